From an optimization exercise on the open Yosys and OpenROAD flow, aimed at small area, a short achievable clock period and few clock cycles per item; shortcuts taken in it are not production practice.
Where RTL was checked, it was by simulation tests only, not by an equivalence proof against the original.
The runs stand in the order in which they began. Some may have run side by side, so a run need not build on the results above it, and the first need not be the original design.
Not every run is shown, and edits may drop behaviour that the tests do not exercise.
For runs 2 to 6, 9, 10, 17, 19, 22, 28 and 29, only the layout was checked, not whether the RTL still works.
No activity file was given, so power comes from the tool's default toggle rates.

==> design/flow/run.sh <==
#!/bin/bash
# synth_recipe.tcl (not shown) runs the flow's synth.tcl, then flattens the netlist and writes it again
# the make line also repeats each setting of config.mk as NAME=value (left out here)
make -C /OpenROAD-flow-scripts/flow DESIGN_CONFIG=/design/flow/config.mk WORK_HOME=/design/flow/orfs CLKGATE_MAP_FILE= SYNTH_SCRIPT=/design/flow/synth_recipe.tcl finish
==> design/flow/config.mk <==
export PLATFORM = sky130hd
export DESIGN_NAME = restoringDividerFinal
export DESIGN_NICKNAME = restoringDividerFinal
export VERILOG_FILES = /design/flow/design.v
export SDC_FILE = /design/flow/constraint.sdc
export NUM_CORES = 4
export LEC_CHECK = 0
export CAP_MARGIN = 20
export CORE_MARGIN = 2
export CORE_UTILIZATION = 40
export SLEW_MARGIN = 20
==> design/flow/constraint.sdc <==
create_clock -name core_clock -period 4.0 [get_ports {clk}]
set_input_delay 0.8000 -clock core_clock [delete_from_list [all_inputs] [get_ports {clk}]]
set_output_delay 0.8000 -clock core_clock [all_outputs]
set_load 0.01 [all_outputs]
==> design/flow/design.v <==
`timescale 1ns / 1ps
module restoringDividerFinal (
    input  logic        clk,          
    input  logic        rst,          
    input  logic        start,        
    input  logic        toggle,       
    input  logic        push,         
    input  logic [15:0] user_input,   
    output logic        valid,        
    output logic [6:0]  seg,          
    output logic [7:0]  an,           
    output logic [15:0] quotient,     
    output logic [15:0] remainder     
);
    typedef enum logic {
        IDLE,          
        DIVIDE         
    } state_t;
    state_t current_state, next_state;
    logic [31:0] combined_reg, next_combined_reg;
    logic [31:0] shifted_reg;
    logic [16:0] temp_diff;           
    logic [4:0] iteration_count, next_iteration_count;
    logic next_valid;
    assign remainder = combined_reg[31:16];
    assign quotient  = combined_reg[15:0];
    logic [15:0] divisor; 
    logic [15:0] dividend;
    always_ff@(posedge clk or posedge rst) begin
        if (rst) begin                           
            divisor <= 16'd0;
            dividend <= 16'd0;
        end else if (push) begin                
            if (toggle) begin                   
                divisor <= user_input;
            end else begin
                dividend <= user_input;
            end        
        end
    end
    always_ff @(posedge clk or posedge rst) begin
        if (rst) begin                                   
            combined_reg     <= 32'd0;
            current_state    <= IDLE;
            iteration_count  <= 5'd0;
            valid            <= 1'b0;
        end else begin                                   
            combined_reg     <= next_combined_reg;       
            current_state    <= next_state;              
            iteration_count  <= next_iteration_count;    
            valid            <= next_valid;              
        end
    end
    always_comb begin
        next_state           = current_state;
        next_combined_reg    = combined_reg;  
        next_iteration_count = iteration_count;
        next_valid           = 1'b0;
        shifted_reg          = combined_reg << 1;
        temp_diff            = {combined_reg[31], shifted_reg[31:16]} - {1'b0, divisor};
        case (current_state)
            IDLE: begin
                next_iteration_count = 5'd0;
                if (start) begin
                    if (divisor == 16'd0) begin                  
                        next_state        = IDLE;
                        next_combined_reg = {dividend, 16'd0};   
                        next_valid        = 1'b1;                
                    end else begin
                        next_state        = DIVIDE;              
                        next_combined_reg = {16'd0, dividend};   
                    end
                end else begin
                    next_state        = IDLE;                    
                    next_combined_reg = 32'd0;                   
                end
            end
            DIVIDE: begin                                       
                if (temp_diff[16]) begin
                    next_combined_reg = {shifted_reg[31:16], shifted_reg[15:1], 1'b0};
                end else begin
                    next_combined_reg = {temp_diff[15:0], shifted_reg[15:1], 1'b1};
                end
                next_iteration_count = iteration_count + 1;
                if (iteration_count == 5'd15) begin   
                    next_state = IDLE;
                    next_valid = 1'b1;
                end else begin
                    next_state = DIVIDE;
                    next_valid = 1'b0;
                end
            end
        endcase
    end
    sevenSegController disp (
        .clk(clk),
        .rst(rst),
        .remainder(remainder),
        .quotient(quotient),
        .seg(seg),
        .an(an),
        .valid(valid)
    );
endmodule
module sevenSegController (
    input  logic clk,
    input  logic rst,
    input  logic valid,
    input  logic [15:0] remainder,
    input  logic [15:0] quotient,
    output logic [6:0] seg,
    output logic [7:0] an
);
    logic clk_100Hz;
    logic scan_tick;    
    logic [3:0] digit;
    logic [2:0] active_sel;
    logic [16:0] clk_div_count;
    logic [3:0] r_digit0,r_digit1,r_digit2,r_digit3;  
    logic [3:0] q_digit0,q_digit1,q_digit2,q_digit3;  
        always_ff@(posedge clk or posedge rst) begin
                if(rst) begin   
                        r_digit0 <= 4'h0;  
                        r_digit1 <= 4'h0;
                        r_digit2 <= 4'h0;
                        r_digit3 <= 4'h0;  
                        q_digit0 <= 4'h0;  
                        q_digit1 <= 4'h0;
                        q_digit2 <= 4'h0;
                        q_digit3 <= 4'h0;
                end else if (valid) begin   
                        r_digit3 <= remainder[15:12];   
                        r_digit2 <= remainder[11:8];
                        r_digit1 <= remainder[7:4];
                        r_digit0 <= remainder[3:0];     
                        q_digit3 <= quotient[15:12];    
                        q_digit2 <= quotient[11:8];
                        q_digit1 <= quotient[7:4];
                        q_digit0 <= quotient[3:0];      
                end
        end
        always_ff @(posedge clk or posedge rst) begin 
            if (rst) begin
                clk_div_count <= 0;
                clk_100Hz <= 0;
            end else if (clk_div_count == 10) begin
                clk_div_count <= 0;
                clk_100Hz <= ~clk_100Hz;
            end else begin
                clk_div_count <= clk_div_count + 1;
            end
        end
        assign scan_tick = (clk_div_count == 10) && !clk_100Hz;
        always_ff @(posedge clk or posedge rst) begin
            if (rst) begin
                active_sel <= 0;
            end else if (scan_tick) begin
                active_sel <= active_sel + 1;
            end
        end
    always_comb begin
        case (active_sel)
            3'd0: begin an = 8'b11111110; digit = r_digit0; end
            3'd1: begin an = 8'b11111101; digit = r_digit1; end
            3'd2: begin an = 8'b11111011; digit = r_digit2; end
            3'd3: begin an = 8'b11110111; digit = r_digit3; end
            3'd4: begin an = 8'b11101111; digit = q_digit0; end
            3'd5: begin an = 8'b11011111; digit = q_digit1; end
            3'd6: begin an = 8'b10111111; digit = q_digit2; end
            3'd7: begin an = 8'b01111111; digit = q_digit3; end
        endcase
        case (digit)
            4'h0: seg = 7'b1000000;
            4'h1: seg = 7'b1111001;
            4'h2: seg = 7'b0100100;
            4'h3: seg = 7'b0110000;
            4'h4: seg = 7'b0011001;
            4'h5: seg = 7'b0010010;
            4'h6: seg = 7'b0000010;
            4'h7: seg = 7'b1111000;
            4'h8: seg = 7'b0000000;
            4'h9: seg = 7'b0011000;
            4'hA: seg = 7'b0001000;   
            4'hB: seg = 7'b0000011;   
            4'hC: seg = 7'b1000110;   
            4'hD: seg = 7'b0100001;   
            4'hE: seg = 7'b0000110;   
            4'hF: seg = 7'b0001110;   
            default: seg = 7'b0111111;  
        endcase
    end
endmodule
==> reports/results.ini, run 1 <==
[cts]
cts.clk_slew.worst_paths_ns=0.06
clockRootBuffer=clkbuf_16
clock_sinks=124
cts_max_level=4
cts_made_buffers=17
clk_path_buf_depth=2
clock_latency_ns=0.41
cts_tree=yes

[timing]
slew_headroom=0.454
final_max_slew_viol_count=0
tns_ns=0
hold_viol=0
finClkSkew_ns=0.0127
period_share=0.970
clock.fmax_mhz=258
period_needed_ns=3.88
tightest_slew_ns=0.818
setup_violations=0
setup_ws_ns=0.119

[finish]
drive_above_1_share=0.196
final_util=0.510
area_delta_synth_final_pct=25.5
fin_cells=896
fin_area_mm2=0.00804
largest_reg_flops=32
nets=720
diodes=0

[worst_setup_path]
path_max_fanout=8
crit_start=disp.active_sel[1]
critical_path_arrival_ns=3.08
crit_type=reg -> out
worstPathRequired_ns=3.20
r2r_start=combined_reg[15]
end_kind=output port
start_kind=flop

[die]
coreArea_mm2=0.0158
num_io_pins=69
initial_core_util=0.406
die_h_um=131
die_w_um=131
rows=46
die_area_mm2=0.0170

[power]
leakagePower_nw=3.63
power_density_mw_per_mm2=756
ir_drop_uv=403

[drt]
antenna_left=0
route.detailed.drc=0
vias_per_cell=5.45
wl_per_cell_um=17.5
route.vias.total=4883
drtIter0Drc=266
wl_um=15600
drt_first_pass_iters=5

[worst_hold_path]
hp-start=disp.clk_100Hz
hold_path.class=reg -> reg

[logic_synthesis]
yosysWarnings=2
yosysMostFrequentCell=dfrtp_1
synth_ff_type=dfrtp_1
ys_top_cells_by_count=dfrtp_1 (124), mux2_2 (65), nand2_1 (61), ha_1 (31), inv_1 (30)
ys_async_sr_fraction=1.00
synth.top_cell.area_share=0.485
synth_cell_types=55
synth-edff-count=0
ys_seq_area_frac=0.485
synthCells=591
synthesis.area_mm2=0.00640
synth_area_leader_cell=dfrtp_1
synth_area_leaders=dfrtp_1 (48%), mux2_2 (11%), ha_1 (6.1%)
ys_ff_latch=124
avgSynthCellArea_um2=10.8

[placement]
gp_congestion=0.895
dp_hpwl_um=11500
post_dp_cell_area_mm2=0.00735
place_ws_ns=0.0554
io_buffers=68
dp.cells=858

[flow_run]
drv_cap=0

[status]
status=timing/DRC/antenna clean

[global_route]
antenna_found_initial=0
grt_overflow=0
grt_pass1_vias=4855
grt_pass1_wl_um=25000
grtUsageTotal=0.191
grt_max_degree=89

final timing paths:
check                                   endpoint  slack, ns  cells after the start
worst max-delay path                      seg[1]       0.12                     12
worst min-delay path              disp.clk_100Hz       0.47                      1
worst max register to register  combined_reg[16]       1.15                     10
worst min register to register    disp.clk_100Hz       0.47                      1
max in group asynchronous       combined_reg[29]       2.23                      3
min in group asynchronous            dividend[5]       0.88                      2
through the flow:
step	power [mW]	hold slack, ns
finish	6.08	0.471
global route	6.46	0.496
CTS	6.06	0.473
detailed placement	4.54	0.459
global placement	4.45	0.445
floorplan	3.57	0.432
what timing repair did:
item	CTS	global route
endpoints found under the setup margin	7	7
buffers inserted	2	3
pin swaps	2	2
hold buffers	0	0
gates resized for setup	10	18
worst max-delay path: stages (launching register included):
cell and delay [ns]:
dfrtp_1 0.38, inv_1 0.09, ha_1 0.24, buf_4 0.18, a22oi_1 0.19, nor2_1 0.08, a31oi_2 0.22, a31oi_4 0.13
buf_4 0.17, ha_1 0.35, mux2_2 0.28, o32ai_1 0.15, buf_2 0.20
final cells by class:
class | instances | area, µm²
Fill cell | 1426 | 7730
Multi-Input combinational cell | 410 | 3150
Sequential cell | 124 | 3100
Timing Repair Buffer | 84 | 816
Clock buffer | 22 | 464
Tap cell | 216 | 270
Inverter | 30 | 116
Clock inverter | 10 | 115
report_power, final:
group / total, mW / internal (mW) / switching (mW)
registers: 2.02 / 1.63 / 0.393
logic: 2.55 / 1.29 / 1.26
clock network: 1.50 / 0.948 / 0.552
total: 6.08 / 3.87 / 2.21
logic make-up (layout without fill, tap and decap cells):
group / count (synthesis) / in the layout / synth area share
fa+ha+maj: 32 / 32 / 0.0637
compound gates: 118 / 118 / 0.129
flops: 124 / 124 / 0.485
buf+inv: 57 / 146 / 0.0354
simple gates: 161 / 161 / 0.125
mux: 70 / 70 / 0.122
xor+xnor: 29 / 29 / 0.0397
placed cells by master, fill, tap and decap left out, types with 4 or more instances in the layout:
cell type        instances
dfrtp_1                124
mux2_2                  65
nand2_1                 61
clkdlybuf4s50_1         61
ha_1                    29
inv_1                   28
a21oi_1                 21
nor2_1                  20
o21ai_0                 19
a22o_1                  18
clkbuf_16               17
nand3_1                 16
xor2_1                  15
xnor2_1                 14
buf_4                   14
o211ai_1                12
nor2b_1                  9
nor4_1                   8
nand2b_1                 8
and3_1                   7
a211oi_1                 6
nand4_1                  6
and2_1                   5
mux2i_1                  5
nor3_1                   4
a21o_1                   4
o21ai_1                  4
o22ai_1                  4
a31o_2                   4
clkinvlp_4               4
dlymetal6s2s_1           4
layer usage:
metal / track usage / wire length (µm) / up-vias
li1: - / - / 2294
met1: 0.254 / 7180 / 2422
met2: 0.311 / 7500 / 147
met3: 0.0460 / 716 / 20
met4: 0.0594 / 248 / 0
met5: 0 / 0 / -
Testbench counts, summed over its fixed seeds: cycles 45,600, items 2,400.
==> run 2, diff against run 1 <==
==> design/flow/design.v (replaced) <==
`timescale 1ns / 1ps
module restoringDividerFinal (
    input  logic        clk,
    input  logic        rst,
    input  logic        start,
    input  logic        toggle,
    input  logic        push,
    input  logic [15:0] user_input,
    output logic        valid,
    output logic [6:0]  seg,
    output logic [7:0]  an,
    output logic [15:0] quotient,
    output logic [15:0] remainder
);
    function automatic logic [3:0] msb_pos(input logic [15:0] v);
        logic [7:0] v8;
        logic [3:0] v4;
        logic [1:0] v2;
        msb_pos[3] = |v[15:8];
        v8 = msb_pos[3] ? v[15:8] : v[7:0];
        msb_pos[2] = |v8[7:4];
        v4 = msb_pos[2] ? v8[7:4] : v8[3:0];
        msb_pos[1] = |v4[3:2];
        v2 = msb_pos[1] ? v4[3:2] : v4[1:0];
        msb_pos[0] = v2[1];
    endfunction
    logic [15:0] divisor, dividend;
    logic [3:0]  pb, pa;            
    always_ff @(posedge clk or posedge rst) begin
        if (rst) begin
            divisor  <= 16'd0;
            dividend <= 16'd0;
            pb       <= 4'd0;
            pa       <= 4'd0;
        end else if (push) begin
            if (toggle) begin
                divisor <= user_input;
                pb      <= msb_pos(user_input);
            end else begin
                dividend <= user_input;
                pa       <= msb_pos(user_input);
            end
        end
    end
    logic [15:0] rem_reg;           
    logic [15:0] quo_reg;           
    logic        abit;              
    logic [3:0]  count;             
    logic        busy;
    logic [4:0]  m_diff;            
    logic [3:0]  m;                 
    logic        zero_q;            
    logic [15:0] init_rem;
    always_comb begin
        m_diff   = {1'b0, pa} - {1'b0, pb};
        m        = m_diff[3:0];
        zero_q   = m_diff[4] || (divisor == 16'd0);
        init_rem = zero_q ? dividend : ((dividend >> 1) >> m);
    end
    logic [16:0] shifted;
    logic [16:0] diff;
    logic        qbit;
    logic [3:0]  next_index;
    always_comb begin
        shifted    = {rem_reg, abit};
        diff       = shifted - {1'b0, divisor};
        qbit       = ~diff[16];
        next_index = busy ? count - 4'd1 : m;
    end
    always_ff @(posedge clk) begin
        if (busy) begin
            rem_reg <= qbit ? diff[15:0] : shifted[15:0];
            quo_reg <= {quo_reg[14:0], qbit};
            count   <= count - 4'd1;
        end else begin
            rem_reg <= init_rem;
            quo_reg <= 16'd0;
            count   <= m;
        end
        abit <= dividend[next_index];
    end
    always_ff @(posedge clk or posedge rst) begin
        if (rst) begin
            busy  <= 1'b0;
            valid <= 1'b0;
        end else if (busy) begin
            busy  <= (count != 4'd0);
            valid <= (count == 4'd0);
        end else begin
            busy  <= start && !zero_q;
            valid <= start && zero_q;
        end
    end
    assign remainder = rem_reg;
    assign quotient  = quo_reg;
    logic [31:0] shown, shown_next;     
    logic [3:0]  div_count;             
    logic        phase;
    logic        scan_tick;
    logic [7:0]  an_next;
    logic [3:0]  digit_next;
    logic [6:0]  seg_next;
    always_comb begin
        shown_next = valid ? {quotient, remainder} : shown;
        scan_tick  = (div_count == 4'd10) && !phase;
        an_next    = scan_tick ? {an[6:0], an[7]} : an;
        digit_next = 4'd0;
        for (int i = 0; i < 8; i++)
            digit_next = digit_next | (shown_next[i*4 +: 4] & {4{~an_next[i]}});
        case (digit_next)
            4'h0: seg_next = 7'b1000000;
            4'h1: seg_next = 7'b1111001;
            4'h2: seg_next = 7'b0100100;
            4'h3: seg_next = 7'b0110000;
            4'h4: seg_next = 7'b0011001;
            4'h5: seg_next = 7'b0010010;
            4'h6: seg_next = 7'b0000010;
            4'h7: seg_next = 7'b1111000;
            4'h8: seg_next = 7'b0000000;
            4'h9: seg_next = 7'b0011000;
            4'hA: seg_next = 7'b0001000;
            4'hB: seg_next = 7'b0000011;
            4'hC: seg_next = 7'b1000110;
            4'hD: seg_next = 7'b0100001;
            4'hE: seg_next = 7'b0000110;
            default: seg_next = 7'b0001110;
        endcase
    end
    always_ff @(posedge clk or posedge rst) begin
        if (rst) begin
            shown     <= 32'd0;
            div_count <= 4'd0;
            phase     <= 1'b0;
            an        <= 8'b11111110;
            seg       <= 7'b1000000;
        end else begin
            shown <= shown_next;
            if (div_count == 4'd10) begin
                div_count <= 4'd0;
                phase     <= ~phase;
            end else begin
                div_count <= div_count + 4'd1;
            end
            an  <= an_next;
            seg <= seg_next;
        end
    end
endmodule
==> run 2 against run 1 <==
Net effect:
- design area rose by 7.9%
- clock skew fell by 0.0058 ns
- still clean
- critical path depth fell by 2
==> reports/results.ini, run 2 <==
[timing]
tns_ns=0  ; unchanged
period_share=0.829  ; -0.141
period_needed_ns=3.32  ; -0.563 ns
tightest_slew_ns=1.04  ; +0.226 ns
setup_violations=0  ; unchanged
hold_viol=0  ; unchanged
final_max_slew_viol_count=0  ; unchanged
slew_headroom=0.303  ; -0.152
rsz0062_at_grt=false
finClkSkew_ns=0.00689  ; -0.00577 ns
clock.fmax_mhz=301  ; +17%

[logic_synthesis]
ys_seq_area_frac=0.437  ; -0.0480
ys_ff_latch=131  ; +5.6%
avgSynthCellArea_um2=10.8  ; -0.62%
ys_top_cells_by_count=dfrtp_1 (86), mux2i_1 (74), inv_1 (66), mux2_2 (42), dfxtp_1 (37)
synth-edff-count=0  ; unchanged
synthesis.area_mm2=0.00711  ; +11%
synth_area_leader_cell=dfrtp_1
synth_ff_type=dfrtp_1
synth_area_leaders=dfrtp_1 (30%), dfxtp_1 (10%), mux2i_1 (10%)
yosysWarnings=1  ; -1
ys_async_sr_fraction=0.718  ; -0.282
synthCells=660  ; +12%
yosysMostFrequentCell=dfrtp_1
synth.top_cell.area_share=0.303  ; -0.182
synth_cell_types=59  ; +7.3%

[worst_setup_path]
critPathTopFamily=simple AND/OR/NAND/NOR gates
cp.buffers_inverters=1  ; -3
cpPeakStageDelay_ns=0.71  ; +0.33 ns
start_kind=flop
ff2ff_setup_slack_ns=0.68  ; -0.47 ns
worstPathRequired_ns=4.33  ; +1.13 ns
r2r_start=abit
cp_slowest_cell=or3_1
path_max_fanout=18  ; +10
end_kind=flop
r2r-end=rem_reg[14]
critical_path_arrival_ns=3.65  ; +0.57 ns
path_cells=inv_1 -> ha_1 -> fa_1 -> nor2b_1 -> o31a_1 -> o21ai_1 -> and3b_1 -> or3_1 -> and2_1 -> a211oi_1
cp.depth=10  ; -2
ff2ff_path_depth=10  ; unchanged
crit_type=reg -> reg

[worst_hold_path]
hp-start=pb[2]
hold_path_depth=2  ; +1
min_to=pb[2]
hold_path.class=reg -> reg

[finish]
largest_reg_flops=32  ; unchanged
diodes=0  ; unchanged
layout_commonest_cell=dfrtp_1
drive_above_1_share=0.154  ; -0.0412
final_cell_mix=dfrtp_1 (85), mux2i_1 (74), clkdlybuf4s50_1 (68), inv_1 (65), mux2_2 (42)
fillers=1570  ; +10%
final_util=0.500  ; -0.00982
nets=781  ; +8.5%
area_delta_synth_final_pct=22.1

[placement]
dp_hpwl_um=13800  ; +20%
io_buffers=68  ; unchanged
gp_congestion=0.845  ; -5.6%

[power]
ir_drop_uv=417  ; +3.7%
leakagePower_nw=3.84  ; +5.8%
finalPower_mw=6.94  ; +14%
power_density_mw_per_mm2=800  ; +5.8%

[drt]
route.detailed.drc=0  ; unchanged
wl_per_cell_um=18.8  ; +7.4%
antenna_left=0  ; unchanged
drt_first_pass_iters=5  ; unchanged
route.vias.total=5337  ; +9.3%
wl_um=18200  ; +16%
vias_per_cell=5.50  ; +0.96%
drtIter0Drc=336  ; +26%

[global_route]
grtUsageTotal=0.203  ; +0.0117
grt_pass1_wl_um=28600  ; +14%
grt_overflow=0  ; unchanged
antenna_found_initial=0  ; unchanged
grt_max_degree=47  ; -47%
grt_pass1_vias=5330  ; +9.8%

[die]
num_io_pins=69  ; unchanged
rows=48  ; +4.3%
coreArea_mm2=0.0174  ; +10%
die_w_um=137  ; +5.2%
die_area_mm2=0.0188  ; +11%
initial_core_util=0.409  ; +0.00340
die_h_um=137  ; +5.2%

[cts]
clockRootBuffer=clkbuf_16
cts_tree=yes
cts_max_level=4  ; unchanged
postCtsSetupBuffers=0  ; -2
clock_sinks=131  ; +5.6%
cts_resized=0  ; -10
hold_buffers=0  ; unchanged
clock_latency_ns=0.43  ; +0.02 ns
cts.clk_slew.worst_paths_ns=0.06  ; about the same
clk_path_buf_depth=2  ; unchanged
cts_made_buffers=17  ; unchanged

[status]
status=timing/DRC/antenna clean

[flow_run]
drv_cap=0  ; unchanged

[run 2: cell count changes after synthesis, moves of 15 or more]
cell	previous run	this run
mux2i_1	5	74
inv_1	30	66
a22o_1	18	1
o22ai_1	4	19
mux4_2	0	15
mux2_2	65	42
dfrtp_1	124	86
dfxtp_1	0	37
nand2_1	61	32
[run 2: worst min-delay path, stage by stage (launching register included)]
cell     delay [ns]
dfrtp_1        0.34
nand2_1        0.05
o21ai_0        0.06
[run 2: through the flow]
stage / cells / setup slack (ns) / instance area [µm²] / hold slack, ns
4_1_cts: 970 / 0.691 / 8680 / 0.484
6_report: 970 / 0.682 / 8680 / 0.477
3_3_place_gp: 938 / 0.836 / 8060 / 0.463
5_1_grt: 970 / 0.470 / 8680 / 0.496
2_1_floorplan: 660 / 0.765 / 7110 / 0.446
3_5_place_dp: 938 / 0.728 / 8060 / 0.471
[run 2: final cells by class]
| class | count | area, µm² | share of cell area |
|---|---|---|---|
| clock buffers | 20 | 457 | 0.0526 |
| clock inverters | 12 | 156 | 0.0180 |
| inverters | 67 | 253 | 0.0291 |
| multi-input cells | 437 | 3660 | 0.421 |
| flip-flops and latches | 131 | 3100 | 0.358 |
| well taps | 225 | 282 | 0.0324 |
| repair buffers | 78 | 768 | 0.0885 |
[run 2: worst max-delay path by stage]
| stage | startpoint | end |
|---|---|---|
| floorplan | rst | an[0] |
| global placement | abit | rem_reg[14] |
| detailed placement | abit | rem_reg[14] |
| CTS | abit | rem_reg[14] |
| global route | abit | rem_reg[14] |
| finish | abit | rem_reg[14] |
[run 2: kinds of logic (layout without fill, tap and decap cells)]
logic type | after synthesis | count (layout) | share of synthesized area
AOI/OAI and AO/OA | 131 | 131 | 0.121
xor gates and xnor gates | 17 | 17 | 0.0210
adders and majority gates | 28 | 28 | 0.0514
buffers and inverters | 92 | 177 | 0.0493
DFF | 131 | 131 | 0.437
muxes | 132 | 132 | 0.220
and+or+nand+nor | 129 | 129 | 0.101
[run 2: layer usage]
| layer | wire (µm) | GRT usage | up-vias | share of wire |
|---|---|---|---|---|
| met3 | 763 | 0.0423 | 37 | 0.042 |
| met5 | 0 | 0 | - | 0 |
| met4 | 514 | 0.0951 | 0 | 0.028 |
| met2 | 8910 | 0.343 | 153 | 0.49 |
| li1 | - | - | 2526 | - |
| met1 | 8010 | 0.247 | 2621 | 0.44 |
[run 2: where the power goes]
group	switching [mW]	internal [mW]
clock	0.599	1.01
sequential	0.346	1.68
combinational	1.75	1.56
==> run 3, diff against run 2 <==
--- a/design/flow/config.mk
+++ b/design/flow/config.mk
@@ -7,5 +7,7 @@
 export LEC_CHECK = 0
+export ABC_CLOCK_PERIOD_IN_PS = 2000
 export CAP_MARGIN = 20
 export CORE_MARGIN = 2
-export CORE_UTILIZATION = 40
+export CORE_UTILIZATION = 60
+export SETUP_SLACK_MARGIN = 2.0
 export SLEW_MARGIN = 20
==> run 3 against run 2 <==
Net effect:
- critical endpoint is now seg[4]
- design area up 14%
- setup slack better by 0.58 ns
- global-route usage up 13 points
- still clean on timing, DRC and antenna
- synthesized cell count did not move
- sequential cell count stayed put
- largest cell class unchanged
- count of clock-buffer cells in the layout stayed put
==> reports/results.ini, run 3 <==
[logic_synthesis]
synth_xor_area_frac=0.0210  ; unchanged
synth_ff_type=dfrtp_1
synthSimpleGateAreaFrac=0.101  ; unchanged
synth-edff-count=0  ; unchanged
synth_cell_types=59  ; unchanged
avgSynthCellArea_um2=10.8  ; unchanged
ys_seq_area_frac=0.437  ; unchanged
synthCells=660  ; unchanged
ys_top_cells_by_count=dfrtp_1 (86), mux2i_1 (74), inv_1 (66), mux2_2 (42), dfxtp_1 (37)
synth.top_cell.area_share=0.303  ; unchanged
synth_area_leaders=dfrtp_1 (30%), dfxtp_1 (10%), mux2i_1 (10%)
synth_area_leader_cell=dfrtp_1
muxShareOfSynthArea=0.220  ; unchanged
synthesis.area_mm2=0.00711  ; unchanged
synth_top_family_by_area=multiplexers
synth_compound_area_frac=0.121  ; unchanged
ys_ff_latch=131  ; unchanged
ys_async_sr_fraction=0.718  ; unchanged
yosysMostFrequentCell=dfrtp_1
synth_fa_ha_area_frac=0.0514  ; unchanged
yosysWarnings=1  ; unchanged

[die]
die_w_um=113  ; -18%
rows=39  ; -19%
coreArea_mm2=0.0115  ; -34%
die_area_mm2=0.0127  ; -32%
die_h_um=113  ; -18%
num_io_pins=69  ; unchanged
initial_core_util=0.620  ; +0.210

[timing]
finClkSkew_ns=0.00843  ; +0.00154 ns
final_max_slew_viol_count=0  ; unchanged
period_share=0.684  ; -0.146
tns_ns=0  ; unchanged
setup_violations=0  ; unchanged
hold_viol=0  ; unchanged
clock.fmax_mhz=366  ; +21%
slew_headroom=0.558  ; +0.255
tightest_slew_ns=0.664  ; -0.381 ns
period_needed_ns=2.73  ; -0.583 ns
rsz0062_at_grt=true

[drt]
drtIter0Drc=405  ; +21%
route.detailed.drc=0  ; unchanged
wl_um=21900  ; +20%
route.vias.total=6002  ; +12%
drt_first_pass_iters=6  ; +1
antenna_left=0  ; unchanged
vias_per_cell=6.30  ; +15%
wl_per_cell_um=23.0  ; +23%

[global_route]
grt_overflow=0  ; unchanged
grt_util_met1=0.392  ; +0.145
grt_max_degree=53  ; +13%
met2_usage=0.613  ; +0.269
grtUsageTotal=0.337  ; +0.135
grt_util_met3=0.0525  ; +0.0102
grt_pass1_vias=6056  ; +14%
top_usage_layer=met2
antenna_found_initial=0  ; unchanged
grt_pass1_wl_um=32800  ; +15%

[cts]
cts.clk_slew.worst_paths_ns=0.06  ; about the same
clockRootBuffer=clkbuf_16
clock_sinks=131  ; unchanged
clk_path_buf_depth=2  ; unchanged
cts_max_level=4  ; unchanged
hold_buffers=0  ; unchanged
clock_latency_ns=0.43  ; about the same
cts_made_buffers=17  ; unchanged
cts_tree=yes

[power]
power_density_mw_per_mm2=845  ; +5.7%
ir_drop_uv=623  ; +49%
leakagePower_nw=4.46  ; +16%

[finish]
largest_reg_flops=32  ; unchanged
diodes=0  ; unchanged
area_delta_synth_final_pct=39.1
fin_cells=952  ; -1.9%
final_util=0.862  ; +0.362
final_cell_mix=dfrtp_1 (84), mux2i_1 (63), inv_1 (59), buf_4 (47), dlygate4sd2_1 (43)
layout_commonest_cell=dfrtp_1
drive_above_1_share=0.392  ; +0.237
nets=845  ; +8.2%

[worst_setup_path]
ff2ff_setup_slack_ns=1.27  ; +0.58 ns
start_kind=flop
r2r-end=seg[4]
end_kind=flop
critical_path_arrival_ns=3.08  ; -0.57 ns
path_max_fanout=5  ; -13
endpoint=seg[4]
worstPathRequired_ns=4.34  ; about the same
r2r_start=div_count[2]
crit_type=reg -> reg
ff2ff_path_depth=12  ; +2
crit_start=div_count[2]

[worst_hold_path]
hold_path.class=reg -> reg
hp-start=pa[3]

[placement]
dp_hpwl_um=12700  ; -8.0%
gp_congestion=0.934  ; +11%
dp.cells=855  ; -8.8%
io_buffers=68  ; unchanged

[status]
status=timing/DRC/antenna clean

[flow_run]
drv_cap=0  ; unchanged

==> run 3: cell counts after synthesis <==
No cell type changed its count.
==> run 3: power breakdown <==
group          leakage, nW  switching [mW]  internal (mW)
Sequential            1.44           0.381           1.70
Clock                0.303           0.593           1.08
Combinational         2.72            2.36           2.25
==> run 3: worst min-delay path by stage <==
stage | end | slack, ns | cells past startpoint
CTS | shown[27] | 0.48 | 2
global route | shown[26] | 0.51 | 2
floorplan | shown[10] | 0.45 | 2
global placement | pa[0] | 0.47 | 2
detailed placement | shown[27] | 0.47 | 2
finish | pa[3] | 0.48 | 2
==> run 3: logic make-up after synthesis <==
logic type / Yosys count
simple gates: 129
xor+xnor: 17
mux: 132
compound gates: 131
buf+inv: 92
flops: 131
fa+ha+maj: 28
==> run 3: repair_timing <==
action,CTS,global route
buffers inserted,42,19
gates resized for setup,166,86
pin swaps,28,43
endpoints found under the setup margin,114,38
endpoints found under the hold margin,0,0
gates cloned,3,1
==> run 3: area by class of cell <==
type,count,area (µm²)
clock buffers,20,457
flip-flops and latches,131,3130
repair buffers,140,1280
inverters,67,263
multi-input cells,439,4400
clock inverters,12,179
fillers,586,1580
well taps,143,179
==> run 3: through the flow <==
step                      hold slack, ns  worst slack, ns  total power, mW  cell area, µm²
after floorplan                    0.446             1.43             4.62            7380
after global placement             0.465            0.996             5.40            8160
after detailed placement           0.467            0.916             5.50            8160
after CTS                          0.481             1.38             7.73            9510
after global routing               0.508             1.17             8.73            9890
final                              0.477             1.27             8.36            9890
==> run 3: routing by layer <==
metal	wire (µm)	vias to the layer above
met5	0	-
met4	928	0
met3	1360	71
met2	11700	288
met1	7940	2981
li1	-	2662
==> run 3: critical path: stages (launching register included) <==
cell and delay (ns):
dfrtp_1 0.39, nand2b_4 0.16, nor3_4 0.26, buf_6 0.15, buf_16 0.11, mux2_4 0.22
o22ai_4 0.09, nor4_4 0.38, buf_4 0.20, ha_4 0.16, inv_1 0.08, mux2_4 0.30
o22ai_2 0.15
==> run 4, diff against run 3 <==
--- a/design/flow/config.mk
+++ b/design/flow/config.mk
@@ -7,3 +7,3 @@
 export LEC_CHECK = 0
-export ABC_CLOCK_PERIOD_IN_PS = 2000
+export ABC_CLOCK_PERIOD_IN_PS = 2500
 export CAP_MARGIN = 20
@@ -11,3 +11,3 @@
 export CORE_UTILIZATION = 60
-export SETUP_SLACK_MARGIN = 2.0
+export SETUP_SLACK_MARGIN = 1.5
 export SLEW_MARGIN = 20
==> run 4 against run 3 <==
Net effect:
- still clean
- routed wire length down 11%
- fmax about the same
- worst hold slack better by 0.0044 ns
- via count down 4.0%
- design area down 5.6%
- total power down 8.4%
- critical endpoint unchanged
- largest cell class unchanged
- largest power group unchanged
==> reports/results.ini, run 4 <==
[power]
switching_power_mw=3.03  ; -9.2%
p_comb_frac=0.541  ; -0.010
clkPwrFrac=0.194  ; -0.006
seqPwrFrac=0.264  ; +0.015
switching_share=0.395  ; -0.00363
leakagePower_nw=4.07  ; -8.6%
ir_drop_uv=499  ; -20%
internal_power_mw=4.63  ; -7.8%
power_density_mw_per_mm2=820  ; -2.9%

[finish]
layout_commonest_cell=dfrtp_1
fillers=686  ; +17%
area_delta_synth_final_pct=31.3
largest_reg_flops=32  ; unchanged
diodes=0  ; unchanged
fin_area_mm2=0.00933  ; -5.6%
final_cell_mix=dfrtp_1 (84), mux2i_1 (69), clkdlybuf4s50_1 (68), inv_1 (60), dfxtp_1 (36)
nets=816  ; -3.4%
drive_above_1_share=0.279  ; -0.112

[timing]
slew_headroom=0.339  ; -0.218
period_share=0.683  ; about the same
rsz0062_at_grt=true
hold_viol=0  ; unchanged
finClkSkew_ns=0.00574  ; -0.00269 ns
tightest_slew_ns=0.988  ; +0.325 ns
setup_violations=0  ; unchanged
clock.fmax_mhz=366  ; about the same
tns_ns=0  ; unchanged
period_needed_ns=2.73  ; -0.00172 ns
final_max_slew_viol_count=0  ; unchanged

[cts]
clock_sinks=131  ; unchanged
cts.clk_slew.worst_paths_ns=0.06  ; about the same
cts_tree=yes
clk_path_buf_depth=2  ; unchanged
clock_latency_ns=0.42  ; about the same
clockRootBuffer=clkbuf_16
cts_made_buffers=17  ; unchanged
cts_max_level=4  ; unchanged

[global_route]
antenna_found_initial=0  ; unchanged
grt_max_degree=52  ; -1.9%
grt_util_met3=0.0493  ; -0.00321
top_usage_layer=met2
met2_usage=0.505  ; -0.107
grt_pass1_wl_um=29100  ; -11%
grt_overflow=0  ; unchanged
grtUsageTotal=0.293  ; -0.0441
grt_pass1_vias=5686  ; -6.1%
grt_util_met1=0.353  ; -0.0388

[placement]
dp_hpwl_um=12300  ; -2.8%
io_buffers=68  ; unchanged
post_dp_cell_area_mm2=0.00803  ; -1.6%
gp_congestion=0.961  ; +2.9%

[die]
die_area_mm2=0.0127  ; unchanged
die_w_um=113  ; unchanged
coreArea_mm2=0.0115  ; unchanged
rows=39  ; unchanged
die_h_um=113  ; unchanged
num_io_pins=69  ; unchanged
initial_core_util=0.620  ; unchanged

[logic_synthesis]
synth-edff-count=0  ; unchanged
synthCells=660  ; unchanged
synth_cell_types=59  ; unchanged
synth_ff_type=dfrtp_1
ys_ff_latch=131  ; unchanged
ys_seq_area_frac=0.437  ; unchanged
ys_top_cells_by_count=dfrtp_1 (86), mux2i_1 (74), inv_1 (66), mux2_2 (42), dfxtp_1 (37)
synthesis.area_mm2=0.00711  ; unchanged
synth_area_leader_cell=dfrtp_1
ys_async_sr_fraction=0.718  ; unchanged
synth_area_leaders=dfrtp_1 (30%), dfxtp_1 (10%), mux2i_1 (10%)
yosysWarnings=1  ; unchanged
avgSynthCellArea_um2=10.8  ; unchanged
synth.top_cell.area_share=0.303  ; unchanged
yosysMostFrequentCell=dfrtp_1

[worst_setup_path]
worstPathRequired_ns=4.34  ; about the same
path_common_cell=mux2_4
cp_slowest_cell=nor4_4
path_cells=nand2b_4 -> nor3_4 -> clkbuf_16 -> mux2_4 -> o22ai_4 -> nor4_4 -> buf_4 -> ha_4 -> inv_2 -> mux2_4 -> o22ai_2
critical_path_arrival_ns=3.07  ; about the same
cpPeakStageDelay_ns=0.41  ; +0.02 ns
end_kind=flop
crit_type=reg -> reg
path_max_fanout=5  ; unchanged
start_kind=flop

[drt]
wl_per_cell_um=21.1  ; -8.3%
route.detailed.drc=0  ; unchanged
vias_per_cell=6.24  ; -0.95%
drt_first_pass_iters=5  ; -1
wl_um=19500  ; -11%
route.vias.total=5764  ; -4.0%
drtIter0Drc=370  ; -8.6%
antenna_left=0  ; unchanged

[flow_run]
drv_cap=0  ; unchanged

[worst_hold_path]
hold_path.class=reg -> reg

[status]
status=timing/DRC/antenna clean

## run 4: cell count changes in the layout (fill, tap and decap cells not counted), moves of 11 or more
cell / change
buf_4: -15
buf_6: -11
clkdlybuf4s50_1: +62
dfxtp_1: +16
dfxtp_2: -16
dlygate4sd2_1: -43
## run 4: cell families (layout without fill, tap and decap cells)
| kind of cell | count (synthesis) | after routing | share of synthesized area |
|---|---|---|---|
| multiplexers | 132 | 132 | 0.220 |
| AO/OA/AOI/OAI | 131 | 131 | 0.121 |
| flip-flops | 131 | 131 | 0.437 |
| AND/OR/NAND/NOR | 129 | 130 | 0.101 |
| buffers and inverters | 92 | 211 | 0.0493 |
| adder cells (fa/ha/maj) | 28 | 28 | 0.0514 |
| XOR/XNOR | 17 | 17 | 0.0210 |
## run 4: routing by layer
metal	vias to the layer above	routed length (µm)
met2	239	9970
met5	-	0
met4	0	847
li1	2604	-
met1	2859	7600
met3	62	1040
## run 4: power by group through the flow
stage | Sequential (mW) | Combinational (mW) | Clock [mW]
final | 2.02 | 4.15 | 1.49
after global routing | 2.05 | 4.45 | 1.56
after CTS | 2.00 | 3.74 | 1.50
after detailed placement | 2.03 | 3.30 | 0
after global placement | 2.01 | 3.20 | 0
after floorplan | 1.93 | 2.52 | 0
## run 4: timing repair
item / CTS / global route
endpoints found under the setup margin: 27 / 26
resized for setup: 41 / 43
pin swaps: 18 / 17
hold endpoints to repair: 0 / 0
hold buffers: 0 / 0
gates cloned: 1 / 1
setup buffers: 22 / 13
## run 4: final timing paths
path / from / endpoint / slack (ns) / cells after the start
max: div_count[2] / seg[4] / 1.27 / 11
min: pb[1] / pb[1] / 0.48 / 2
min reg2reg: pb[1] / pb[1] / 0.48 / 2
max reg2reg: div_count[2] / seg[4] / 1.27 / 11
max in group asynchronous: rst / seg[6] / 2.28 / 3
min in group asynchronous: rst / valid / 0.93 / 2
## run 4: metrics by stage
step                      hold slack (ns)  utilization  cells  total power [mW]  setup slack [ns]
after floorplan                     0.446            -    660              4.45              1.48
after global placement              0.460        0.700    854              5.22             0.995
after detailed placement            0.465        0.700    854              5.33             0.929
after CTS                           0.480        0.784    909              7.24              1.43
after global routing                0.518        0.814    923              8.07              1.23
final                               0.481        0.814    923              7.66              1.27
## run 4: critical path, delay by kind of cell, from the launching register on
family / cells / cell delay [ns]
AND/OR/NAND/NOR: 3 / 0.88
multiplexers: 2 / 0.49
buffers and inverters: 3 / 0.46
flip-flops: 1 / 0.38
AO/OA/AOI/OAI: 2 / 0.27
adder cells (fa/ha/maj): 1 / 0.16
## run 4: layout make-up
type | instances | area (µm²) | share of cell area
Clock inverter | 12 | 105 | 0.0113
Timing Repair Buffer | 112 | 1100 | 0.118
Multi-Input combinational cell | 438 | 4110 | 0.440
Inverter | 67 | 258 | 0.0276
Sequential cell | 131 | 3110 | 0.333
Clock buffer | 20 | 467 | 0.0500
Tap cell | 143 | 179 | 0.0192
==> run 5, diff against run 4 <==
--- a/design/flow/design.v
+++ b/design/flow/design.v
@@ -60,3 +60,5 @@
     logic [16:0] shifted;
-    logic [16:0] diff;
+    logic [16:0] bg, bp;            
+    logic [16:0] borrow;            
+    logic [15:0] diff;
     logic        qbit;
@@ -64,5 +66,17 @@
     always_comb begin
-        shifted    = {rem_reg, abit};
-        diff       = shifted - {1'b0, divisor};
-        qbit       = ~diff[16];
+        logic [16:0] g, p;
+        shifted = {rem_reg, abit};
+        bg = ~shifted & {1'b0, divisor};
+        bp = ~(shifted ^ {1'b0, divisor});
+        g = bg;
+        p = bp;
+        for (int d = 1; d < 17; d = d * 2) begin
+            for (int i = 16; i >= d; i--) begin
+                g[i] = g[i] | (p[i] & g[i-d]);
+                p[i] = p[i] & p[i-d];
+            end
+        end
+        borrow     = {g[15:0], 1'b0};
+        diff       = shifted[15:0] ^ divisor ^ borrow[15:0];
+        qbit       = ~g[16];
         next_index = busy ? count - 4'd1 : m;
@@ -71,3 +85,3 @@
         if (busy) begin
-            rem_reg <= qbit ? diff[15:0] : shifted[15:0];
+            rem_reg <= qbit ? diff : shifted[15:0];
             quo_reg <= {quo_reg[14:0], qbit};
@@ -98,3 +112,3 @@
     logic        phase;
-    logic        scan_tick;
+    logic        scan_tick;             
     logic [7:0]  an_next;
@@ -104,3 +118,2 @@
         shown_next = valid ? {quotient, remainder} : shown;
-        scan_tick  = (div_count == 4'd10) && !phase;
         an_next    = scan_tick ? {an[6:0], an[7]} : an;
@@ -133,2 +146,3 @@
             phase     <= 1'b0;
+            scan_tick <= 1'b0;
             an        <= 8'b11111110;
@@ -143,2 +157,3 @@
             end
+            scan_tick <= (div_count == 4'd9) && !phase;
             an  <= an_next;
--- a/design/flow/config.mk
+++ b/design/flow/config.mk
@@ -7,3 +7,2 @@
 export LEC_CHECK = 0
-export ABC_CLOCK_PERIOD_IN_PS = 2500
 export CAP_MARGIN = 20
@@ -11,3 +10,3 @@
 export CORE_UTILIZATION = 60
-export SETUP_SLACK_MARGIN = 1.5
+export SETUP_SLACK_MARGIN = 2.2
 export SLEW_MARGIN = 20
==> run 5 against run 4 <==
Net effect:
- still clean
- clock skew grew 0.0012 ns
- total power grew 13%
- setup slack gained 0.0032 ns
- largest cell class unchanged
==> reports/results.ini, run 5 <==
[logic_synthesis]
synth_fa_ha_area_frac=0.0510  ; -0.000377
synth_area_leaders=dfrtp_1 (30%), dfxtp_1 (10%), mux2_2 (10%)
ys_seq_area_frac=0.437  ; about the same
synth_area_leader_cell=dfrtp_1
avgSynthCellArea_um2=10.4  ; -3.1%
yosysMostFrequentCell=dfrtp_1
synth_compound_area_frac=0.134  ; +0.0133
ys_async_sr_fraction=0.720  ; +0.00214
synth-edff-count=0  ; unchanged
synth_top_family_by_area=multiplexers
synth_ff_type=dfrtp_1
yosysWarnings=1  ; unchanged
synthSimpleGateAreaFrac=0.114  ; +0.0136
synthCells=686  ; +3.9%
synthesis.area_mm2=0.00716  ; +0.74%
ys_ff_latch=132  ; +0.76%
synth_cell_types=65  ; +10%
ys_top_cells_by_count=dfrtp_1 (87), mux2_2 (65), mux2i_1 (53), inv_1 (45), nand2_1 (44)
synth_xor_area_frac=0.0208  ; -0.000154
muxShareOfSynthArea=0.196  ; -0.0236
synth.top_cell.area_share=0.304  ; +0.00127

[finish]
diodes=0  ; unchanged
final_util=0.870  ; +0.0558
layout_commonest_cell=dfrtp_1
drive_above_1_share=0.465  ; +0.186
largest_reg_flops=32  ; unchanged
nets=887  ; +8.7%
area_delta_synth_final_pct=39.9
final_cell_mix=dfrtp_1 (82), buf_6 (57), mux2_2 (56), buf_4 (53)

[global_route]
antenna_found_initial=0  ; unchanged
grt_pass1_vias=6304  ; +11%
grt_overflow=0  ; unchanged
grt_max_degree=52  ; unchanged
grt_pass1_wl_um=34700  ; +19%
grtUsageTotal=0.353  ; +0.0600

[die]
initial_core_util=0.622  ; +0.00194
num_io_pins=69  ; unchanged
coreArea_mm2=0.0115  ; +0.43%
die_area_mm2=0.0128  ; +0.71%
rows=39  ; unchanged
die_h_um=113  ; +0.35%
die_w_um=113  ; +0.35%

[cts]
hold_buffers=0  ; unchanged
cts.clk_slew.worst_paths_ns=0.06  ; about the same
cts_max_level=4  ; unchanged
clock_sinks=132  ; +0.76%
cts_tree=yes
clk_path_buf_depth=2  ; unchanged
cts_made_buffers=17  ; unchanged
clock_latency_ns=0.43  ; about the same
clockRootBuffer=clkbuf_16

[placement]
io_buffers=68  ; unchanged
place_ws_ns=1.01  ; +0.0763 ns
gp_congestion=0.958  ; -0.28%
dp_hpwl_um=13700  ; +11%

[power]
switching_power_mw=3.52  ; +16%
p_comb_frac=0.568  ; +0.027
switching_share=0.406  ; +0.0109
power_density_mw_per_mm2=865  ; +5.4%
leakagePower_nw=4.52  ; +11%
seqPwrFrac=0.242  ; -0.022
clkPwrFrac=0.190  ; -0.004
ir_drop_uv=551  ; +10%
finalPower_mw=8.66  ; +13%
internal_power_mw=5.14  ; +11%

[drt]
wl_per_cell_um=24.5  ; +16%
route.vias.total=6511  ; +13%
drtIter0Drc=795  ; +110%
route.detailed.drc=0  ; unchanged
wl_um=24300  ; +25%
drt_first_pass_iters=16  ; +11
vias_per_cell=6.55  ; +4.9%
antenna_left=0  ; unchanged

[timing]
tightest_slew_ns=0.655  ; -0.334 ns
rsz0062_at_grt=true
setup_violations=0  ; unchanged
final_max_slew_viol_count=0  ; unchanged
slew_headroom=0.564  ; +0.224
setup_ws_ns=1.27  ; +0.00324 ns
whs_ns=0.476  ; -0.00579 ns
period_needed_ns=2.73  ; -0.00324 ns
period_share=0.682  ; -0.000810
finClkSkew_ns=0.00697  ; +0.00122 ns
hold_viol=0  ; unchanged
clock.fmax_mhz=366  ; +0.12%
tns_ns=0  ; unchanged

[worst_setup_path]
crit_type=reg -> reg
critical_path_arrival_ns=3.04  ; -0.03 ns
r2r_start=valid
ff2ff_path_depth=8  ; -3
crit_start=valid
start_kind=flop
end_kind=flop
r2r-end=seg[3]
worstPathRequired_ns=4.31  ; -0.03 ns
ff2ff_setup_slack_ns=1.27  ; about the same
endpoint=seg[3]
path_max_fanout=6  ; +1

[flow_run]
drv_cap=0  ; unchanged

[worst_hold_path]
hold_path.class=reg -> reg

[status]
status=timing/DRC/antenna clean

-- run 5: cell count changes after synthesis, moves of 7 or more --
| cell | before | now |
|---|---|---|
| o21ai_0 | 28 | 38 |
| mux4_2 | 15 | 5 |
| mux2_2 | 42 | 65 |
| nor2_1 | 17 | 35 |
| mux2i_1 | 74 | 53 |
| nand2_1 | 32 | 44 |
| inv_1 | 66 | 45 |
| a22oi_1 | 0 | 9 |
| a22o_1 | 1 | 8 |
| a21oi_1 | 24 | 34 |
| o22ai_1 | 19 | 4 |
-- run 5: per-stage QoR --
step / cell area, µm² / instances
2_1_floorplan: 7400 / 686
5_1_grt: 10000 / 994
6_report: 10000 / 994
3_5_place_dp: 8110 / 873
4_1_cts: 9580 / 965
3_3_place_gp: 8110 / 873
-- run 5: kinds of logic (layout without fill, tap and decap cells) --
kind of cell / count (synthesis) / count (layout)
and+or+nand+nor: 160 / 161
muxes: 125 / 125
xor gates and xnor gates: 17 / 17
DFF: 132 / 132
adders and majority gates: 28 / 28
buffers and inverters: 77 / 240
AOI/OAI and AO/OA: 147 / 148
-- run 5: layout make-up --
class	instances	area, µm²
multi-input cells	479	4330
flip-flops and latches	132	3210
fillers	554	1500
repair buffers	163	1500
clock buffers	19	443
inverters	45	180
well taps	143	179
clock inverters	13	171
-- run 5: power groups by stage --
stage	Combinational [mW]	Sequential, mW	Clock [mW]
after floorplan	2.64	1.97	0
after global routing	5.20	2.12	1.70
after global placement	3.35	2.09	0
after detailed placement	3.43	2.11	0
after CTS	4.16	2.05	1.63
final	4.92	2.10	1.65
-- run 5: worst min path at each step --
stage / start / end / slack, ns / depth (start not counted)
3_5_place_dp: pb[2] / pb[2] / 0.47 / 2
2_1_floorplan: phase / scan_tick / 0.43 / 1
6_report: quo_reg[7] / quo_reg[8] / 0.48 / 1
3_3_place_gp: phase / scan_tick / 0.45 / 1
5_1_grt: quo_reg[14] / quo_reg[15] / 0.50 / 1
4_1_cts: quo_reg[4] / quo_reg[5] / 0.47 / 1
-- run 5: layer usage --
| layer | up-vias | GRT usage | share of wire |
|---|---|---|---|
| met5 | - | 0 | 0 |
| met4 | 0 | 0.107 | 0.033 |
| met3 | 95 | 0.0761 | 0.088 |
| met2 | 398 | 0.561 | 0.47 |
| met1 | 3217 | 0.491 | 0.41 |
| li1 | 2801 | - | - |
-- run 5: worst max-delay path, cell delays in order, from the launching register on --
cell and delay [ns]:
dfrtp_4 0.53, buf_8 0.16, mux2_4 0.33, a22oi_2 0.17
and3_4 0.20, nand4_1 0.21, ha_4 0.39, mux2_4 0.30
a221o_1 0.31
-- run 5: what timing repair did --
action | in CTS | in global routing
gates cloned | 3 | 2
endpoints found under the setup margin | 119 | 84
buffers inserted | 57 | 27
pin swaps | 28 | 39
hold endpoints to repair | 0 | 0
resized for setup | 361 | 92
==> run 6, diff against run 5 <==
--- a/design/flow/config.mk
+++ b/design/flow/config.mk
@@ -10,2 +10,3 @@
 export CORE_UTILIZATION = 60
+export CTS_BUF_LIST = sky130_fd_sc_hd__clkbuf_8
 export SETUP_SLACK_MARGIN = 2.2
==> run 6 against run 5 <==
Net effect:
- still clean on timing, DRC and antenna
- worst hold slack got worse by 0.0055 ns
- routed wire length down 0.94%
- register-to-register slack improved by 0.05 ns
- critical endpoint unchanged
- largest power group unchanged
- highest routed layer unchanged
==> reports/results.ini, run 6 <==
[placement]
dp_hpwl_um=13700  ; unchanged
post_dp_cell_area_mm2=0.00811  ; unchanged
io_buffers=68  ; unchanged
dp.cells=873  ; unchanged
place_ws_ns=1.01  ; unchanged
gp_congestion=0.958  ; unchanged

[logic_synthesis]
synth.top_cell.area_share=0.304  ; unchanged
yosysWarnings=1  ; unchanged
synth_area_leader_cell=dfrtp_1
ys_seq_area_frac=0.437  ; unchanged
synthCells=686  ; unchanged
synth_cell_types=65  ; unchanged
synthesis.area_mm2=0.00716  ; unchanged
avgSynthCellArea_um2=10.4  ; unchanged
synth_ff_type=dfrtp_1
synth_area_leaders=dfrtp_1 (30%), dfxtp_1 (10%), mux2_2 (10%)
synth-edff-count=0  ; unchanged
ys_top_cells_by_count=dfrtp_1 (87), mux2_2 (65), mux2i_1 (53), inv_1 (45), nand2_1 (44)
ys_async_sr_fraction=0.720  ; unchanged
ys_ff_latch=132  ; unchanged
yosysMostFrequentCell=dfrtp_1

[drt]
vias_per_cell=6.55  ; about the same
wl_um=24100  ; -0.94%
drt_first_pass_iters=17  ; +1
route.vias.total=6546  ; +0.54%
drtIter0Drc=562  ; -29%
wl_per_cell_um=24.1  ; -1.5%
antenna_left=0  ; unchanged
route.detailed.drc=0  ; unchanged

[die]
initial_core_util=0.622  ; unchanged
num_io_pins=69  ; unchanged
die_w_um=113  ; unchanged
die_h_um=113  ; unchanged
rows=39  ; unchanged
die_area_mm2=0.0128  ; unchanged
coreArea_mm2=0.0115  ; unchanged

[cts]
cts_tree=yes
cts_made_buffers=17  ; unchanged
cts.clk_slew.worst_paths_ns=0.09  ; +0.03 ns
clockRootBuffer=clkbuf_8
clock_sinks=132  ; unchanged
cts_max_level=4  ; unchanged
clk_path_buf_depth=2  ; unchanged
clock_latency_ns=0.47  ; +0.04 ns
hold_buffers=0  ; unchanged

[timing]
whs_ns=0.470  ; -0.00547 ns
setup_violations=0  ; unchanged
clock.fmax_mhz=374  ; +2.0%
rsz0062_at_grt=true
finClkSkew_ns=0.0145  ; +0.00755 ns
tns_ns=0  ; unchanged
period_needed_ns=2.68  ; -0.0526 ns
hold_viol=0  ; unchanged
slew_headroom=0.551  ; -0.0122
tightest_slew_ns=0.673  ; +0.0183 ns
final_max_slew_viol_count=0  ; unchanged
setup_ws_ns=1.32  ; +0.0526 ns
period_share=0.669  ; -0.0132

[global_route]
grt_max_degree=52  ; unchanged
grt_util_met3=0.0916  ; +0.0155
antenna_found_initial=1  ; +1
top_usage_layer=met2
grt_overflow=0  ; unchanged
grt_util_met1=0.482  ; -0.00882
met2_usage=0.572  ; +0.0104
grtUsageTotal=0.357  ; +0.00411
grt_pass1_vias=6117  ; -3.0%
grt_pass1_wl_um=34700  ; -0.10%

[status]
status=timing/DRC/antenna clean

[worst_setup_path]
end_kind=flop
critical_path_arrival_ns=3.04  ; about the same
start_kind=flop
cpPeakStageDelay_ns=0.53  ; about the same
crit_type=reg -> reg
path_cells=buf_12 -> mux2_4 -> a22oi_2 -> and3_4 -> nand4_1 -> ha_4 -> mux2_4 -> a221o_1
path_max_fanout=5  ; -1
cp_slowest_cell=dfrtp_4
worstPathRequired_ns=4.36  ; +0.05 ns
path_common_cell=mux2_4

[power]
finalPower_mw=8.18  ; -5.6%
ir_drop_uv=519  ; -5.7%
power_density_mw_per_mm2=820  ; -5.1%
leakagePower_nw=4.49  ; -0.72%

[finish]
regArea_mm2=0.00321  ; -0.19%
fin_cells=1000  ; +0.60%
nets=893  ; +0.68%
fillers=555  ; +0.18%
final_util=0.865  ; -0.00424
fin_area_mm2=0.00997  ; -0.49%
final_cell_mix=dfrtp_1 (82), buf_6 (67), mux2_2 (57), buf_4 (57), nand2_1 (41)
multi_input_area_mm2=0.00436  ; +0.64%
layout_commonest_cell=dfrtp_1
diodes=0  ; unchanged
area_delta_synth_final_pct=39.2
drive_above_1_share=0.474  ; +0.00841
largest_reg_flops=32  ; unchanged

[worst_hold_path]
hold_path.class=reg -> reg

[flow_run]
drv_cap=0  ; unchanged

-- run 6: cell counts after synthesis --
No cell type changed its count.
-- run 6: critical path, delay by kind of cell, from the launching register on --
kind            cells  cell delay (ns)
compound gates      2             0.48
fa+ha+maj           1             0.38
buf+inv             1             0.15
flops               1             0.53
mux                 2             0.62
simple gates        2             0.41
-- run 6: final cells by class --
type / count / share of cell area
Tap cell: 143 / 0.0180
Timing Repair Buffer: 169 / 0.163
Clock inverter: 14 / 0.0176
Multi-Input combinational cell: 479 / 0.437
Inverter: 45 / 0.0181
Clock buffer: 18 / 0.0249
Sequential cell: 132 / 0.322
-- run 6: path summary, 6_finish.rpt --
| kind | start | endpoint | slack (ns) | depth (start not counted) |
|---|---|---|---|---|
| min in group asynchronous | rst | valid | 0.56 | 2 |
| setup / recovery | valid | seg[3] | 1.32 | 8 |
| setup reg to reg | valid | seg[3] | 1.32 | 8 |
| hold / removal | quo_reg[4] | quo_reg[5] | 0.47 | 1 |
| max in group asynchronous | rst | divisor[12] | 2.54 | 3 |
| hold reg to reg | quo_reg[4] | quo_reg[5] | 0.47 | 1 |
-- run 6: cell families (layout without fill, tap and decap cells) --
group | after synthesis | in the layout | share of synthesized area
AND/OR/NAND/NOR | 160 | 161 | 0.114
XOR/XNOR | 17 | 17 | 0.0208
buffers and inverters | 77 | 246 | 0.0463
flip-flops | 132 | 132 | 0.437
AO/OA/AOI/OAI | 147 | 148 | 0.134
multiplexers | 125 | 125 | 0.196
adder cells (fa/ha/maj) | 28 | 28 | 0.0510
-- run 6: where the power goes --
part / internal [mW] / leakage [nW] / switching, mW / total (mW)
Combinational: 2.37 / 2.83 / 2.50 / 4.87
Sequential: 1.75 / 1.46 / 0.333 / 2.09
Clock: 0.640 / 0.206 / 0.582 / 1.22
-- run 6: repair_timing --
action	in CTS	in global routing
endpoints found under the setup margin	119	84
pin swaps	28	29
resized for setup	387	77
gates cloned	3	3
endpoints found under the hold margin	0	0
setup buffers	61	28
-- run 6: routing by layer --
metal / routed length (µm) / share of wire
met1: 9500 / 0.39
met2: 11600 / 0.48
met3: 2310 / 0.096
met4: 731 / 0.030
met5: 0 / 0
==> run 7, diff against run 6 <==
--- a/design/flow/design.v
+++ b/design/flow/design.v
@@ -49,3 +49,2 @@
     logic        busy;
-    logic [4:0]  m_diff;            
     logic [3:0]  m;                 
@@ -54,11 +53,20 @@
     always_comb begin
-        m_diff   = {1'b0, pa} - {1'b0, pb};
-        m        = m_diff[3:0];
-        zero_q   = m_diff[4] || (divisor == 16'd0);
-        init_rem = zero_q ? dividend : ((dividend >> 1) >> m);
+        logic [4:0]  bw;            
+        logic [15:0] sh;
+        bw[0] = 1'b0;
+        for (int i = 0; i < 4; i++) begin
+            m[i]    = pa[i] ^ pb[i] ^ bw[i];
+            bw[i+1] = (~pa[i] & pb[i]) | (~(pa[i] ^ pb[i]) & bw[i]);
+        end
+        zero_q = bw[4] || (divisor == 16'd0);
+        sh = {1'b0, dividend[15:1]};
+        if (m[0]) sh = {1'b0, sh[15:1]};
+        if (m[1]) sh = {2'b0, sh[15:2]};
+        if (m[2]) sh = {4'b0, sh[15:4]};
+        if (m[3]) sh = {8'b0, sh[15:8]};
+        init_rem = zero_q ? dividend : sh;
     end
     logic [16:0] shifted;
-    logic [16:0] bg, bp;            
     logic [16:0] borrow;            
-    logic [15:0] diff;
+    logic [15:0] rem_sub;           
     logic        qbit;
@@ -66,12 +74,10 @@
     always_comb begin
-        logic [16:0] g, p;
+        logic [16:0] g, t;
         shifted = {rem_reg, abit};
-        bg = ~shifted & {1'b0, divisor};
-        bp = ~(shifted ^ {1'b0, divisor});
-        g = bg;
-        p = bp;
+        g = ~shifted & {1'b0, divisor};       
+        t = ~shifted | {1'b0, divisor};       
         for (int d = 1; d < 17; d = d * 2) begin
             for (int i = 16; i >= d; i--) begin
-                g[i] = g[i] | (p[i] & g[i-d]);
-                p[i] = p[i] & p[i-d];
+                g[i] = g[i] | (t[i] & g[i-d]);
+                t[i] = t[i] & t[i-d];
             end
@@ -79,4 +85,4 @@
         borrow     = {g[15:0], 1'b0};
-        diff       = shifted[15:0] ^ divisor ^ borrow[15:0];
         qbit       = ~g[16];
+        rem_sub    = shifted[15:0] ^ ({16{qbit}} & (divisor ^ borrow[15:0]));
         next_index = busy ? count - 4'd1 : m;
@@ -85,3 +91,3 @@
         if (busy) begin
-            rem_reg <= qbit ? diff : shifted[15:0];
+            rem_reg <= rem_sub;
             quo_reg <= {quo_reg[14:0], qbit};
@@ -109,3 +115,3 @@
     assign quotient  = quo_reg;
-    logic [31:0] shown, shown_next;     
+    logic [31:0] shown;                 
     logic [3:0]  div_count;             
@@ -117,7 +123,13 @@
     always_comb begin
-        shown_next = valid ? {quotient, remainder} : shown;
-        an_next    = scan_tick ? {an[6:0], an[7]} : an;
-        digit_next = 4'd0;
-        for (int i = 0; i < 8; i++)
-            digit_next = digit_next | (shown_next[i*4 +: 4] & {4{~an_next[i]}});
+        logic [3:0] new_digit, old_digit;
+        an_next   = scan_tick ? {an[6:0], an[7]} : an;
+        new_digit = 4'd0;
+        old_digit = 4'd0;
+        for (int i = 0; i < 4; i++) begin
+            new_digit = new_digit | (remainder[i*4 +: 4] & {4{~an_next[i]}})
+                                  | (quotient[i*4 +: 4]  & {4{~an_next[i+4]}});
+            old_digit = old_digit | (shown[i*4 +: 4]      & {4{~an_next[i]}})
+                                  | (shown[i*4+16 +: 4]   & {4{~an_next[i+4]}});
+        end
+        digit_next = valid ? new_digit : old_digit;
         case (digit_next)
@@ -150,3 +162,3 @@
         end else begin
-            shown <= shown_next;
+            if (valid) shown <= {quotient, remainder};
             if (div_count == 4'd10) begin
==> design/flow/flow/run.sh (new file) <==
#!/bin/bash
# The standard ORFS flow (standard.sh) with two changes:
#  - synthesis does not extract full/half adder cells (ABC maps that logic)
#  - port buffers are buf_1 cells (the resizer upsizes those that timing needs)
# make's full output goes to flow.log; ORFS keeps each step's log under orfs/logs.
bash standard.sh ADDER_MAP_FILE= "BUFFER_PORTS_ARGS=-buffer_cell sky130_fd_sc_hd__buf_1" finish > flow.log 2>&1
==> design/flow/standard.sh (new file) <==
#!/bin/bash
# synth_recipe.tcl (not shown) runs the flow's synth.tcl, then flattens the netlist and writes it again
# the make line also repeats each setting of config.mk as NAME=value (left out here)
make -C /OpenROAD-flow-scripts/flow DESIGN_CONFIG=/design/flow/config.mk WORK_HOME=/design/flow/orfs CLKGATE_MAP_FILE= SYNTH_SCRIPT=/design/flow/synth_recipe.tcl "${@:-finish}"
--- a/design/flow/config.mk
+++ b/design/flow/config.mk
@@ -10,4 +10,3 @@
 export CORE_UTILIZATION = 60
-export CTS_BUF_LIST = sky130_fd_sc_hd__clkbuf_8
-export SETUP_SLACK_MARGIN = 2.2
+export SETUP_SLACK_MARGIN = 1.8
 export SLEW_MARGIN = 20
removed: design/flow/run.sh
==> run 7 against run 6 <==
Net effect:
- clock power is 34% higher
- critical path depth is 3 higher
- setup slack worse by 0.033 ns
- core utilization is 2.9 points lower
- count of clock-buffer cells in the layout is 3 higher
- non-clock buffer count is 21 lower
- design area is 3.8% lower
- sequential share of layout area is 0.72 points higher
- combinational power is 25% lower
- register-to-register slack worse by 0.03 ns
- clock skew is 0.0075 ns lower
- critical endpoint is now rem_reg[9]
==> reports/results.ini, run 7 <==
[timing]
period_share=0.677  ; +0.00815
final_max_slew_viol_count=0  ; unchanged
tightest_slew_ns=1.07  ; +0.402 ns
clock.fmax_mhz=369  ; -1.2%
slew_headroom=0.280  ; -0.271
tns_ns=0  ; unchanged
setup_ws_ns=1.29  ; -0.0326 ns
rsz0062_at_grt=true
whs_ns=0.462  ; -0.00813 ns
setup_violations=0  ; unchanged
finClkSkew_ns=0.00703  ; -0.00749 ns
period_needed_ns=2.71  ; +0.0326 ns
hold_viol=0  ; unchanged

[logic_synthesis]
avgSynthCellArea_um2=10.6  ; +1.6%
synth_area_leader_cell=dfrtp_1
synthCells=668  ; -2.6%
synth.top_cell.area_share=0.308  ; +0.00339
ys_seq_area_frac=0.442  ; +0.00487
ys_ff_latch=132  ; unchanged
synth-edff-count=0  ; unchanged
yosysMostFrequentCell=dfrtp_1
synth_ff_type=dfrtp_1
ys_top_cells_by_count=dfrtp_1 (87), mux2_2 (64), nand2_1 (42), dfxtp_1 (37), a21oi_1 (34)
yosysWarnings=1  ; unchanged
synth_cell_types=66  ; +1.5%
synthesis.area_mm2=0.00708  ; -1.1%
synth_area_leaders=dfrtp_1 (31%), dfxtp_1 (10%), mux2_2 (10%)
ys_async_sr_fraction=0.720  ; unchanged

[power]
switching_share=0.403  ; -0.0151
finalPower_mw=7.67  ; -6.1%
seqPwrFrac=0.311  ; +0.056
power_density_mw_per_mm2=800  ; -2.5%
leakagePower_nw=3.94  ; -12%
clkPwrFrac=0.213  ; +0.064
internal_power_mw=4.58  ; -3.7%
switching_power_mw=3.09  ; -9.5%
p_comb_frac=0.476  ; -0.119
ir_drop_uv=608  ; +17%

[drt]
antenna_left=0  ; unchanged
drt_first_pass_iters=8  ; -9
wl_um=22400  ; -7.2%
vias_per_cell=6.67  ; +1.8%
wl_per_cell_um=23.2  ; -3.8%
drtIter0Drc=933  ; +66%
route.detailed.drc=0  ; unchanged
route.vias.total=6432  ; -1.7%

[die]
die_h_um=113  ; -0.53%
rows=39  ; unchanged
die_area_mm2=0.0127  ; -1.1%
coreArea_mm2=0.0115  ; -0.42%
initial_core_util=0.617  ; -0.00423
num_io_pins=69  ; unchanged
die_w_um=113  ; -0.53%

[finish]
fillers=644  ; +16%
multi_input_area_mm2=0.00454  ; +4.3%
layout_commonest_cell=dfrtp_1
diodes=0  ; unchanged
drive_above_1_share=0.401  ; -0.0723
regArea_mm2=0.00315  ; -1.6%
area_delta_synth_final_pct=35.4
fin_cells=965  ; -3.5%
fin_area_mm2=0.00959  ; -3.8%
nets=830  ; -7.1%
final_util=0.836  ; -0.0293
largest_reg_flops=32  ; unchanged
final_cell_mix=dfrtp_1 (79), buf_1 (65), mux2_2 (64), buf_4 (59), nand2_1 (37)

[worst_setup_path]
cp_slowest_cell=dfxtp_2
critical_path_arrival_ns=2.99  ; -0.05 ns
start_kind=flop
path_max_fanout=6  ; +1
path_cells=nand2b_4 -> nand4_1 -> nand4_1 -> o211ai_2 -> nand3_2 -> a211oi_4 -> buf_6 -> o221a_4 -> o31ai_2 -> xnor2_1 -> a21oi_1
worstPathRequired_ns=4.28  ; -0.08 ns
path_common_cell=nand4_1
cpPeakStageDelay_ns=0.47  ; -0.06 ns
crit_type=reg -> reg
end_kind=flop

[global_route]
grt_pass1_wl_um=33800  ; -2.5%
grt_max_degree=64  ; +23%
antenna_found_initial=0  ; -1
grtUsageTotal=0.346  ; -0.0116
grt_overflow=0  ; unchanged
grt_pass1_vias=6300  ; +3.0%

[placement]
dp_hpwl_um=13500  ; -1.6%
io_buffers=68  ; unchanged
post_dp_cell_area_mm2=0.00763  ; -5.9%
dp.cells=854  ; -2.2%
place_ws_ns=1.02  ; +0.0119 ns
gp_congestion=0.980  ; +2.2%

[cts]
clk_path_buf_depth=2  ; unchanged
cts_made_buffers=17  ; unchanged
cts_tree=yes
cts.clk_slew.worst_paths_ns=0.06  ; -0.03 ns
clockRootBuffer=clkbuf_16
cts_max_level=4  ; unchanged
clock_latency_ns=0.43  ; -0.04 ns
clock_sinks=132  ; unchanged

[flow_run]
drv_cap=0  ; unchanged

[status]
status=timing/DRC/antenna clean

[worst_hold_path]
hold_path.class=reg -> reg

[run 7: metal layers]
| metal | global-route usage | vias to the layer above | share of wire |
|---|---|---|---|
| met3 | 0.0772 | 100 | 0.069 |
| met5 | 0 | - | 0 |
| met2 | 0.571 | 344 | 0.50 |
| met1 | 0.422 | 3215 | 0.38 |
| met4 | 0.190 | 0 | 0.051 |
| li1 | - | 2773 | - |
[run 7: layout make-up]
type	instances	area share
Clock buffer	21	0.0491
Clock inverter	11	0.0154
Inverter	26	0.0106
Multi-Input combinational cell	484	0.474
Sequential cell	132	0.329
Tap cell	143	0.0187
Timing Repair Buffer	148	0.103
[run 7: cells by family after synthesis]
family,count (synthesis),share of synthesized area
AOI/OAI and AO/OA,160,0.167
xor gates and xnor gates,36,0.0483
adders and majority gates,9,0.0131
DFF,132,0.442
buffers and inverters,57,0.0322
and+or+nand+nor,170,0.122
muxes,104,0.176
[run 7: worst paths after layout]
check | from | to | slack [ns] | depth (start not counted)
setup / recovery | rem_reg[4] | rem_reg[9] | 1.29 | 11
hold / removal | phase | scan_tick | 0.46 | 1
setup reg to reg | rem_reg[4] | rem_reg[9] | 1.29 | 11
hold reg to reg | phase | scan_tick | 0.46 | 1
max in group asynchronous | rst | pa[0] | 2.72 | 3
min in group asynchronous | rst | shown[20] | 0.49 | 2
[run 7: worst max-delay path, delay by kind of cell, from the launching register on]
family	cells	cell delay, ns
AO/OA/AOI/OAI	5	1.04
AND/OR/NAND/NOR	4	0.62
flip-flops	1	0.47
XOR/XNOR	1	0.27
buffers and inverters	1	0.15
[run 7: what timing repair did]
item | 4_1_cts | 5_1_grt
setup buffers | 58 | 16
gates cloned | 5 | 0
pin swaps | 67 | 48
gates resized for setup | 91 | 60
hold buffers | 0 | 0
endpoints found under the setup margin | 29 | 29
[run 7: power by group through the flow]
| stage | clock, mW | sequential (mW) | combinational (mW) |
|---|---|---|---|
| floorplan | 0 | 2.16 | 2.14 |
| global placement | 0 | 2.32 | 2.66 |
| detailed placement | 0 | 2.33 | 2.73 |
| CTS | 1.64 | 2.34 | 3.34 |
| global route | 1.69 | 2.42 | 3.88 |
| finish | 1.63 | 2.39 | 3.65 |
Testbench counts for the RTL of run 7, summed over its fixed seeds: cycles 12,627, items 2,400.
==> run 8, diff against run 7 <==
==> design/flow/run.sh (new file) <==
#!/bin/bash
# synth_recipe.tcl (not shown) runs the flow's synth.tcl, then flattens the netlist and writes it again
# the make line also repeats each setting of config.mk as NAME=value (left out here)
make -C /OpenROAD-flow-scripts/flow DESIGN_CONFIG=/design/flow/config.mk WORK_HOME=/design/flow/orfs CLKGATE_MAP_FILE= SYNTH_SCRIPT=/design/flow/synth_recipe.tcl finish
removed: design/flow/flow/run.sh
removed: design/flow/standard.sh
==> run 8 against run 7 <==
Net effect:
- routed wire length increased by 10%
- design area rose by 5.5%
- global-route usage rose by 2.0 points
- count of clock-buffer cells in the layout is the same
- critical endpoint is now rem_reg[1]
==> reports/results.ini, run 8 <==
[status]
status=timing/DRC/antenna clean

[power]
power_density_mw_per_mm2=788  ; -1.5%
leakagePower_nw=4.40  ; +12%
ir_drop_uv=572  ; -5.8%
finalPower_mw=7.97  ; +3.9%

[global_route]
antenna_found_initial=0  ; unchanged
grt_max_degree=54  ; -16%
grt_pass1_wl_um=35300  ; +4.3%
grt_pass1_vias=6525  ; +3.6%
grtUsageTotal=0.366  ; +0.0197
grt_overflow=0  ; unchanged

[cts]
hold_buffers=0  ; unchanged
clock_sinks=132  ; unchanged
clock_latency_ns=0.43  ; about the same
cts.clk_slew.worst_paths_ns=0.06  ; about the same
clk_path_buf_depth=2  ; unchanged
clockRootBuffer=clkbuf_16
cts_tree=yes
cts_made_buffers=17  ; unchanged
cts_max_level=4  ; unchanged

[placement]
dp.cells=876  ; +2.6%
gp_congestion=0.978  ; -0.23%
io_buffers=68  ; unchanged
post_dp_cell_area_mm2=0.00823  ; +7.8%
dp_hpwl_um=14300  ; +6.1%

[drt]
wl_per_cell_um=25.0  ; +7.8%
antenna_left=0  ; unchanged
drtIter0Drc=644  ; -31%
vias_per_cell=6.63  ; -0.60%
wl_um=24600  ; +10%
route.detailed.drc=0  ; unchanged
drt_first_pass_iters=6  ; -2
route.vias.total=6539  ; +1.7%

[logic_synthesis]
synth-edff-count=0  ; unchanged
ys_top_cells_by_count=dfrtp_1 (87), mux2_2 (71), a21oi_1 (53), nand2_1 (48), inv_1 (40)
yosysMostFrequentCell=dfrtp_1
synth_ff_type=dfrtp_1
synth_area_leader_cell=dfrtp_1
avgSynthCellArea_um2=10.4  ; -2.3%
ys_seq_area_frac=0.442  ; about the same
synth_cell_types=67  ; +1.5%
synth_area_leaders=dfrtp_1 (31%), mux2_2 (11%), dfxtp_1 (10%)
synth.top_cell.area_share=0.307  ; about the same
ys_ff_latch=132  ; unchanged
ys_async_sr_fraction=0.720  ; unchanged
yosysWarnings=1  ; unchanged
synthCells=684  ; +2.4%
synthesis.area_mm2=0.00708  ; about the same

[worst_setup_path]
path_max_fanout=6  ; unchanged
crit_type=reg -> reg
start_kind=flop
end_kind=flop
worstPathRequired_ns=4.30  ; +0.02 ns
critical_path_arrival_ns=3.14  ; +0.15 ns

[timing]
setup_violations=0  ; unchanged
period_needed_ns=2.84  ; +0.131 ns
final_max_slew_viol_count=0  ; unchanged
finClkSkew_ns=0.0105  ; +0.00347 ns
tightest_slew_ns=1.25  ; +0.171 ns
clock.fmax_mhz=352  ; -4.6%
hold_viol=0  ; unchanged
slew_headroom=0.170  ; -0.111
tns_ns=0  ; unchanged
period_share=0.710  ; +0.0328
rsz0062_at_grt=true

[finish]
area_delta_synth_final_pct=42.9
drive_above_1_share=0.440  ; +0.0381
fin_cells=987  ; +2.3%
final_util=0.882  ; +0.0462
final_cell_mix=dfrtp_1 (79), mux2_2 (68), buf_4 (54), a21oi_1 (44), nand2_1 (43)
largest_reg_flops=32  ; unchanged
layout_commonest_cell=dfrtp_1
fillers=518  ; -20%
diodes=0  ; unchanged
nets=863  ; +4.0%
fin_area_mm2=0.0101  ; +5.5%

[flow_run]
drv_cap=0  ; unchanged

[die]
die_w_um=113  ; about the same
initial_core_util=0.617  ; about the same
die_area_mm2=0.0127  ; about the same
coreArea_mm2=0.0115  ; unchanged
rows=39  ; unchanged
die_h_um=113  ; about the same
num_io_pins=69  ; unchanged

[worst_hold_path]
hold_path.class=reg -> reg

## run 8: where the power goes
group	internal, mW	switching [mW]
logic	2.09	2.07
registers	1.76	0.577
clock network	0.872	0.606
total	4.72	3.25
## run 8: area by class of cell
class	instances	area [µm²]	share of cell area
sequential	132	3190	0.315
clock buffer	21	450	0.0445
inverter	40	166	0.0164
multi-input combinational	484	4500	0.445
clock inverter	11	105	0.0104
tap	143	179	0.0177
timing repair buffer	156	1520	0.151
## run 8: through the flow
step | worst slack, ns | hold slack (ns)
global route | 1.02 | 0.522
global placement | 0.900 | 0.454
CTS | 1.21 | 0.469
detailed placement | 0.847 | 0.451
finish | 1.16 | 0.506
floorplan | 1.42 | 0.430
## run 8: worst max-delay path: stages (launching register included)
cell	delay [ns]
dfrtp_1	0.37
inv_1	0.06
ha_2	0.16
inv_2	0.04
fa_2	0.33
fa_2	0.35
inv_2	0.07
fa_2	0.48
buf_6	0.17
buf_4	0.14
a211oi_2	0.20
a211oi_2	0.05
a21oi_1	0.31
## run 8: layer usage
layer | up-vias | global-route usage | routed length [µm]
li1 | 2792 | - | -
met1 | 3190 | 0.412 | 8700
met2 | 422 | 0.620 | 12400
met3 | 135 | 0.0821 | 1730
met4 | 0 | 0.245 | 1830
met5 | - | 0 | 0
## run 8: final timing paths
kind / startpoint / endpoint / slack (ns) / cells past startpoint
max: pa[0] / rem_reg[1] / 1.16 / 12
min: phase / scan_tick / 0.51 / 1
max reg2reg: pa[0] / rem_reg[1] / 1.16 / 12
min reg2reg: phase / scan_tick / 0.51 / 1
max in group asynchronous: rst / an[4] / 2.29 / 3
min in group asynchronous: rst / div_count[0] / 0.92 / 2
## run 8: cells by family (layout without fill, tap and decap cells)
family	Yosys count	count (layout)	synth area share
simple gates	155	155	0.112
xor+xnor	31	31	0.0383
buf+inv	69	228	0.0369
flops	132	132	0.442
mux	110	111	0.175
compound gates	171	171	0.166
fa+ha+maj	16	16	0.0300
## run 8: timing repair
| item | CTS | global route |
|---|---|---|
| cloned | 2 | 1 |
| gates resized for setup | 113 | 109 |
| buffers inserted | 62 | 14 |
| endpoints found under the setup margin | 61 | 49 |
| pin swaps | 21 | 36 |
==> run 9, diff against run 8 <==
--- a/design/flow/design.v
+++ b/design/flow/design.v
@@ -27,3 +27,14 @@
     logic [15:0] divisor, dividend;
-    logic [3:0]  pb, pa;            
+    logic [3:0]  m;                 
+    logic        zero_q;            
+    logic [3:0]  in_pos, pa, pb;    
+    logic [4:0]  m_new_a;           
+    logic [4:0]  m_new_b;           
+    assign in_pos = msb_pos(user_input);
+    assign pa     = msb_pos(dividend);
+    assign pb     = msb_pos(divisor);
+    always_comb begin
+        m_new_a = {1'b0, in_pos} - {1'b0, pb};
+        m_new_b = {1'b0, pa} - {1'b0, in_pos};
+    end
     always_ff @(posedge clk or posedge rst) begin
@@ -32,4 +43,4 @@
             dividend <= 16'd0;
-            pb       <= 4'd0;
-            pa       <= 4'd0;
+            m        <= 4'd0;
+            zero_q   <= 1'b1;
         end else if (push) begin
@@ -37,6 +48,8 @@
                 divisor <= user_input;
-                pb      <= msb_pos(user_input);
+                m       <= m_new_b[3:0];
+                zero_q  <= m_new_b[4] || (user_input == 16'd0);
             end else begin
                 dividend <= user_input;
-                pa       <= msb_pos(user_input);
+                m        <= m_new_a[3:0];
+                zero_q   <= m_new_a[4] || (divisor == 16'd0);
             end
@@ -49,53 +62,23 @@
     logic        busy;
-    logic [3:0]  m;                 
-    logic        zero_q;            
-    logic [15:0] init_rem;
-    always_comb begin
-        logic [4:0]  bw;            
-        logic [15:0] sh;
-        bw[0] = 1'b0;
-        for (int i = 0; i < 4; i++) begin
-            m[i]    = pa[i] ^ pb[i] ^ bw[i];
-            bw[i+1] = (~pa[i] & pb[i]) | (~(pa[i] ^ pb[i]) & bw[i]);
-        end
-        zero_q = bw[4] || (divisor == 16'd0);
-        sh = {1'b0, dividend[15:1]};
-        if (m[0]) sh = {1'b0, sh[15:1]};
-        if (m[1]) sh = {2'b0, sh[15:2]};
-        if (m[2]) sh = {4'b0, sh[15:4]};
-        if (m[3]) sh = {8'b0, sh[15:8]};
-        init_rem = zero_q ? dividend : sh;
-    end
-    logic [16:0] shifted;
-    logic [16:0] borrow;            
-    logic [15:0] rem_sub;           
-    logic        qbit;
+    logic [15:0] shr;               
+    dv_shr u_shr (.a(dividend), .m(m), .y(shr));
+    logic [15:0] keep;              
+    logic        qsel;              
+    logic [15:0] rem_next;
     logic [3:0]  next_index;
     always_comb begin
-        logic [16:0] g, t;
-        shifted = {rem_reg, abit};
-        g = ~shifted & {1'b0, divisor};       
-        t = ~shifted | {1'b0, divisor};       
-        for (int d = 1; d < 17; d = d * 2) begin
-            for (int i = 16; i >= d; i--) begin
-                g[i] = g[i] | (t[i] & g[i-d]);
-                t[i] = t[i] & t[i-d];
-            end
-        end
-        borrow     = {g[15:0], 1'b0};
-        qbit       = ~g[16];
-        rem_sub    = shifted[15:0] ^ ({16{qbit}} & (divisor ^ borrow[15:0]));
+        for (int i = 0; i < 16; i++)
+            keep[i] = (busy || zero_q) ? (busy ? (i == 0 ? abit : rem_reg[i-1]) : dividend[i])
+                                       : shr[i];
         next_index = busy ? count - 4'd1 : m;
     end
+    dv_step u_step (
+        .r(rem_reg), .abit(abit), .b(divisor), .busy(busy), .keep(keep),
+        .qsel(qsel), .r_next(rem_next)
+    );
     always_ff @(posedge clk) begin
-        if (busy) begin
-            rem_reg <= rem_sub;
-            quo_reg <= {quo_reg[14:0], qbit};
-            count   <= count - 4'd1;
-        end else begin
-            rem_reg <= init_rem;
-            quo_reg <= 16'd0;
-            count   <= m;
-        end
-        abit <= dividend[next_index];
+        rem_reg <= rem_next;
+        quo_reg <= {quo_reg[14:0] & {15{busy}}, qsel};
+        count   <= busy ? count - 4'd1 : m;
+        abit    <= dividend[next_index];
     end
@@ -175 +158,109 @@
 endmodule
+module dv_shr (
+    input  logic [15:0] a,
+    input  logic [3:0]  m,
+    output logic [15:0] y
+);
+    logic [15:0] s1;
+    always_comb begin
+        case (m[1:0])
+            2'd0: s1 = {1'b0, a[15:1]};
+            2'd1: s1 = {2'b0, a[15:2]};
+            2'd2: s1 = {3'b0, a[15:3]};
+            default: s1 = {4'b0, a[15:4]};
+        endcase
+        case (m[3:2])
+            2'd0: y = s1;
+            2'd1: y = {4'b0, s1[15:4]};
+            2'd2: y = {8'b0, s1[15:8]};
+            default: y = {12'b0, s1[15:12]};
+        endcase
+    end
+endmodule
+module dv_step (
+    input  logic [15:0] r,
+    input  logic        abit,
+    input  logic [15:0] b,
+    input  logic        busy,
+    input  logic [15:0] keep,
+    output logic        qsel,
+    output logic [15:0] r_next
+);
+    logic [16:0] x, y;
+    assign x = {r, abit};
+    assign y = {1'b0, b};
+    logic [16:0] g0, t0;
+    logic [16:0] g1n, t1n;
+    logic [16:0] g2, t2;
+    logic [16:0] g3n, t3n;
+    logic [16:0] g4, t4;
+    genvar i;
+    generate
+        for (i = 0; i < 17; i++) begin : l0
+            dv_pg c (.x(x[i]), .y(y[i]), .g(g0[i]), .t(t0[i]));
+        end
+        for (i = 0; i < 17; i++) begin : l1
+            if (i < 1) begin : p
+                dv_inv c (.a(g0[i]), .y(g1n[i]));
+                assign t1n[i] = 1'b1;
+            end else begin : c
+                dv_pre_p c (.gh(g0[i]), .th(t0[i]), .gl(g0[i-1]), .tl(t0[i-1]), .gn(g1n[i]), .tn(t1n[i]));
+            end
+        end
+        for (i = 0; i < 17; i++) begin : l2
+            if (i < 2) begin : p
+                dv_inv c (.a(g1n[i]), .y(g2[i]));
+                assign t2[i] = 1'b0;
+            end else begin : c
+                dv_pre_n c (.gnh(g1n[i]), .tnh(t1n[i]), .gnl(g1n[i-2]), .tnl(t1n[i-2]), .g(g2[i]), .t(t2[i]));
+            end
+        end
+        for (i = 0; i < 17; i++) begin : l3
+            if (i < 4) begin : p
+                dv_inv c (.a(g2[i]), .y(g3n[i]));
+                assign t3n[i] = 1'b1;
+            end else begin : c
+                dv_pre_p c (.gh(g2[i]), .th(t2[i]), .gl(g2[i-4]), .tl(t2[i-4]), .gn(g3n[i]), .tn(t3n[i]));
+            end
+        end
+        for (i = 0; i < 17; i++) begin : l4
+            if (i < 8) begin : p
+                dv_inv c (.a(g3n[i]), .y(g4[i]));
+                assign t4[i] = 1'b0;
+            end else begin : c
+                dv_pre_n c (.gnh(g3n[i]), .tnh(t3n[i]), .gnl(g3n[i-8]), .tnl(t3n[i-8]), .g(g4[i]), .t(t4[i]));
+            end
+        end
+    endgenerate
+    dv_sel u_sel (.g16(g4[16]), .t16(t4[16]), .g0(g4[0]), .busy(busy), .qsel(qsel));
+    generate
+        for (i = 0; i < 16; i++) begin : rb
+            if (i == 0) begin : z
+                dv_rbit c (.t(t0[i]), .bin(1'b0), .sel(qsel), .keep(keep[i]), .o(r_next[i]));
+            end else begin : n
+                dv_rbit c (.t(t0[i]), .bin(g4[i-1]), .sel(qsel), .keep(keep[i]), .o(r_next[i]));
+            end
+        end
+    endgenerate
+endmodule
+module dv_pg (input logic x, y, output logic g, t);
+    assign g = ~x & y;
+    assign t = ~(x ^ y);
+endmodule
+module dv_inv (input logic a, output logic y);
+    assign y = ~a;
+endmodule
+module dv_pre_p (input logic gh, th, gl, tl, output logic gn, tn);
+    assign gn = ~(gh | (th & gl));
+    assign tn = ~(th & tl);
+endmodule
+module dv_pre_n (input logic gnh, tnh, gnl, tnl, output logic g, t);
+    assign g = ~(gnh & (tnh | gnl));
+    assign t = ~(tnh | tnl);
+endmodule
+module dv_sel (input logic g16, t16, g0, busy, output logic qsel);
+    assign qsel = busy & ~(g16 | (t16 & g0));
+endmodule
+module dv_rbit (input logic t, bin, sel, keep, output logic o);
+    assign o = sel ? ~(t ^ bin) : keep;
+endmodule
==> design/flow/flow/run.sh (new file) <==
#!/bin/bash
# The standard ORFS flow (standard.sh) with two changes:
#  - synthesis does not extract full/half adder cells (ABC maps that logic)
#  - port buffers are buf_1 cells (the resizer upsizes those that timing needs)
# make's full output goes to flow.log; ORFS keeps each step's log under orfs/logs.
bash standard.sh ADDER_MAP_FILE= "BUFFER_PORTS_ARGS=-buffer_cell sky130_fd_sc_hd__buf_1" finish > flow.log 2>&1
==> design/flow/standard.sh (new file) <==
#!/bin/bash
# synth_recipe.tcl (not shown) runs the flow's synth.tcl, then flattens the netlist and writes it again
# the make line also repeats each setting of config.mk as NAME=value (left out here)
make -C /OpenROAD-flow-scripts/flow DESIGN_CONFIG=/design/flow/config.mk WORK_HOME=/design/flow/orfs CLKGATE_MAP_FILE= SYNTH_SCRIPT=/design/flow/synth_recipe.tcl "${@:-finish}"
removed: design/flow/run.sh
==> run 9 against run 8 <==
Net effect:
- still clean
- core utilization down 9.1 points
- worst hold slack lost 0.027 ns
- synthesized area grew 6.7%
- design area down 4.8%
- sequential cell count shrank 3
- die area increased by 6.4%
- total power is 7.2% lower
- first-iteration DRC count up 40%
- global-route usage decreased by 1.1 points
- sequential share of layout area is 0.45 points higher
==> reports/results.ini, run 9 <==
[logic_synthesis]
synth_xor_area_frac=0.0510  ; +0.0127
muxShareOfSynthArea=0.161  ; -0.0144
synth_area_leader_cell=dfrtp_1
synth_compound_area_frac=0.181  ; +0.0150
yosysWarnings=2  ; +1
synthSimpleGateAreaFrac=0.135  ; +0.0230
synth.top_cell.area_share=0.275  ; -0.0325
avgSynthCellArea_um2=9.65  ; -6.8%
synth-edff-count=0  ; unchanged
ys_top_cells_by_count=dfrtp_1 (83), mux2_2 (76), nor2_1 (61), a21oi_1 (59), nand2_1 (49)
ys_ff_latch=129  ; -2.3%
synth_fa_ha_area_frac=0.0136  ; -0.0165
ys_seq_area_frac=0.404  ; -0.0374
synth_ff_type=dfrtp_1
synth_cell_types=77  ; +15%
synth_area_leaders=dfrtp_1 (27%), mux2_2 (11%), dfxtp_1 (9.8%)
synthesis.area_mm2=0.00755  ; +6.7%
ys_async_sr_fraction=0.713  ; -0.00652
yosysMostFrequentCell=dfrtp_1
synthCells=783  ; +14%
synth_top_family_by_area=compound AO/OA/AOI/OAI gates

[timing]
tns_ns=0  ; unchanged
finClkSkew_ns=0.0103  ; -0.000160 ns
clock.fmax_mhz=354  ; +0.63%
tightest_slew_ns=0.983  ; -0.262 ns
final_max_slew_viol_count=0  ; unchanged
setup_violations=0  ; unchanged
period_share=0.706  ; -0.00446
hold_viol=0  ; unchanged
slew_headroom=0.343  ; +0.173
period_needed_ns=2.82  ; -0.0178 ns
rsz0062_at_grt=true
whs_ns=0.479  ; -0.0271 ns

[worst_setup_path]
critPathTopFamily=compound AO/OA/AOI/OAI gates
r2r_start=divisor[0]
ff2ff_path_depth=11  ; -1
path_max_fanout=5  ; -1
cp.depth=11  ; -1
critical_path_arrival_ns=3.12  ; -0.02 ns
cp_slowest_cell=dfrtp_2
path_cells=nor2b_4 -> a211oi_4 -> buf_6 -> o31ai_4 -> a31oi_2 -> o21a_1 -> maj3_2 -> a221oi_2 -> nor4b_2 -> xnor2_1 -> mux2i_1
cp.buffers_inverters=1  ; -4
end_kind=flop
start_kind=flop
crit_start=divisor[0]
crit_type=reg -> reg
cpPeakStageDelay_ns=0.44  ; -0.04 ns
worstPathRequired_ns=4.30  ; about the same

[finish]
drive_above_1_share=0.350  ; -0.0895
largest_reg_flops=32  ; unchanged
fillers=771  ; +49%
diodes=0  ; unchanged
regArea_mm2=0.00308  ; -3.5%
layout_commonest_cell=mux2_2
area_delta_synth_final_pct=27.4
multi_input_area_mm2=0.00472  ; +4.7%
final_cell_mix=mux2_2 (76), dfrtp_1 (70), buf_1 (61), buf_4 (51), a21oi_1 (50)
nets=905  ; +4.9%

[global_route]
grt_pass1_wl_um=36000  ; +2.0%
grtUsageTotal=0.355  ; -0.0108
grt_max_degree=51  ; -5.6%
antenna_found_initial=0  ; unchanged
grt_overflow=0  ; unchanged
grt_pass1_vias=6660  ; +2.1%

[status]
status=timing/DRC/antenna clean

[cts]
cts_tree=yes
cts_max_level=4  ; unchanged
clk_path_buf_depth=2  ; unchanged
cts.clk_slew.worst_paths_ns=0.06  ; about the same
clock_sinks=129  ; -2.3%
cts_made_buffers=17  ; unchanged
clock_latency_ns=0.43  ; about the same
clockRootBuffer=clkbuf_16

[power]
switching_power_mw=3.15  ; -3.2%
switching_share=0.426  ; +0.0176
internal_power_mw=4.25  ; -10%
ir_drop_uv=483  ; -16%
leakagePower_nw=3.89  ; -12%
seqPwrFrac=0.321  ; +0.028
p_comb_frac=0.469  ; -0.053
power_density_mw_per_mm2=769  ; -2.5%
clkPwrFrac=0.211  ; +0.026

[die]
initial_core_util=0.621  ; +0.00363
die_w_um=116  ; +3.2%
rows=40  ; +2.6%
die_h_um=116  ; +3.2%
num_io_pins=69  ; unchanged
die_area_mm2=0.0135  ; +6.4%
coreArea_mm2=0.0122  ; +6.1%

[drt]
antenna_left=0  ; unchanged
wl_um=26100  ; +5.8%
drt_first_pass_iters=6  ; unchanged
route.detailed.drc=0  ; unchanged
wl_per_cell_um=24.5  ; -2.0%
route.vias.total=7142  ; +9.2%
vias_per_cell=6.71  ; +1.2%
drtIter0Drc=903  ; +40%

[worst_hold_path]
hold_path_depth=1  ; unchanged
hold_path.class=reg -> reg
hp-start=phase

[placement]
dp_hpwl_um=15400  ; +7.6%
io_buffers=68  ; unchanged
gp_congestion=0.886  ; -9.4%

[flow_run]
drv_cap=0  ; unchanged

run 9: changes by cell type in the layout (fill, tap and decap cells not counted), sizes merged, moves of 6 or more:
cell,delta
nor2,+29
buf,+44
a22oi,+9
ha,-8
clkdlybuf4s50,-34
a21oi,+6
a211oi,-6
and3,+10
dlygate4sd2,-19
xor2,+8
dlymetal6s2s,-12
run 9: what timing repair did:
action                     in CTS  in global routing
hold endpoints to repair        0                  0
pin swaps                      40                 39
hold buffers                    0                  0
buffers inserted               35                 27
resized for setup              61                 66
setup endpoints to repair      31                 31
cloned                          3                  0
run 9: layout make-up:
| class | count | area share |
|---|---|---|
| flip-flops and latches | 129 | 0.320 |
| inverters | 34 | 0.0139 |
| clock inverters | 12 | 0.0126 |
| clock buffers | 20 | 0.0486 |
| well taps | 168 | 0.0218 |
| repair buffers | 135 | 0.0936 |
| multi-input cells | 567 | 0.490 |
run 9: through the flow:
stage               cells  cell area, µm²  total power, mW  setup WS [ns]  utilization
floorplan             783            7750             4.34          0.858            -
global placement      968            7970             4.91          0.524        0.655
detailed placement    968            7970             5.00          0.473        0.655
CTS                  1038            9150             6.87           1.10        0.752
global route         1065            9630             7.72           1.09        0.792
finish               1065            9630             7.40           1.18        0.792
run 9: cell families after synthesis:
logic type	Yosys count
adder cells (fa/ha/maj)	10
buffers and inverters	90
XOR/XNOR	44
AND/OR/NAND/NOR	203
multiplexers	108
AO/OA/AOI/OAI	199
flip-flops	129
run 9: layer usage:
| layer | wire, µm | track usage | up-vias |
|---|---|---|---|
| met5 | 0 | 0 | - |
| met4 | 1660 | 0.194 | 0 |
| met3 | 2550 | 0.0815 | 141 |
| met2 | 12600 | 0.602 | 488 |
| met1 | 9260 | 0.418 | 3461 |
| li1 | - | - | 3052 |
run 9: worst paths after layout:
kind,end,slack (ns)
setup reg to reg,rem_reg[14],1.18
min in group asynchronous,shown[22],0.58
hold reg to reg,scan_tick,0.48
setup / recovery,rem_reg[14],1.18
hold / removal,scan_tick,0.48
max in group asynchronous,zero_q,2.61
run 9: power groups by stage:
stage | Clock [mW] | Sequential (mW) | Combinational [mW]
after floorplan | 0 | 2.01 | 2.34
after global placement | 0 | 2.30 | 2.61
after detailed placement | 0 | 2.32 | 2.67
after CTS | 1.54 | 2.31 | 3.02
after global routing | 1.63 | 2.40 | 3.69
final | 1.56 | 2.37 | 3.47
run 9: worst reg2reg max path: stages, from the launching register on:
cell      delay (ns)
dfrtp_2         0.44
nor2b_4         0.15
a211oi_4        0.32
buf_6           0.16
o31ai_4         0.06
a31oi_2         0.22
o21a_1          0.21
maj3_2          0.32
a221oi_2        0.11
nor4b_2         0.33
xnor2_1         0.24
mux2i_1         0.13
==> run 10, diff against run 9 <==
--- a/design/flow/config.mk
+++ b/design/flow/config.mk
@@ -12 +12,3 @@
 export SLEW_MARGIN = 20
+export SYNTH_HIERARCHICAL = 1
+export SYNTH_MINIMUM_KEEP_SIZE = 0
==> run 10 against run 9 <==
Net effect:
- still clean
- sequential share of layout area fell by 1.4 points
- design area rose by 5.1%
- global-route usage down 1.2 points
- synthesized cell count up 7.0%
- register-to-register slack improved by 0.10 ns
- non-clock buffer count fell by 11
- count of clock-buffer cells in the layout rose by 3
- sequential cell count unchanged
- setup slack lost 0.055 ns
- via count rose by 1.9%
- critical endpoint is now zero_q
- largest power group unchanged
==> reports/results.ini, run 10 <==
[logic_synthesis]
avgSynthCellArea_um2=9.53  ; -1.3%
yosysWarnings=8  ; +6
synthesis.area_mm2=0.00798  ; +5.7%
synthCells=838  ; +7.0%

[finish]
largest_reg_flops=32  ; unchanged
fin_cells=1146  ; +7.6%
fin_area_mm2=0.0101  ; +5.1%
multi_input_area_mm2=0.00523  ; +11%
final_cell_mix=nand2_1 (121), dfrtp_1 (70), buf_1 (65), mux2_2 (51), nor2_1 (44)
fillers=893  ; +16%
nets=978  ; +8.1%
regArea_mm2=0.00309  ; +0.53%
drive_above_1_share=0.355  ; +0.00458
layout_commonest_cell=nand2_1
area_delta_synth_final_pct=26.7
final_util=0.770  ; -0.0216
diodes=0  ; unchanged

[worst_setup_path]
end_kind=flop
start_kind=input pin
crit_type=in -> reg
path_max_fanout=3  ; -2
worstPathRequired_ns=4.35  ; +0.05 ns
cpPeakStageDelay_ns=0.53  ; +0.09 ns
critical_path_arrival_ns=3.23  ; +0.11 ns
path_cells=buf_8 -> or4_4 -> a311o_4 -> o211a_4 -> a211oi_2 -> o32ai_2 -> maj3_2 -> a211oi_2 -> or3_1 -> o211ai_2
cp_slowest_cell=or4_4
path_common_cell=a211oi_2

[die]
die_w_um=119  ; +2.7%
num_io_pins=69  ; unchanged
die_h_um=119  ; +2.7%
initial_core_util=0.608  ; -0.0135
rows=42  ; +5.0%
coreArea_mm2=0.0131  ; +8.0%
die_area_mm2=0.0142  ; +5.5%

[global_route]
grt_pass1_vias=7080  ; +6.3%
antenna_found_initial=0  ; unchanged
grt_max_degree=93  ; +82%
grt_pass1_wl_um=37700  ; +4.8%
grt_overflow=0  ; unchanged
grtUsageTotal=0.343  ; -0.0120

[power]
power_density_mw_per_mm2=778  ; +1.2%
finalPower_mw=7.87  ; +6.4%
ir_drop_uv=539  ; +11%
leakagePower_nw=4.21  ; +8.2%

[cts]
clock_latency_ns=0.43  ; about the same
cts.clk_slew.worst_paths_ns=0.06  ; about the same
clock_sinks=129  ; unchanged
hold_buffers=0  ; unchanged
cts_made_buffers=17  ; unchanged
clk_path_buf_depth=2  ; unchanged
cts_tree=yes
clockRootBuffer=clkbuf_16
cts_max_level=4  ; unchanged

[status]
status=timing/DRC/antenna clean

[timing]
rsz0062_at_grt=true
slew_headroom=0.429  ; +0.0864
final_max_slew_viol_count=0  ; unchanged
setup_ws_ns=1.12  ; -0.0554 ns
setup_violations=0  ; unchanged
clock.fmax_mhz=347  ; -1.9%
whs_ns=0.465  ; -0.0142 ns
tns_ns=0  ; unchanged
finClkSkew_ns=0.00707  ; -0.00327 ns
period_share=0.720  ; +0.0139
period_needed_ns=2.88  ; +0.0554 ns
hold_viol=0  ; unchanged
tightest_slew_ns=0.854  ; -0.130 ns

[placement]
io_buffers=68  ; unchanged
dp.cells=1064  ; +9.9%
dp_hpwl_um=15800  ; +2.6%
place_ws_ns=0.478  ; +0.00525 ns
post_dp_cell_area_mm2=0.00851  ; +6.8%
gp_congestion=0.946  ; +6.8%

[drt]
route.vias.total=7278  ; +1.9%
drt_first_pass_iters=7  ; +1
drtIter0Drc=661  ; -27%
antenna_left=0  ; unchanged
vias_per_cell=6.35  ; -5.3%
route.detailed.drc=0  ; unchanged
wl_per_cell_um=21.5  ; -12%
wl_um=24600  ; -5.5%

[worst_hold_path]
hold_path.class=reg -> reg

[flow_run]
drv_cap=0  ; unchanged

## run 10: timing repair
item | 4_1_cts | 5_1_grt
endpoints found under the setup margin | 29 | 29
pin swaps | 34 | 17
gates resized for setup | 101 | 39
gates cloned | 1 | 0
buffers inserted | 42 | 7
## run 10: worst paths after layout
check	startpoint	depth (start not counted)	slack (ns)	end
max	user_input[7]	10	1.12	zero_q
min reg2reg	phase	1	0.46	scan_tick
max reg2reg	dividend[8]	9	1.28	zero_q
min in group asynchronous	rst	3	0.50	shown[2]
min	phase	1	0.46	scan_tick
max in group asynchronous	rst	3	3.07	dividend[14]
## run 10: area by class of cell
type	instances	area share
Tap cell	176	0.0218
Clock inverter	9	0.00792
Sequential cell	129	0.306
Timing Repair Buffer	124	0.0797
Multi-Input combinational cell	647	0.517
Inverter	38	0.0147
Clock buffer	23	0.0537
## run 10: metal layers
metal | share of wire | global-route usage
met4 | 0.044 | 0.179
met2 | 0.51 | 0.594
met5 | 0 | 0
met1 | 0.37 | 0.406
met3 | 0.079 | 0.0623
## run 10: worst max-delay path: cells and delay by family
| kind | cells | cell delay [ns] |
|---|---|---|
| AOI/OAI and AO/OA | 6 | 1.29 |
| and+or+nand+nor | 2 | 0.67 |
| adders and majority gates | 1 | 0.37 |
| buffers and inverters | 1 | 0.10 |
## run 10: power breakdown
part,internal [mW],switching (mW)
combinational,1.91,2.05
sequential,1.69,0.598
clock,0.974,0.635
total,4.58,3.29
==> run 11, diff against run 10 <==
==> design/flow/design.v: back to that of run 7 <==
==> design/flow/run.sh (new file) <==
#!/bin/bash
# synth_recipe.tcl (not shown) runs the flow's synth.tcl, then flattens the netlist and writes it again
# the make line also repeats each setting of config.mk as NAME=value (left out here)
make -C /OpenROAD-flow-scripts/flow DESIGN_CONFIG=/design/flow/config.mk WORK_HOME=/design/flow/orfs CLKGATE_MAP_FILE= SYNTH_SCRIPT=/design/flow/synth_recipe.tcl finish
--- a/design/flow/config.mk
+++ b/design/flow/config.mk
@@ -7,2 +7,3 @@
 export LEC_CHECK = 0
+export ABC_AREA = 1
 export CAP_MARGIN = 20
@@ -10,5 +11,3 @@
 export CORE_UTILIZATION = 60
-export SETUP_SLACK_MARGIN = 1.8
+export SETUP_SLACK_MARGIN = 2.0
 export SLEW_MARGIN = 20
-export SYNTH_HIERARCHICAL = 1
-export SYNTH_MINIMUM_KEEP_SIZE = 0
removed: design/flow/flow/run.sh
removed: design/flow/standard.sh
==> run 11 against run 10 <==
Net effect:
- design area down 2.1%
- non-clock buffer count is 1 higher
- largest cell class unchanged
- sequential share of layout area up 1.3 points
- synthesized cell count rose by 31%
- first-iteration DRC count is 17% higher
- worst hold slack worse by 0.027 ns
- fmax increased by 10%
- critical path depth is 4 higher
- die area decreased by 4.4%
==> reports/results.ini, run 11 <==
[finish]
final_cell_mix=nand2_1 (312), inv_1 (128), o21ai_0 (112), dfrtp_1 (86), nand3_1 (51)
largest_reg_flops=32  ; unchanged
drive_above_1_share=0.223  ; -0.131
fin_area_mm2=0.00991  ; -2.1%
nets=1245  ; +27%
fin_cells=1398  ; +22%
diodes=0  ; unchanged
fillers=942  ; +5.5%
layout_commonest_cell=nand2_1
area_delta_synth_final_pct=30.0
final_util=0.791  ; +0.0214

[logic_synthesis]
ys_seq_area_frac=0.411
yosysMostFrequentCell=nand2_1
ys_top_cells_by_count=nand2_1 (348), inv_1 (149), o21ai_0 (130), dfrtp_1 (87), nor2_1 (56)
ys_ff_latch=132
synthesis.area_mm2=0.00762  ; -4.5%
synthCells=1101  ; +31%
synth-edff-count=0
avgSynthCellArea_um2=6.92  ; -27%
synth_top_family_by_area=simple AND/OR/NAND/NOR gates
synth_xor_area_frac=0.0115
muxShareOfSynthArea=0.00263
synth_area_leader_cell=dfrtp_1
synth.top_cell.area_share=0.286
synth_fa_ha_area_frac=0.0210
synthSimpleGateAreaFrac=0.297
ys_async_sr_fraction=0.720
synth_area_leaders=dfrtp_1 (29%), nand2_1 (17%), dfxtp_1 (9.7%)
synth_cell_types=44
synth_compound_area_frac=0.153
synth_ff_type=dfrtp_1
yosysWarnings=1  ; -7

[global_route]
grt_pass1_wl_um=35600  ; -5.5%
grt_pass1_vias=7063  ; -0.24%
grtUsageTotal=0.346  ; +0.00281
grt_overflow=0  ; unchanged
antenna_found_initial=0  ; unchanged
grt_max_degree=62  ; -33%

[power]
power_density_mw_per_mm2=752  ; -3.3%
finalPower_mw=7.45  ; -5.3%
ir_drop_uv=538  ; -0.17%
internal_power_mw=4.05  ; -12%
switching_power_mw=3.40  ; +3.5%
leakagePower_nw=5.02  ; +19%
clkPwrFrac=0.201  ; -0.003
p_comb_frac=0.506  ; +0.002
seqPwrFrac=0.293  ; +0.002
switching_share=0.457  ; +0.0387

[cts]
cts.clk_slew.worst_paths_ns=0.06  ; about the same
clk_path_buf_depth=2  ; unchanged
clock_sinks=132  ; +2.3%
clock_latency_ns=0.42  ; about the same
cts_tree=yes
clockRootBuffer=clkbuf_16
hold_buffers=0  ; unchanged
cts_made_buffers=17  ; unchanged
cts_max_level=4  ; unchanged

[die]
die_h_um=117  ; -2.2%
num_io_pins=69  ; unchanged
die_w_um=117  ; -2.2%
coreArea_mm2=0.0125  ; -4.7%
rows=41  ; -2.4%
initial_core_util=0.609  ; +0.00114
die_area_mm2=0.0136  ; -4.4%

[timing]
hold_viol=0  ; unchanged
tns_ns=0  ; unchanged
period_needed_ns=2.62  ; -0.261 ns
clock.fmax_mhz=382  ; +10%
slew_headroom=0.501  ; +0.0714
setup_violations=0  ; unchanged
whs_ns=0.438  ; -0.0266 ns
finClkSkew_ns=0.00973  ; +0.00265 ns
tightest_slew_ns=0.747  ; -0.107 ns
final_max_slew_viol_count=0  ; unchanged
setup_ws_ns=1.38  ; +0.261 ns
period_share=0.654  ; -0.0653
rsz0062_at_grt=true

[drt]
antenna_left=0  ; unchanged
drt_first_pass_iters=5  ; -2
drtIter0Drc=775  ; +17%
wl_per_cell_um=17.3  ; -19%
route.vias.total=7880  ; +8.3%
wl_um=24200  ; -1.7%
route.detailed.drc=0  ; unchanged
vias_per_cell=5.64  ; -11%

[worst_setup_path]
worstPathRequired_ns=4.36  ; about the same
end_kind=flop
ff2ff_path_depth=14  ; +5
critical_path_arrival_ns=2.98  ; -0.25 ns
start_kind=flop
crit_type=reg -> reg
path_max_fanout=5  ; +2

[worst_hold_path]
hold_path.class=reg -> reg
hold_path_depth=2  ; +1

[placement]
place_ws_ns=1.33  ; +0.848 ns
dp.cells=1313  ; +23%
io_buffers=68  ; unchanged
post_dp_cell_area_mm2=0.00843  ; -1.0%
dp_hpwl_um=16200  ; +2.6%
gp_congestion=0.960  ; +1.5%

[status]
status=timing/DRC/antenna clean

[flow_run]
drv_cap=0  ; unchanged

run 11: cell types whose count changed in the layout (fill, tap and decap cells not counted), moves of 46 or more:
cell	before	now
buf_1	65	0
mux2_2	51	0
o21ai_0	35	112
inv_1	35	128
nand3_1	5	51
nand2_1	121	312
run 11: power groups by stage:
stage	Sequential [mW]	Combinational, mW	Clock (mW)
2_1_floorplan	2.09	2.34	0
3_3_place_gp	2.15	3.30	0
3_5_place_dp	2.15	3.34	0
4_1_cts	2.16	3.43	1.50
5_1_grt	2.22	4.19	1.56
6_report	2.18	3.77	1.50
run 11: critical path, stage by stage, from the launching register on:
cell and delay [ns]:
dfrtp_1 0.38, inv_1 0.06, ha_2 0.16, inv_2 0.03
fa_2 0.34, fa_2 0.39, inv_2 0.06, fa_2 0.49
buf_4 0.18, buf_6 0.11, nor2_4 0.08, nor2_2 0.05
inv_1 0.06, nand3_1 0.08, nand2_2 0.09
run 11: worst paths after layout:
kind                            startpoint         end  slack [ns]
min in group asynchronous              rst   shown[15]        0.86
worst max register to register       pa[0]        abit        1.38
worst min-delay path            quo_reg[1]  quo_reg[2]        0.44
max in group asynchronous              rst       pa[2]        2.35
worst min register to register  quo_reg[1]  quo_reg[2]        0.44
worst max-delay path                 pa[0]        abit        1.38
run 11: logic make-up (layout without fill, tap and decap cells):
| group | after synthesis | in the layout |
|---|---|---|
| AND/OR/NAND/NOR | 527 | 527 |
| AO/OA/AOI/OAI | 216 | 216 |
| XOR/XNOR | 10 | 10 |
| buffers and inverters | 203 | 328 |
| adder cells (fa/ha/maj) | 11 | 11 |
| multiplexers | 2 | 2 |
| flip-flops | 132 | 132 |
run 11: layout make-up:
type	instances	area, µm²	area share
Timing Repair Buffer	125	1120	0.113
Tap cell	172	215	0.0217
Multi-Input combinational cell	766	4170	0.420
Timing Repair inverter	1	5.00	0.000505
Sequential cell	132	3160	0.319
Inverter	170	674	0.0681
Clock buffer	21	460	0.0465
Clock inverter	11	105	0.0106
run 11: metal layers:
metal	GRT usage	share of wire	vias up
met5	0	0	-
li1	-	-	3754
met3	0.0778	0.073	86
met1	0.412	0.38	3645
met4	0.152	0.041	0
met2	0.599	0.50	395
run 11: repair_timing:
item	in CTS	in global routing
cloned	1	0
buffers inserted	35	17
endpoints found under the setup margin	83	37
pin swaps	25	43
gates resized for setup	156	102
Testbench counts for the RTL of run 11, summed over its fixed seeds: cycles 12,627, items 2,400.
==> run 12, diff against run 11 <==
==> design/flow/flow/run.sh (new file) <==
#!/bin/bash
# The standard ORFS flow (standard.sh) with two changes:
#  - synthesis does not extract full/half adder cells (ABC maps that logic)
#  - port buffers are buf_1 cells (the resizer upsizes those that timing needs)
# make's full output goes to flow.log; ORFS keeps each step's log under orfs/logs.
bash standard.sh ADDER_MAP_FILE= "BUFFER_PORTS_ARGS=-buffer_cell sky130_fd_sc_hd__buf_1" finish > flow.log 2>&1
==> design/flow/standard.sh (new file) <==
#!/bin/bash
# synth_recipe.tcl (not shown) runs the flow's synth.tcl, then flattens the netlist and writes it again
# the make line also repeats each setting of config.mk as NAME=value (left out here)
make -C /OpenROAD-flow-scripts/flow DESIGN_CONFIG=/design/flow/config.mk WORK_HOME=/design/flow/orfs CLKGATE_MAP_FILE= SYNTH_SCRIPT=/design/flow/synth_recipe.tcl "${@:-finish}"
removed: design/flow/run.sh
==> run 12 against run 11 <==
Net effect:
- non-clock buffer count is 18 lower
- sequential cell count did not move
- design area fell by 5.8%
- total power is 3.3% lower
- via count fell by 0.76%
- core utilization fell by 5.2 points
- first-iteration DRC count is 20% lower
- die area rose by 2.0%
- routed wire length is 5.6% lower
- critical path type unchanged
- largest cell class unchanged
==> reports/results.ini, run 12 <==
[status]
status=timing/DRC/antenna clean

[die]
die_w_um=118  ; +1.0%
initial_core_util=0.617  ; +0.00784
die_area_mm2=0.0139  ; +2.0%
coreArea_mm2=0.0126  ; +0.82%
die_h_um=118  ; +1.0%
num_io_pins=69  ; unchanged
rows=41  ; unchanged

[cts]
cts_tree=yes
cts.clk_slew.worst_paths_ns=0.06  ; about the same
clock_sinks=132  ; unchanged
clock_latency_ns=0.43  ; about the same
cts_made_buffers=17  ; unchanged
cts_max_level=4  ; unchanged
clk_path_buf_depth=2  ; unchanged
clockRootBuffer=clkbuf_16
hold_buffers=0  ; unchanged

[timing]
finClkSkew_ns=0.00547  ; -0.00426 ns
rsz0062_at_grt=true
tightest_slew_ns=0.751  ; +0.00379 ns
hold_viol=0  ; unchanged
clock.fmax_mhz=506  ; +32%
setup_violations=0  ; unchanged
period_needed_ns=1.98  ; -0.640 ns
period_share=0.494  ; -0.160
final_max_slew_viol_count=0  ; unchanged
slew_headroom=0.498  ; -0.00269
tns_ns=0  ; unchanged

[logic_synthesis]
avgSynthCellArea_um2=6.70  ; -3.2%
synthSimpleGateAreaFrac=0.331  ; +0.0347
synth_xor_area_frac=0.0201  ; +0.00861
yosysWarnings=1  ; unchanged
ys_async_sr_fraction=0.720  ; unchanged
ys_top_cells_by_count=nand2_1 (439), inv_1 (147), o21ai_0 (123), dfrtp_1 (87), nor2_1 (63)
synth.top_cell.area_share=0.280  ; -0.00593
synth_ff_type=dfrtp_1
synth-edff-count=0  ; unchanged
synth_area_leader_cell=dfrtp_1
ys_seq_area_frac=0.402  ; -0.00852
synth_area_leaders=dfrtp_1 (28%), nand2_1 (21%), dfxtp_1 (9.5%)
synth_fa_ha_area_frac=0  ; -0.0210
synth_top_family_by_area=simple AND/OR/NAND/NOR gates
synthCells=1161  ; +5.4%
muxShareOfSynthArea=0  ; -0.00263
yosysMostFrequentCell=nand2_1
ys_ff_latch=132  ; unchanged
synth_cell_types=47  ; +6.8%
synth_compound_area_frac=0.140  ; -0.0131
synthesis.area_mm2=0.00778  ; +2.1%

[worst_setup_path]
path_common_cell=nand2_1
cp_slowest_cell=dfxtp_1
crit_type=reg -> reg
path_cells=inv_1 -> nand2_1 -> nand2_1 -> nand2_1 -> nand2_1 -> nand2_1 -> nand2_1 -> nand2_2 -> nand2_2 -> nor2_4 -> clkbuf_16 -> nand4_1 -> nand3_1 -> nand2_1
ff2ff_setup_slack_ns=2.02  ; +0.64 ns
path_max_fanout=6  ; +1
cpPeakStageDelay_ns=0.40  ; -0.09 ns
end_kind=flop
critical_path_arrival_ns=2.29  ; -0.69 ns
endpoint=rem_reg[13]
r2r-end=rem_reg[13]
ff2ff_path_depth=14  ; unchanged
worstPathRequired_ns=4.32  ; -0.04 ns
start_kind=flop
crit_start=rem_reg[2]
r2r_start=rem_reg[2]

[finish]
fillers=1065  ; +13%
final_cell_mix=nand2_1 (413), inv_1 (131), o21ai_0 (114), dfrtp_1 (81), buf_1 (68)
fin_area_mm2=0.00933  ; -5.8%
area_delta_synth_final_pct=19.9
diodes=0  ; unchanged
nets=1277  ; +2.6%
largest_reg_flops=32  ; unchanged
drive_above_1_share=0.161  ; -0.0627
fin_cells=1441  ; +3.1%
layout_commonest_cell=nand2_1

[placement]
post_dp_cell_area_mm2=0.00810  ; -3.9%
gp_congestion=0.926  ; -3.6%
io_buffers=68  ; unchanged
dp.cells=1371  ; +4.4%
dp_hpwl_um=16400  ; +1.0%

[global_route]
antenna_found_initial=0  ; unchanged
grt_pass1_wl_um=34900  ; -1.9%
grtUsageTotal=0.321  ; -0.0245
grt_max_degree=90  ; +45%
grt_overflow=0  ; unchanged
grt_pass1_vias=7022  ; -0.58%

[flow_run]
drv_cap=0  ; unchanged

[drt]
vias_per_cell=5.43  ; -3.7%
drtIter0Drc=621  ; -20%
route.vias.total=7820  ; -0.76%
drt_first_pass_iters=5  ; unchanged
wl_per_cell_um=15.9  ; -8.4%
antenna_left=0  ; unchanged
route.detailed.drc=0  ; unchanged
wl_um=22900  ; -5.6%

[worst_hold_path]
hold_path.class=in -> async

[power]
ir_drop_uv=550  ; +2.2%
power_density_mw_per_mm2=772  ; +2.6%
leakagePower_nw=4.68  ; -6.8%

-- run 12: cell types whose count changed in the layout (fill, tap and decap cells not counted), moves of 8 or more --
cell             previous run  this run
buf_1                       0        68
buf_4                      38        29
buf_6                      15         3
clkdlybuf4s50_1            13         0
dfxtp_1                    21        33
dfxtp_2                    12         4
dlygate4sd2_1              39         0
dlymetal6s2s_1              8         0
nand2_1                   312       413
nand2_4                    19         6
nand3_1                    51        59
nor2_1                     49        57
-- run 12: cell families (layout without fill, tap and decap cells) --
| family | Yosys count | in the layout |
|---|---|---|
| DFF | 132 | 132 |
| AOI/OAI and AO/OA | 199 | 200 |
| xor gates and xnor gates | 14 | 14 |
| and+or+nand+nor | 617 | 619 |
| buffers and inverters | 199 | 304 |
-- run 12: area by class of cell --
cell class	count	area, µm²	area share
sequential	132	3140	0.337
clock buffer	23	489	0.0524
clock inverter	9	92.6	0.00992
timing repair buffer	107	637	0.0682
tap	172	215	0.0231
multi-input combinational	833	4120	0.441
inverter	165	639	0.0685
-- run 12: repair_timing --
action,in CTS,in global routing
cloned,0,4
pin swaps,5,21
resized for setup,20,83
setup endpoints to repair,37,29
buffers inserted,10,24
-- run 12: power breakdown --
part	internal, mW	switching [mW]
registers	1.69	0.333
clock network	0.931	0.602
logic	1.26	2.39
total	3.88	3.32
-- run 12: metrics by stage --
step                 util  total power [mW]  hold WS (ns)  setup WS, ns
floorplan               -              4.30         0.429          2.03
detailed placement  0.642              5.05         0.444          1.51
CTS                 0.702              6.75         0.273          1.94
global route        0.739              7.70         0.285          1.93
global placement    0.642              5.02         0.436          1.52
finish              0.739              7.20         0.279          2.02
-- run 12: worst min path at each step --
stage                     depth (start not counted)       start           end
after floorplan                                   1       phase     scan_tick
after global placement                            2  quo_reg[9]   quo_reg[10]
after detailed placement                          1       phase     scan_tick
after CTS                                         2         rst         phase
after global routing                              2         rst  div_count[1]
final                                             2         rst  div_count[2]
-- run 12: worst max-delay path, delay by kind of cell, from the launching register on --
| kind | cells | cell delay [ns] |
|---|---|---|
| buffers and inverters | 2 | 0.33 |
| DFF | 1 | 0.40 |
| and+or+nand+nor | 12 | 1.16 |
-- run 12: metal layers --
layer  wire, µm  up-vias  GRT usage
met5          0        -          0
met4        715        0      0.120
met3       1830       61     0.0795
met2      11200      323      0.541
met1       9120     3569      0.399
li1           -     3867          -
==> run 13, diff against run 12 <==
--- a/design/flow/config.mk
+++ b/design/flow/config.mk
@@ -11,3 +11,3 @@
 export CORE_UTILIZATION = 60
-export SETUP_SLACK_MARGIN = 2.0
+export SETUP_SLACK_MARGIN = 2.2
 export SLEW_MARGIN = 20
==> run 13 against run 12 <==
Net effect:
- still clean on timing, DRC and antenna
- sequential cell count unchanged
- setup slack worse by 0.11 ns
- core utilization is 13 points higher
- synthesized cell count is the same
- fmax is 5.4% lower
- critical path depth decreased by 1
- non-clock buffer count increased by 73
- count of clock-buffer cells in the layout down 5
- clock power rose by 12%
==> reports/results.ini, run 13 <==
[cts]
cts.clk_slew.worst_paths_ns=0.06  ; about the same
cts_max_level=4  ; unchanged
clockRootBuffer=clkbuf_16
clock_sinks=132  ; unchanged
cts_tree=yes
clock_latency_ns=0.43  ; about the same
clk_path_buf_depth=2  ; unchanged
cts_made_buffers=17  ; unchanged

[placement]
io_buffers=68  ; unchanged
post_dp_cell_area_mm2=0.00812  ; +0.22%
dp.cells=1372  ; +0.073%
dp_hpwl_um=16500  ; +1.0%
place_ws_ns=1.58  ; +0.0678 ns
gp_congestion=0.945  ; +2.0%

[worst_setup_path]
ff2ff_setup_slack_ns=1.91  ; -0.11 ns
ff2ff_path_depth=13  ; -1
start_kind=flop
path_common_cell=nand2_1
path_max_fanout=5  ; -1
cpPeakStageDelay_ns=0.42  ; +0.02 ns
cp_slowest_cell=dfrtp_1
worstPathRequired_ns=4.37  ; +0.05 ns
critical_path_arrival_ns=2.46  ; +0.17 ns
r2r-end=rem_reg[2]
path_cells=inv_2 -> nand2_8 -> o21ai_4 -> buf_6 -> buf_8 -> buf_12 -> xor2_4 -> nand2_1 -> nand2_1 -> nand2_1 -> nand3_1 -> nand3_1 -> nand2_1
end_kind=flop
r2r_start=pa[0]
crit_start=pa[0]
crit_type=reg -> reg

[die]
die_w_um=118  ; unchanged
rows=41  ; unchanged
num_io_pins=69  ; unchanged
initial_core_util=0.617  ; unchanged
coreArea_mm2=0.0126  ; unchanged
die_area_mm2=0.0139  ; unchanged
die_h_um=118  ; unchanged

[drt]
drtIter0Drc=1143  ; +84%
wl_per_cell_um=20.2  ; +27%
wl_um=30600  ; +34%
vias_per_cell=6.03  ; +11%
route.vias.total=9156  ; +17%
route.detailed.drc=0  ; unchanged
antenna_left=0  ; unchanged
drt_first_pass_iters=6  ; +1

[finish]
nets=1355  ; +6.1%
drive_above_1_share=0.335  ; +0.174
regArea_mm2=0.00318  ; +1.0%
area_delta_synth_final_pct=40.6
largest_reg_flops=32  ; unchanged
fillers=697  ; -35%
layout_commonest_cell=nand2_1
diodes=0  ; unchanged
final_cell_mix=nand2_1 (358), inv_1 (114), o21ai_0 (95), dfrtp_1 (78), buf_4 (70)
multi_input_area_mm2=0.00480  ; +17%
fin_cells=1519  ; +5.4%
fin_area_mm2=0.0109  ; +17%

[global_route]
grt_max_degree=43  ; -52%
antenna_found_initial=0  ; unchanged
grtUsageTotal=0.377  ; +0.0563
grt_pass1_vias=7903  ; +13%
grt_pass1_wl_um=41000  ; +17%
grt_overflow=0  ; unchanged

[logic_synthesis]
ys_top_cells_by_count=nand2_1 (439), inv_1 (147), o21ai_0 (123), dfrtp_1 (87), nor2_1 (63)
synthCells=1161  ; unchanged
synth_ff_type=dfrtp_1
synth_area_leader_cell=dfrtp_1
synth.top_cell.area_share=0.280  ; unchanged
synth_area_leaders=dfrtp_1 (28%), nand2_1 (21%), dfxtp_1 (9.5%)
yosysMostFrequentCell=nand2_1
synth-edff-count=0  ; unchanged
ys_ff_latch=132  ; unchanged
avgSynthCellArea_um2=6.70  ; unchanged
ys_async_sr_fraction=0.720  ; unchanged
yosysWarnings=1  ; unchanged
synthesis.area_mm2=0.00778  ; unchanged
ys_seq_area_frac=0.402  ; unchanged
synth_cell_types=47  ; unchanged

[power]
finalPower_mw=8.57  ; +19%
power_density_mw_per_mm2=783  ; +1.4%
seqPwrFrac=0.240  ; -0.041
leakagePower_nw=5.44  ; +16%
switching_share=0.471  ; +0.00965
clkPwrFrac=0.199  ; -0.014
internal_power_mw=4.53  ; +17%
p_comb_frac=0.561  ; +0.055
switching_power_mw=4.03  ; +21%
ir_drop_uv=490  ; -11%

[worst_hold_path]
hold_path.class=reg -> reg
min_to=quo_reg[10]
hold_path_depth=2
hp-start=quo_reg[9]

[timing]
clock.fmax_mhz=478  ; -5.4%
period_needed_ns=2.09  ; +0.113 ns
slew_headroom=0.406  ; -0.0921
finClkSkew_ns=0.0111  ; +0.00559 ns
setup_violations=0  ; unchanged
hold_viol=0  ; unchanged
tightest_slew_ns=0.889  ; +0.138 ns
tns_ns=0  ; unchanged
period_share=0.523  ; +0.0282
rsz0062_at_grt=true
final_max_slew_viol_count=0  ; unchanged
setup_ws_ns=1.91  ; -0.113 ns

[flow_run]
drv_cap=0  ; unchanged

[status]
status=timing/DRC/antenna clean

run 13: worst max-delay path, delay by kind of cell, from the launching register on:
kind | cells | cell delay [ns]
buffers and inverters | 4 | 0.49
flip-flops | 1 | 0.42
AO/OA/AOI/OAI | 1 | 0.21
AND/OR/NAND/NOR | 7 | 0.66
XOR/XNOR | 1 | 0.23
run 13: how the worst max path moves through the flow:
stage	end	slack, ns	depth (start not counted)
3_3_place_gp	divisor[5]	1.51	5
6_report	rem_reg[2]	1.91	13
4_1_cts	valid	2.04	1
3_5_place_dp	divisor[5]	1.58	5
5_1_grt	seg[3]	1.83	14
2_1_floorplan	an[0]	2.09	1
run 13: cell type report:
type | count | area share
Clock buffer | 18 | 0.0392
Clock inverter | 14 | 0.0183
Inverter | 165 | 0.0635
Multi-Input combinational cell | 836 | 0.439
Sequential cell | 132 | 0.290
Tap cell | 172 | 0.0197
Timing Repair Buffer | 180 | 0.129
Timing Repair inverter | 2 | 0.00183
run 13: power by group through the flow:
stage,Sequential [mW],Clock (mW),Combinational (mW)
finish,2.06,1.71,4.81
global route,2.07,1.76,5.14
CTS,2.01,1.68,3.79
detailed placement,2.02,0,3.01
global placement,2.02,0,2.99
floorplan,1.97,0,2.33
run 13: cell families (layout without fill, tap and decap cells):
group / after synthesis / count (layout) / synth area share
AO/OA/AOI/OAI: 199 / 200 / 0.140
flip-flops: 132 / 132 / 0.402
buffers and inverters: 199 / 379 / 0.107
XOR/XNOR: 14 / 15 / 0.0201
AND/OR/NAND/NOR: 617 / 621 / 0.331
run 13: per-stage QoR:
| step | hold slack (ns) | utilization |
|---|---|---|
| 6_report | 0.439 | 0.867 |
| 5_1_grt | 0.470 | 0.867 |
| 2_1_floorplan | 0.429 | - |
| 4_1_cts | 0.444 | 0.790 |
| 3_3_place_gp | 0.434 | 0.643 |
| 3_5_place_dp | 0.434 | 0.643 |
run 13: what timing repair did:
action                                  CTS  global route
gates cloned                              7             2
pin swaps                                55            89
resized for setup                       188           201
hold buffers                              0             0
setup buffers                            62            44
endpoints found under the setup margin   76            67
run 13: routing by layer:
layer | global-route usage | share of wire | vias to the layer above
met5 | 0 | 0 | -
met4 | 0.202 | 0.074 | 0
met3 | 0.0756 | 0.098 | 222
met2 | 0.638 | 0.48 | 728
met1 | 0.454 | 0.35 | 4178
li1 | - | - | 4028
==> run 14, diff against run 13 <==
--- a/design/flow/config.mk
+++ b/design/flow/config.mk
@@ -11,3 +11,3 @@
 export CORE_UTILIZATION = 60
-export SETUP_SLACK_MARGIN = 2.2
+export SETUP_SLACK_MARGIN = 1.9
 export SLEW_MARGIN = 20
==> run 14 against run 13 <==
Net effect:
- final cell count decreased by 6.6%
- total power decreased by 20%
- clock skew decreased by 0.0058 ns
- critical path type unchanged
- synthesized area unchanged
- clock power decreased by 11%
- register-to-register slack improved by 0.10 ns
- worst hold slack got worse by 0.16 ns
- global-route usage decreased by 5.8 points
==> reports/results.ini, run 14 <==
[placement]
io_buffers=68  ; unchanged
gp_congestion=0.926  ; -2.0%
dp.cells=1371  ; -0.073%
place_ws_ns=1.51  ; -0.0678 ns
dp_hpwl_um=16400  ; -1.0%

[global_route]
grtUsageTotal=0.319  ; -0.0585
grt_overflow=0  ; unchanged
grt_max_degree=90  ; +110%
antenna_found_initial=0  ; unchanged
grt_pass1_vias=6963  ; -12%
grt_pass1_wl_um=34700  ; -15%

[finish]
largest_reg_flops=32  ; unchanged
fillers=1135  ; +63%
layout_commonest_cell=nand2_1
regArea_mm2=0.00314  ; -1.3%
drive_above_1_share=0.115  ; -0.219
final_cell_mix=nand2_1 (430), inv_1 (142), o21ai_0 (118), dfrtp_1 (83), buf_1 (68)
multi_input_area_mm2=0.00398  ; -17%
fin_cells=1419  ; -6.6%
nets=1255  ; -7.4%
area_delta_synth_final_pct=15.2
diodes=0  ; unchanged

[power]
ir_drop_uv=489  ; -0.23%
leakagePower_nw=4.53  ; -17%
power_density_mw_per_mm2=766  ; -2.2%

[drt]
wl_per_cell_um=15.4  ; -24%
wl_um=21900  ; -29%
antenna_left=0  ; unchanged
route.detailed.drc=0  ; unchanged
route.vias.total=7639  ; -17%
drtIter0Drc=612  ; -46%
drt_first_pass_iters=5  ; -1
vias_per_cell=5.38  ; -11%

[cts]
cts_made_buffers=17  ; unchanged
clk_path_buf_depth=2  ; unchanged
cts.clk_slew.worst_paths_ns=0.06  ; about the same
cts_max_level=4  ; unchanged
cts_tree=yes
clock_latency_ns=0.42  ; about the same
clock_sinks=132  ; unchanged
clockRootBuffer=clkbuf_16
hold_buffers=0  ; unchanged

[worst_setup_path]
worstPathRequired_ns=4.37  ; about the same
cpPeakStageDelay_ns=0.42  ; about the same
start_kind=flop
path_common_cell=nand2_1
end_kind=flop
path_cells=inv_2 -> nand2_4 -> nand2_4 -> o21ai_0 -> o21ai_0 -> nand2_1 -> nand2_1 -> nand3_1 -> o21ai_1 -> nand2_1 -> nand2_1
path_max_fanout=30  ; +25
cp.buffers_inverters=1  ; -3
cp_slowest_cell=dfrtp_1
critical_path_arrival_ns=2.36  ; -0.10 ns
crit_type=reg -> reg
critPathTopFamily=simple AND/OR/NAND/NOR gates

[logic_synthesis]
ys_ff_latch=132  ; unchanged
ys_top_cells_by_count=nand2_1 (439), inv_1 (147), o21ai_0 (123), dfrtp_1 (87), nor2_1 (63)
ys_seq_area_frac=0.402  ; unchanged
synth_cell_types=47  ; unchanged
synth_area_leader_cell=dfrtp_1
synth_area_leaders=dfrtp_1 (28%), nand2_1 (21%), dfxtp_1 (9.5%)
synth_ff_type=dfrtp_1
yosysMostFrequentCell=nand2_1
ys_async_sr_fraction=0.720  ; unchanged
synthCells=1161  ; unchanged
synth-edff-count=0  ; unchanged
yosysWarnings=1  ; unchanged
avgSynthCellArea_um2=6.70  ; unchanged
synth.top_cell.area_share=0.280  ; unchanged
synthesis.area_mm2=0.00778  ; unchanged

[timing]
finClkSkew_ns=0.00522  ; -0.00583 ns
tns_ns=0  ; unchanged
final_max_slew_viol_count=0  ; unchanged
hold_viol=0  ; unchanged
tightest_slew_ns=0.555  ; -0.334 ns
rsz0062_at_grt=true
clock.fmax_mhz=502  ; +5.0%
setup_violations=0  ; unchanged
slew_headroom=0.628  ; +0.222
period_needed_ns=1.99  ; -0.100 ns
period_share=0.498  ; -0.0250
setup_ws_ns=2.01  ; +0.100 ns

[die]
die_area_mm2=0.0139  ; unchanged
coreArea_mm2=0.0126  ; unchanged
die_w_um=118  ; unchanged
rows=41  ; unchanged
initial_core_util=0.617  ; unchanged
die_h_um=118  ; unchanged
num_io_pins=69  ; unchanged

[flow_run]
drv_cap=0  ; unchanged

[status]
status=timing/DRC/antenna clean

[worst_hold_path]
hold_path.class=in -> async

[run 14: cell counts after synthesis]
No cell type changed its count.
[run 14: timing repair]
| action | in CTS | in global routing |
|---|---|---|
| cloned | 0 | 1 |
| endpoints found under the setup margin | 24 | 38 |
| pin swaps | 1 | 5 |
| gates resized for setup | 7 | 38 |
| setup buffers | 1 | 14 |
[run 14: per-layer routing]
metal	vias up	share of wire	track usage
met5	-	0	0
met4	0	0.023	0.117
met3	42	0.060	0.0775
met2	246	0.49	0.533
met1	3536	0.43	0.401
li1	3815	-	-
[run 14: path summary, 6_finish.rpt]
check	startpoint	to	slack (ns)	cells after the start
worst max-delay path	pa[0]	rem_reg[8]	2.01	11
worst min-delay path	rst	div_count[2]	0.28	2
worst max register to register	pa[0]	rem_reg[8]	2.01	11
worst min register to register	quo_reg[9]	quo_reg[10]	0.46	2
max in group asynchronous	rst	divisor[8]	2.97	3
min in group core_clock	quo_reg[9]	quo_reg[10]	0.46	2
[run 14: cell families (layout without fill, tap and decap cells)]
family / Yosys count / in the layout / share of synthesized area
simple gates: 617 / 617 / 0.331
compound gates: 199 / 199 / 0.140
xor+xnor: 14 / 15 / 0.0201
flops: 132 / 132 / 0.402
buf+inv: 199 / 284 / 0.107
[run 14: layout make-up]
type	count	share of cell area
Multi-Input combinational cell	831	0.444
Timing Repair Buffer	87	0.0464
Tap cell	172	0.0240
Clock inverter	9	0.0103
Inverter	165	0.0711
Sequential cell	132	0.350
Clock buffer	23	0.0546
[run 14: worst register-to-register path, delay by kind of cell, from the launching register on]
family          cells  cell delay [ns]
buf+inv             1             0.08
flops               1             0.42
simple gates        7             0.87
compound gates      3             0.58
[run 14: where the power goes]
group / internal (mW) / leakage [nW] / switching [mW]
Clock: 0.931 / 0.288 / 0.600
Sequential: 1.69 / 1.47 / 0.315
Combinational: 1.10 / 2.77 / 2.23
[run 14: metrics by stage]
step / power [mW] / instance area, µm² / hold WS, ns / utilization
2_1_floorplan: 4.30 / 7780 / 0.429 / -
3_3_place_gp: 5.02 / 8100 / 0.436 / 0.642
3_5_place_dp: 5.05 / 8100 / 0.444 / 0.642
4_1_cts: 6.62 / 8730 / 0.273 / 0.692
5_1_grt: 7.36 / 8960 / 0.286 / 0.710
6_report: 6.86 / 8960 / 0.280 / 0.710
==> run 15, diff against run 14 <==
--- a/design/flow/config.mk
+++ b/design/flow/config.mk
@@ -11,3 +11,4 @@
 export CORE_UTILIZATION = 60
-export SETUP_SLACK_MARGIN = 1.9
+export CTS_BUF_LIST = sky130_fd_sc_hd__clkbuf_4 sky130_fd_sc_hd__clkbuf_8
+export SETUP_SLACK_MARGIN = 2.0
 export SLEW_MARGIN = 20
==> run 15 against run 14 <==
Net effect:
- still clean
- sequential share of layout area is 0.73 points lower
- count of clock-buffer cells in the layout is 1 lower
- setup slack worse by 0.017 ns
- clock skew is 0.0042 ns higher
- worst hold slack worse by 0.042 ns
- sequential power hardly changed
==> reports/results.ini, run 15 <==
[die]
die_h_um=118  ; unchanged
die_w_um=118  ; unchanged
initial_core_util=0.617  ; unchanged
coreArea_mm2=0.0126  ; unchanged
die_area_mm2=0.0139  ; unchanged
rows=41  ; unchanged
num_io_pins=69  ; unchanged

[flow_run]
drv_cap=0  ; unchanged

[logic_synthesis]
ys_ff_latch=132  ; unchanged
avgSynthCellArea_um2=6.70  ; unchanged
ys_top_cells_by_count=nand2_1 (439), inv_1 (147), o21ai_0 (123), dfrtp_1 (87), nor2_1 (63)
synth_area_leaders=dfrtp_1 (28%), nand2_1 (21%), dfxtp_1 (9.5%)
synth_cell_types=47  ; unchanged
synthCells=1161  ; unchanged
synth-edff-count=0  ; unchanged
yosysMostFrequentCell=nand2_1
synth_ff_type=dfrtp_1
synthesis.area_mm2=0.00778  ; unchanged
synth_area_leader_cell=dfrtp_1
ys_seq_area_frac=0.402  ; unchanged
yosysWarnings=1  ; unchanged
synth.top_cell.area_share=0.280  ; unchanged
ys_async_sr_fraction=0.720  ; unchanged

[finish]
nets=1275  ; +1.6%
fin_area_mm2=0.00919  ; +2.5%
fillers=1098  ; -3.3%
area_delta_synth_final_pct=18.1
drive_above_1_share=0.173  ; +0.0574
diodes=0  ; unchanged
final_cell_mix=nand2_1 (409), inv_1 (130), o21ai_0 (113), dfrtp_1 (80), buf_1 (68)
layout_commonest_cell=nand2_1
largest_reg_flops=32  ; unchanged
final_util=0.728  ; +0.0179

[power]
power_density_mw_per_mm2=746  ; -2.6%
ir_drop_uv=405  ; -17%
leakagePower_nw=4.59  ; +1.4%

[global_route]
grt_pass1_vias=6995  ; +0.46%
grtUsageTotal=0.320  ; +0.000691
grt_pass1_wl_um=34700  ; +0.16%
antenna_found_initial=0  ; unchanged
grt_max_degree=90  ; unchanged
grt_overflow=0  ; unchanged

[worst_setup_path]
r2r-end=rem_reg[11]
path_max_fanout=10  ; -67%
end_kind=flop
start_kind=flop
critical_path_arrival_ns=2.36  ; about the same
crit_type=reg -> reg
worstPathRequired_ns=4.35  ; -0.02 ns
crit_start=divisor[9]
r2r_start=divisor[9]
ff2ff_path_depth=12  ; +1
ff2ff_setup_slack_ns=1.99  ; -0.02 ns
endpoint=rem_reg[11]

[cts]
hold_buffers=0  ; unchanged
cts.clk_slew.worst_paths_ns=0.08  ; +0.02 ns
clock_sinks=132  ; unchanged
cts_max_level=4  ; unchanged
cts_made_buffers=17  ; unchanged
cts_tree=yes
clk_path_buf_depth=2  ; unchanged
clockRootBuffer=clkbuf_8
clock_latency_ns=0.46  ; +0.04 ns

[timing]
final_max_slew_viol_count=0  ; unchanged
tns_ns=0  ; unchanged
finClkSkew_ns=0.00943  ; +0.00420 ns
period_share=0.502  ; +0.00417
slew_headroom=0.660  ; +0.0316
tightest_slew_ns=0.511  ; -0.0446 ns
setup_violations=0  ; unchanged
rsz0062_at_grt=true
period_needed_ns=2.01  ; +0.0167 ns
hold_viol=0  ; unchanged
whs_ns=0.238  ; -0.0421 ns
clock.fmax_mhz=498  ; -0.83%

[placement]
post_dp_cell_area_mm2=0.00810  ; unchanged
dp_hpwl_um=16400  ; unchanged
gp_congestion=0.926  ; unchanged
io_buffers=68  ; unchanged

[drt]
drt_first_pass_iters=5  ; unchanged
drtIter0Drc=580  ; -5.2%
antenna_left=0  ; unchanged
wl_um=22600  ; +3.4%
vias_per_cell=5.43  ; +0.91%
route.detailed.drc=0  ; unchanged
route.vias.total=7817  ; +2.3%
wl_per_cell_um=15.7  ; +2.0%

[worst_hold_path]
hold_path.class=in -> async

[status]
status=timing/DRC/antenna clean

[run 15: worst min-delay path by stage]
| stage | cells past startpoint | to | slack, ns | start |
|---|---|---|---|---|
| after global routing | 2 | div_count[1] | 0.23 | rst |
| final | 2 | div_count[0] | 0.24 | rst |
| after CTS | 2 | phase | 0.23 | rst |
| after detailed placement | 1 | scan_tick | 0.44 | phase |
| after global placement | 2 | quo_reg[10] | 0.44 | quo_reg[9] |
| after floorplan | 1 | scan_tick | 0.43 | phase |
[run 15: power breakdown]
| group | leakage, nW | switching [mW] | internal (mW) |
|---|---|---|---|
| sequential | 1.47 | 0.308 | 1.69 |
| clock | 0.212 | 0.552 | 0.614 |
| combinational | 2.91 | 2.42 | 1.27 |
[run 15: stage by stage]
stage               cells  total power, mW  setup WS [ns]
floorplan            1161             4.30           2.03
global placement     1371             5.02           1.52
detailed placement   1371             5.05           1.51
CTS                  1411             6.35           1.89
global route         1439             7.35           1.95
finish               1439             6.86           1.99
[run 15: logic make-up (layout without fill, tap and decap cells)]
kind of cell              Yosys count  after routing  synth area share
xor gates and xnor gates           14             15            0.0201
and+or+nand+nor                   617            619             0.331
buffers and inverters             199            302             0.107
AOI/OAI and AO/OA                 199            199             0.140
DFF                               132            132             0.402
[run 15: critical path: stages, from the launching register on]
cell and delay, ns:
dfrtp_1 0.42, inv_2 0.09, nand2_4 0.08, nand2_2 0.10
nor2_4 0.13, nand2_1 0.06, inv_1 0.11, nand4_1 0.23
buf_4 0.23, nand3_4 0.10, o21ai_0 0.13, nand3_1 0.14
nand2_1 0.07
[run 15: cell type report]
class / count / area, µm² / area share
clock buffers: 22 / 284 / 0.0309
clock inverters: 10 / 123 / 0.0133
inverters: 165 / 639 / 0.0696
multi-input cells: 833 / 4180 / 0.454
flip-flops and latches: 132 / 3150 / 0.343
well taps: 172 / 215 / 0.0234
repair buffers: 105 / 603 / 0.0656
[run 15: routing by layer]
metal,share of wire,track usage,up-vias
met3,0.065,0.0824,71
met1,0.41,0.400,3595
met4,0.033,0.117,0
met2,0.49,0.534,291
li1,-,-,3860
met5,0,0,-
[run 15: what timing repair did]
action / in CTS / in global routing
pin swaps: 4 / 27
setup buffers: 8 / 24
hold endpoints to repair: 0 / 0
setup endpoints to repair: 25 / 39
cloned: 0 / 4
resized for setup: 18 / 102
==> run 16, diff against run 15 <==
--- a/design/flow/config.mk
+++ b/design/flow/config.mk
@@ -12,3 +12,3 @@
 export CTS_BUF_LIST = sky130_fd_sc_hd__clkbuf_4 sky130_fd_sc_hd__clkbuf_8
-export SETUP_SLACK_MARGIN = 2.0
+export SETUP_SLACK_MARGIN = 1.8
 export SLEW_MARGIN = 20
==> run 16 against run 15 <==
Net effect:
- still clean
- total power down 6.6%
- global-route usage fell by 0.20 points
- synthesized area stayed put
- largest cell class unchanged
- largest power group unchanged
==> reports/results.ini, run 16 <==
[logic_synthesis]
synth_cell_types=47  ; unchanged
ys_top_cells_by_count=nand2_1 (439), inv_1 (147), o21ai_0 (123), dfrtp_1 (87), nor2_1 (63)
synth_area_leaders=dfrtp_1 (28%), nand2_1 (21%), dfxtp_1 (9.5%)
synthesis.area_mm2=0.00778  ; unchanged
muxShareOfSynthArea=0  ; unchanged
synth_compound_area_frac=0.140  ; unchanged
synth_fa_ha_area_frac=0  ; unchanged
ys_ff_latch=132  ; unchanged
synthSimpleGateAreaFrac=0.331  ; unchanged
synth.top_cell.area_share=0.280  ; unchanged
synthCells=1161  ; unchanged
synth_ff_type=dfrtp_1
synth_top_family_by_area=simple AND/OR/NAND/NOR gates
ys_seq_area_frac=0.402  ; unchanged
synth-edff-count=0  ; unchanged
synth_xor_area_frac=0.0201  ; unchanged
synth_area_leader_cell=dfrtp_1
yosysWarnings=1  ; unchanged
yosysMostFrequentCell=nand2_1
ys_async_sr_fraction=0.720  ; unchanged
avgSynthCellArea_um2=6.70  ; unchanged

[drt]
route.detailed.drc=0  ; unchanged
drtIter0Drc=521  ; -10%
wl_per_cell_um=15.3  ; -2.8%
route.vias.total=7513  ; -3.9%
vias_per_cell=5.34  ; -1.8%
antenna_left=0  ; unchanged
wl_um=21500  ; -4.9%
drt_first_pass_iters=6  ; +1

[die]
die_area_mm2=0.0139  ; unchanged
die_h_um=118  ; unchanged
num_io_pins=69  ; unchanged
rows=41  ; unchanged
initial_core_util=0.617  ; unchanged
coreArea_mm2=0.0126  ; unchanged
die_w_um=118  ; unchanged

[global_route]
grt_max_degree=90  ; unchanged
grt_overflow=0  ; unchanged
grtUsageTotal=0.318  ; -0.00198
grt_pass1_vias=6919  ; -1.1%
antenna_found_initial=0  ; unchanged
grt_pass1_wl_um=34600  ; -0.48%

[timing]
clock.fmax_mhz=476  ; -4.4%
hold_viol=0  ; unchanged
final_max_slew_viol_count=0  ; unchanged
rsz0062_at_grt=true
slew_headroom=0.494  ; -0.165
finClkSkew_ns=0.0110  ; +0.00156 ns
period_needed_ns=2.10  ; +0.0925 ns
setup_violations=0  ; unchanged
tightest_slew_ns=0.756  ; +0.246 ns
period_share=0.525  ; +0.0231
tns_ns=0  ; unchanged

[worst_setup_path]
path_cells=inv_1 -> nor2_2 -> nand2_1 -> o21ai_0 -> nand2_1 -> nand3_1 -> nand2_1 -> nand3_1 -> nand2_1 -> o21ai_0 -> nand3_1 -> nand2_1
path_max_fanout=5  ; -5
start_kind=flop
crit_start=divisor[0]
crit_type=reg -> reg
worstPathRequired_ns=4.40  ; +0.05 ns
end_kind=flop
critical_path_arrival_ns=2.50  ; +0.14 ns
cpPeakStageDelay_ns=0.34  ; -0.08 ns
path_common_cell=nand2_1
r2r_start=divisor[0]
cp_slowest_cell=dfrtp_1

[cts]
cts.clk_slew.worst_paths_ns=0.08  ; about the same
clock_sinks=132  ; unchanged
clock_latency_ns=0.46  ; about the same
clk_path_buf_depth=2  ; unchanged
clockRootBuffer=clkbuf_8
cts_tree=yes
cts_max_level=4  ; unchanged
hold_buffers=0  ; unchanged
cts_made_buffers=17  ; unchanged

[finish]
regArea_mm2=0.00313  ; -0.48%
diodes=0  ; unchanged
area_delta_synth_final_pct=11.2
fillers=1195  ; +8.8%
drive_above_1_share=0.0963  ; -0.0766
layout_commonest_cell=nand2_1
final_cell_mix=nand2_1 (438), inv_1 (146), o21ai_0 (122), dfrtp_1 (85), buf_1 (68)
largest_reg_flops=32  ; unchanged
multi_input_area_mm2=0.00392  ; -6.2%
nets=1244  ; -2.4%

[flow_run]
drv_cap=0  ; unchanged

[placement]
io_buffers=68  ; unchanged
dp_hpwl_um=16400  ; unchanged
gp_congestion=0.926  ; unchanged

[power]
leakagePower_nw=4.40  ; -4.2%
finalPower_mw=6.40  ; -6.6%
ir_drop_uv=395  ; -2.3%
power_density_mw_per_mm2=740  ; -0.88%

[worst_hold_path]
hold_path.class=in -> async

[status]
status=timing/DRC/antenna clean

-- run 16: worst paths after layout --
path / to / slack (ns) / cells after the start
hold / removal: div_count[3] / 0.24 / 2
min in group core_clock: quo_reg[7] / 0.46 / 2
setup / recovery: rem_reg[14] / 1.90 / 12
hold reg to reg: quo_reg[7] / 0.46 / 2
setup reg to reg: rem_reg[14] / 1.90 / 12
max in group asynchronous: valid / 3.04 / 3
-- run 16: area by class of cell --
class | instances | area share
timing repair buffer | 77 | 0.0402
sequential | 132 | 0.362
multi-input combinational | 830 | 0.452
inverter | 165 | 0.0736
clock inverter | 10 | 0.0142
clock buffer | 22 | 0.0328
tap | 172 | 0.0249
-- run 16: timing repair --
| action | CTS | global route |
|---|---|---|
| setup endpoints to repair | 17 | 28 |
| pin swaps | 0 | 2 |
| gates resized for setup | 5 | 16 |
| buffers inserted | 0 | 5 |
-- run 16: kinds of logic (layout without fill, tap and decap cells) --
logic type             Yosys count  count (layout)
AO/OA/AOI/OAI                  199             199
XOR/XNOR                        14              14
buffers and inverters          199             274
flip-flops                     132             132
AND/OR/NAND/NOR                617             617
-- run 16: through the flow --
stage / area (µm²) / hold slack [ns] / setup WS [ns] / util / instances
finish: 8660 / 0.236 / 1.90 / 0.686 / 1408
floorplan: 7780 / 0.429 / 2.03 / - / 1161
global placement: 8100 / 0.436 / 1.52 / 0.642 / 1371
detailed placement: 8100 / 0.444 / 1.51 / 0.642 / 1371
global route: 8660 / 0.231 / 1.79 / 0.686 / 1408
CTS: 8540 / 0.228 / 1.80 / 0.676 / 1403
-- run 16: report_power, final --
part	switching, mW	internal, mW	total, mW
sequential	0.326	1.68	2.01
clock	0.551	0.614	1.17
combinational	2.18	1.05	3.23
-- run 16: worst max-delay path: cells and delay by family, from the launching register on --
kind | cells | cell delay [ns]
AO/OA/AOI/OAI | 2 | 0.50
AND/OR/NAND/NOR | 9 | 1.12
buffers and inverters | 1 | 0.10
flip-flops | 1 | 0.34
-- run 16: routing by layer --
metal / global-route usage / wire length (µm) / part of all wire / up-vias
li1: - / - / - / 3784
met1: 0.399 / 9030 / 0.42 / 3435
met2: 0.534 / 10500 / 0.49 / 251
met3: 0.0809 / 1490 / 0.069 / 43
met4: 0.108 / 539 / 0.025 / 0
met5: 0 / 0 / 0 / -
==> run 17, diff against run 16 <==
--- a/design/flow/design.v
+++ b/design/flow/design.v
@@ -115,3 +115,3 @@
     assign quotient  = quo_reg;
-    logic [31:0] shown;                 
+    logic [31:0] shown, shown_next;     
     logic [3:0]  div_count;             
@@ -123,13 +123,7 @@
     always_comb begin
-        logic [3:0] new_digit, old_digit;
-        an_next   = scan_tick ? {an[6:0], an[7]} : an;
-        new_digit = 4'd0;
-        old_digit = 4'd0;
-        for (int i = 0; i < 4; i++) begin
-            new_digit = new_digit | (remainder[i*4 +: 4] & {4{~an_next[i]}})
-                                  | (quotient[i*4 +: 4]  & {4{~an_next[i+4]}});
-            old_digit = old_digit | (shown[i*4 +: 4]      & {4{~an_next[i]}})
-                                  | (shown[i*4+16 +: 4]   & {4{~an_next[i+4]}});
-        end
-        digit_next = valid ? new_digit : old_digit;
+        shown_next = valid ? {quotient, remainder} : shown;
+        an_next    = scan_tick ? {an[6:0], an[7]} : an;
+        digit_next = 4'd0;
+        for (int i = 0; i < 8; i++)
+            digit_next = digit_next | (shown_next[i*4 +: 4] & {4{~an_next[i]}});
         case (digit_next)
@@ -162,3 +156,3 @@
         end else begin
-            if (valid) shown <= {quotient, remainder};
+            shown <= shown_next;
             if (div_count == 4'd10) begin
--- a/design/flow/config.mk
+++ b/design/flow/config.mk
@@ -12,3 +12,3 @@
 export CTS_BUF_LIST = sky130_fd_sc_hd__clkbuf_4 sky130_fd_sc_hd__clkbuf_8
-export SETUP_SLACK_MARGIN = 1.8
+export SETUP_SLACK_MARGIN = 1.9
 export SLEW_MARGIN = 20
==> run 17 against run 16 <==
Net effect:
- sequential share of layout area down 0.60 points
- global-route usage down 0.80 points
- combinational power up 5%
- clock skew down 0.00050 ns
- total power up 2.6%
- largest power group unchanged
==> reports/results.ini, run 17 <==
[logic_synthesis]
yosysMostFrequentCell=nand2_1
synthesis.area_mm2=0.00749  ; -3.7%
synth_area_leader_cell=dfrtp_1
synthSimpleGateAreaFrac=0.323  ; -0.00837
ys_ff_latch=132  ; unchanged
synth_ff_type=dfrtp_1
synth_fa_ha_area_frac=0  ; unchanged
synth_xor_area_frac=0.0304  ; +0.0103
ys_top_cells_by_count=nand2_1 (423), inv_1 (153), o21ai_0 (112), dfrtp_1 (87), nor2_1 (78)
synth-edff-count=0  ; unchanged
synth_compound_area_frac=0.118  ; -0.0225
synth_top_family_by_area=simple AND/OR/NAND/NOR gates
yosysWarnings=1  ; unchanged
muxShareOfSynthArea=0.00651  ; +0.00651
synth.top_cell.area_share=0.290  ; +0.0107
avgSynthCellArea_um2=6.79  ; +1.3%
ys_seq_area_frac=0.417  ; +0.0154
synth_area_leaders=dfrtp_1 (29%), nand2_1 (21%), dfxtp_1 (9.9%)
synth_cell_types=47  ; unchanged
ys_async_sr_fraction=0.720  ; unchanged
synthCells=1104  ; -4.9%

[timing]
tightest_slew_ns=0.931  ; +0.174 ns
tns_ns=0  ; unchanged
setup_violations=0  ; unchanged
finClkSkew_ns=0.0105  ; -0.000502 ns
final_max_slew_viol_count=0  ; unchanged
period_share=0.512  ; -0.0132
hold_viol=0  ; unchanged
clock.fmax_mhz=489  ; +2.6%
slew_headroom=0.378  ; -0.116
rsz0062_at_grt=true
period_needed_ns=2.05  ; -0.0528 ns

[worst_setup_path]
worstPathRequired_ns=3.20  ; -1.20 ns
path_max_fanout=8  ; +3
critical_path_arrival_ns=1.25  ; -1.25 ns
crit_type=reg -> out
cpPeakStageDelay_ns=0.58  ; +0.24 ns
cp_slowest_cell=dfrtp_4
path_cells=buf_1
end_kind=output port
critPathTopFamily=flip-flops
cp.buffers_inverters=1  ; unchanged
start_kind=flop

[finish]
nets=1211  ; -2.7%
fillers=1014  ; -15%
largest_reg_flops=32  ; unchanged
drive_above_1_share=0.125  ; +0.0284
area_delta_synth_final_pct=17.4
final_cell_mix=nand2_1 (415), inv_1 (146), o21ai_0 (91), dfrtp_1 (85)
layout_commonest_cell=nand2_1
diodes=0  ; unchanged

[power]
clkPwrFrac=0.183  ; about the same
switching_power_mw=3.04  ; -0.64%
leakagePower_nw=4.46  ; +1.2%
ir_drop_uv=459  ; +16%
internal_power_mw=3.53  ; +5.5%
power_density_mw_per_mm2=746  ; +0.87%
switching_share=0.463  ; -0.0150
p_comb_frac=0.515  ; +0.011
finalPower_mw=6.57  ; +2.6%
seqPwrFrac=0.302  ; -0.012

[cts]
cts_max_level=4  ; unchanged
clockRootBuffer=clkbuf_8
cts_tree=yes
clock_latency_ns=0.46  ; about the same
cts_made_buffers=17  ; unchanged
clk_path_buf_depth=2  ; unchanged
hold_buffers=0  ; unchanged
cts.clk_slew.worst_paths_ns=0.08  ; about the same
clock_sinks=132  ; unchanged

[die]
die_h_um=116  ; -1.8%
num_io_pins=69  ; unchanged
die_area_mm2=0.0134  ; -3.6%
rows=40  ; -2.4%
initial_core_util=0.619  ; +0.00220
coreArea_mm2=0.0121  ; -4.0%
die_w_um=116  ; -1.8%

[placement]
io_buffers=68  ; unchanged
gp_congestion=0.994  ; +7.4%
dp_hpwl_um=14400  ; -12%

[worst_hold_path]
hold_path.class=reg -> reg

[flow_run]
drv_cap=0  ; unchanged

[drt]
route.vias.total=7344  ; -2.2%
antenna_left=0  ; unchanged
wl_um=21000  ; -2.5%
wl_per_cell_um=15.3  ; +0.17%
drtIter0Drc=764  ; +47%
drt_first_pass_iters=9  ; +3
vias_per_cell=5.36  ; +0.39%
route.detailed.drc=0  ; unchanged

[global_route]
grt_max_degree=57  ; -37%
antenna_found_initial=0  ; unchanged
grt_overflow=0  ; unchanged
grtUsageTotal=0.310  ; -0.00802
grt_pass1_vias=6330  ; -8.5%
grt_pass1_wl_um=31900  ; -7.6%

[status]
status=timing/DRC/antenna clean

[run 17: cell count changes after synthesis, moves of 6 or more]
cell      previous run  this run
o21ai_1             20         7
nand2_1            439       423
clkbuf_1            15         9
o21ai_0            123       112
inv_2               14         5
inv_1              147       153
o21ai_2              8         0
nor2_1              63        78
[run 17: layout make-up]
| class | count | area [µm²] | area share |
|---|---|---|---|
| Timing Repair inverter | 1 | 5.00 | 0.000569 |
| Timing Repair Buffer | 96 | 619 | 0.0704 |
| Clock inverter | 11 | 151 | 0.0172 |
| Multi-Input combinational cell | 783 | 3800 | 0.432 |
| Clock buffer | 21 | 270 | 0.0307 |
| Tap cell | 168 | 210 | 0.0239 |
| Inverter | 159 | 613 | 0.0697 |
| Sequential cell | 132 | 3130 | 0.356 |
[run 17: repair_timing]
| action | 4_1_cts | 5_1_grt |
|---|---|---|
| resized for setup | 13 | 69 |
| setup endpoints to repair | 24 | 30 |
| gates cloned | 0 | 6 |
| pin swaps | 1 | 11 |
| setup buffers | 8 | 13 |
[run 17: final timing paths]
path / from / endpoint / slack (ns) / depth (start not counted)
setup / recovery: valid / valid / 1.95 / 1
hold / removal: quo_reg[10] / quo_reg[11] / 0.45 / 2
setup reg to reg: pa[0] / rem_reg[12] / 1.97 / 9
hold reg to reg: quo_reg[10] / quo_reg[11] / 0.45 / 2
max in group asynchronous: rst / an[1] / 2.66 / 3
min in group asynchronous: rst / dividend[1] / 0.52 / 2
[run 17: power by group through the flow]
| stage | Combinational (mW) | Sequential, mW | Clock, mW |
|---|---|---|---|
| after global routing | 3.79 | 2.02 | 1.26 |
| after floorplan | 2.21 | 1.94 | 0 |
| after CTS | 2.99 | 1.94 | 1.21 |
| after detailed placement | 2.78 | 2.01 | 0 |
| after global placement | 2.75 | 2.01 | 0 |
| final | 3.38 | 1.98 | 1.20 |
[run 17: logic make-up after synthesis]
family,after synthesis
compound gates,164
xor+xnor,17
buf+inv,190
flops,132
mux,4
simple gates,597
[run 17: routing by layer]
metal,up-vias,global-route usage,part of all wire
li1,3633,-,-
met1,3446,0.467,0.48
met2,240,0.450,0.43
met3,25,0.0748,0.067
met4,0,0.0754,0.014
met5,-,0,0
[run 17: per-stage QoR]
stage               worst slack, ns  utilization  hold slack [ns]  cell area [µm²]  cells
finish                         1.95        0.727            0.453             8800   1371
global route                   1.84        0.727            0.467             8800   1371
CTS                            1.92        0.690            0.458             8360   1352
detailed placement             1.47        0.645            0.444             7810   1312
global placement               1.52        0.645            0.439             7810   1312
floorplan                      1.93            -            0.429             7500   1104
==> run 18, diff against run 17 <==
--- a/design/flow/design.v
+++ b/design/flow/design.v
@@ -115,3 +115,3 @@
     assign quotient  = quo_reg;
-    logic [31:0] shown, shown_next;     
+    logic [31:0] shown;                 
     logic [3:0]  div_count;             
@@ -123,7 +123,13 @@
     always_comb begin
-        shown_next = valid ? {quotient, remainder} : shown;
-        an_next    = scan_tick ? {an[6:0], an[7]} : an;
-        digit_next = 4'd0;
-        for (int i = 0; i < 8; i++)
-            digit_next = digit_next | (shown_next[i*4 +: 4] & {4{~an_next[i]}});
+        logic [3:0] new_digit, old_digit;
+        an_next   = scan_tick ? {an[6:0], an[7]} : an;
+        new_digit = 4'd0;
+        old_digit = 4'd0;
+        for (int i = 0; i < 4; i++) begin
+            new_digit = new_digit | (remainder[i*4 +: 4] & {4{~an_next[i]}})
+                                  | (quotient[i*4 +: 4]  & {4{~an_next[i+4]}});
+            old_digit = old_digit | (shown[i*4 +: 4]      & {4{~an_next[i]}})
+                                  | (shown[i*4+16 +: 4]   & {4{~an_next[i+4]}});
+        end
+        digit_next = valid ? new_digit : old_digit;
         case (digit_next)
@@ -156,3 +162,3 @@
         end else begin
-            shown <= shown_next;
+            if (valid) shown <= {quotient, remainder};
             if (div_count == 4'd10) begin
==> run 18 against run 17 <==
Net effect:
- still clean on timing, DRC and antenna
- fmax grew 1.8%
- sequential share of layout area grew 0.22 points
- routed wire length grew 3.0%
- critical path depth grew 11
- register-to-register slack gained 0.02 ns
- clock skew shrank 0.00063 ns
- core utilization shrank 3.3 points
- total power shrank 1.8%
- sequential cell count is the same
- die area grew 3.7%
- design area shrank 0.58%
- final cell count grew 3.4%
- critical endpoint is now abit
- largest power group unchanged
==> reports/results.ini, run 18 <==
[global_route]
grt_pass1_vias=6931  ; +9.5%
grt_pass1_wl_um=34600  ; +8.3%
grt_max_degree=90  ; +58%
antenna_found_initial=0  ; unchanged
grt_overflow=0  ; unchanged
grtUsageTotal=0.318  ; +0.00823

[logic_synthesis]
ys_top_cells_by_count=nand2_1 (439), inv_1 (147), o21ai_0 (123), dfrtp_1 (87), nor2_1 (63)
synth_area_leader_cell=dfrtp_1
synth_area_leaders=dfrtp_1 (28%), nand2_1 (21%), dfxtp_1 (9.5%)
synth_ff_type=dfrtp_1
synth-edff-count=0  ; unchanged
yosysWarnings=1  ; unchanged
avgSynthCellArea_um2=6.70  ; -1.3%
ys_async_sr_fraction=0.720  ; unchanged
synthesis.area_mm2=0.00778  ; +3.8%
ys_seq_area_frac=0.402  ; -0.0154
yosysMostFrequentCell=nand2_1
synthCells=1161  ; +5.2%
ys_ff_latch=132  ; unchanged
synth.top_cell.area_share=0.280  ; -0.0107
synth_cell_types=47  ; unchanged

[cts]
clock_sinks=132  ; unchanged
cts_max_level=4  ; unchanged
clockRootBuffer=clkbuf_8
clk_path_buf_depth=2  ; unchanged
cts_made_buffers=17  ; unchanged
clock_latency_ns=0.46  ; about the same
cts.clk_slew.worst_paths_ns=0.07  ; about the same
cts_tree=yes

[worst_setup_path]
critical_path_arrival_ns=2.37  ; +1.12 ns
crit_type=reg -> reg
end_kind=flop
worstPathRequired_ns=4.36  ; +1.16 ns
r2r_start=pa[1]
start_kind=flop
crit_start=pa[1]
path_max_fanout=12  ; +4

[timing]
hold_viol=0  ; unchanged
slew_headroom=0.494  ; +0.116
final_max_slew_viol_count=0  ; unchanged
rsz0062_at_grt=true
tightest_slew_ns=0.757  ; -0.174 ns
setup_violations=0  ; unchanged
period_share=0.503  ; -0.00895
tns_ns=0  ; unchanged
whs_ns=0.239  ; -0.213 ns
finClkSkew_ns=0.00986  ; -0.000626 ns
clock.fmax_mhz=497  ; +1.8%
period_needed_ns=2.01  ; -0.0358 ns

[power]
p_comb_frac=0.510  ; -0.005
switching_share=0.476  ; +0.0135
ir_drop_uv=387  ; -16%
internal_power_mw=3.38  ; -4.3%
power_density_mw_per_mm2=737  ; -1.3%
seqPwrFrac=0.309  ; +0.007
leakagePower_nw=4.45  ; -0.21%
switching_power_mw=3.07  ; +1.0%
clkPwrFrac=0.181  ; -0.002

[finish]
largest_reg_flops=32  ; unchanged
area_delta_synth_final_pct=12.5
drive_above_1_share=0.112  ; -0.0131
nets=1254  ; +3.6%
diodes=0  ; unchanged
regArea_mm2=0.00313  ; about the same
final_cell_mix=nand2_1 (434), inv_1 (144), o21ai_0 (118), dfrtp_1 (84), buf_1 (68)
multi_input_area_mm2=0.00395  ; +3.9%
fillers=1177  ; +16%
layout_commonest_cell=nand2_1
final_util=0.693  ; -0.0333

[drt]
met1Wirelength_um=9050  ; -11%
route.detailed.drc=0  ; unchanged
wl_met3_um=1350  ; -3.2%
vias_per_cell=5.35  ; -0.15%
antenna_left=0  ; unchanged
top_layer=met4
wl_per_cell_um=15.2  ; -0.38%
route.vias.total=7584  ; +3.3%
drtIter0Drc=561  ; -27%
drt_first_pass_iters=6  ; -3
wl_um=21600  ; +3.0%
dr_wl_met2_um=10600  ; +17%

[die]
die_area_mm2=0.0139  ; +3.7%
coreArea_mm2=0.0126  ; +4.2%
die_w_um=118  ; +1.8%
rows=41  ; +2.5%
initial_core_util=0.617  ; -0.00220
num_io_pins=69  ; unchanged
die_h_um=118  ; +1.8%

[status]
status=timing/DRC/antenna clean

[placement]
io_buffers=68  ; unchanged
dp_hpwl_um=16400  ; +14%
gp_congestion=0.926  ; -6.9%

[flow_run]
drv_cap=0  ; unchanged

[worst_hold_path]
hold_path.class=in -> async

[run 18: changes by cell type in the layout (fill, tap and decap cells not counted), moves of 5 or more]
cell | previous run | this run
o21ai_0 | 91 | 118
inv_2 | 8 | 15
nor2_1 | 67 | 58
nand2_1 | 415 | 434
o21ai_1 | 19 | 25
nand2_2 | 13 | 18
clkinvlp_4 | 7 | 2
[run 18: per-layer routing]
metal | vias to the layer above | track usage
met5 | - | 0
met1 | 3487 | 0.399
li1 | 3806 | -
met3 | 45 | 0.0809
met2 | 246 | 0.534
met4 | 0 | 0.108
[run 18: area by class of cell]
type	instances	area share
clock inverter	10	0.0140
tap	172	0.0246
sequential	132	0.358
multi-input combinational	830	0.451
inverter	165	0.0728
timing repair buffer	87	0.0470
clock buffer	22	0.0325
[run 18: final timing paths]
kind | endpoint | slack, ns | cells past startpoint
worst max-delay path | abit | 1.99 | 12
worst min-delay path | div_count[2] | 0.24 | 2
worst max register to register | abit | 1.99 | 12
worst min register to register | quo_reg[10] | 0.46 | 2
max in group asynchronous | divisor[13] | 3.03 | 3
min in group core_clock | quo_reg[10] | 0.46 | 2
[run 18: cell families (layout without fill, tap and decap cells)]
group	count (synthesis)	in the layout	synth area share
AO/OA/AOI/OAI	199	199	0.140
flip-flops	132	132	0.402
AND/OR/NAND/NOR	617	617	0.331
buffers and inverters	199	284	0.107
XOR/XNOR	14	14	0.0201
[run 18: through the flow]
| stage | setup slack [ns] | cells | power [mW] | area (µm²) |
|---|---|---|---|---|
| after detailed placement | 1.51 | 1371 | 5.05 | 8100 |
| after global routing | 1.84 | 1418 | 6.96 | 8750 |
| after global placement | 1.52 | 1371 | 5.02 | 8100 |
| final | 1.99 | 1418 | 6.45 | 8750 |
| after floorplan | 2.03 | 1161 | 4.30 | 7780 |
| after CTS | 1.80 | 1404 | 6.25 | 8560 |
[run 18: critical path, stage by stage, from the launching register on]
cell,delay (ns)
dfrtp_1,0.38
inv_1,0.06
nand2_2,0.12
nand2_4,0.11
o21ai_4,0.23
buf_4,0.18
xnor2_4,0.13
buf_4,0.18
o21ai_2,0.15
inv_1,0.09
nand2_1,0.06
nand2_1,0.05
o21a_1,0.16
[run 18: timing repair]
item | in CTS | in global routing
hold buffers | 0 | 0
cloned | 0 | 0
setup endpoints to repair | 25 | 38
pin swaps | 1 | 5
resized for setup | 9 | 26
buffers inserted | 1 | 14
[run 18: power groups by stage]
stage	Combinational (mW)	Clock (mW)	Sequential, mW
finish	3.29	1.17	1.99
global route	3.70	1.23	2.03
CTS	3.08	1.17	2.00
detailed placement	3.04	0	2.02
global placement	3.00	0	2.01
floorplan	2.33	0	1.97
Testbench counts for the RTL of run 18, summed over its fixed seeds: cycles 12,627, items 2,400.
==> run 19, diff against run 18 <==
--- a/design/flow/design.v
+++ b/design/flow/design.v
@@ -78,7 +78,4 @@
         t = ~shifted | {1'b0, divisor};       
-        for (int d = 1; d < 17; d = d * 2) begin
-            for (int i = 16; i >= d; i--) begin
-                g[i] = g[i] | (t[i] & g[i-d]);
-                t[i] = t[i] & t[i-d];
-            end
+        for (int i = 1; i < 17; i++) begin
+            g[i] = g[i] | (t[i] & g[i-1]);
         end
@@ -115,3 +112,3 @@
     assign quotient  = quo_reg;
-    logic [31:0] shown;                 
+    logic [31:0] shown, shown_next;     
     logic [3:0]  div_count;             
@@ -123,13 +120,7 @@
     always_comb begin
-        logic [3:0] new_digit, old_digit;
-        an_next   = scan_tick ? {an[6:0], an[7]} : an;
-        new_digit = 4'd0;
-        old_digit = 4'd0;
-        for (int i = 0; i < 4; i++) begin
-            new_digit = new_digit | (remainder[i*4 +: 4] & {4{~an_next[i]}})
-                                  | (quotient[i*4 +: 4]  & {4{~an_next[i+4]}});
-            old_digit = old_digit | (shown[i*4 +: 4]      & {4{~an_next[i]}})
-                                  | (shown[i*4+16 +: 4]   & {4{~an_next[i+4]}});
-        end
-        digit_next = valid ? new_digit : old_digit;
+        shown_next = valid ? {quotient, remainder} : shown;
+        an_next    = scan_tick ? {an[6:0], an[7]} : an;
+        digit_next = 4'd0;
+        for (int i = 0; i < 8; i++)
+            digit_next = digit_next | (shown_next[i*4 +: 4] & {4{~an_next[i]}});
         case (digit_next)
@@ -162,3 +153,3 @@
         end else begin
-            if (valid) shown <= {quotient, remainder};
+            shown <= shown_next;
             if (div_count == 4'd10) begin
==> run 19 against run 18 <==
Net effect:
- sequential power about the same
- count of clock-buffer cells in the layout up 3
- synthesized area down 12%
- combinational power up 3%
- critical endpoint is now rem_reg[7]
- largest cell class unchanged
- largest power group unchanged
==> reports/results.ini, run 19 <==
[finish]
layout_commonest_cell=nand2_1
nets=1044  ; -17%
diodes=0  ; unchanged
final_cell_mix=nand2_1 (217), inv_1 (104), dfrtp_1 (84), o21ai_0 (77), buf_4 (60)
fin_area_mm2=0.00876  ; +0.11%
drive_above_1_share=0.254  ; +0.142
area_delta_synth_final_pct=28.5
largest_reg_flops=32  ; unchanged
fillers=733  ; -38%

[global_route]
antenna_found_initial=0  ; unchanged
grt_max_degree=56  ; -38%
grt_pass1_vias=6530  ; -5.8%
grt_overflow=0  ; unchanged
grt_pass1_wl_um=34800  ; +0.56%
grtUsageTotal=0.363  ; +0.0448

[worst_setup_path]
critical_path_arrival_ns=2.89  ; +0.52 ns
cp_slowest_cell=dfrtp_1
worstPathRequired_ns=4.36  ; about the same
path_max_fanout=8  ; -4
path_common_cell=nand3_2
crit_type=reg -> reg
start_kind=flop
path_cells=nand2_2 -> nand2_2 -> nand3_2 -> nand3_2 -> nand3_2 -> nand3_2 -> nand3_2 -> nand3_2 -> nand3_2 -> nand3_2 -> nand3_2 -> nand3_2 -> nand3_2 -> nand3_2 -> nand3_4 -> nand3_4 -> nand2_8 -> nand3_1 -> nand3_2 -> nand2_1
cp.buffers_inverters=0  ; -4
critPathTopFamily=simple AND/OR/NAND/NOR gates
cpPeakStageDelay_ns=0.41  ; +0.03 ns
end_kind=flop

[timing]
period_needed_ns=2.53  ; +0.516 ns
tns_ns=0  ; unchanged
setup_ws_ns=1.47  ; -0.516 ns
final_max_slew_viol_count=0  ; unchanged
rsz0062_at_grt=true
slew_headroom=0.395  ; -0.0997
hold_viol=0  ; unchanged
period_share=0.632  ; +0.129
finClkSkew_ns=0.0106  ; +0.000780 ns
clock.fmax_mhz=396  ; -20%
tightest_slew_ns=0.906  ; +0.149 ns
setup_violations=0  ; unchanged
whs_ns=0.458  ; +0.218 ns

[cts]
cts_made_buffers=17  ; unchanged
clk_path_buf_depth=2  ; unchanged
hold_buffers=0  ; unchanged
clock_latency_ns=0.47  ; about the same
cts_max_level=4  ; unchanged
cts.clk_slew.worst_paths_ns=0.08  ; about the same
clockRootBuffer=clkbuf_8
cts_tree=yes
clock_sinks=132  ; unchanged

[die]
rows=38  ; -7.3%
die_area_mm2=0.0122  ; -12%
initial_core_util=0.621  ; +0.00427
die_h_um=111  ; -6.2%
die_w_um=111  ; -6.2%
num_io_pins=69  ; unchanged
coreArea_mm2=0.0110  ; -13%

[power]
power_density_mw_per_mm2=755  ; +2.5%
leakagePower_nw=4.27  ; -3.9%
ir_drop_uv=702  ; +82%
finalPower_mw=6.62  ; +2.7%

[logic_synthesis]
ys_seq_area_frac=0.459  ; +0.0567
synthesis.area_mm2=0.00682  ; -12%
synth_area_leader_cell=dfrtp_1
ys_async_sr_fraction=0.720  ; unchanged
yosysMostFrequentCell=nand2_1
avgSynthCellArea_um2=7.77  ; +16%
yosysWarnings=1  ; unchanged
synth_area_leaders=dfrtp_1 (32%), nand2_1 (13%), dfxtp_1 (11%)
synth_cell_types=44  ; -6.4%
synth_ff_type=dfrtp_1
ys_top_cells_by_count=nand2_1 (237), inv_1 (123), o21ai_0 (107), dfrtp_1 (87), nor2_1 (59)
synth.top_cell.area_share=0.319  ; +0.0395
ys_ff_latch=132  ; unchanged
synth-edff-count=0  ; unchanged
synthCells=878  ; -24%

[flow_run]
drv_cap=0  ; unchanged

[drt]
wl_um=22900  ; +6.2%
wl_per_cell_um=19.5  ; +28%
vias_per_cell=5.88  ; +9.9%
route.detailed.drc=0  ; unchanged
route.vias.total=6910  ; -8.9%
drt_first_pass_iters=5  ; -1
antenna_left=0  ; unchanged
drtIter0Drc=930  ; +66%

[status]
status=timing/DRC/antenna clean

[placement]
io_buffers=68  ; unchanged
gp_congestion=0.986  ; +6.5%
post_dp_cell_area_mm2=0.00722  ; -11%
place_ws_ns=1.11  ; -0.401 ns
dp_hpwl_um=13800  ; -16%

[worst_hold_path]
hold_path.class=reg -> reg

## run 19: cell count changes in the layout (fill, tap and decap cells not counted), moves of 16 or more
| cell | previous run | this run |
|---|---|---|
| o21ai_0 | 118 | 77 |
| nand3_1 | 59 | 36 |
| inv_1 | 144 | 104 |
| nand4_1 | 17 | 1 |
| a22o_1 | 0 | 16 |
| nand2_1 | 434 | 217 |
| buf_4 | 16 | 60 |
## run 19: where the power goes
group | internal [mW] | switching, mW
registers | 1.68 | 0.300
logic | 1.31 | 2.06
clock network | 0.721 | 0.542
total | 3.72 | 2.90
## run 19: per-layer routing
layer  part of all wire  GRT usage  vias to the layer above
li1                   -          -                     3147
met1               0.41      0.494                     3260
met2               0.46      0.545                      413
met3               0.10      0.106                       90
met4              0.035      0.150                        0
met5                  0          0                        -
## run 19: final timing paths
| path | slack, ns | cells past startpoint | from | end |
|---|---|---|---|---|
| max | 1.47 | 20 | divisor[0] | rem_reg[7] |
| min | 0.46 | 2 | quo_reg[4] | quo_reg[5] |
| max reg2reg | 1.47 | 20 | divisor[0] | rem_reg[7] |
| min reg2reg | 0.46 | 2 | quo_reg[4] | quo_reg[5] |
| max in group asynchronous | 2.68 | 3 | rst | an[7] |
| min in group asynchronous | 0.50 | 2 | rst | dividend[2] |
## run 19: repair_timing
action                                  4_1_cts  5_1_grt
setup buffers                                53       18
gates cloned                                  7        3
gates resized for setup                      93       71
pin swaps                                    19       19
endpoints found under the setup margin       29       39
## run 19: metrics by stage
stage,instances,util
2_1_floorplan,878,-
3_3_place_gp,1063,0.657
3_5_place_dp,1063,0.657
4_1_cts,1155,0.762
5_1_grt,1176,0.798
6_report,1176,0.798
## run 19: cells by family (layout without fill, tap and decap cells)
group | Yosys count | count (layout) | synth area share
simple gates | 372 | 374 | 0.238
compound gates | 174 | 176 | 0.145
buf+inv | 155 | 309 | 0.0908
flops | 132 | 132 | 0.459
mux | 24 | 24 | 0.0394
xor+xnor | 21 | 21 | 0.0281
## run 19: area by class of cell
cell class / count / area (µm²) / share of cell area
sequential: 132 / 3140 / 0.358
clock buffer: 25 / 325 / 0.0371
tap: 140 / 175 / 0.0200
clock inverter: 7 / 119 / 0.0136
timing repair inverter: 4 / 27.5 / 0.00314
inverter: 125 / 497 / 0.0567
multi-input combinational: 595 / 3520 / 0.402
timing repair buffer: 148 / 960 / 0.110
## run 19: worst reg2reg max path, cell delays in order, from the launching register on
cell and delay (ns):
dfrtp_1 0.41, nand2_2 0.10, nand2_2 0.09, nand3_2 0.10, nand3_2 0.08, nand3_2 0.08, nand3_2 0.09, nand3_2 0.09
nand3_2 0.09, nand3_2 0.09, nand3_2 0.08, nand3_2 0.08, nand3_2 0.09, nand3_2 0.09, nand3_2 0.10, nand3_4 0.09
nand3_4 0.17, nand2_8 0.17, nand3_1 0.15, nand3_2 0.13, nand2_1 0.06
==> run 20, diff against run 19 <==
--- a/design/flow/design.v
+++ b/design/flow/design.v
@@ -78,4 +78,9 @@
         t = ~shifted | {1'b0, divisor};       
-        for (int i = 1; i < 17; i++) begin
-            g[i] = g[i] | (t[i] & g[i-1]);
+        for (int l = 0; l < 5; l++) begin
+            for (int i = 0; i < 17; i++) begin
+                if ((i >> l) % 2 == 1) begin
+                    g[i] = g[i] | (t[i] & g[((i >> l) << l) - 1]);
+                    t[i] = t[i] & t[((i >> l) << l) - 1];
+                end
+            end
         end
==> run 20 against run 19 <==
Net effect:
- combinational power fell by 7.4%
- synthesized area increased by 5.6%
- critical path depth fell by 18
- critical path type is now reg -> out
- largest cell class unchanged
==> reports/results.ini, run 20 <==
[flow_run]
drv_cap=0  ; unchanged

[logic_synthesis]
synth.top_cell.area_share=0.302  ; -0.0170
synth_top_family_by_area=simple AND/OR/NAND/NOR gates
synth-edff-count=0  ; unchanged
synthesis.area_mm2=0.00720  ; +5.6%
synth_area_leader_cell=dfrtp_1
synth_ff_type=dfrtp_1
synth_compound_area_frac=0.132  ; -0.0129
ys_top_cells_by_count=nand2_1 (368), inv_1 (146), o21ai_0 (111), dfrtp_1 (87), nor2_1 (60)
synth_fa_ha_area_frac=0  ; unchanged
avgSynthCellArea_um2=6.97  ; -10%
yosysMostFrequentCell=nand2_1
yosysWarnings=1  ; unchanged
synthCells=1034  ; +18%
synthSimpleGateAreaFrac=0.293  ; +0.0543
ys_seq_area_frac=0.434  ; -0.0245
synth_xor_area_frac=0.0273  ; -0.000802
synth_area_leaders=dfrtp_1 (30%), nand2_1 (19%), dfxtp_1 (10%)
muxShareOfSynthArea=0.00782  ; -0.0316
ys_async_sr_fraction=0.720  ; unchanged
synth_cell_types=39  ; -11%
ys_ff_latch=132  ; unchanged

[die]
num_io_pins=69  ; unchanged
rows=40  ; +5.3%
die_area_mm2=0.0129  ; +5.4%
die_w_um=114  ; +2.7%
coreArea_mm2=0.0119  ; +8.0%
initial_core_util=0.607  ; -0.0136
die_h_um=114  ; +2.7%

[finish]
diodes=0  ; unchanged
largest_reg_flops=32  ; unchanged
final_cell_mix=nand2_1 (360), inv_1 (141), o21ai_0 (94), dfrtp_1 (85), buf_1 (68)
fin_cells=1272  ; +8.2%
layout_commonest_cell=nand2_1
drive_above_1_share=0.123  ; -0.131
nets=1133  ; +8.5%
area_delta_synth_final_pct=17.3
fillers=1039  ; +42%
final_util=0.712  ; -0.0855

[timing]
tns_ns=0  ; unchanged
rsz0062_at_grt=true
final_max_slew_viol_count=0  ; unchanged
hold_viol=0  ; unchanged
whs_ns=0.332  ; -0.126 ns
period_share=0.518  ; -0.114
clock.fmax_mhz=483  ; +22%
finClkSkew_ns=0.0105  ; -0.000166 ns
tightest_slew_ns=0.756  ; -0.150 ns
setup_violations=0  ; unchanged
slew_headroom=0.496  ; +0.101
setup_ws_ns=1.93  ; +0.456 ns
period_needed_ns=2.07  ; -0.456 ns

[worst_setup_path]
cpPeakStageDelay_ns=0.55  ; +0.14 ns
cp.buffers_inverters=2  ; +2
crit_start=valid
cp.depth=2  ; -90%
critical_path_arrival_ns=1.27  ; -1.62 ns
r2r-end=rem_reg[8]
start_kind=flop
path_cells=buf_4 -> buf_1
critPathTopFamily=flip-flops
path_max_fanout=5  ; -3
r2r_start=divisor[14]
end_kind=output port
crit_type=reg -> out
endpoint=valid
cp_slowest_cell=dfrtp_4
worstPathRequired_ns=3.20  ; -1.16 ns
ff2ff_path_depth=10  ; -50%
ff2ff_setup_slack_ns=1.99  ; +0.52 ns

[global_route]
grt_max_degree=51  ; -8.9%
grt_overflow=0  ; unchanged
grt_pass1_wl_um=31000  ; -11%
antenna_found_initial=0  ; unchanged
grtUsageTotal=0.309  ; -0.0531
grt_pass1_vias=6118  ; -6.3%

[placement]
gp_congestion=0.949  ; -3.8%
dp_hpwl_um=13300  ; -3.5%
dp.cells=1220  ; +15%
io_buffers=68  ; unchanged
place_ws_ns=1.55  ; +0.431 ns

[cts]
cts_max_level=4  ; unchanged
cts_made_buffers=17  ; unchanged
clockRootBuffer=clkbuf_8
hold_buffers=0  ; unchanged
clk_path_buf_depth=2  ; unchanged
clock_sinks=132  ; unchanged
clock_latency_ns=0.45  ; -0.02 ns
cts.clk_slew.worst_paths_ns=0.07  ; about the same
cts_tree=yes

[drt]
wl_um=19300  ; -16%
drt_first_pass_iters=6  ; +1
antenna_left=0  ; unchanged
drtIter0Drc=760  ; -18%
vias_per_cell=5.30  ; -9.8%
route.detailed.drc=0  ; unchanged
route.vias.total=6743  ; -2.4%
wl_per_cell_um=15.2  ; -22%

[worst_hold_path]
hold_path.class=in -> async

[power]
power_density_mw_per_mm2=757  ; +0.22%
ir_drop_uv=405  ; -42%
leakagePower_nw=4.22  ; -1.3%

[status]
status=timing/DRC/antenna clean

run 20: through the flow:
step | power, mW | cell area, µm²
global route | 6.89 | 8450
finish | 6.39 | 8450
floorplan | 3.98 | 7210
CTS | 6.09 | 8140
global placement | 4.54 | 7500
detailed placement | 4.57 | 7500
run 20: final cells by class:
cell class / instances / area (µm²) / share of cell area
repair inverters: 3 / 22.5 / 0.00267
inverters: 152 / 592 / 0.0701
clock inverters: 11 / 198 / 0.0234
well taps: 147 / 184 / 0.0218
multi-input cells: 718 / 3570 / 0.422
clock buffers: 21 / 277 / 0.0327
repair buffers: 88 / 474 / 0.0561
flip-flops and latches: 132 / 3130 / 0.371
run 20: cells by family after synthesis:
| kind of cell | Yosys count |
|---|---|
| buf+inv | 186 |
| xor+xnor | 19 |
| compound gates | 177 |
| flops | 132 |
| simple gates | 515 |
| mux | 5 |
run 20: worst min-delay path by stage:
stage	end	slack [ns]	cells after the start
detailed placement	quo_reg[15]	0.45	2
global route	divisor[12]	0.33	2
CTS	quo_reg[15]	0.46	2
global placement	quo_reg[15]	0.44	2
finish	pa[0]	0.33	2
floorplan	scan_tick	0.43	1
run 20: worst reg2reg max path: stages, from the launching register on:
cell and delay [ns]:
dfrtp_1 0.46, inv_1 0.15, nand4_1 0.12, nor2_1 0.26, a22oi_1 0.17, nand2_4 0.19
clkinvlp_4 0.18, nand3_1 0.13, o21ai_0 0.12, nand2_1 0.08, nand2_1 0.05
run 20: metal layers:
metal,GRT usage,part of all wire,up-vias
met1,0.462,0.45,3056
met2,0.468,0.45,251
met5,0,0,-
li1,-,-,3405
met4,0.0870,0.020,0
met3,0.0542,0.080,31
run 20: power by group:
group	switching [mW]	internal (mW)	total [mW]	leakage, nW
clock network	0.537	0.793	1.33	0.237
registers	0.256	1.68	1.93	1.46
logic	2.07	1.06	3.13	2.52
run 20: timing repair:
action,4_1_cts,5_1_grt
pin swaps,0,6
buffers inserted,3,11
endpoints found under the hold margin,0,0
gates cloned,3,2
setup endpoints to repair,27,38
resized for setup,28,53
Testbench counts for the RTL of run 20, summed over its fixed seeds: cycles 12,627, items 2,400.
==> run 21, diff against run 20 <==
--- a/design/flow/config.mk
+++ b/design/flow/config.mk
@@ -12,2 +12,4 @@
 export CTS_BUF_LIST = sky130_fd_sc_hd__clkbuf_4 sky130_fd_sc_hd__clkbuf_8
+export CTS_CLUSTER_DIAMETER = 100
+export CTS_CLUSTER_SIZE = 30
 export SETUP_SLACK_MARGIN = 1.9
==> run 21 against run 20 <==
Net effect:
- worst hold slack unchanged
- count of clock-buffer cells in the layout unchanged
- still clean
- die area unchanged
- fmax unchanged
- clock power about the same
- register-to-register slack about the same
- synthesized cell count unchanged
- highest routed layer unchanged
- largest power group unchanged
- design area unchanged
==> reports/results.ini, run 21 <==
[worst_setup_path]
ff2ff_path_depth=10  ; unchanged
critical_path_arrival_ns=1.27  ; about the same
path_max_fanout=5  ; unchanged
r2r_start=divisor[14]
crit_start=valid
worstPathRequired_ns=3.20  ; about the same
r2r-end=rem_reg[8]
ff2ff_setup_slack_ns=1.99  ; about the same
start_kind=flop
endpoint=valid
end_kind=output port
crit_type=reg -> out

[drt]
top_layer=met4
vias_per_cell=5.30  ; unchanged
antenna_left=0  ; unchanged
drtIter0Drc=760  ; unchanged
wl_met3_um=1540  ; unchanged
dr_wl_met2_um=8600  ; unchanged
route.detailed.drc=0  ; unchanged
met1Wirelength_um=8760  ; unchanged
drt_first_pass_iters=6  ; unchanged
wl_per_cell_um=15.2  ; unchanged
route.vias.total=6743  ; unchanged
wl_um=19300  ; unchanged

[logic_synthesis]
synth_ff_type=dfrtp_1
synth_area_leaders=dfrtp_1 (30%), nand2_1 (19%), dfxtp_1 (10%)
ys_ff_latch=132  ; unchanged
ys_async_sr_fraction=0.720  ; unchanged
synth_area_leader_cell=dfrtp_1
yosysMostFrequentCell=nand2_1
synthCells=1034  ; unchanged
avgSynthCellArea_um2=6.97  ; unchanged
synth.top_cell.area_share=0.302  ; unchanged
synthesis.area_mm2=0.00720  ; unchanged
ys_seq_area_frac=0.434  ; unchanged
synth_cell_types=39  ; unchanged
synth-edff-count=0  ; unchanged
yosysWarnings=1  ; unchanged
ys_top_cells_by_count=nand2_1 (368), inv_1 (146), o21ai_0 (111), dfrtp_1 (87), nor2_1 (60)

[global_route]
grt_max_degree=51  ; unchanged
grtUsageTotal=0.309  ; unchanged
antenna_found_initial=0  ; unchanged
grt_pass1_wl_um=31000  ; unchanged
grt_pass1_vias=6118  ; unchanged
grt_overflow=0  ; unchanged

[finish]
nets=1133  ; unchanged
layout_commonest_cell=nand2_1
largest_reg_flops=32  ; unchanged
fin_area_mm2=0.00845  ; unchanged
drive_above_1_share=0.123  ; unchanged
fin_cells=1272  ; unchanged
area_delta_synth_final_pct=17.3  ; unchanged
final_cell_mix=nand2_1 (360), inv_1 (141), o21ai_0 (94), dfrtp_1 (85), buf_1 (68)
diodes=0  ; unchanged

[die]
die_h_um=114  ; unchanged
num_io_pins=69  ; unchanged
rows=40  ; unchanged
coreArea_mm2=0.0119  ; unchanged
die_area_mm2=0.0129  ; unchanged
die_w_um=114  ; unchanged
initial_core_util=0.607  ; unchanged

[power]
clkPwrFrac=0.208  ; about the same
switching_share=0.447  ; unchanged
power_density_mw_per_mm2=757  ; unchanged
internal_power_mw=3.53  ; unchanged
leakagePower_nw=4.22  ; unchanged
switching_power_mw=2.86  ; unchanged
seqPwrFrac=0.303  ; about the same
ir_drop_uv=405  ; unchanged
finalPower_mw=6.39  ; unchanged
p_comb_frac=0.489  ; about the same

[timing]
final_max_slew_viol_count=0  ; unchanged
hold_viol=0  ; unchanged
tns_ns=0  ; unchanged
rsz0062_at_grt=true
slew_headroom=0.496  ; unchanged
setup_violations=0  ; unchanged
period_needed_ns=2.07  ; unchanged
period_share=0.518  ; unchanged
clock.fmax_mhz=483  ; unchanged
finClkSkew_ns=0.0105  ; unchanged
tightest_slew_ns=0.756  ; unchanged

[cts]
hold_buffers=0  ; unchanged
cts_tree=yes
clock_sinks=132  ; unchanged
cts_made_buffers=17  ; unchanged
cts_max_level=4  ; unchanged
clock_latency_ns=0.45  ; about the same
clockRootBuffer=clkbuf_8
cts.clk_slew.worst_paths_ns=0.07  ; about the same
clk_path_buf_depth=2  ; unchanged

[placement]
gp_congestion=0.949  ; unchanged
dp.cells=1220  ; unchanged
post_dp_cell_area_mm2=0.00750  ; unchanged
dp_hpwl_um=13300  ; unchanged
io_buffers=68  ; unchanged

[status]
status=timing/DRC/antenna clean

[flow_run]
drv_cap=0  ; unchanged

[worst_hold_path]
hold_path.class=in -> async

==> run 21: cell counts in the layout (fill, tap and decap cells not counted) <==
No cell type changed its count.
==> run 21: layout make-up <==
class	instances	area, µm²
repair inverters	3	22.5
clock inverters	11	198
inverters	152	592
fillers	1039	3410
flip-flops and latches	132	3130
multi-input cells	718	3570
well taps	147	184
repair buffers	88	474
clock buffers	21	277
==> run 21: worst min-delay path by stage <==
stage,end,depth (start not counted),start,slack [ns]
floorplan,scan_tick,1,phase,0.43
global placement,quo_reg[15],2,quo_reg[14],0.44
detailed placement,quo_reg[15],2,quo_reg[14],0.45
CTS,quo_reg[15],2,quo_reg[14],0.46
global route,divisor[12],2,rst,0.33
finish,pa[0],2,rst,0.33
==> run 21: critical path: stages, from the launching register on <==
cell,delay (ns)
dfrtp_4,0.55
buf_4,0.16
buf_1,0.11
==> run 21: kinds of logic (layout without fill, tap and decap cells) <==
| group | after synthesis | in the layout | share of synthesized area |
|---|---|---|---|
| AO/OA/AOI/OAI | 177 | 177 | 0.132 |
| XOR/XNOR | 19 | 19 | 0.0273 |
| buffers and inverters | 186 | 275 | 0.106 |
| flip-flops | 132 | 132 | 0.434 |
| multiplexers | 5 | 5 | 0.00782 |
| AND/OR/NAND/NOR | 515 | 517 | 0.293 |
==> run 21: routing by layer <==
metal	vias up	track usage
li1	3405	-
met3	31	0.0542
met4	0	0.0870
met5	-	0
met2	251	0.468
met1	3056	0.462
==> run 21: timing repair <==
| item | CTS | global route |
|---|---|---|
| gates cloned | 3 | 2 |
| setup endpoints to repair | 27 | 38 |
| pin swaps | 0 | 6 |
| endpoints found under the hold margin | 0 | 0 |
| setup buffers | 3 | 11 |
| gates resized for setup | 28 | 53 |
==> run 21: per-stage QoR <==
step / worst slack [ns] / hold slack (ns) / util
after global routing: 1.86 / 0.331 / 0.712
after floorplan: 2.00 / 0.430 / -
after global placement: 1.55 / 0.441 / 0.632
after CTS: 1.87 / 0.456 / 0.687
after detailed placement: 1.55 / 0.445 / 0.632
final: 1.93 / 0.332 / 0.712
==> run 21: power groups by stage <==
stage / Clock, mW / Sequential, mW / Combinational (mW)
finish: 1.33 / 1.93 / 3.13
global route: 1.40 / 1.97 / 3.52
CTS: 1.34 / 1.92 / 2.82
detailed placement: 0 / 1.99 / 2.58
global placement: 0 / 1.99 / 2.56
floorplan: 0 / 1.93 / 2.06
==> run 22, diff against run 21 <==
--- a/design/flow/design.v
+++ b/design/flow/design.v
@@ -49,2 +49,3 @@
     logic        busy;
+    logic        load_n;            
     logic [3:0]  m;                 
@@ -105,10 +106,13 @@
         if (rst) begin
-            busy  <= 1'b0;
-            valid <= 1'b0;
+            busy   <= 1'b0;
+            valid  <= 1'b0;
+            load_n <= 1'b1;
         end else if (busy) begin
-            busy  <= (count != 4'd0);
-            valid <= (count == 4'd0);
+            busy   <= (count != 4'd0);
+            valid  <= (count == 4'd0);
+            load_n <= (count != 4'd0);
         end else begin
-            busy  <= start && !zero_q;
-            valid <= start && zero_q;
+            busy   <= start && !zero_q;
+            valid  <= start && zero_q;
+            load_n <= !(start && zero_q);
         end
@@ -125,3 +129,3 @@
     always_comb begin
-        shown_next = valid ? {quotient, remainder} : shown;
+        shown_next = load_n ? shown : {quotient, remainder};
         an_next    = scan_tick ? {an[6:0], an[7]} : an;
--- a/design/flow/config.mk
+++ b/design/flow/config.mk
@@ -12,4 +12,2 @@
 export CTS_BUF_LIST = sky130_fd_sc_hd__clkbuf_4 sky130_fd_sc_hd__clkbuf_8
-export CTS_CLUSTER_DIAMETER = 100
-export CTS_CLUSTER_SIZE = 30
 export SETUP_SLACK_MARGIN = 1.9
==> run 22 against run 21 <==
Net effect:
- critical path depth up 11
- fmax fell by 1.6%
- clock power fell by 11%
- critical path type is now reg -> reg
- total power increased by 3.0%
==> reports/results.ini, run 22 <==
[placement]
post_dp_cell_area_mm2=0.00753  ; +0.35%
dp_hpwl_um=13000  ; -2.0%
gp_congestion=0.943  ; -0.63%
io_buffers=68  ; unchanged

[cts]
clk_path_buf_depth=2  ; unchanged
clock_sinks=133  ; +0.76%
clockRootBuffer=clkbuf_8
cts_made_buffers=17  ; unchanged
hold_buffers=0  ; unchanged
cts_max_level=4  ; unchanged
cts.clk_slew.worst_paths_ns=0.07  ; about the same
clock_latency_ns=0.46  ; about the same
cts_tree=yes

[logic_synthesis]
synth_top_family_by_area=simple AND/OR/NAND/NOR gates
synth.top_cell.area_share=0.301  ; -0.00136
synthesis.area_mm2=0.00724  ; +0.45%
synth_xor_area_frac=0.0273  ; +0.0000503
synthCells=1036  ; +0.19%
synth_area_leader_cell=dfrtp_1
yosysMostFrequentCell=nand2_1
synth_cell_types=43  ; +10%
synth-edff-count=0  ; unchanged
synth_ff_type=dfrtp_1
yosysWarnings=1  ; unchanged
ys_ff_latch=133  ; +0.76%
ys_async_sr_fraction=0.722  ; +0.00211
synthSimpleGateAreaFrac=0.285  ; -0.00702
ys_top_cells_by_count=nand2_1 (369), inv_1 (147), o21ai_0 (119), dfrtp_1 (87), nor2_1 (54)
avgSynthCellArea_um2=6.98  ; +0.26%
synth_compound_area_frac=0.145  ; +0.0132
synth_fa_ha_area_frac=0  ; unchanged
ys_seq_area_frac=0.436  ; +0.00168
muxShareOfSynthArea=0  ; -0.00782
synth_area_leaders=dfrtp_1 (30%), nand2_1 (19%), dfxtp_1 (10%)

[timing]
tns_ns=0  ; unchanged
period_needed_ns=2.11  ; +0.0343 ns
slew_headroom=0.461  ; -0.0352
rsz0062_at_grt=true
hold_viol=0  ; unchanged
tightest_slew_ns=0.807  ; +0.0510 ns
final_max_slew_viol_count=0  ; unchanged
whs_ns=0.453  ; +0.121 ns
period_share=0.526  ; +0.00858
clock.fmax_mhz=475  ; -1.6%
finClkSkew_ns=0.0122  ; +0.00171 ns
setup_violations=0  ; unchanged

[finish]
nets=1146  ; +1.1%
layout_commonest_cell=nand2_1
drive_above_1_share=0.129  ; +0.00662
final_cell_mix=nand2_1 (355), inv_1 (142), o21ai_0 (99), dfrtp_1 (85), buf_1 (68)
diodes=0  ; unchanged
largest_reg_flops=32  ; unchanged
area_delta_synth_final_pct=18.2
fin_area_mm2=0.00855  ; +1.2%

[drt]
wl_um=19500  ; +0.96%
route.detailed.drc=0  ; unchanged
wl_per_cell_um=15.2  ; about the same
vias_per_cell=5.35  ; +0.98%
route.vias.total=6873  ; +1.9%
drtIter0Drc=556  ; -27%
drt_first_pass_iters=5  ; -1
antenna_left=0  ; unchanged

[worst_setup_path]
crit_start=load_n
critPathTopFamily=simple AND/OR/NAND/NOR gates
path_max_fanout=6  ; +1
cp_slowest_cell=dfstp_4
worstPathRequired_ns=4.35  ; +1.15 ns
cpPeakStageDelay_ns=0.64  ; +0.09 ns
cp.buffers_inverters=4  ; +2
path_cells=buf_8 -> buf_12 -> o21ai_0 -> nand2_1 -> nand2_1 -> nor2_2 -> nand2_2 -> inv_2 -> nand2_2 -> nand2_2 -> nand2_2 -> xor2_1 -> inv_1
end_kind=flop
path_common_cell=nand2_2
ff2ff_setup_slack_ns=1.89  ; -0.10 ns
crit_type=reg -> reg
critical_path_arrival_ns=2.45  ; +1.18 ns
start_kind=flop
r2r_start=load_n

[global_route]
grt_pass1_wl_um=29600  ; -4.5%
grtUsageTotal=0.292  ; -0.0179
grt_overflow=0  ; unchanged
grt_pass1_vias=6045  ; -1.2%
grt_max_degree=41  ; -20%
antenna_found_initial=0  ; unchanged

[die]
num_io_pins=69  ; unchanged
die_h_um=114  ; +0.22%
die_w_um=114  ; +0.22%
rows=40  ; unchanged
coreArea_mm2=0.0119  ; +0.42%
die_area_mm2=0.0130  ; +0.43%
initial_core_util=0.607  ; about the same

[worst_hold_path]
hold_path.class=reg -> reg
hp-start=quo_reg[13]

[power]
leakagePower_nw=4.25  ; +0.78%
power_density_mw_per_mm2=770  ; +1.7%
ir_drop_uv=381  ; -5.8%

[status]
status=timing/DRC/antenna clean

[flow_run]
drv_cap=0  ; unchanged

## run 22: final timing paths
check / cells past startpoint / to
max: 13 / seg[3]
max in group asynchronous: 3 / divisor[5]
max reg2reg: 13 / seg[3]
min: 2 / quo_reg[14]
min reg2reg: 2 / quo_reg[14]
min in group asynchronous: 2 / shown[30]
## run 22: stage by stage
stage,setup slack [ns],util,std cells,power (mW)
floorplan,1.98,-,1036,4.12
global placement,1.50,0.632,1223,4.68
detailed placement,1.50,0.632,1223,4.70
CTS,1.90,0.674,1258,5.97
global route,1.78,0.718,1284,7.07
finish,1.89,0.718,1284,6.59
## run 22: what timing repair did
action,CTS,global route
setup buffers,4,19
resized for setup,13,76
pin swaps,0,17
endpoints found under the setup margin,25,28
gates cloned,0,7
## run 22: worst min-delay path, cell delays in order, from the launching register on
cell     delay, ns
dfxtp_1       0.32
nand2_1       0.06
inv_1         0.03
## run 22: report_power, final
group | leakage, nW | internal, mW | switching, mW
clock | 0.201 | 0.664 | 0.517
sequential | 1.49 | 1.70 | 0.238
combinational | 2.56 | 1.26 | 2.21
## run 22: per-layer routing
layer	vias up	share of wire	track usage
li1	3444	-	-
met4	0	0.027	0.106
met5	-	0	0
met1	3143	0.43	0.385
met3	49	0.050	0.0484
met2	237	0.49	0.488
## run 22: cell families after synthesis
logic type      Yosys count
xor+xnor                 17
flops                   133
compound gates          193
simple gates            505
buf+inv                 188
## run 22: layout make-up
cell class / count / area, µm²
clock buffers: 22 / 284
clock inverters: 9 / 130
fillers: 979 / 3360
inverters: 156 / 618
multi-input cells: 716 / 3510
flip-flops and latches: 133 / 3160
well taps: 147 / 184
repair buffers: 100 / 654
repair inverters: 1 / 8.76
==> run 23, diff against run 22 <==
--- a/design/flow/design.v
+++ b/design/flow/design.v
@@ -49,3 +49,3 @@
     logic        busy;
-    logic        load_n;            
+    logic        pre_ok;            
     logic [3:0]  m;                 
@@ -90,15 +90,23 @@
         rem_sub    = shifted[15:0] ^ ({16{qbit}} & (divisor ^ borrow[15:0]));
-        next_index = busy ? count - 4'd1 : m;
+        next_index = busy ? count - 4'd1 : (start ? m : 4'd0);
+    end
+    logic        one_step;          
+    logic        step_now;          
+    always_comb begin
+        one_step = (m == 4'd0) && pre_ok;
+        step_now = busy || (start && !zero_q && one_step);
     end
     always_ff @(posedge clk) begin
-        if (busy) begin
+        if (step_now) begin
             rem_reg <= rem_sub;
-            quo_reg <= {quo_reg[14:0], qbit};
-            count   <= count - 4'd1;
-        end else begin
+            quo_reg <= {quo_reg[14:0] & {15{busy}}, qbit};
+        end else if (start) begin
             rem_reg <= init_rem;
             quo_reg <= 16'd0;
-            count   <= m;
+        end else begin
+            rem_reg <= {1'b0, dividend[15:1]};
+            quo_reg <= 16'd0;
         end
-        abit <= dividend[next_index];
+        count <= busy ? count - 4'd1 : m;
+        abit  <= dividend[next_index];
     end
@@ -108,11 +116,12 @@
             valid  <= 1'b0;
-            load_n <= 1'b1;
-        end else if (busy) begin
-            busy   <= (count != 4'd0);
-            valid  <= (count == 4'd0);
-            load_n <= (count != 4'd0);
+            pre_ok <= 1'b0;
         end else begin
-            busy   <= start && !zero_q;
-            valid  <= start && zero_q;
-            load_n <= !(start && zero_q);
+            if (busy) begin
+                busy  <= (count != 4'd0);
+                valid <= (count == 4'd0);
+            end else begin
+                busy  <= start && !zero_q && !one_step;
+                valid <= start && (zero_q || one_step);
+            end
+            pre_ok <= !busy && !start && !(push && !toggle);
         end
@@ -129,3 +138,3 @@
     always_comb begin
-        shown_next = load_n ? shown : {quotient, remainder};
+        shown_next = valid ? {quotient, remainder} : shown;
         an_next    = scan_tick ? {an[6:0], an[7]} : an;
==> run 23 against run 22 <==
Net effect:
- final cell count rose by 7.2%
- register-to-register slack better by 0.07 ns
- combinational power decreased by 12%
- worst hold slack got worse by 0.11 ns
- first-iteration DRC count up 63%
- clock power hardly changed
- fmax grew 3.5%
- synthesized area up 4.0%
- critical endpoint is now rem_reg[8]
==> reports/results.ini, run 23 <==
[worst_setup_path]
end_kind=flop
r2r-end=rem_reg[8]
ff2ff_path_depth=12  ; -1
crit_start=pb[0]
crit_type=reg -> reg
worstPathRequired_ns=4.40  ; +0.05 ns
critical_path_arrival_ns=2.43  ; -0.02 ns
endpoint=rem_reg[8]
ff2ff_setup_slack_ns=1.97  ; +0.07 ns
path_max_fanout=7  ; +1
start_kind=flop
r2r_start=pb[0]

[logic_synthesis]
synth_ff_type=dfrtp_1
synth_area_leaders=dfrtp_1 (29%), nand2_1 (20%), dfxtp_1 (9.8%)
synth_cell_types=42  ; -2.3%
ys_top_cells_by_count=nand2_1 (395), inv_1 (140), o21ai_0 (90), dfrtp_1 (88), nand3_1 (82)
synth-edff-count=0  ; unchanged
ys_seq_area_frac=0.419  ; -0.0168
yosysWarnings=1  ; unchanged
ys_ff_latch=133  ; unchanged
synth_area_leader_cell=dfrtp_1
synth.top_cell.area_share=0.293  ; -0.00818
synthCells=1106  ; +6.8%
avgSynthCellArea_um2=6.80  ; -2.6%
yosysMostFrequentCell=nand2_1
ys_async_sr_fraction=0.722  ; unchanged
synthesis.area_mm2=0.00752  ; +4.0%

[flow_run]
drv_cap=0  ; unchanged

[power]
ir_drop_uv=423  ; +11%
power_density_mw_per_mm2=717  ; -7.0%
leakagePower_nw=4.45  ; +4.7%

[drt]
route.detailed.drc=0  ; unchanged
drtIter0Drc=908  ; +63%
wl_per_cell_um=15.7  ; +3.8%
antenna_left=0  ; unchanged
route.vias.total=7398  ; +7.6%
drt_first_pass_iters=5  ; unchanged
wl_um=21700  ; +11%
vias_per_cell=5.37  ; +0.37%

[cts]
cts.clk_slew.worst_paths_ns=0.09  ; +0.02 ns
clock_latency_ns=0.45  ; about the same
cts_max_level=4  ; unchanged
clk_path_buf_depth=2  ; unchanged
cts_made_buffers=17  ; unchanged
clock_sinks=133  ; unchanged
hold_buffers=0  ; unchanged
cts_tree=yes
clockRootBuffer=clkbuf_8

[global_route]
grt_overflow=0  ; unchanged
grtUsageTotal=0.326  ; +0.0347
grt_max_degree=42  ; +2.4%
antenna_found_initial=0  ; unchanged
grt_pass1_vias=6496  ; +7.5%
grt_pass1_wl_um=33300  ; +12%

[status]
status=timing/DRC/antenna clean

[die]
die_w_um=116  ; +1.9%
rows=40  ; unchanged
coreArea_mm2=0.0121  ; +1.7%
die_area_mm2=0.0135  ; +3.8%
num_io_pins=69  ; unchanged
die_h_um=116  ; +1.9%
initial_core_util=0.621  ; +0.0137

[timing]
slew_headroom=0.248  ; -0.213
tns_ns=0  ; unchanged
rsz0062_at_grt=true
hold_viol=0  ; unchanged
final_max_slew_viol_count=0  ; unchanged
setup_violations=0  ; unchanged
period_needed_ns=2.03  ; -0.0718 ns
period_share=0.508  ; -0.0179
tightest_slew_ns=1.13  ; +0.321 ns
setup_ws_ns=1.97  ; +0.0717 ns
clock.fmax_mhz=492  ; +3.5%
finClkSkew_ns=0.0114  ; -0.000776 ns

[finish]
multi_input_area_mm2=0.00378  ; +7.8%
regArea_mm2=0.00317  ; +0.12%
fillers=1078  ; +10%
diodes=0  ; unchanged
final_util=0.717  ; -0.000810
drive_above_1_share=0.129  ; -0.000255
largest_reg_flops=32  ; unchanged
final_cell_mix=nand2_1 (387), inv_1 (135), dfrtp_1 (84), nand3_1 (81), o21ai_0 (76)
nets=1217  ; +6.2%
layout_commonest_cell=nand2_1
area_delta_synth_final_pct=15.4

[placement]
dp_hpwl_um=15200  ; +17%
gp_congestion=0.996  ; +5.6%
place_ws_ns=1.55  ; +0.0528 ns
io_buffers=68  ; unchanged

[worst_hold_path]
hold_path.class=in -> async

==> run 23: cell types whose count changed after synthesis, sizes merged, moves of 4 or more <==
cell	change
a21oi	+21
clkbuf	+4
inv	-5
mux2	+4
nand2	+32
nand3	+35
nor2	+28
o21ai	-42
xor2	-4
==> run 23: worst max-delay path, stage by stage (launching register included) <==
cell and delay, ns:
dfrtp_1 0.40, buf_4 0.14, nand2_2 0.20, nand2_4 0.13
inv_1 0.18, nand2_1 0.13, o21ai_1 0.18, nand2_1 0.09
nand2_1 0.07, nand3_1 0.14, nand2_1 0.11, nand3_1 0.11
nand2_1 0.08
==> run 23: worst min-delay path by stage <==
stage / start / end
2_1_floorplan: phase / scan_tick
3_3_place_gp: quo_reg[6] / quo_reg[7]
3_5_place_dp: quo_reg[6] / quo_reg[7]
4_1_cts: rst / valid
5_1_grt: rst / valid
6_report: rst / shown[17]
==> run 23: area by class of cell <==
type / instances / area share
clock buffer: 18 / 0.0278
clock inverter: 14 / 0.0193
inverter: 154 / 0.0705
multi-input combinational: 790 / 0.436
sequential: 133 / 0.365
tap: 168 / 0.0242
timing repair buffer: 100 / 0.0579
==> run 23: routing by layer <==
metal  global-route usage  share of wire
met1                0.489           0.46
met2                0.483           0.43
met3               0.0622          0.095
met4               0.0944          0.019
met5                    0              0
==> run 23: what timing repair did <==
action,in CTS,in global routing
gates resized for setup,16,57
setup buffers,7,18
pin swaps,4,9
gates cloned,1,5
setup endpoints to repair,26,29
==> run 23: cell families (layout without fill, tap and decap cells) <==
logic type / Yosys count / in the layout / share of synthesized area
AND/OR/NAND/NOR: 608 / 614 / 0.340
buffers and inverters: 189 / 286 / 0.109
AO/OA/AOI/OAI: 161 / 161 / 0.112
flip-flops: 133 / 133 / 0.419
XOR/XNOR: 11 / 11 / 0.0128
multiplexers: 4 / 4 / 0.00748
==> run 23: stage by stage <==
stage	std cells	hold slack, ns	power, mW	cell area (µm²)
2_1_floorplan	1106	0.429	4.05	7530
3_3_place_gp	1314	0.435	4.58	7810
3_5_place_dp	1314	0.437	4.61	7810
4_1_cts	1354	0.328	5.88	8350
5_1_grt	1377	0.338	6.70	8680
6_report	1377	0.338	6.22	8680
==> run 23: power breakdown <==
| group | switching (mW) | total (mW) | internal [mW] | leakage, nW |
|---|---|---|---|---|
| Combinational | 2.04 | 3.05 | 1.01 | 2.78 |
| Sequential | 0.307 | 2.00 | 1.69 | 1.47 |
| Clock | 0.591 | 1.17 | 0.581 | 0.203 |
| Total | 2.94 | 6.22 | 3.28 | 4.45 |
Testbench counts for the RTL of run 23, summed over its fixed seeds: cycles 12,201, items 2,400.
==> run 24, diff against run 23 <==
--- a/design/flow/config.mk
+++ b/design/flow/config.mk
@@ -10,3 +10,3 @@
 export CORE_MARGIN = 2
-export CORE_UTILIZATION = 60
+export CORE_UTILIZATION = 66
 export CTS_BUF_LIST = sky130_fd_sc_hd__clkbuf_4 sky130_fd_sc_hd__clkbuf_8
==> run 24 against run 23 <==
Net effect:
- still clean on timing, DRC and antenna
- design area is 0.22% higher
- die area down 8.8%
- first-iteration DRC count is 17% lower
- synthesized cell count stayed put
- sequential power about the same
- setup slack got worse by 0.062 ns
- count of clock-buffer cells in the layout rose by 1
- total power up 2.9%
- combinational power barely moved
- clock skew fell by 0.0026 ns
- routed wire length is 1.6% lower
- highest routed layer unchanged
- fmax down 3.0%
==> reports/results.ini, run 24 <==
[drt]
vias_per_cell=5.58  ; +3.8%
route.detailed.drc=0  ; unchanged
wl_um=21300  ; -1.6%
route.vias.total=7497  ; +1.3%
drt_first_pass_iters=7  ; +2
wl_per_cell_um=15.9  ; +0.84%
antenna_left=0  ; unchanged
drtIter0Drc=753  ; -17%

[die]
die_h_um=111  ; -4.5%
coreArea_mm2=0.0110  ; -9.3%
initial_core_util=0.685  ; +0.0638
die_w_um=111  ; -4.5%
rows=38  ; -5.0%
num_io_pins=69  ; unchanged
die_area_mm2=0.0123  ; -8.8%

[placement]
dp.cells=1283  ; -2.4%
io_buffers=68  ; unchanged
dp_hpwl_um=14000  ; -7.8%
gp_congestion=0.953  ; -4.4%

[logic_synthesis]
synthCells=1106  ; unchanged
synthesis.area_mm2=0.00752  ; unchanged
synth_cell_types=42  ; unchanged
ys_ff_latch=133  ; unchanged
ys_top_cells_by_count=nand2_1 (395), inv_1 (140), o21ai_0 (90), dfrtp_1 (88), nand3_1 (82)
ys_async_sr_fraction=0.722  ; unchanged
yosysMostFrequentCell=nand2_1
synth-edff-count=0  ; unchanged
synth_area_leader_cell=dfrtp_1
ys_seq_area_frac=0.419  ; unchanged
yosysWarnings=1  ; unchanged
synth_area_leaders=dfrtp_1 (29%), nand2_1 (20%), dfxtp_1 (9.8%)
synth.top_cell.area_share=0.293  ; unchanged
synth_ff_type=dfrtp_1
avgSynthCellArea_um2=6.80  ; unchanged

[finish]
largest_reg_flops=32  ; unchanged
fin_cells=1344  ; -2.4%
area_delta_synth_final_pct=15.7
diodes=0  ; unchanged
layout_commonest_cell=nand2_1
final_cell_mix=nand2_1 (391), inv_1 (138), dfrtp_1 (85), nand3_1 (79), o21ai_0 (78)
nets=1212  ; -0.41%
drive_above_1_share=0.119  ; -0.0103

[worst_setup_path]
path_common_cell=buf_6
path_cells=buf_6 -> buf_6
start_kind=flop
worstPathRequired_ns=3.20  ; -1.20 ns
critical_path_arrival_ns=1.30  ; -1.13 ns
path_max_fanout=7  ; unchanged
cpPeakStageDelay_ns=0.56  ; +0.16 ns
cp_slowest_cell=dfrtp_4
end_kind=output port
crit_type=reg -> out

[global_route]
grt_max_degree=59  ; +40%
antenna_found_initial=0  ; unchanged
grt_overflow=0  ; unchanged
grt_pass1_wl_um=32600  ; -2.0%
grt_pass1_vias=6571  ; +1.2%
grtUsageTotal=0.331  ; +0.00514

[worst_hold_path]
hold_path.class=reg -> reg

[flow_run]
drv_cap=0  ; unchanged

[cts]
cts.clk_slew.worst_paths_ns=0.08  ; about the same
cts_max_level=4  ; unchanged
clock_latency_ns=0.45  ; about the same
cts_tree=yes
clk_path_buf_depth=2  ; unchanged
clockRootBuffer=clkbuf_8
cts_made_buffers=17  ; unchanged
clock_sinks=133  ; unchanged

[power]
power_density_mw_per_mm2=736  ; +2.7%
ir_drop_uv=587  ; +39%
leakagePower_nw=4.49  ; +0.77%
finalPower_mw=6.40  ; +2.9%

[timing]
whs_ns=0.442  ; +0.104 ns
period_needed_ns=2.10  ; +0.0623 ns
tightest_slew_ns=0.863  ; -0.265 ns
setup_violations=0  ; unchanged
clock.fmax_mhz=477  ; -3.0%
period_share=0.524  ; +0.0156
finClkSkew_ns=0.00881  ; -0.00259 ns
rsz0062_at_grt=true
final_max_slew_viol_count=0  ; unchanged
slew_headroom=0.424  ; +0.175
hold_viol=0  ; unchanged
tns_ns=0  ; unchanged

[status]
status=timing/DRC/antenna clean

-- run 24: cell counts after synthesis --
Identical to the previous run, type by type.
-- run 24: layout make-up --
class,count,area (µm²)
clock inverter,13,219
fill,836,2280
sequential,133,3160
inverter,154,624
clock buffer,19,262
multi-input combinational,788,3740
tap,140,175
timing repair buffer,97,515
-- run 24: cells by family (layout without fill, tap and decap cells) --
| logic type | count (synthesis) | count (layout) | share of synthesized area |
|---|---|---|---|
| compound gates | 161 | 161 | 0.112 |
| mux | 4 | 4 | 0.00748 |
| xor+xnor | 11 | 11 | 0.0128 |
| buf+inv | 189 | 283 | 0.109 |
| flops | 133 | 133 | 0.419 |
| simple gates | 608 | 612 | 0.340 |
-- run 24: timing repair --
action / 4_1_cts / 5_1_grt
cloned: 0 / 4
hold buffers: 0 / 0
gates resized for setup: 8 / 64
setup buffers: 3 / 22
setup endpoints to repair: 26 / 38
pin swaps: 1 / 7
-- run 24: worst paths after layout --
kind                                   from         end  slack [ns]  cells past startpoint
max in group asynchronous               rst      seg[6]        2.70                      3
worst min register to register   quo_reg[3]  quo_reg[4]        0.44                      2
worst max-delay path                  valid       valid        1.90                      2
min in group asynchronous               rst      pre_ok        0.49                      2
worst min-delay path             quo_reg[3]  quo_reg[4]        0.44                      2
worst max register to register  divisor[15]  rem_reg[0]        1.96                     11
-- run 24: critical path, delay by kind of cell (launching register included) --
kind | cells | cell delay, ns
flops | 1 | 0.56
buf+inv | 2 | 0.28
-- run 24: metrics by stage --
stage                util  setup slack [ns]  cell area, µm²
global route        0.792              1.88            8700
finish              0.792              1.90            8700
floorplan               -              1.93            7530
detailed placement  0.707              1.48            7770
CTS                 0.756              1.84            8300
global placement    0.707              1.57            7770
-- run 24: where the power goes --
part	internal, mW	switching (mW)
logic	1.03	2.02
registers	1.69	0.312
clock network	0.788	0.566
-- run 24: routing by layer --
layer	GRT usage	share of wire
met1	0.471	0.42
met2	0.510	0.44
met3	0.0831	0.11
met4	0.0892	0.027
met5	0	0
==> run 25, diff against run 24 <==
--- a/design/flow/config.mk
+++ b/design/flow/config.mk
@@ -10,5 +10,5 @@
 export CORE_MARGIN = 2
-export CORE_UTILIZATION = 66
+export CORE_UTILIZATION = 60
 export CTS_BUF_LIST = sky130_fd_sc_hd__clkbuf_4 sky130_fd_sc_hd__clkbuf_8
-export SETUP_SLACK_MARGIN = 1.9
+export SETUP_SLACK_MARGIN = 1.95
 export SLEW_MARGIN = 20
==> run 25 against run 24 <==
Net effect:
- register-to-register slack about the same
- count of clock-buffer cells in the layout down 1
- via count up 0.92%
- largest cell class unchanged
- largest power group unchanged
- synthesized area unchanged
- sequential cell count unchanged
- routed wire length up 3.3%
- total power up 0.68%
- sequential share of layout area down 0.46 points
- clock power about the same
==> reports/results.ini, run 25 <==
[worst_setup_path]
crit_start=divisor[15]
end_kind=flop
ff2ff_path_depth=11  ; unchanged
cp_slowest_cell=dfrtp_1
critPathTopFamily=simple AND/OR/NAND/NOR gates
crit_type=reg -> reg
r2r-end=rem_reg[7]
cp.depth=11  ; +9
endpoint=rem_reg[7]
worstPathRequired_ns=4.40  ; +1.20 ns
critical_path_arrival_ns=2.43  ; +1.13 ns
path_cells=inv_1 -> nand4_1 -> nor2_1 -> a22oi_2 -> nand2_4 -> nor2_4 -> nand2_4 -> nand2_8 -> inv_4 -> nand3_1 -> nand2_1
ff2ff_setup_slack_ns=1.97  ; about the same
cp.buffers_inverters=2  ; unchanged
r2r_start=divisor[15]
path_common_cell=nand2_4
start_kind=flop
cpPeakStageDelay_ns=0.45  ; -0.11 ns
path_max_fanout=10  ; +3

[timing]
rsz0062_at_grt=true
tns_ns=0  ; unchanged
final_max_slew_viol_count=0  ; unchanged
period_share=0.507  ; -0.0167
finClkSkew_ns=0.0123  ; +0.00352 ns
whs_ns=0.435  ; -0.00670 ns
tightest_slew_ns=0.689  ; -0.174 ns
setup_violations=0  ; unchanged
clock.fmax_mhz=493  ; +3.3%
setup_ws_ns=1.97  ; +0.0668 ns
slew_headroom=0.541  ; +0.117
period_needed_ns=2.03  ; -0.0668 ns
hold_viol=0  ; unchanged

[power]
switching_power_mw=2.96  ; +2.0%
internal_power_mw=3.49  ; -0.45%
clkPwrFrac=0.206  ; -0.005
seqPwrFrac=0.308  ; -0.005
leakagePower_nw=4.48  ; about the same
power_density_mw_per_mm2=730  ; -0.76%
switching_share=0.459  ; +0.00614
ir_drop_uv=437  ; -26%
p_comb_frac=0.487  ; +0.011

[logic_synthesis]
synth_area_leaders=dfrtp_1 (29%), nand2_1 (20%), dfxtp_1 (9.8%)
yosysMostFrequentCell=nand2_1
avgSynthCellArea_um2=6.80  ; unchanged
synth-edff-count=0  ; unchanged
yosysWarnings=1  ; unchanged
synth.top_cell.area_share=0.293  ; unchanged
synth_cell_types=42  ; unchanged
synth_ff_type=dfrtp_1
ys_ff_latch=133  ; unchanged
ys_async_sr_fraction=0.722  ; unchanged
ys_seq_area_frac=0.419  ; unchanged
synth_area_leader_cell=dfrtp_1
synthCells=1106  ; unchanged
ys_top_cells_by_count=nand2_1 (395), inv_1 (140), o21ai_0 (90), dfrtp_1 (88), nand3_1 (82)
synthesis.area_mm2=0.00752  ; unchanged

[die]
die_area_mm2=0.0135  ; +9.6%
die_h_um=116  ; +4.7%
initial_core_util=0.621  ; -0.0638
coreArea_mm2=0.0121  ; +10%
die_w_um=116  ; +4.7%
rows=40  ; +5.3%
num_io_pins=69  ; unchanged

[global_route]
grt_overflow=0  ; unchanged
grt_pass1_vias=6523  ; -0.73%
antenna_found_initial=0  ; unchanged
grtUsageTotal=0.322  ; -0.00922
grt_pass1_wl_um=32900  ; +0.91%
grt_max_degree=97  ; +64%

[drt]
wl_per_cell_um=16.0  ; +1.1%
vias_per_cell=5.51  ; -1.2%
route.vias.total=7566  ; +0.92%
route.detailed.drc=0  ; unchanged
antenna_left=0  ; unchanged
drtIter0Drc=690  ; -8.4%
drt_first_pass_iters=7  ; unchanged
wl_um=22000  ; +3.3%

[finish]
final_cell_mix=nand2_1 (380), inv_1 (133), dfrtp_1 (85), nand3_1 (80), o21ai_0 (78)
fillers=1059  ; +27%
layout_commonest_cell=nand2_1
regArea_mm2=0.00317  ; +0.16%
diodes=0  ; unchanged
largest_reg_flops=32  ; unchanged
fin_area_mm2=0.00883  ; +1.5%
nets=1213  ; +0.083%
multi_input_area_mm2=0.00384  ; +2.7%
drive_above_1_share=0.142  ; +0.0231
area_delta_synth_final_pct=17.3

[cts]
cts_max_level=4  ; unchanged
clock_sinks=133  ; unchanged
cts.clk_slew.worst_paths_ns=0.08  ; about the same
clock_latency_ns=0.46  ; about the same
cts_made_buffers=17  ; unchanged
clockRootBuffer=clkbuf_8
cts_tree=yes
hold_buffers=0  ; unchanged
clk_path_buf_depth=2  ; unchanged

[placement]
post_dp_cell_area_mm2=0.00780  ; +0.39%
io_buffers=68  ; unchanged
place_ws_ns=1.55  ; +0.0625 ns
gp_congestion=0.946  ; -0.67%
dp_hpwl_um=14500  ; +3.0%

[flow_run]
drv_cap=0  ; unchanged

[status]
status=timing/DRC/antenna clean

[worst_hold_path]
hold_path.class=in -> async

[run 25: worst min path at each step]
stage | from | end | slack (ns) | cells after the start
6_report | rst | dividend[12] | 0.44 | 3
5_1_grt | quo_reg[12] | quo_reg[13] | 0.46 | 2
4_1_cts | quo_reg[12] | quo_reg[13] | 0.44 | 2
3_5_place_dp | quo_reg[12] | quo_reg[13] | 0.43 | 2
3_3_place_gp | quo_reg[5] | quo_reg[6] | 0.43 | 2
2_1_floorplan | phase | scan_tick | 0.43 | 1
[run 25: cell type report]
| class | instances | share of cell area |
|---|---|---|
| well taps | 168 | 0.0238 |
| clock inverters | 14 | 0.0252 |
| inverters | 154 | 0.0707 |
| clock buffers | 18 | 0.0274 |
| repair buffers | 96 | 0.0585 |
| multi-input cells | 790 | 0.436 |
| flip-flops and latches | 133 | 0.359 |
[run 25: cells by family (layout without fill, tap and decap cells)]
family,after synthesis,after routing,synth area share
simple gates,608,614,0.340
mux,4,4,0.00748
flops,133,133,0.419
xor+xnor,11,11,0.0128
compound gates,161,161,0.112
buf+inv,189,282,0.109
[run 25: timing repair]
item,4_1_cts,5_1_grt
pin swaps,2,14
buffers inserted,6,19
cloned,0,6
endpoints found under the setup margin,26,38
resized for setup,18,74
[run 25: per-stage QoR]
step	total power [mW]	cells	util
6_report	6.45	1373	0.729
5_1_grt	6.93	1373	0.729
4_1_cts	6.04	1348	0.693
3_5_place_dp	4.59	1310	0.644
3_3_place_gp	4.55	1310	0.644
2_1_floorplan	4.05	1106	-
[run 25: tightest hold or removal path, cell delays in order]
cell and delay, ns:
buf_1 0.09, clkinvlp_4 0.08, buf_12 0.36
[run 25: power by group through the flow]
stage | Sequential, mW | Combinational, mW | Clock (mW)
floorplan | 1.95 | 2.10 | 0
global placement | 2.05 | 2.50 | 0
detailed placement | 2.05 | 2.55 | 0
CTS | 1.97 | 2.73 | 1.33
global route | 2.03 | 3.51 | 1.39
finish | 1.98 | 3.14 | 1.33
[run 25: metal layers]
metal  vias to the layer above  track usage  routed length, µm
li1                       3663            -                  -
met1                      3448        0.472               9910
met2                       398        0.460               9330
met3                        57       0.0811               2240
met4                         0        0.125                539
met5                         -            0                  0
==> run 26, diff against run 25 <==
--- a/design/flow/config.mk
+++ b/design/flow/config.mk
@@ -12,3 +12,3 @@
 export CTS_BUF_LIST = sky130_fd_sc_hd__clkbuf_4 sky130_fd_sc_hd__clkbuf_8
-export SETUP_SLACK_MARGIN = 1.95
+export SETUP_SLACK_MARGIN = 1.85
 export SLEW_MARGIN = 20
==> run 26 against run 25 <==
Net effect:
- still clean
- final cell count is essentially flat
- routed wire length shrank 2.8%
- combinational power shrank 6%
- core utilization shrank 1.9 points
- register-to-register slack lost 0.05 ns
- count of clock-buffer cells in the layout is the same
- design area shrank 2.6%
- sequential share of layout area grew 0.90 points
- synthesized area is the same
- clock power shrank 12%
- critical endpoint unchanged
- largest cell class unchanged
- largest power group unchanged
==> reports/results.ini, run 26 <==
[cts]
clock_sinks=133  ; unchanged
cts.clk_slew.worst_paths_ns=0.08  ; about the same
clockRootBuffer=clkbuf_8
hold_buffers=0  ; unchanged
clk_path_buf_depth=2  ; unchanged
cts_made_buffers=17  ; unchanged
cts_max_level=4  ; unchanged
clock_latency_ns=0.45  ; about the same
cts_tree=yes

[logic_synthesis]
synth-edff-count=0  ; unchanged
ys_ff_latch=133  ; unchanged
yosysWarnings=1  ; unchanged
ys_seq_area_frac=0.419  ; unchanged
ys_async_sr_fraction=0.722  ; unchanged
synth.top_cell.area_share=0.293  ; unchanged
yosysMostFrequentCell=nand2_1
ys_top_cells_by_count=nand2_1 (395), inv_1 (140), o21ai_0 (90), dfrtp_1 (88), nand3_1 (82)
synth_area_leader_cell=dfrtp_1
synth_cell_types=42  ; unchanged
synthCells=1106  ; unchanged
synth_area_leaders=dfrtp_1 (29%), nand2_1 (20%), dfxtp_1 (9.8%)
avgSynthCellArea_um2=6.80  ; unchanged
synthesis.area_mm2=0.00752  ; unchanged
synth_ff_type=dfrtp_1

[timing]
rsz0062_at_grt=true
setup_ws_ns=1.93  ; -0.0457 ns
clock.fmax_mhz=482  ; -2.2%
period_share=0.519  ; +0.0114
final_max_slew_viol_count=0  ; unchanged
tns_ns=0  ; unchanged
setup_violations=0  ; unchanged
finClkSkew_ns=0.0117  ; -0.000629 ns
tightest_slew_ns=0.836  ; +0.148 ns
hold_viol=0  ; unchanged
slew_headroom=0.442  ; -0.0984
period_needed_ns=2.07  ; +0.0457 ns

[die]
initial_core_util=0.621  ; unchanged
coreArea_mm2=0.0121  ; unchanged
rows=40  ; unchanged
die_area_mm2=0.0135  ; unchanged
die_h_um=116  ; unchanged
die_w_um=116  ; unchanged
num_io_pins=69  ; unchanged

[worst_setup_path]
worstPathRequired_ns=4.34  ; -0.06 ns
crit_type=reg -> reg
critical_path_arrival_ns=2.42  ; about the same
path_max_fanout=16  ; +6
end_kind=flop
start_kind=flop

[placement]
place_ws_ns=1.55  ; +0.00518 ns
io_buffers=68  ; unchanged
dp.cells=1314  ; +0.31%
gp_congestion=0.996  ; +5.3%
dp_hpwl_um=15200  ; +5.2%

[global_route]
grt_pass1_wl_um=32700  ; -0.50%
grt_util_met3=0.0649  ; -0.0162
met2_usage=0.474  ; +0.0140
grt_max_degree=42  ; -57%
grt_util_met1=0.475  ; +0.00321
grt_pass1_vias=6405  ; -1.8%
grt_overflow=0  ; unchanged
top_usage_layer=met1
antenna_found_initial=0  ; unchanged
grtUsageTotal=0.320  ; -0.00215

[status]
status=timing/DRC/antenna clean

[power]
leakagePower_nw=4.42  ; -1.3%
ir_drop_uv=422  ; -3.5%
power_density_mw_per_mm2=712  ; -2.5%

[finish]
final_cell_mix=nand2_1 (390), inv_1 (137), dfrtp_1 (85), nand3_1 (80), o21ai_0 (79)
regArea_mm2=0.00316  ; -0.20%
fin_cells=1372  ; -0.073%
drive_above_1_share=0.115  ; -0.0265
layout_commonest_cell=nand2_1
nets=1212  ; -0.082%
largest_reg_flops=32  ; unchanged
area_delta_synth_final_pct=14.3
diodes=0  ; unchanged
multi_input_area_mm2=0.00373  ; -3.0%
fillers=1076  ; +1.6%

[drt]
route.detailed.drc=0  ; unchanged
antenna_left=0  ; unchanged
drtIter0Drc=819  ; +19%
vias_per_cell=5.36  ; -2.8%
drt_first_pass_iters=6  ; -1
wl_per_cell_um=15.6  ; -2.7%
wl_um=21400  ; -2.8%
route.vias.total=7349  ; -2.9%

[worst_hold_path]
hold_path.class=in -> async

[flow_run]
drv_cap=0  ; unchanged

==> run 26: metal layers <==
metal | part of all wire | routed length (µm) | up-vias
met5 | 0 | 0 | -
met4 | 0.025 | 541 | 0
met3 | 0.088 | 1890 | 43
met2 | 0.42 | 9010 | 303
met1 | 0.47 | 9960 | 3343
li1 | - | - | 3660
==> run 26: where the power goes <==
group          internal (mW)  switching (mW)
clock network          0.581           0.590
registers               1.69           0.304
logic                  0.970            1.99
total                   3.24            2.88
==> run 26: area by class of cell <==
| cell class | instances | area share |
|---|---|---|
| tap | 168 | 0.0245 |
| multi-input combinational | 789 | 0.434 |
| clock inverter | 14 | 0.0195 |
| timing repair buffer | 96 | 0.0546 |
| clock buffer | 18 | 0.0281 |
| inverter | 154 | 0.0718 |
| sequential | 133 | 0.368 |
==> run 26: what timing repair did <==
item / 4_1_cts / 5_1_grt
cloned: 0 / 5
gates resized for setup: 7 / 50
endpoints found under the hold margin: 0 / 0
pin swaps: 0 / 8
endpoints found under the setup margin: 26 / 28
buffers inserted: 1 / 20
==> run 26: worst paths after layout <==
check / from / endpoint / depth (start not counted) / slack, ns
worst min-delay path: rst / valid / 2 / 0.33
worst max-delay path: pa[1] / rem_reg[7] / 14 / 1.93
min in group core_clock: quo_reg[12] / quo_reg[13] / 2 / 0.44
worst max register to register: pa[1] / rem_reg[7] / 14 / 1.93
max in group asynchronous: rst / div_count[3] / 3 / 2.83
worst min register to register: quo_reg[12] / quo_reg[13] / 2 / 0.44
==> run 26: cells by family after synthesis <==
family,after synthesis,share of synthesized area
DFF,133,0.419
and+or+nand+nor,608,0.340
AOI/OAI and AO/OA,161,0.112
muxes,4,0.00748
buffers and inverters,189,0.109
xor gates and xnor gates,11,0.0128
==> run 26: worst max-delay path: stages (launching register included) <==
cell and delay [ns]:
dfrtp_1 0.41, inv_2 0.06, nand2_2 0.08, nand3_2 0.14, nand2_1 0.10, nand3_4 0.11, nand2_8 0.12, inv_8 0.12
nand3_2 0.13, nor2_4 0.17, nand2_4 0.11, nand2_8 0.14, inv_6 0.07, nand3_1 0.13, nand2_1 0.06
==> run 26: per-stage QoR <==
stage	cell area [µm²]	hold slack [ns]	util	power [mW]
6_report	8600	0.335	0.710	6.12
5_1_grt	8600	0.338	0.710	6.61
4_1_cts	8260	0.328	0.682	5.82
3_5_place_dp	7810	0.437	0.645	4.61
3_3_place_gp	7810	0.435	0.645	4.58
2_1_floorplan	7530	0.429	-	4.05
==> run 27, diff against run 26 <==
--- a/design/flow/config.mk
+++ b/design/flow/config.mk
@@ -12,3 +12,4 @@
 export CTS_BUF_LIST = sky130_fd_sc_hd__clkbuf_4 sky130_fd_sc_hd__clkbuf_8
-export SETUP_SLACK_MARGIN = 1.85
+export SETUP_SLACK_MARGIN = 1.9
 export SLEW_MARGIN = 20
+export TNS_END_PERCENT = 5
==> run 27 against run 26 <==
Net effect:
- still clean
- sequential cell count unchanged
- final cell count about the same
- fmax down 1.8%
- first-iteration DRC count up 0.61%
- setup slack worse by 0.037 ns
- clock power about the same
- sequential share of layout area up 0.13 points
- critical path type unchanged
==> reports/results.ini, run 27 <==
[status]
status=timing/DRC/antenna clean

[drt]
wl_per_cell_um=15.5  ; -0.55%
wl_um=21300  ; -0.62%
route.vias.total=7305  ; -0.60%
antenna_left=0  ; unchanged
drt_first_pass_iters=5  ; -1
drtIter0Drc=824  ; +0.61%
route.detailed.drc=0  ; unchanged
vias_per_cell=5.33  ; -0.53%

[power]
internal_power_mw=3.23  ; -0.23%
seqPwrFrac=0.327  ; about the same
leakagePower_nw=4.41  ; -0.18%
power_density_mw_per_mm2=711  ; -0.13%
clkPwrFrac=0.192  ; about the same
ir_drop_uv=421  ; -0.14%
finalPower_mw=6.09  ; -0.48%
switching_share=0.469  ; -0.00133
p_comb_frac=0.481  ; -0.002
switching_power_mw=2.86  ; -0.76%

[timing]
rsz0062_at_grt=true
slew_headroom=0.459  ; +0.0168
final_max_slew_viol_count=0  ; unchanged
finClkSkew_ns=0.0114  ; -0.000271 ns
setup_ws_ns=1.89  ; -0.0373 ns
setup_violations=0  ; unchanged
period_share=0.528  ; +0.00933
period_needed_ns=2.11  ; +0.0373 ns
whs_ns=0.337  ; +0.00188 ns
tightest_slew_ns=0.811  ; -0.0252 ns
tns_ns=0  ; unchanged
clock.fmax_mhz=473  ; -1.8%
hold_viol=0  ; unchanged

[global_route]
grt_overflow=0  ; unchanged
antenna_found_initial=0  ; unchanged
grtUsageTotal=0.320  ; -0.000557
grt_max_degree=42  ; unchanged
grt_pass1_wl_um=32600  ; -0.29%
grt_pass1_vias=6377  ; -0.44%

[die]
num_io_pins=69  ; unchanged
die_w_um=116  ; unchanged
die_h_um=116  ; unchanged
rows=40  ; unchanged
die_area_mm2=0.0135  ; unchanged
coreArea_mm2=0.0121  ; unchanged
initial_core_util=0.621  ; unchanged

[logic_synthesis]
ys_ff_latch=133  ; unchanged
synth_area_leader_cell=dfrtp_1
ys_async_sr_fraction=0.722  ; unchanged
synthesis.area_mm2=0.00752  ; unchanged
synth_ff_type=dfrtp_1
synth.top_cell.area_share=0.293  ; unchanged
yosysMostFrequentCell=nand2_1
yosysWarnings=1  ; unchanged
synth_cell_types=42  ; unchanged
synthCells=1106  ; unchanged
ys_seq_area_frac=0.419  ; unchanged
avgSynthCellArea_um2=6.80  ; unchanged
synth-edff-count=0  ; unchanged
synth_area_leaders=dfrtp_1 (29%), nand2_1 (20%), dfxtp_1 (9.8%)
ys_top_cells_by_count=nand2_1 (395), inv_1 (140), o21ai_0 (90), dfrtp_1 (88), nand3_1 (82)

[cts]
clock_sinks=133  ; unchanged
cts_max_level=4  ; unchanged
clk_path_buf_depth=2  ; unchanged
cts.clk_slew.worst_paths_ns=0.08  ; about the same
clockRootBuffer=clkbuf_8
clock_latency_ns=0.45  ; about the same
hold_buffers=0  ; unchanged
cts_made_buffers=17  ; unchanged
cts_tree=yes

[worst_setup_path]
start_kind=flop
ff2ff_setup_slack_ns=1.89  ; -0.04 ns
crit_type=reg -> reg
r2r_start=pa[1]
end_kind=flop
r2r-end=rem_reg[7]
critical_path_arrival_ns=2.45  ; +0.03 ns
ff2ff_path_depth=14  ; unchanged
worstPathRequired_ns=4.34  ; about the same
path_max_fanout=16  ; unchanged

[placement]
io_buffers=68  ; unchanged
dp_hpwl_um=15200  ; unchanged
dp.cells=1314  ; unchanged
gp_congestion=0.996  ; unchanged
post_dp_cell_area_mm2=0.00781  ; unchanged
place_ws_ns=1.55  ; unchanged

[finish]
nets=1211  ; -0.083%
final_util=0.707  ; -0.00248
area_delta_synth_final_pct=13.9
fin_area_mm2=0.00857  ; -0.35%
largest_reg_flops=32  ; unchanged
fin_cells=1371  ; -0.073%
regArea_mm2=0.00316  ; unchanged
drive_above_1_share=0.113  ; -0.00240
multi_input_area_mm2=0.00370  ; -0.67%
final_cell_mix=nand2_1 (390), inv_1 (138), dfrtp_1 (85), o21ai_0 (82), nand3_1 (80)
diodes=0  ; unchanged
layout_commonest_cell=nand2_1
fillers=1082  ; +0.56%

[worst_hold_path]
hold_path.class=in -> async

[flow_run]
drv_cap=0  ; unchanged

-- run 27: worst max-delay path by stage --
stage	from	end	slack [ns]	cells after the start
floorplan	user_input[12]	pa[0]	1.93	13
global placement	pb[0]	rem_reg[7]	1.58	13
detailed placement	pb[0]	rem_reg[7]	1.55	13
CTS	pb[0]	rem_reg[7]	1.78	14
global route	pb[1]	rem_reg[5]	1.78	13
finish	pa[1]	rem_reg[7]	1.89	14
-- run 27: kinds of logic after synthesis --
logic type	Yosys count	synth area share
XOR/XNOR	11	0.0128
multiplexers	4	0.00748
AND/OR/NAND/NOR	608	0.340
AO/OA/AOI/OAI	161	0.112
flip-flops	133	0.419
buffers and inverters	189	0.109
-- run 27: repair_timing --
item                       4_1_cts  5_1_grt
gates resized for setup          5       43
setup endpoints to repair       26       30
cloned                           0        4
pin swaps                        0        7
setup buffers                    0       21
-- run 27: power by group through the flow --
stage	clock [mW]	combinational (mW)	sequential, mW
global placement	0	2.55	2.02
floorplan	0	2.10	1.95
detailed placement	0	2.59	2.02
global route	1.25	3.30	2.03
finish	1.17	2.93	1.99
CTS	1.19	2.62	2.00
-- run 27: area by class of cell --
cell class / count / share of cell area
tap: 168 / 0.0245
multi-input combinational: 788 / 0.432
inverter: 154 / 0.0714
clock buffer: 18 / 0.0282
sequential: 133 / 0.369
timing repair buffer: 96 / 0.0548
clock inverter: 14 / 0.0196
-- run 27: layer usage --
layer  global-route usage  vias up  routed length, µm
li1                     -     3655                  -
met1                0.476     3291               9830
met2                0.471      325               8950
met3               0.0649       34               1990
met4               0.0976        0                506
met5                    0        -                  0
-- run 27: critical path, stage by stage, from the launching register on --
cell and delay [ns]:
dfrtp_1 0.41, inv_2 0.06, nand2_2 0.08, nand3_2 0.14, nand2_1 0.10, nand3_4 0.11, nand2_8 0.12, inv_6 0.13
nand3_2 0.11, nor2_2 0.20, nand2_4 0.12, nand2_8 0.14, inv_6 0.07, nand3_1 0.13, nand2_1 0.06
==> run 28, diff against run 27 <==
--- a/design/flow/design.v
+++ b/design/flow/design.v
@@ -28,2 +28,12 @@
     logic [3:0]  pb, pa;            
+    logic [3:0]  m;                 
+    logic        zero_q;            
+    logic [3:0]  in_pos;            
+    logic [4:0]  m_new_a;           
+    logic [4:0]  m_new_b;           
+    assign in_pos = msb_pos(user_input);
+    always_comb begin
+        m_new_a = {1'b0, in_pos} - {1'b0, pb};
+        m_new_b = {1'b0, pa} - {1'b0, in_pos};
+    end
     always_ff @(posedge clk or posedge rst) begin
@@ -34,2 +44,4 @@
             pa       <= 4'd0;
+            m        <= 4'd0;
+            zero_q   <= 1'b1;
         end else if (push) begin
@@ -37,6 +49,10 @@
                 divisor <= user_input;
-                pb      <= msb_pos(user_input);
+                pb      <= in_pos;
+                m       <= m_new_b[3:0];
+                zero_q  <= m_new_b[4] || (user_input == 16'd0);
             end else begin
                 dividend <= user_input;
-                pa       <= msb_pos(user_input);
+                pa       <= in_pos;
+                m        <= m_new_a[3:0];
+                zero_q   <= m_new_a[4] || (divisor == 16'd0);
             end
@@ -50,14 +66,5 @@
     logic        pre_ok;            
-    logic [3:0]  m;                 
-    logic        zero_q;            
     logic [15:0] init_rem;
     always_comb begin
-        logic [4:0]  bw;            
         logic [15:0] sh;
-        bw[0] = 1'b0;
-        for (int i = 0; i < 4; i++) begin
-            m[i]    = pa[i] ^ pb[i] ^ bw[i];
-            bw[i+1] = (~pa[i] & pb[i]) | (~(pa[i] ^ pb[i]) & bw[i]);
-        end
-        zero_q = bw[4] || (divisor == 16'd0);
         sh = {1'b0, dividend[15:1]};
--- a/design/flow/config.mk
+++ b/design/flow/config.mk
@@ -14,2 +14 @@
 export SLEW_MARGIN = 20
-export TNS_END_PERCENT = 5
==> run 28 against run 27 <==
Net effect:
- final cell count shrank 2.6%
- total power grew 13%
- register-to-register slack lost 0.23 ns
- sequential power grew 4%
- synthesized area grew 0.88%
- core utilization grew 7.2 points
- global-route usage grew 0.85 points
- via count grew 2.8%
- clock power is essentially flat
- worst hold slack lost 0.035 ns
- critical path depth shrank 6
- critical path type unchanged
- largest cell class unchanged
==> reports/results.ini, run 28 <==
[logic_synthesis]
ys_top_cells_by_count=nand2_1 (287), inv_1 (141), o21ai_0 (105), dfrtp_1 (92), nor2_1 (81)
ys_seq_area_frac=0.432  ; +0.0130
synthCells=1027  ; -7.1%
ys_ff_latch=138  ; +3.8%
synth_cell_types=54  ; +29%
yosysWarnings=1  ; unchanged
synth-edff-count=0  ; unchanged
synthesis.area_mm2=0.00759  ; +0.88%
synth_area_leaders=dfrtp_1 (30%), nand2_1 (14%), dfxtp_1 (9.8%)
synth_ff_type=dfrtp_1
avgSynthCellArea_um2=7.39  ; +8.6%
yosysMostFrequentCell=nand2_1
ys_async_sr_fraction=0.732  ; +0.0101
synth_area_leader_cell=dfrtp_1
synth.top_cell.area_share=0.303  ; +0.0106

[finish]
nets=1171  ; -3.3%
final_cell_mix=nand2_1 (243), inv_1 (124), dfrtp_1 (87), o21ai_0 (86), nor2_1 (61)
fin_area_mm2=0.00971  ; +13%
drive_above_1_share=0.259  ; +0.146
largest_reg_flops=32  ; unchanged
fillers=906  ; -16%
layout_commonest_cell=nand2_1
diodes=0  ; unchanged
final_util=0.779  ; +0.0717
area_delta_synth_final_pct=27.9

[timing]
finClkSkew_ns=0.0160  ; +0.00460 ns
setup_violations=0  ; unchanged
tightest_slew_ns=0.719  ; -0.0922 ns
clock.fmax_mhz=428  ; -9.7%
slew_headroom=0.520  ; +0.0610
rsz0062_at_grt=true
period_share=0.584  ; +0.0564
final_max_slew_viol_count=0  ; unchanged
period_needed_ns=2.34  ; +0.226 ns
hold_viol=0  ; unchanged
tns_ns=0  ; unchanged

[worst_setup_path]
crit_type=reg -> reg
path_max_fanout=5  ; -11
critical_path_arrival_ns=2.67  ; +0.22 ns
start_kind=flop
worstPathRequired_ns=4.33  ; about the same
end_kind=flop
ff2ff_setup_slack_ns=1.66  ; -0.23 ns

[global_route]
antenna_found_initial=0  ; unchanged
grt_pass1_wl_um=33800  ; +3.5%
grt_pass1_vias=6588  ; +3.3%
grt_overflow=0  ; unchanged
grtUsageTotal=0.328  ; +0.00853
grt_max_degree=57  ; +36%

[drt]
drt_first_pass_iters=7  ; +2
antenna_left=0  ; unchanged
route.vias.total=7510  ; +2.8%
vias_per_cell=5.63  ; +5.6%
drtIter0Drc=801  ; -2.8%
wl_um=23500  ; +10%
wl_per_cell_um=17.6  ; +13%
route.detailed.drc=0  ; unchanged

[die]
die_w_um=116  ; +0.42%
coreArea_mm2=0.0125  ; +2.9%
rows=41  ; +2.5%
die_h_um=116  ; +0.42%
die_area_mm2=0.0136  ; +0.85%
num_io_pins=69  ; unchanged
initial_core_util=0.609  ; -0.0123

[cts]
cts_tree=yes
hold_buffers=0  ; unchanged
clk_path_buf_depth=2  ; unchanged
clockRootBuffer=clkbuf_8
clock_sinks=138  ; +3.8%
cts.clk_slew.worst_paths_ns=0.09  ; about the same
clock_latency_ns=0.47  ; +0.02 ns
cts_made_buffers=17  ; unchanged
cts_max_level=4  ; unchanged

[power]
leakagePower_nw=4.61  ; +4.5%
ir_drop_uv=530  ; +26%
power_density_mw_per_mm2=710  ; -0.14%

[placement]
post_dp_cell_area_mm2=0.00804  ; +2.9%
dp_hpwl_um=14800  ; -3.1%
gp_congestion=0.948  ; -4.9%
io_buffers=68  ; unchanged

[worst_hold_path]
hold_path.class=in -> async

[flow_run]
drv_cap=0  ; unchanged

[status]
status=timing/DRC/antenna clean

==> run 28: path summary, 6_finish.rpt <==
check	startpoint	cells after the start	to
min in group core_clock	quo_reg[14]	2	quo_reg[15]
max reg2reg	valid	8	seg[2]
max in group asynchronous	rst	3	an[4]
max	valid	8	seg[2]
min	rst	2	dividend[14]
min reg2reg	quo_reg[14]	2	quo_reg[15]
==> run 28: routing by layer <==
layer	wire length, µm	up-vias	GRT usage
li1	-	3579	-
met4	428	0	0.113
met5	0	-	0
met1	10200	3527	0.480
met2	10900	358	0.489
met3	1940	46	0.0643
==> run 28: cell type report <==
cell class                 instances  area (µm²)  area share
multi-input combinational        713        4240       0.436
sequential                       138        3290       0.339
timing repair buffer             137        1010       0.104
inverter                         143         562      0.0579
clock buffer                      18         248      0.0255
tap                              172         215      0.0222
clock inverter                    14         148      0.0152
==> run 28: kinds of logic after synthesis <==
family | after synthesis | share of synthesized area
buffers and inverters | 177 | 0.0925
XOR/XNOR | 19 | 0.0229
AO/OA/AOI/OAI | 200 | 0.152
multiplexers | 22 | 0.0328
flip-flops | 138 | 0.432
adder cells (fa/ha/maj) | 1 | 0.00132
AND/OR/NAND/NOR | 470 | 0.266
==> run 28: per-stage QoR <==
step	setup WS, ns	cells	power, mW	hold WS (ns)
final	1.66	1335	6.89	0.302
after CTS	1.80	1302	6.09	0.451
after detailed placement	1.08	1241	4.50	0.439
after floorplan	1.68	1027	3.89	0.430
after global routing	1.57	1335	7.30	0.313
after global placement	1.11	1241	4.46	0.434
==> run 28: where the power goes <==
group | leakage, nW | internal, mW | total (mW) | switching [mW]
clock network | 0.202 | 0.534 | 1.17 | 0.635
registers | 1.53 | 1.75 | 2.06 | 0.317
logic | 2.89 | 1.46 | 3.66 | 2.20
total | 4.61 | 3.74 | 6.89 | 3.15
==> run 28: timing repair <==
action,4_1_cts,5_1_grt
pin swaps,25,53
buffers inserted,27,29
setup endpoints to repair,30,29
cloned,2,3
gates resized for setup,72,143
==> run 28: critical path: stages (launching register included) <==
cell and delay (ns):
dfrtp_4 0.55, buf_12 0.16, buf_4 0.13, mux2_2 0.29
nand2_1 0.07, nand2_1 0.11, nor4_4 0.39, nand2_1 0.16
o32ai_1 0.35
==> run 29, diff against run 28 <==
--- a/design/flow/design.v
+++ b/design/flow/design.v
@@ -28,12 +28,2 @@
     logic [3:0]  pb, pa;            
-    logic [3:0]  m;                 
-    logic        zero_q;            
-    logic [3:0]  in_pos;            
-    logic [4:0]  m_new_a;           
-    logic [4:0]  m_new_b;           
-    assign in_pos = msb_pos(user_input);
-    always_comb begin
-        m_new_a = {1'b0, in_pos} - {1'b0, pb};
-        m_new_b = {1'b0, pa} - {1'b0, in_pos};
-    end
     always_ff @(posedge clk or posedge rst) begin
@@ -44,4 +34,2 @@
             pa       <= 4'd0;
-            m        <= 4'd0;
-            zero_q   <= 1'b1;
         end else if (push) begin
@@ -49,10 +37,6 @@
                 divisor <= user_input;
-                pb      <= in_pos;
-                m       <= m_new_b[3:0];
-                zero_q  <= m_new_b[4] || (user_input == 16'd0);
+                pb      <= msb_pos(user_input);
             end else begin
                 dividend <= user_input;
-                pa       <= in_pos;
-                m        <= m_new_a[3:0];
-                zero_q   <= m_new_a[4] || (divisor == 16'd0);
+                pa       <= msb_pos(user_input);
             end
@@ -66,5 +50,14 @@
     logic        pre_ok;            
+    logic [3:0]  m;                 
+    logic        zero_q;            
     logic [15:0] init_rem;
     always_comb begin
+        logic [4:0]  bw;            
         logic [15:0] sh;
+        bw[0] = 1'b0;
+        for (int i = 0; i < 4; i++) begin
+            m[i]    = pa[i] ^ pb[i] ^ bw[i];
+            bw[i+1] = (~pa[i] & pb[i]) | (~(pa[i] ^ pb[i]) & bw[i]);
+        end
+        zero_q = bw[4] || (divisor == 16'd0);
         sh = {1'b0, dividend[15:1]};
@@ -145,7 +138,14 @@
     always_comb begin
+        logic [3:0] new_digit, old_digit;
         shown_next = valid ? {quotient, remainder} : shown;
         an_next    = scan_tick ? {an[6:0], an[7]} : an;
-        digit_next = 4'd0;
-        for (int i = 0; i < 8; i++)
-            digit_next = digit_next | (shown_next[i*4 +: 4] & {4{~an_next[i]}});
+        new_digit  = 4'd0;
+        old_digit  = 4'd0;
+        for (int i = 0; i < 4; i++) begin
+            new_digit = new_digit | (remainder[i*4 +: 4] & {4{~an_next[i]}})
+                                  | (quotient[i*4 +: 4]  & {4{~an_next[i+4]}});
+            old_digit = old_digit | (shown[i*4 +: 4]      & {4{~an_next[i]}})
+                                  | (shown[i*4+16 +: 4]   & {4{~an_next[i+4]}});
+        end
+        digit_next = valid ? new_digit : old_digit;
         case (digit_next)
==> run 29 against run 28 <==
Net effect:
- non-clock buffer count down 43
- core utilization down 7.0 points
- worst hold slack better by 0.14 ns
- design area down 8.2%
- critical path depth down 6
- synthesized cell count up 14%
- largest cell class unchanged
- highest routed layer unchanged
==> reports/results.ini, run 29 <==
[finish]
layout_commonest_cell=nand2_1
largest_reg_flops=32  ; unchanged
final_cell_mix=nand2_1 (433), inv_1 (144), o21ai_0 (109), nand3_1 (92), dfrtp_1 (85)
fin_area_mm2=0.00891  ; -8.2%
drive_above_1_share=0.108  ; -0.151
final_util=0.709  ; -0.0698
diodes=0  ; unchanged
area_delta_synth_final_pct=15.7
nets=1275  ; +8.9%

[logic_synthesis]
synth_ff_type=dfrtp_1
ys_ff_latch=133  ; -3.6%
synth_area_leader_cell=dfrtp_1
synth_cell_types=42  ; -22%
avgSynthCellArea_um2=6.57  ; -11%
synth.top_cell.area_share=0.286  ; -0.0176
yosysWarnings=1  ; unchanged
ys_seq_area_frac=0.409  ; -0.0229
synthesis.area_mm2=0.00771  ; +1.5%
synth-edff-count=0  ; unchanged
ys_async_sr_fraction=0.722  ; -0.0101
synth_area_leaders=dfrtp_1 (29%), nand2_1 (22%), dfxtp_1 (9.6%)
synthCells=1173  ; +14%
yosysMostFrequentCell=nand2_1
ys_top_cells_by_count=nand2_1 (442), inv_1 (148), o21ai_0 (111), nand3_1 (93), dfrtp_1 (88)

[timing]
tns_ns=0  ; unchanged
tightest_slew_ns=0.794  ; +0.0752 ns
clock.fmax_mhz=499  ; +17%
setup_violations=0  ; unchanged
final_max_slew_viol_count=0  ; unchanged
setup_ws_ns=2.00  ; +0.334 ns
period_share=0.501  ; -0.0835
finClkSkew_ns=0.00864  ; -0.00740 ns
slew_headroom=0.469  ; -0.0507
rsz0062_at_grt=true
period_needed_ns=2.00  ; -0.334 ns
hold_viol=0  ; unchanged

[cts]
cts_tree=yes
clockRootBuffer=clkbuf_8
cts_max_level=4  ; unchanged
clk_path_buf_depth=2  ; unchanged
clock_sinks=133  ; -3.6%
cts.clk_slew.worst_paths_ns=0.08  ; about the same
cts_made_buffers=17  ; unchanged
hold_buffers=0  ; unchanged
clock_latency_ns=0.45  ; -0.02 ns

[drt]
wl_per_cell_um=15.2  ; -14%
vias_per_cell=5.35  ; -4.9%
route.detailed.drc=0  ; unchanged
route.vias.total=7701  ; +2.5%
antenna_left=0  ; unchanged
wl_met3_um=1210  ; -38%
top_layer=met4
met1Wirelength_um=9160  ; -10%
drt_first_pass_iters=5  ; -2
wl_um=21900  ; -6.8%
drtIter0Drc=669  ; -16%
dr_wl_met2_um=10800  ; -1.3%

[global_route]
grtUsageTotal=0.315  ; -0.0127
grt_max_degree=43  ; -25%
grt_pass1_wl_um=34200  ; +1.4%
antenna_found_initial=0  ; unchanged
grt_pass1_vias=6890  ; +4.6%
grt_overflow=0  ; unchanged

[power]
leakagePower_nw=4.55  ; -1.3%
finalPower_mw=6.55  ; -5.1%
ir_drop_uv=410  ; -23%
power_density_mw_per_mm2=735  ; +3.4%

[die]
initial_core_util=0.613  ; +0.00429
num_io_pins=69  ; unchanged
coreArea_mm2=0.0126  ; +0.82%
rows=41  ; unchanged
die_w_um=117  ; +0.74%
die_area_mm2=0.0138  ; +1.5%
die_h_um=117  ; +0.74%

[placement]
place_ws_ns=1.56  ; +0.482 ns
post_dp_cell_area_mm2=0.00806  ; +0.28%
io_buffers=68  ; unchanged
gp_congestion=1.02  ; +7.5%
dp_hpwl_um=15700  ; +6.5%

[worst_setup_path]
r2r-end=rem_reg[5]
path_max_fanout=21  ; +16
cp_slowest_cell=dfrtp_2
cpPeakStageDelay_ns=0.43  ; -0.12 ns
r2r_start=pb[1]
path_cells=buf_12 -> buf_1
start_kind=flop
ff2ff_setup_slack_ns=2.00  ; +0.33 ns
worstPathRequired_ns=3.20  ; -1.13 ns
crit_type=reg -> out
critical_path_arrival_ns=1.20  ; -1.47 ns
ff2ff_path_depth=14  ; +6
end_kind=output port

[worst_hold_path]
min_to=quo_reg[12]
hold_path_depth=2
hp-start=quo_reg[11]
hold_path.class=reg -> reg

[status]
status=timing/DRC/antenna clean

[flow_run]
drv_cap=0  ; unchanged

==> run 29: cell types whose count changed after synthesis, moves of 8 or more <==
cell	before	now
nand2_1	287	442
nand3_1	53	93
nor2_1	81	59
mux2_2	15	0
nand4_1	3	18
inv_2	1	15
nand2_2	5	16
o211ai_1	11	2
o221ai_1	8	0
==> run 29: area by class of cell <==
type	count	area, µm²
fillers	1089	3660
clock buffers	19	255
repair buffers	94	492
multi-input cells	843	3920
flip-flops and latches	133	3160
well taps	172	215
inverters	165	646
clock inverters	13	230
==> run 29: cells by family after synthesis <==
group,count (synthesis),share of synthesized area
buffers and inverters,200,0.103
AOI/OAI and AO/OA,178,0.121
xor gates and xnor gates,10,0.0114
DFF,133,0.409
and+or+nand+nor,652,0.355
==> run 29: power by group <==
group	leakage [nW]	switching [mW]	internal [mW]
Clock	0.235	0.532	0.827
Sequential	1.49	0.319	1.69
Combinational	2.83	2.10	1.08
Total	4.55	2.95	3.60
==> run 29: how the worst max path moves through the flow <==
stage / start / endpoint / slack (ns) / cells after the start
2_1_floorplan: start / abit / 2.03 / 11
3_3_place_gp: pa[1] / rem_reg[13] / 1.61 / 13
3_5_place_dp: start / rem_reg[14] / 1.56 / 9
4_1_cts: valid / seg[3] / 1.77 / 10
5_1_grt: scan_tick / seg[3] / 1.85 / 14
6_report: valid / valid / 2.00 / 2
==> run 29: per-layer routing <==
metal  vias up  track usage
met3        54       0.0661
met4         0        0.130
met2       279        0.529
met1      3504        0.398
li1       3864            -
met5         -            0
==> run 29: timing repair <==
action                                  in CTS  in global routing
pin swaps                                    1                  8
endpoints found under the setup margin      26                 25
buffers inserted                             6                 12
gates cloned                                 1                  3
hold endpoints to repair                     0                  0
gates resized for setup                     10                 38
==> run 29: through the flow <==
step / instances / hold WS (ns)
4_1_cts: 1424 / 0.445
5_1_grt: 1439 / 0.484
6_report: 1439 / 0.439
3_5_place_dp: 1385 / 0.443
3_3_place_gp: 1385 / 0.432
2_1_floorplan: 1173 / 0.429
==> run 29: worst max-delay path: cells and delay by family, from the launching register on <==
family / cells / cell delay [ns]
DFF: 1 / 0.43
buffers and inverters: 2 / 0.32
==> run 30, diff against run 29 <==
--- a/design/flow/design.v
+++ b/design/flow/design.v
@@ -138,14 +138,7 @@
     always_comb begin
-        logic [3:0] new_digit, old_digit;
         shown_next = valid ? {quotient, remainder} : shown;
         an_next    = scan_tick ? {an[6:0], an[7]} : an;
-        new_digit  = 4'd0;
-        old_digit  = 4'd0;
-        for (int i = 0; i < 4; i++) begin
-            new_digit = new_digit | (remainder[i*4 +: 4] & {4{~an_next[i]}})
-                                  | (quotient[i*4 +: 4]  & {4{~an_next[i+4]}});
-            old_digit = old_digit | (shown[i*4 +: 4]      & {4{~an_next[i]}})
-                                  | (shown[i*4+16 +: 4]   & {4{~an_next[i+4]}});
-        end
-        digit_next = valid ? new_digit : old_digit;
+        digit_next = 4'd0;
+        for (int i = 0; i < 8; i++)
+            digit_next = digit_next | (shown_next[i*4 +: 4] & {4{~an_next[i]}});
         case (digit_next)
--- a/design/flow/config.mk
+++ b/design/flow/config.mk
@@ -11,3 +11,3 @@
 export CORE_UTILIZATION = 60
-export CTS_BUF_LIST = sky130_fd_sc_hd__clkbuf_4 sky130_fd_sc_hd__clkbuf_8
+export CTS_BUF_LIST = sky130_fd_sc_hd__clkbuf_2 sky130_fd_sc_hd__clkbuf_4 sky130_fd_sc_hd__clkbuf_8
 export SETUP_SLACK_MARGIN = 1.9
==> run 30 against run 29 <==
Net effect:
- sequential share of layout area grew 1.0 points
- routed wire length shrank 0.91%
- total power shrank 4.9%
- design area shrank 2.6%
- clock skew grew 0.0028 ns
- count of clock-buffer cells in the layout shrank 1
- core utilization grew 0.78 points
- first-iteration DRC count grew 36%
- synthesized area shrank 2.4%
- critical endpoint is now rem_reg[8]
- largest cell class unchanged
- highest routed layer unchanged
==> reports/results.ini, run 30 <==
[power]
power_density_mw_per_mm2=717  ; -2.4%
ir_drop_uv=423  ; +3.3%
finalPower_mw=6.22  ; -4.9%
leakagePower_nw=4.45  ; -2.2%

[cts]
cts.clk_slew.worst_paths_ns=0.09  ; about the same
clock_sinks=133  ; unchanged
cts_made_buffers=17  ; unchanged
cts_max_level=4  ; unchanged
clockRootBuffer=clkbuf_8
clock_latency_ns=0.45  ; about the same
cts_tree=yes
clk_path_buf_depth=2  ; unchanged

[global_route]
grt_pass1_vias=6496  ; -5.7%
grt_overflow=0  ; unchanged
antenna_found_initial=0  ; unchanged
grt_pass1_wl_um=33300  ; -2.8%
grtUsageTotal=0.326  ; +0.0110
grt_max_degree=42  ; -2.3%

[die]
rows=40  ; -2.4%
num_io_pins=69  ; unchanged
coreArea_mm2=0.0121  ; -3.6%
die_w_um=116  ; -1.2%
initial_core_util=0.621  ; +0.00804
die_h_um=116  ; -1.2%
die_area_mm2=0.0135  ; -2.3%

[worst_setup_path]
ff2ff_path_depth=12  ; -2
ff2ff_setup_slack_ns=1.97  ; -0.03 ns
crit_start=pb[0]
r2r_start=pb[0]
path_max_fanout=7  ; -67%
start_kind=flop
crit_type=reg -> reg
path_cells=buf_4 -> nand2_2 -> nand2_4 -> inv_1 -> nand2_1 -> o21ai_1 -> nand2_1 -> nand2_1 -> nand3_1 -> nand2_1 -> nand3_1 -> nand2_1
critical_path_arrival_ns=2.43  ; +1.23 ns
path_common_cell=nand2_1
endpoint=rem_reg[8]
cpPeakStageDelay_ns=0.40  ; -0.03 ns
r2r-end=rem_reg[8]
worstPathRequired_ns=4.40  ; +1.20 ns
cp_slowest_cell=dfrtp_1
end_kind=flop

[finish]
fin_cells=1377  ; -4.3%
nets=1217  ; -4.5%
final_cell_mix=nand2_1 (387), inv_1 (135), dfrtp_1 (84), nand3_1 (81), o21ai_0 (76)
fin_area_mm2=0.00868  ; -2.6%
largest_reg_flops=32  ; unchanged
drive_above_1_share=0.129  ; +0.0209
diodes=0  ; unchanged
layout_commonest_cell=nand2_1
area_delta_synth_final_pct=15.4
final_util=0.717  ; +0.00783
fillers=1078  ; -1.0%

[drt]
wl_per_cell_um=15.7  ; +3.5%
wl_um=21700  ; -0.91%
drt_first_pass_iters=5  ; unchanged
drtIter0Drc=908  ; +36%
antenna_left=0  ; unchanged
route.vias.total=7398  ; -3.9%
vias_per_cell=5.37  ; +0.39%
route.detailed.drc=0  ; unchanged

[logic_synthesis]
synth_ff_type=dfrtp_1
synth-edff-count=0  ; unchanged
synthesis.area_mm2=0.00752  ; -2.4%
yosysWarnings=1  ; unchanged
ys_seq_area_frac=0.419  ; +0.00993
avgSynthCellArea_um2=6.80  ; +3.5%
ys_ff_latch=133  ; unchanged
ys_async_sr_fraction=0.722  ; unchanged
yosysMostFrequentCell=nand2_1
ys_top_cells_by_count=nand2_1 (395), inv_1 (140), o21ai_0 (90), dfrtp_1 (88), nand3_1 (82)
synth.top_cell.area_share=0.293  ; +0.00694
synth_area_leader_cell=dfrtp_1
synth_area_leaders=dfrtp_1 (29%), nand2_1 (20%), dfxtp_1 (9.8%)
synth_cell_types=42  ; unchanged
synthCells=1106  ; -5.7%

[placement]
dp_hpwl_um=15200  ; -3.1%
gp_congestion=0.996  ; -2.3%
dp.cells=1314  ; -5.1%
place_ws_ns=1.55  ; -0.0120 ns
io_buffers=68  ; unchanged
post_dp_cell_area_mm2=0.00781  ; -3.1%

[status]
status=timing/DRC/antenna clean

[worst_hold_path]
hold_path.class=in -> async

[timing]
final_max_slew_viol_count=0  ; unchanged
period_needed_ns=2.03  ; +0.0296 ns
rsz0062_at_grt=true
tns_ns=0  ; unchanged
tightest_slew_ns=1.13  ; +0.333 ns
setup_violations=0  ; unchanged
slew_headroom=0.248  ; -0.221
whs_ns=0.338  ; -0.101 ns
hold_viol=0  ; unchanged
period_share=0.508  ; +0.00741
setup_ws_ns=1.97  ; -0.0296 ns
finClkSkew_ns=0.0114  ; +0.00277 ns
clock.fmax_mhz=492  ; -1.5%

[flow_run]
drv_cap=0  ; unchanged

run 30: power by group:
part	internal, mW	switching, mW
Clock	0.581	0.591
Combinational	1.01	2.04
Sequential	1.69	0.307
Total	3.28	2.94
run 30: cell type report:
cell class                      instances  area, µm²  share of cell area
Multi-Input combinational cell        790       3780               0.436
Sequential cell                       133       3170               0.365
Inverter                              154        612              0.0705
Timing Repair Buffer                  100        503              0.0579
Clock buffer                           18        241              0.0278
Tap cell                              168        210              0.0242
Clock inverter                         14        168              0.0193
run 30: worst min-delay path by stage:
stage	cells after the start	to	slack, ns
after CTS	2	valid	0.33
after floorplan	1	scan_tick	0.43
after global placement	2	quo_reg[7]	0.43
final	2	shown[17]	0.34
after detailed placement	2	quo_reg[7]	0.44
after global routing	2	valid	0.34
run 30: per-layer routing:
| layer | wire, µm | vias up | global-route usage |
|---|---|---|---|
| met3 | 2050 | 37 | 0.0622 |
| met4 | 416 | 0 | 0.0944 |
| met5 | 0 | - | 0 |
| li1 | - | 3666 | - |
| met1 | 9940 | 3366 | 0.489 |
| met2 | 9270 | 329 | 0.483 |
run 30: cell families after synthesis:
| logic type | synth area share |
|---|---|
| flip-flops | 0.419 |
| AND/OR/NAND/NOR | 0.340 |
| XOR/XNOR | 0.0128 |
| AO/OA/AOI/OAI | 0.112 |
| buffers and inverters | 0.109 |
| multiplexers | 0.00748 |
run 30: what timing repair did:
item	CTS	global route
setup endpoints to repair	26	29
cloned	1	5
resized for setup	16	57
hold buffers	0	0
pin swaps	4	9
buffers inserted	7	18
run 30: critical path, delay by kind of cell, from the launching register on:
kind                   cells  cell delay (ns)
and+or+nand+nor            9             1.06
DFF                        1             0.40
buffers and inverters      2             0.32
AOI/OAI and AO/OA          1             0.18
Testbench counts for the RTL of run 30, summed over its fixed seeds: cycles 12,201, items 2,400.
==> run 31, diff against run 30 <==
--- a/design/flow/config.mk
+++ b/design/flow/config.mk
@@ -11,3 +11,4 @@
 export CORE_UTILIZATION = 60
-export CTS_BUF_LIST = sky130_fd_sc_hd__clkbuf_2 sky130_fd_sc_hd__clkbuf_4 sky130_fd_sc_hd__clkbuf_8
+export CTS_BUF_LIST = sky130_fd_sc_hd__clkbuf_4 sky130_fd_sc_hd__clkbuf_8
+export GPL_TIMING_DRIVEN = 0
 export SETUP_SLACK_MARGIN = 1.9
==> run 31 against run 30 <==
Net effect:
- sequential cell count is the same
- clock power fell by 5%
- setup slack got worse by 0.045 ns
- synthesized cell count is the same
- synthesized area unchanged
- sequential power down 3%
- die area unchanged
- first-iteration DRC count decreased by 32%
- design area is 0.30% lower
- combinational power up 2%
- core utilization decreased by 0.22 points
- fmax shrank 2.1%
- critical path type unchanged
- critical endpoint is now rem_reg[6]
==> reports/results.ini, run 31 <==
[finish]
nets=1227  ; +0.82%
layout_commonest_cell=nand2_1
final_cell_mix=nand2_1 (388), inv_1 (138), dfrtp_1 (87), nand3_1 (78), nor2_1 (74)
area_delta_synth_final_pct=15.1
multi_input_area_mm2=0.00365  ; -3.5%
regArea_mm2=0.00316  ; -0.28%
fillers=1093  ; +1.4%
diodes=0  ; unchanged
largest_reg_flops=32  ; unchanged
drive_above_1_share=0.122  ; -0.00680

[timing]
slew_headroom=0.630  ; +0.382
setup_violations=0  ; unchanged
setup_ws_ns=1.92  ; -0.0445 ns
clock.fmax_mhz=481  ; -2.1%
finClkSkew_ns=0.0156  ; +0.00415 ns
rsz0062_at_grt=true
tns_ns=0  ; unchanged
tightest_slew_ns=0.549  ; -0.579 ns
period_needed_ns=2.08  ; +0.0445 ns
hold_viol=0  ; unchanged
period_share=0.519  ; +0.0111
final_max_slew_viol_count=0  ; unchanged

[drt]
route.vias.total=7428  ; +0.41%
drtIter0Drc=614  ; -32%
vias_per_cell=5.36  ; -0.32%
antenna_left=0  ; unchanged
route.detailed.drc=0  ; unchanged
wl_um=21500  ; -0.76%
wl_per_cell_um=15.5  ; -1.5%
drt_first_pass_iters=5  ; unchanged

[logic_synthesis]
synthesis.area_mm2=0.00752  ; unchanged
yosysMostFrequentCell=nand2_1
synth_cell_types=42  ; unchanged
synthCells=1106  ; unchanged
ys_async_sr_fraction=0.722  ; unchanged
synth_area_leader_cell=dfrtp_1
synth_area_leaders=dfrtp_1 (29%), nand2_1 (20%), dfxtp_1 (9.8%)
yosysWarnings=1  ; unchanged
ys_top_cells_by_count=nand2_1 (395), inv_1 (140), o21ai_0 (90), dfrtp_1 (88), nand3_1 (82)
synth.top_cell.area_share=0.293  ; unchanged
ys_seq_area_frac=0.419  ; unchanged
ys_ff_latch=133  ; unchanged
synth-edff-count=0  ; unchanged
avgSynthCellArea_um2=6.80  ; unchanged
synth_ff_type=dfrtp_1

[worst_setup_path]
end_kind=flop
start_kind=flop
crit_type=reg -> reg
path_max_fanout=10  ; +3
worstPathRequired_ns=4.38  ; -0.02 ns
critical_path_arrival_ns=2.46  ; +0.03 ns

[cts]
clk_path_buf_depth=2  ; unchanged
cts.clk_slew.worst_paths_ns=0.07  ; -0.02 ns
clockRootBuffer=clkbuf_8
cts_max_level=4  ; unchanged
clock_sinks=133  ; unchanged
hold_buffers=0  ; unchanged
cts_tree=yes
clock_latency_ns=0.45  ; about the same
cts_made_buffers=17  ; unchanged

[placement]
gp_congestion=1.06  ; +6.6%
place_ws_ns=1.51  ; -0.0410 ns
io_buffers=67  ; -1.5%
dp_hpwl_um=16100  ; +5.9%

[power]
leakagePower_nw=4.47  ; +0.40%
power_density_mw_per_mm2=711  ; -0.82%
ir_drop_uv=402  ; -5.0%

[global_route]
grt_overflow=0  ; unchanged
grt_pass1_vias=6749  ; +3.9%
grtUsageTotal=0.333  ; +0.00631
antenna_found_initial=0  ; unchanged
grt_pass1_wl_um=33900  ; +1.8%
grt_max_degree=35  ; -17%

[die]
die_area_mm2=0.0135  ; unchanged
die_w_um=116  ; unchanged
num_io_pins=69  ; unchanged
die_h_um=116  ; unchanged
rows=40  ; unchanged
coreArea_mm2=0.0121  ; unchanged
initial_core_util=0.621  ; unchanged

[worst_hold_path]
hold_path.class=in -> async

[status]
status=timing/DRC/antenna clean

[flow_run]
drv_cap=0  ; unchanged

==> run 31: worst max-delay path, cell delays in order (launching register included) <==
cell,delay (ns)
dfrtp_1,0.41
inv_2,0.05
nand2_2,0.10
nand3_2,0.14
nand2_1,0.10
nand3_2,0.12
nand2_2,0.12
nand2_4,0.10
nand2_4,0.14
buf_2,0.25
a21oi_1,0.11
o21ai_1,0.17
nand2_2,0.11
nand2_1,0.09
==> run 31: stage by stage <==
stage	instance area, µm²	std cells	total power, mW	util	hold slack (ns)
floorplan	7530	1106	4.05	-	0.429
detailed placement	8060	1344	4.84	0.665	0.435
finish	8660	1387	6.15	0.715	0.373
global route	8660	1387	6.64	0.715	0.403
global placement	7990	1341	4.78	0.660	0.429
CTS	8450	1376	5.96	0.697	0.363
==> run 31: per-layer routing <==
| metal | track usage | share of wire |
|---|---|---|
| met1 | 0.473 | 0.45 |
| met2 | 0.492 | 0.43 |
| met3 | 0.108 | 0.10 |
| met4 | 0.0913 | 0.019 |
| met5 | 0 | 0 |
==> run 31: kinds of logic after synthesis <==
logic type / after synthesis / synth area share
buffers and inverters: 189 / 0.109
AND/OR/NAND/NOR: 608 / 0.340
AO/OA/AOI/OAI: 161 / 0.112
multiplexers: 4 / 0.00748
XOR/XNOR: 11 / 0.0128
flip-flops: 133 / 0.419
==> run 31: path summary, 6_finish.rpt <==
path | startpoint | to | slack, ns | cells after the start
hold / removal | rst | pb[2] | 0.37 | 2
setup reg to reg | pa[1] | rem_reg[6] | 1.92 | 13
max in group asynchronous | rst | an[2] | 2.89 | 4
hold reg to reg | quo_reg[14] | quo_reg[15] | 0.44 | 2
min in group core_clock | quo_reg[14] | quo_reg[15] | 0.44 | 2
setup / recovery | pa[1] | rem_reg[6] | 1.92 | 13
==> run 31: final cells by class <==
type                       count  area share
buffer                        35      0.0305
clock buffer                  20      0.0296
clock inverter                12      0.0152
inverter                     154      0.0685
multi-input combinational    785       0.422
sequential                   133       0.365
tap                          168      0.0243
timing repair buffer          80      0.0455
==> run 31: power breakdown <==
group	total (mW)	switching, mW	leakage [nW]	internal (mW)
combinational	3.10	2.04	2.81	1.06
clock	1.11	0.533	0.190	0.576
sequential	1.94	0.257	1.47	1.69
total	6.15	2.83	4.47	3.32
==> run 31: what timing repair did <==
item | 4_1_cts | 5_1_grt
cloned | 0 | 1
resized for setup | 2 | 59
endpoints found under the setup margin | 4 | 24
pin swaps | 0 | 7
setup buffers | 0 | 10

[afterwards: timing with drivers on the ports]
The results above use ideal ports. As a check the final layouts listed here were re-extracted and re-timed, cells and wires unchanged. Step 1 (the two cells are an assumption about what drives the block):
set clk [get_ports {clk}]
set_driving_cell -lib_cell sky130_fd_sc_hd__clkbuf_16 $clk
set_driving_cell -lib_cell sky130_fd_sc_hd__buf_2 [delete_from_list [all_inputs] $clk]
Step 2 moves the port delays by t, midway between the first and last clock arrival at a register: inputs arrive t later, outputs are due t later. That takes back most of the time a late clock gives input paths. Slacks: ideal / step 1 / step 2; pairs: ideal / step 1.
| run | t (ns) | setup WS [ns] | worst setup path after step 2 | latest minus earliest clock arrival (ns) | pins driven straight from the clock port |
|---|---|---|---|---|---|
| run 1 | 0.449 | 0.119 / 0.079 / 0.527 | register to output | 0.013 / 0.013 | 1 |
| run 2 | 0.472 | 0.682 / 0.682 / 0.682 | register to register | 0.008 / 0.007 | 1 |
| run 3 | 0.463 | 1.266 / 1.266 / 1.266 | register to register | 0.008 / 0.009 | 1 |
| run 4 | 0.461 | 1.267 / 1.267 / 1.171 | input to register | 0.007 / 0.006 | 1 |
| run 5 | 0.463 | 1.271 / 1.271 / 1.271 | register to register | 0.007 / 0.007 | 1 |
| run 6 | 0.505 | 1.323 / 1.323 / 1.323 | register to register | 0.015 / 0.014 | 1 |
| run 7 | 0.464 | 1.291 / 1.291 / 1.192 | input to register | 0.007 / 0.007 | 1 |
| run 8 | 0.470 | 1.159 / 1.159 / 1.159 | register to register | 0.013 / 0.012 | 1 |
| run 9 | 0.468 | 1.177 / 1.177 / 0.727 | input to register | 0.012 / 0.013 | 1 |
| run 10 | 0.464 | 1.122 / 1.125 / 0.661 | input to register | 0.010 / 0.010 | 1 |
| run 11 | 0.463 | 1.383 / 1.383 / 1.383 | register to register | 0.009 / 0.010 | 1 |
| run 12 | 0.466 | 2.023 / 1.995 / 1.684 | input to register | 0.006 / 0.005 | 1 |
| run 13 | 0.474 | 1.910 / 1.910 / 1.682 | input to register | 0.011 / 0.011 | 1 |
| run 14 | 0.466 | 2.010 / 1.993 / 1.685 | input to register | 0.006 / 0.006 | 1 |
| run 15 | 0.495 | 1.993 / 1.993 / 1.683 | input to register | 0.010 / 0.009 | 1 |
| run 16 | 0.491 | 1.901 / 1.869 / 1.577 | input to register | 0.011 / 0.011 | 1 |
| run 17 | 0.494 | 1.953 / 1.917 / 1.590 | input to register | 0.011 / 0.011 | 1 |
| run 18 | 0.496 | 1.989 / 1.958 / 1.570 | input to register | 0.010 / 0.010 | 1 |
| run 19 | 0.502 | 1.473 / 1.473 / 1.312 | input to register | 0.011 / 0.011 | 1 |
| run 20 | 0.482 | 1.929 / 1.893 / 1.634 | input to register | 0.011 / 0.011 | 1 |
| run 21 | 0.482 | 1.929 / 1.893 / 1.634 | input to register | 0.011 / 0.011 | 1 |
| run 22 | 0.489 | 1.895 / 1.895 / 1.611 | input to register | 0.012 / 0.012 | 1 |
| run 23 | 0.485 | 1.967 / 1.967 / 1.657 | input to register | 0.012 / 0.012 | 1 |
| run 24 | 0.480 | 1.904 / 1.870 / 1.623 | input to register | 0.009 / 0.009 | 1 |
| run 25 | 0.494 | 1.971 / 1.971 / 1.531 | input to register | 0.012 / 0.012 | 1 |
| run 26 | 0.484 | 1.925 / 1.925 / 1.665 | input to register | 0.012 / 0.011 | 1 |
| run 27 | 0.483 | 1.888 / 1.888 / 1.656 | input to register | 0.012 / 0.012 | 1 |
| run 28 | 0.501 | 1.662 / 1.662 / 1.291 | input to register | 0.017 / 0.016 | 1 |
| run 29 | 0.487 | 1.996 / 1.958 / 1.622 | input to register | 0.009 / 0.009 | 1 |
| run 30 | 0.485 | 1.967 / 1.967 / 1.657 | input to register | 0.012 / 0.012 | 1 |
| run 31 | 0.475 | 1.922 / 1.922 / 1.600 | input to register | 0.017 / 0.016 | 1 |
After both steps setup and hold are still met in every run listed. The setup slack of run 10, which loses most, moves by +0.003 ns with the drivers and by -0.461 ns with both steps.
